What follows belongs to an exercise in optimizing a design on an open flow for small area and a short achievable clock period; a production flow would make more cautious choices. At most, simulation tests tie the RTL to the original design; equivalence was not proved. Order is by start time. A run may have started before the one above it ended, and the first run may already hold edits. The series may have gaps, and a smaller design here may also do less where the tests do not look. The RTL of runs 3 to 5, 8, 12, 13, 18 and 19 was laid out without a check of its function. Power is estimated from default activity; no workload was simulated.

==> design/flow/design.v <==
module Correlation(
    First_Num,
    Second_Num,
    Target_Num,
    Clock,
    Reset,
	 Correct_guess,
	 Out_1,
	 Out_2
	);
	parameter N=32;
	input [N-1:0] First_Num; 
	input [N-1:0] Second_Num; 
	input [N-1:0] Target_Num; 
	input Clock,Reset;
	output [1:0] Correct_guess;
	output reg [N+2:0] Out_1;
	output reg [N+2:0] Out_2;
	assign Correct_guess = Reset? 2'b00 : {Second_Num==Target_Num,First_Num==Target_Num};
	function [N+2:0] Correlation_Func;
		input [N-1:0] Num;		
		input [N-1:0] Target;
		reg [N+2:0] total;
		integer i;
		begin
			total=0;
			for (i=0;i<N;i=i+1)
				total=total+(Num[i]==Target[i]);
			Correlation_Func=total;
		end
	endfunction
	always @(posedge Clock or posedge Reset) begin
		if(Reset) begin
			Out_1<=0;
			Out_2<=0;
		end
		else begin
			Out_1<=Out_1+Correlation_Func(First_Num,Target_Num);
			Out_2<=Out_2+Correlation_Func(Second_Num,Target_Num);
		end
	end
endmodule 
module  Winner(
	 Out_1,
	 Out_2,
	 Out_wr
	);
	parameter N=32;
	input [N+2:0] Out_1;
	input [N+2:0] Out_2;
	output [1:0] Out_wr;
	assign Out_wr = {Out_2>=Out_1,Out_1>=Out_2};
endmodule 
module Decision(
	Clock,
	Reset,
	Correct_guess,
	Out_wr,
	Result
	);
	input Clock,Reset;
	input [1:0] Correct_guess;
	input [1:0] Out_wr;
	output reg [1:0] Result;
	reg [3:0]counter;
	always @(posedge Clock or posedge Reset) begin
		if(Reset) begin
			Result<=0;
			counter<=0;
		end
		else begin
			if(Result==2'b00) begin
				if(Correct_guess!=2'b00) begin
					Result<=Correct_guess;
				end
				else begin
					counter<=counter+1;
					if(counter==9) begin
						Result<=Out_wr;
					end
				end
			end
		end
	end
endmodule
module Top_module(
    First_Num,
    Second_Num,
    Target_Num,
    Clock,
    Reset,
    Result
    );
	parameter N=32;
	input [N-1:0] First_Num; 
	input [N-1:0] Second_Num; 
	input [N-1:0] Target_Num; 
	input Clock,Reset;
	output [1:0] Result;
	wire [1:0] Correct_guess;
	wire [N+2:0] Out_1;
	wire [N+2:0] Out_2;
	wire [1:0] Out_wr;
	Correlation #(N) correlation(First_Num,Second_Num,Target_Num,Clock,Reset,Correct_guess,Out_1,Out_2);
	Winner #(N) winner(Out_1,Out_2,Out_wr);
	Decision decision(Clock,Reset,Correct_guess,Out_wr,Result);
endmodule
==> design/flow/run.sh <==
#!/bin/bash
# synth_recipe.tcl (not shown) runs the flow's synth.tcl, then flattens the netlist and writes it again
# the make line also repeats each setting of config.mk as NAME=value (left out here)
make -C /OpenROAD-flow-scripts/flow DESIGN_CONFIG=/design/flow/config.mk WORK_HOME=/design/flow/orfs CLKGATE_MAP_FILE= SYNTH_SCRIPT=/design/flow/synth_recipe.tcl finish
==> design/flow/config.mk <==
export PLATFORM = sky130hd
export DESIGN_NAME = Top_module
export DESIGN_NICKNAME = Top_module
export VERILOG_FILES = /design/flow/design.v
export SDC_FILE = /design/flow/constraint.sdc
export NUM_CORES = 4
export LEC_CHECK = 0
export CAP_MARGIN = 20
export CORE_MARGIN = 2
export CORE_UTILIZATION = 40
export SLEW_MARGIN = 20
==> design/flow/constraint.sdc <==
create_clock -name core_clock -period 10.0 [get_ports {Clock}]
set_input_delay 2.0000 -clock core_clock [delete_from_list [all_inputs] [get_ports {Clock}]]
set_output_delay 2.0000 -clock core_clock [all_outputs]
set_load 0.01 [all_outputs]
==> results of run 1 <==
==> state kept, by name (all words and copies together) (netlist names) <==
register / count
correlation.Out_2: 35
correlation.Out_1: 35
decision.counter: 4
decision.Result: 2
==> final timing paths <==
path / startpoint / slack, ns / end
min in group asynchronous: Reset / 2.22 / correlation.Out_1[0]
min: decision.counter[3] / 0.47 / decision.counter[3]
min reg2reg: decision.counter[3] / 0.47 / decision.counter[3]
max in group asynchronous: Reset / 7.29 / decision.counter[1]
max reg2reg: correlation.Out_1[1] / 4.55 / correlation.Out_1[26]
max: Target_Num[26] / 1.93 / correlation.Out_1[26]
==> critical path: stages <==
cell,delay (ns)
clkdlybuf4s50_1,0.51
xor2_1,0.19
inv_1,0.09
fa_1,0.56
inv_1,0.07
fa_1,0.47
fa_1,0.52
fa_1,0.51
fa_1,0.52
fa_1,0.54
inv_1,0.04
ha_1,0.21
fa_1,0.40
a21o_1,0.17
a21oi_1,0.26
o21ai_0,0.15
a31oi_1,0.71
nor3_1,0.18
xnor2_1,0.18
==> layer usage <==
layer  track usage [%]  wire [um]  up-vias  part of all wire (%)
li1                  -          -     2527                     -
met1              25.0       7400     2566                    45
met2              31.7       8080       89                    49
met3              3.17        673       19                   4.1
met4              5.15        246        0                   1.5
met5                 0          0        -                     0
==> kinds of logic (layout without fill, tap and decap cells) <==
family                     count (synthesis)  after routing  synth area share, %
adders and majority gates                137            137                 29.9
AOI/OAI and AO/OA                         67             67                 6.52
and+or+nand+nor                          162            162                 13.4
muxes                                      1              1                0.143
DFF                                       76             76                 27.2
buffers and inverters                    115            226                 6.22
xor gates and xnor gates                 132            132                 16.6
==> final cells by class <==
class,count,area [um2]
clock inverters,4,72.6
flip-flops and latches,76,1900
fillers,1600,8600
multi-input cells,499,4640
repair buffers,100,1000
inverters,111,417
well taps,225,282
clock buffers,11,253
==> cells in the final DEF (no fill, tap or decap), types with 3 or more instances in the layout <==
cell type,n
o21ai_0,11
nand3b_1,3
nand3_1,39
and2_1,4
and4_1,3
a211oi_1,3
clkbuf_16,9
xnor2_1,84
a21oi_1,18
nand4_1,20
nor2_1,22
nor4_1,7
or4_1,4
xor2_1,48
a21o_1,6
nor3_1,12
and3_1,9
nand2_1,20
clkdlybuf4s50_1,99
or4_4,3
fa_1,50
a21boi_0,3
ha_1,87
dfrtp_1,76
inv_1,110
==> stage by stage <==
step / worst slack [ns] / std cells / util (%) / area, um2
finish: 1.93 / 1026 / 49.9 / 8570
global route: 1.66 / 1026 / 49.9 / 8570
CTS: 1.97 / 1026 / 49.9 / 8570
detailed placement: 1.62 / 1011 / 48.0 / 8240
global placement: 1.66 / 1011 / 48.0 / 8240
floorplan: 2.67 / 690 / - / 6980
==> results.txt, run 1 <==
Slew headroom=39.8%; Setup crit end kind=flip-flop; DR vias=5,201; cell type with the largest total area after synthesis=dfrtp_1; Top FF cell, synth=dfrtp_1; Hold WS=0.475 ns; Die Area=18,500 um2; synth top area cells=dfrtp_1 27%, ha_1 16%, fa_1 14%; Slew Viols, Final=0; Seq/Total Area, Yosys=27.2%; fmax=0.124 GHz; synthesized area=6980 um2; Gates resized, CTS repair=0; Die H=136 um; hpwl dp=14,000 um; net count reported at finish=1,032; Area Overhead vs Synth=22.8%; Max-cap violations=0; postcts setup bufs=0; clk sink count=76; vias in the first global route=5,420; Avg Inst Size Synth=10.1 um2; drt total wl=16,400 um; min cycle time layout=8.07 ns; Synth Instances=690; drt wl/cell=16.0 um; top-count cell post-synth=inv_1; Critical Path AT=8.29 ns; root buffer cell=clkbuf_16; worst hold stages=1; Final setup viols=0; Synth cell types=58; layout cells sized above 1=4.37%; initial antenna violation count=0; CP Launch Type=primary input; row cnt=48; clk latency of the worst-skew pair=0.34 ns; Initial Util=40.6%; CORE AREA=17,200 um2; vias per inst=5.07; RSZ-0062 raised after global routing=false; worst path required time=10.22 ns; period utilization=80.7%; Routability Congestion=0.960; Initial DRC Count=231; reg2reg path depth=15; Max Fanout on Critical Path=7; total grt overflow=0; Worst Path Class, Setup=primary input to flip-flop; DR pass1 iterations=4; EDFF count, synth=0; Die X=136 um; Mapped Nets=925; Yosys warning total=2; pin count of the biggest net entering global routing=78; top post-synthesis cells by count=111 x inv_1, 87 x ha_1, 84 x xnor2_1, 76 x dfrtp_1, 50 x fa_1; CTS tree=yes; TritonCTS Buffers=9; Remaining DRCs=0; Post-DRT Antenna Nets=0; top cell type's share of synthesized area=27.2%; setup TNS=0 ns; total I/O pin count=100; Async SR Flop Fraction=100%; Yosys reg bits=76; Longest Clk Path Bufs=2; diodes inserted=0; Worst-Margin Slew=0.895 ns; Setup Skew=0.00583 ns; clock-pin slew of the registers on the worst-case setup and hold paths=0.06 ns; Hold WC Path Type=flip-flop to flip-flop; global-route usage over all layers=18.8%; status=timing/DRC/antenna clean; first-pass GRT wire length=26,900 um; # port buffers=99; hold_buf cts=0; final-report hold violation count=0; # H-tree levels=3
Power of run 1 is not shown: the default activity estimate is doubtful for this run.
==> run 2, diff against run 1 <==
==> design/flow/design.v (replaced) <==
module Top_module(
    First_Num,
    Second_Num,
    Target_Num,
    Clock,
    Reset,
    Result
    );
	input [31:0] First_Num;
	input [31:0] Second_Num;
	input [31:0] Target_Num;
	input Clock, Reset;
	output reg [1:0] Result;
	wire [31:0] m1 = ~(First_Num ^ Target_Num);  
	wire [31:0] x2 = Second_Num ^ Target_Num;     
	wire hit1 = &m1;
	wire hit2 = ~|x2;
	reg st_0_0;
	reg st_0_1;
	reg st_1_0;
	reg st_1_1;
	reg st_2_0;
	reg st_2_1;
	reg st_3_0;
	reg st_3_1;
	reg st_4_0;
	reg st_4_1;
	reg st_5_0;
	reg st_5_1;
	reg st_6_0;
	reg st_6_1;
	reg st_7_0;
	reg st_7_1;
	reg st_8_0;
	reg st_8_1;
	reg st_9_0;
	reg st_9_1;
	wire n1, n2;
	csa_fa u_n1 (.a(st_0_0), .b(st_0_1), .c(m1[0]), .s(n1), .co(n2));
	wire n3, n4;
	csa_fa u_n3 (.a(m1[10]), .b(m1[11]), .c(m1[12]), .s(n3), .co(n4));
	wire n5, n6;
	csa_fa u_n5 (.a(m1[13]), .b(m1[14]), .c(m1[15]), .s(n5), .co(n6));
	wire n7, n8;
	csa_fa u_n7 (.a(m1[16]), .b(m1[17]), .c(m1[18]), .s(n7), .co(n8));
	wire n9, n10;
	csa_fa u_n9 (.a(m1[19]), .b(m1[1]), .c(m1[20]), .s(n9), .co(n10));
	wire n11, n12;
	csa_fa u_n11 (.a(m1[21]), .b(m1[22]), .c(m1[23]), .s(n11), .co(n12));
	wire n13, n14;
	csa_fa u_n13 (.a(m1[24]), .b(m1[25]), .c(m1[26]), .s(n13), .co(n14));
	wire n15, n16;
	csa_fa u_n15 (.a(m1[27]), .b(m1[28]), .c(m1[29]), .s(n15), .co(n16));
	wire n17, n18;
	csa_fa u_n17 (.a(m1[2]), .b(m1[30]), .c(m1[31]), .s(n17), .co(n18));
	wire n19, n20;
	csa_fa u_n19 (.a(m1[3]), .b(m1[4]), .c(m1[5]), .s(n19), .co(n20));
	wire n21, n22;
	csa_fa u_n21 (.a(m1[6]), .b(m1[7]), .c(m1[8]), .s(n21), .co(n22));
	wire n23, n24;
	csa_fa u_n23 (.a(m1[9]), .b(x2[0]), .c(x2[10]), .s(n23), .co(n24));
	wire n25, n26;
	csa_fa u_n25 (.a(x2[11]), .b(x2[12]), .c(x2[13]), .s(n25), .co(n26));
	wire n27, n28;
	csa_fa u_n27 (.a(x2[14]), .b(x2[15]), .c(x2[16]), .s(n27), .co(n28));
	wire n29, n30;
	csa_fa u_n29 (.a(x2[17]), .b(x2[18]), .c(x2[19]), .s(n29), .co(n30));
	wire n31, n32;
	csa_fa u_n31 (.a(x2[1]), .b(x2[20]), .c(x2[21]), .s(n31), .co(n32));
	wire n33, n34;
	csa_fa u_n33 (.a(x2[22]), .b(x2[23]), .c(x2[24]), .s(n33), .co(n34));
	wire n35, n36;
	csa_fa u_n35 (.a(x2[25]), .b(x2[26]), .c(x2[27]), .s(n35), .co(n36));
	wire n37, n38;
	csa_fa u_n37 (.a(x2[28]), .b(x2[29]), .c(x2[2]), .s(n37), .co(n38));
	wire n39, n40;
	csa_fa u_n39 (.a(x2[30]), .b(x2[31]), .c(x2[3]), .s(n39), .co(n40));
	wire n41, n42;
	csa_fa u_n41 (.a(x2[4]), .b(x2[5]), .c(x2[6]), .s(n41), .co(n42));
	wire n43, n44;
	csa_fa u_n43 (.a(x2[7]), .b(x2[8]), .c(x2[9]), .s(n43), .co(n44));
	wire n45, n46;
	csa_fa u_n45 (.a(n1), .b(n11), .c(n13), .s(n45), .co(n46));
	wire n47, n48;
	csa_fa u_n47 (.a(n15), .b(n17), .c(n19), .s(n47), .co(n48));
	wire n49, n50;
	csa_fa u_n49 (.a(n21), .b(n23), .c(n25), .s(n49), .co(n50));
	wire n51, n52;
	csa_fa u_n51 (.a(n27), .b(n29), .c(n3), .s(n51), .co(n52));
	wire n53, n54;
	csa_fa u_n53 (.a(n31), .b(n33), .c(n35), .s(n53), .co(n54));
	wire n55, n56;
	csa_fa u_n55 (.a(n37), .b(n39), .c(n41), .s(n55), .co(n56));
	wire n57, n58;
	csa_fa u_n57 (.a(n43), .b(n5), .c(n7), .s(n57), .co(n58));
	wire n59, n60;
	csa_fa u_n59 (.a(n9), .b(n45), .c(n47), .s(n59), .co(n60));
	wire n61, n62;
	csa_fa u_n61 (.a(n49), .b(n51), .c(n53), .s(n61), .co(n62));
	wire n63, n64;
	csa_fa u_n63 (.a(n55), .b(n57), .c(n59), .s(n63), .co(n64));
	wire n65, n66;
	csa_fa u_n65 (.a(st_1_0), .b(st_1_1), .c(n10), .s(n65), .co(n66));
	wire n67, n68;
	csa_fa u_n67 (.a(n12), .b(n14), .c(n16), .s(n67), .co(n68));
	wire n69, n70;
	csa_fa u_n69 (.a(n18), .b(n2), .c(n20), .s(n69), .co(n70));
	wire n71, n72;
	csa_fa u_n71 (.a(n22), .b(n24), .c(n26), .s(n71), .co(n72));
	wire n73, n74;
	csa_fa u_n73 (.a(n28), .b(n30), .c(n32), .s(n73), .co(n74));
	wire n75, n76;
	csa_fa u_n75 (.a(n34), .b(n36), .c(n38), .s(n75), .co(n76));
	wire n77, n78;
	csa_fa u_n77 (.a(n4), .b(n40), .c(n42), .s(n77), .co(n78));
	wire n79, n80;
	csa_fa u_n79 (.a(n44), .b(n6), .c(n8), .s(n79), .co(n80));
	wire n81, n82;
	csa_fa u_n81 (.a(n46), .b(n48), .c(n50), .s(n81), .co(n82));
	wire n83, n84;
	csa_fa u_n83 (.a(n52), .b(n54), .c(n56), .s(n83), .co(n84));
	wire n85, n86;
	csa_fa u_n85 (.a(n58), .b(n65), .c(n67), .s(n85), .co(n86));
	wire n87, n88;
	csa_fa u_n87 (.a(n69), .b(n71), .c(n73), .s(n87), .co(n88));
	wire n89, n90;
	csa_fa u_n89 (.a(n75), .b(n77), .c(n79), .s(n89), .co(n90));
	wire n91, n92;
	csa_fa u_n91 (.a(n60), .b(n62), .c(n81), .s(n91), .co(n92));
	wire n93, n94;
	csa_fa u_n93 (.a(n83), .b(n85), .c(n87), .s(n93), .co(n94));
	wire n95, n96;
	csa_fa u_n95 (.a(n89), .b(n64), .c(n91), .s(n95), .co(n96));
	wire n97, n98;
	csa_fa u_n97 (.a(st_2_0), .b(st_2_1), .c(n66), .s(n97), .co(n98));
	wire n99, n100;
	csa_fa u_n99 (.a(n68), .b(n70), .c(n72), .s(n99), .co(n100));
	wire n101, n102;
	csa_fa u_n101 (.a(n74), .b(n76), .c(n78), .s(n101), .co(n102));
	wire n103, n104;
	csa_fa u_n103 (.a(n80), .b(n101), .c(n82), .s(n103), .co(n104));
	wire n105, n106;
	csa_fa u_n105 (.a(n84), .b(n86), .c(n88), .s(n105), .co(n106));
	wire n107, n108;
	csa_fa u_n107 (.a(n90), .b(n97), .c(n99), .s(n107), .co(n108));
	wire n109, n110;
	csa_fa u_n109 (.a(n103), .b(n105), .c(n107), .s(n109), .co(n110));
	wire n111, n112;
	csa_fa u_n111 (.a(n92), .b(n94), .c(n109), .s(n111), .co(n112));
	wire n113, n114;
	csa_fa u_n113 (.a(st_3_0), .b(st_3_1), .c(n100), .s(n113), .co(n114));
	wire n115, n116;
	csa_fa u_n115 (.a(n102), .b(n98), .c(n104), .s(n115), .co(n116));
	wire n117, n118;
	csa_fa u_n117 (.a(n106), .b(n108), .c(n113), .s(n117), .co(n118));
	wire n119, n120;
	csa_fa u_n119 (.a(n110), .b(n115), .c(n117), .s(n119), .co(n120));
	wire n121, n122;
	csa_fa u_n121 (.a(st_4_0), .b(st_4_1), .c(n114), .s(n121), .co(n122));
	wire n123, n124;
	csa_fa u_n123 (.a(n116), .b(n118), .c(n121), .s(n123), .co(n124));
	wire n125, n126;
	csa_fa u_n125 (.a(st_5_0), .b(st_5_1), .c(n122), .s(n125), .co(n126));
	wire n127 = st_6_0 ^ st_6_1;
	wire n128 = st_6_0 & st_6_1;
	wire n129 = st_7_0 ^ st_7_1;
	wire n130 = st_7_0 & st_7_1;
	wire n131 = st_8_0 ^ st_8_1;
	wire n132 = st_8_0 & st_8_1;
	wire n133 = st_9_0 ^ st_9_1;
	wire [9:0] tot = {st_9_0, st_8_0, st_7_0, st_6_0, st_5_0, st_4_0, st_3_0, st_2_0, st_1_0, st_0_0} + {st_9_1, st_8_1, st_7_1, st_6_1, st_5_1, st_4_1, st_3_1, st_2_1, st_1_1, st_0_1};
	wire d_neg  = tot[9];
	wire d_zero = ~|tot;
	reg [3:0] cnt;
	always @(posedge Clock or posedge Reset) begin
		if (Reset) begin
			st_0_0 <= 1'b0;
			st_0_1 <= 1'b0;
			st_1_0 <= 1'b0;
			st_1_1 <= 1'b0;
			st_2_0 <= 1'b0;
			st_2_1 <= 1'b0;
			st_3_0 <= 1'b0;
			st_3_1 <= 1'b0;
			st_4_0 <= 1'b0;
			st_4_1 <= 1'b0;
			st_5_0 <= 1'b1;
			st_5_1 <= 1'b0;
			st_6_0 <= 1'b1;
			st_6_1 <= 1'b0;
			st_7_0 <= 1'b1;
			st_7_1 <= 1'b0;
			st_8_0 <= 1'b0;
			st_8_1 <= 1'b0;
			st_9_0 <= 1'b1;
			st_9_1 <= 1'b0;
		end else begin
			st_0_0 <= n61;
			st_0_1 <= n63;
			st_1_0 <= n93;
			st_1_1 <= n95;
			st_2_0 <= n111;
			st_2_1 <= n96;
			st_3_0 <= n112;
			st_3_1 <= n119;
			st_4_0 <= n120;
			st_4_1 <= n123;
			st_5_0 <= n124;
			st_5_1 <= n125;
			st_6_0 <= n126;
			st_6_1 <= n127;
			st_7_0 <= n128;
			st_7_1 <= n129;
			st_8_0 <= n130;
			st_8_1 <= n131;
			st_9_0 <= n132;
			st_9_1 <= n133;
		end
	end
	always @(posedge Clock or posedge Reset) begin
		if (Reset) begin
			Result <= 2'b00;
			cnt <= 4'd0;
		end else begin
			cnt <= cnt + 4'd1;
			if (Result == 2'b00) begin
				if (hit1 | hit2)
					Result <= {hit2, hit1};
				else if (cnt[3] & cnt[0])  
					Result <= {d_neg | d_zero, ~d_neg};
			end
		end
	end
endmodule
module csa_fa(a, b, c, s, co);
	input a, b, c;
	output s, co;
	assign s = a ^ b ^ c;
	assign co = (a & b) | (a & c) | (b & c);
endmodule
==> design/flow/flow/run.sh (new file) <==
#!/bin/bash
# Standard ORFS layout (standard.sh), except that the port buffers
# are the platform's smallest plain buffer instead of the delay buffer
# buffer_ports picks by default. Every port still gets its own buffer.
set -euo pipefail
bash standard.sh "BUFFER_PORTS_ARGS=-buffer_cell sky130_fd_sc_hd__buf_1" finish > standard_make.log 2>&1
==> design/flow/standard.sh (new file) <==
#!/bin/bash
# synth_recipe.tcl (not shown) runs the flow's synth.tcl, then flattens the netlist and writes it again
# the make line also repeats each setting of config.mk as NAME=value (left out here)
make -C /OpenROAD-flow-scripts/flow DESIGN_CONFIG=/design/flow/config.mk WORK_HOME=/design/flow/orfs CLKGATE_MAP_FILE= SYNTH_SCRIPT=/design/flow/synth_recipe.tcl "${@:-finish}"
--- a/design/flow/config.mk
+++ b/design/flow/config.mk
@@ -10,2 +10,3 @@
 export CORE_UTILIZATION = 40
 export SLEW_MARGIN = 20
+export SYNTH_HIERARCHICAL = 1
removed: design/flow/run.sh
==> run 2 against run 1 <==
Net effect:
- still clean on timing, DRC and antenna
- first-iteration DRC count is 77% lower
- flip-flop and latch count is 50 lower
- worst hold slack worse by 0.0043 ns
- core utilization is 1.9 points lower
- global-route usage decreased by 2.1 points
- sequential share of layout area fell by 4.3 points
- critical path type unchanged
- critical endpoint is now st_3_1
==> results.txt, run 2 <==
Critical Path AT=5.35 ns; layout cells sized above 1=2.88%; hpwl dp=6360 um; Yosys warning total=7; Routability Congestion=0.917; leakage=1.39 nW; Hold WS=0.470 ns; Peak VDD IR=0.178 mV; cell type with the largest total area after synthesis=fa_1; setup TNS=0 ns; period utilization=52.1%; postcts setup bufs=0; row cnt=32; Initial DRC Count=53; GRT met2 Usage=26.6%; Max-cap violations=0; clk latency of the worst-skew pair=0.27 ns; Buf/Inv on CP=1; hold_buf cts=0; initial antenna violation count=0; largest family of logic cells by synthesized area=adder cells; Reg with most FFs=cnt; Most common cell on crit path=fa_1; Worst Min Path Start=cnt[3]; Post-DRT Antenna Nets=0; Synth Instances=244; Longest Clk Path Bufs=2; Largest register FFs=4; clock-pin slew of the registers on the worst-case setup and hold paths=0.09 ns; total I/O pin count=100; root buffer cell=clkbuf_8; DR pass1 iterations=4; Synth cell types=30; total grt overflow=0; Multi-input gate area=2430 um2; XOR/XNOR share of the synthesized area=19.7%; top-count cell post-synth=fa_1; most frequent cells in the layout=99 x buf_1, 64 x fa_1, 35 x xor2_1, 35 x xnor2_1, 22 x dfrtp_1; Remaining DRCs=0; synthesized area=3120 um2; commonest non-fill, non-tap cell in the layout=buf_1; first-pass GRT wire length=11,000 um; CP Launch Type=primary input; drt total wl=6770 um; vias per inst=4.84; min cycle time layout=5.21 ns; CTS tree=yes; largest registers=cnt x4, Result x2; Die Area=8520 um2; Slew Viols, Final=0; vias in the first global route=2,328; # H-tree levels=1; Async SR Flop Fraction=100%; final-report hold violation count=0; met3 Use GR=2.93%; synth top area cells=fa_1 41%, dfrtp_1 18%, xnor2_1 9.8%; Largest stage delay, worst path=0.57 ns; hold path endpoint=cnt[3]; Die X=92.3 um; Reg-to-Reg Start=st_0_0; Area Overhead vs Synth=17.8%; # port buffers=99; status=timing/DRC/antenna clean; r2r setup slk=6.59 ns; EDFF count, synth=0; Mapped Nets=416; Critical-path top delay cell=fa_1; pin count of the biggest net entering global routing=27; Seq/Total Area, Yosys=21.0%; global-route usage over all layers=16.7%; diodes inserted=0; Most Crowded Layer GR=met2; Simple-Gate Fraction of Synth Area=7.98%; Worst-Margin Slew=0.482 ns; Final setup viols=0; worst hold stages=1; Synth Area in Compound Gates=5.17%; Post-Synth Adder-Cell Area=45.1%; Worst Path Class, Setup=primary input to flip-flop; Hold WC Path Type=flip-flop to flip-flop; met1 usage=24.2%; RSZ-0062 raised after global routing=false; drt wl/cell=15.1 um; clk sink count=26; top cell type's share of synthesized area=41.1%; Slew headroom=67.9%; mux share of post-synthesis cell area=0%; Filler cells=727; Setup Skew=0.00509 ns; Die H=92.3 um; TritonCTS Buffers=3; Setup crit end kind=flip-flop; Initial Util=40.8%; Top FF cell, synth=dfrtp_1; top post-synthesis cells by count=64 x fa_1, 35 x xnor2_1, 35 x xor2_1, 22 x dfrtp_1, 12 x nand4_1; fmax=0.192 GHz; Yosys reg bits=26; Max Fanout on Critical Path=2; register area=656 um2; DR vias=2,171; net count reported at finish=521; worst path required time=10.14 ns; reg2reg path depth=6; pwr/cell area=319 nW/um2; CORE AREA=7650 um2; Avg Inst Size Synth=12.8 um2; Reg-to-Reg End=st_3_1; CP top delay family=adder cells; Gates resized, CTS repair=0; cells along the critical path=buf_1, xor2_1, fa_1, fa_1, fa_1, fa_1, fa_1, fa_1
-- run 2: modules after synthesis (local to each module, per instance) --
module / flops+latches / cells
Top_module: 26 / 181
csa_fa: 0 / 1
-- run 2: metrics by stage --
step / worst slack [ns] / total power, mW / util (%) / instances / area (um2)
floorplan: 4.84 / 0.901 / - / 244 / 3120
global placement: 4.52 / 1.10 / 47.3 / 445 / 3620
detailed placement: 4.48 / 1.15 / 47.3 / 445 / 3620
CTS: 4.76 / 1.21 / 47.9 / 448 / 3660
global route: 4.61 / 1.33 / 48.1 / 449 / 3670
finish: 4.79 / 1.17 / 48.1 / 449 / 3670
-- run 2: layer usage --
layer  part of all wire [%]  vias to the layer above
li1                       -                     1040
met1                     45                     1059
met2                     49                       66
met3                    5.0                        6
met4                    1.2                        0
met5                      0                        -
-- run 2: where the power goes --
part / total (mW) / switching, mW / internal [mW]
clock: 0.0580 / 0.0310 / 0.0270
sequential: 0.210 / 0.0281 / 0.182
combinational: 0.904 / 0.473 / 0.431
-- run 2: cell families after synthesis --
group           count (synthesis)
fa+ha+maj                      74
compound gates                 24
simple gates                   41
xor+xnor                       70
buf+inv                         9
flops                          26
-- run 2: area by class of cell --
| type | instances | area share (%) |
|---|---|---|
| multi-input combinational | 209 | 66.1 |
| sequential | 26 | 17.8 |
| timing repair buffer | 100 | 10.5 |
| tap | 102 | 3.47 |
| clock buffer | 3 | 1.12 |
| inverter | 9 | 0.919 |
-- run 2: worst max-delay path by stage --
stage,from,to,slack (ns),depth (start not counted)
finish,Target_Num[17],st_3_1,4.79,8
global route,Target_Num[17],st_3_1,4.61,8
CTS,Target_Num[17],st_3_1,4.76,8
detailed placement,Target_Num[17],st_3_1,4.48,8
global placement,Target_Num[17],st_2_0,4.52,8
floorplan,Target_Num[14],st_2_0,4.84,7
==> run 3, diff against run 2 <==
--- a/design/flow/design.v
+++ b/design/flow/design.v
@@ -31,9 +31,6 @@
 	reg st_6_1;
 	reg st_7_0;
-	reg st_7_1;
 	reg st_8_0;
-	reg st_8_1;
 	reg st_9_0;
-	reg st_9_1;
 	wire n1, n2;
 	csa_fa u_n1 (.a(st_0_0), .b(st_0_1), .c(m1[0]), .s(n1), .co(n2));
@@ -164,10 +161,10 @@
 	wire n127 = st_6_0 ^ st_6_1;
 	wire n128 = st_6_0 & st_6_1;
-	wire n129 = st_7_0 ^ st_7_1;
-	wire n130 = st_7_0 & st_7_1;
-	wire n131 = st_8_0 ^ st_8_1;
-	wire n132 = st_8_0 & st_8_1;
-	wire n133 = st_9_0 ^ st_9_1;
-	wire [9:0] tot = {st_9_0, st_8_0, st_7_0, st_6_0, st_5_0, st_4_0, st_3_0, st_2_0, st_1_0, st_0_0} + {st_9_1, st_8_1, st_7_1, st_6_1, st_5_1, st_4_1, st_3_1, st_2_1, st_1_1, st_0_1};
+	wire n129 = st_7_0 ^ n128;
+	wire n130 = st_7_0 & n128;
+	wire n131 = st_8_0 ^ n130;
+	wire n132 = st_8_0 & n130;
+	wire n133 = st_9_0 ^ n132;
+	wire [9:0] tot = {st_9_0, st_8_0, st_7_0, st_6_0, st_5_0, st_4_0, st_3_0, st_2_0, st_1_0, st_0_0} + {1'b0, 1'b0, 1'b0, st_6_1, st_5_1, st_4_1, st_3_1, st_2_1, st_1_1, st_0_1};
 	wire d_neg  = tot[9];
 	wire d_zero = ~|tot;
@@ -190,9 +187,6 @@
 			st_6_1 <= 1'b0;
 			st_7_0 <= 1'b1;
-			st_7_1 <= 1'b0;
 			st_8_0 <= 1'b0;
-			st_8_1 <= 1'b0;
 			st_9_0 <= 1'b1;
-			st_9_1 <= 1'b0;
 		end else begin
 			st_0_0 <= n61;
@@ -210,10 +204,7 @@
 			st_6_0 <= n126;
 			st_6_1 <= n127;
-			st_7_0 <= n128;
-			st_7_1 <= n129;
-			st_8_0 <= n130;
-			st_8_1 <= n131;
-			st_9_0 <= n132;
-			st_9_1 <= n133;
+			st_7_0 <= n129;
+			st_8_0 <= n131;
+			st_9_0 <= n133;
 		end
 	end
==> run 3 against run 2 <==
Net effect:
- non-clock buffer count fell by 1
- die area is 2.5% lower
- via count shrank 1.5%
- clock power shrank 3%
- register-to-register slack about the same
- flip-flop and latch count is 3 lower
- maximum frequency grew 0.52%
- worst hold slack better by 0.0019 ns
==> results.txt, run 3 <==
Max-cap violations=0; Die Area=8310 um2; initial antenna violation count=0; layout cells sized above 1=4.09%; Initial DRC Count=69; clk latency of the worst-skew pair=0.26 ns; Synth cell types=30; diodes inserted=0; net count reported at finish=515; CORE AREA=7290 um2; top-count cell post-synth=fa_1; hpwl dp=6270 um; Peak VDD IR=0.197 mV; DR vias=2,139; Yosys reg bits=23; largest registers=cnt x4, Result x2; CTS tree=yes; Die X=91.2 um; Reg-to-Reg Start=st_0_0; total grt overflow=0; first-pass GRT wire length=12,000 um; Synth Instances=239; Setup Skew=0.00182 ns; most frequent cells in the layout=99 x buf_1, 64 x fa_1, 37 x xor2_1; Largest register FFs=4; total I/O pin count=100; r2r setup slk=6.58 ns; RSZ-0062 raised after global routing=false; Seq/Total Area, Yosys=19.1%; Hold WC Path Type=flip-flop to flip-flop; synthesized area=3040 um2; Setup crit end kind=flip-flop; Critical Path AT=5.33 ns; Remaining DRCs=0; cell type with the largest total area after synthesis=fa_1; top post-synthesis cells by count=64 x fa_1, 37 x xor2_1, 36 x xnor2_1, 19 x dfrtp_1, 12 x nor2_1; final instance count without filler cells=441; end point of the critical path=st_2_0; Top FF cell, synth=dfrtp_1; Mapped Nets=411; global-route usage over all layers=18.4%; postcts setup bufs=0; min cycle time layout=5.19 ns; Final setup viols=0; pin count of the biggest net entering global routing=24; Reg-to-Reg End=st_2_0; hold_buf cts=0; Longest Clk Path Bufs=2; Post-DRT Antenna Nets=0; top cell type's share of synthesized area=42.2%; DR pass1 iterations=4; final-report hold violation count=0; Worst-Margin Slew=0.833 ns; Slew headroom=44.4%; Initial Util=41.7%; fmax=0.193 GHz; CP Launch Point=Target_Num[16]; synth top area cells=fa_1 42%, dfrtp_1 16%, xor2_1 11%; root buffer cell=clkbuf_8; Gates resized, CTS repair=0; Reg with most FFs=cnt; commonest non-fill, non-tap cell in the layout=buf_1; drt total wl=6830 um; status=timing/DRC/antenna clean; placed insts=437; Avg Inst Size Synth=12.7 um2; CP Launch Type=primary input; Filler cells=688; Design Area, Final=3580 um2; drt wl/cell=15.5 um; pwr/cell area=326 nW/um2; Area Overhead vs Synth=17.8%; vias in the first global route=2,524; clock-pin slew of the registers on the worst-case setup and hold paths=0.08 ns; Die H=91.2 um; Power, Total=1.17 mW; Async SR Flop Fraction=100%; row cnt=31; reg2reg path depth=6; Yosys warning total=7; Slew Viols, Final=0; setup TNS=0 ns; leakage=1.33 nW; vias per inst=4.85; TritonCTS Buffers=3; Worst Path Class, Setup=primary input to flip-flop; # port buffers=99; clk sink count=23; Routability Congestion=0.812; Max Fanout on Critical Path=2; period utilization=51.9%; EDFF count, synth=0; # H-tree levels=1; Placed Area=3530 um2; worst path required time=10.14 ns
## run 3: changes by cell type in the layout (fill, tap and decap cells not counted), moves of 2 or more
| cell | delta |
|---|---|
| nand3b_1 | -2 |
| nand3_1 | +2 |
| nor2_1 | +9 |
| o2111ai_1 | -2 |
| or3_1 | -2 |
| a21oi_1 | -5 |
| xor2_1 | +2 |
| dfrtp_1 | -3 |
| nand2b_1 | +2 |
| o21ai_0 | -4 |
| inv_1 | -3 |
| nor4_1 | -2 |
## run 3: through the flow
stage	hold slack, ns	setup WS [ns]	util (%)
after floorplan	0.439	4.84	-
after global placement	0.458	4.55	48.5
after detailed placement	0.463	4.51	48.5
after CTS	0.474	4.80	49.1
after global routing	0.496	4.67	49.1
final	0.472	4.81	49.1
## run 3: how the worst min path moves through the flow
stage,end,start,cells past startpoint
after floorplan,cnt[2],cnt[2],1
after global placement,cnt[2],cnt[2],1
after detailed placement,cnt[2],cnt[2],1
after CTS,cnt[2],cnt[2],1
after global routing,cnt[2],cnt[2],1
final,cnt[2],cnt[2],1
## run 3: routing by layer
| metal | routed length, um | track usage, % | vias to the layer above |
|---|---|---|---|
| met5 | 0 | 0 | - |
| met4 | 59 | 2.40 | 0 |
| met3 | 428 | 3.49 | 6 |
| met2 | 3460 | 32.5 | 65 |
| met1 | 2890 | 24.4 | 1068 |
| li1 | - | - | 1000 |
## run 3: worst max-delay path: stages
cell and delay (ns):
buf_1 0.13, xor2_1 0.27, fa_1 0.50, fa_1 0.47
fa_1 0.49, fa_1 0.52, fa_1 0.54, fa_1 0.41
## run 3: cell type report
type	count	area, um2	share of cell area (%)
clock buffers	3	41.3	1.15
clock inverters	1	5.00	0.140
inverters	6	22.5	0.629
multi-input cells	210	2430	68.0
flip-flops and latches	23	581	16.2
well taps	99	124	3.46
repair buffers	99	372	10.4
## run 3: power by group
group / internal [mW] / total [mW] / switching, mW
Combinational: 0.444 / 0.913 / 0.469
Sequential: 0.166 / 0.197 / 0.0310
Clock: 0.0278 / 0.0562 / 0.0284
Total: 0.638 / 1.17 / 0.528
## run 3: cells by family (layout without fill, tap and decap cells)
group                      count (synthesis)  after routing  synth area share [%]
adders and majority gates                 74             74                  46.3
DFF                                       23             23                  19.1
and+or+nand+nor                           49             49                  8.94
buffers and inverters                      6            109                 0.741
muxes                                      2              2                  1.11
xor gates and xnor gates                  73             73                  21.0
AOI/OAI and AO/OA                         12             12                  2.76
## run 3: Yosys stat by module, one instance, submodules excluded
| module | cells | cell area [um2] |
|---|---|---|
| Top_module | 176 | 1780 |
| csa_fa | 1 | 20.0 |
==> run 4, diff against run 3 <==
--- a/design/flow/design.v
+++ b/design/flow/design.v
@@ -20,14 +20,21 @@
 	reg st_1_0;
 	reg st_1_1;
+	reg st_1_2;
+	reg st_1_3;
 	reg st_2_0;
 	reg st_2_1;
+	reg st_2_2;
+	reg st_2_3;
+	reg st_2_4;
 	reg st_3_0;
 	reg st_3_1;
+	reg st_3_2;
+	reg st_3_3;
+	reg st_3_4;
 	reg st_4_0;
 	reg st_4_1;
+	reg st_4_2;
 	reg st_5_0;
-	reg st_5_1;
 	reg st_6_0;
-	reg st_6_1;
 	reg st_7_0;
 	reg st_8_0;
@@ -98,67 +105,67 @@
 	csa_fa u_n63 (.a(n55), .b(n57), .c(n59), .s(n63), .co(n64));
 	wire n65, n66;
-	csa_fa u_n65 (.a(st_1_0), .b(st_1_1), .c(n10), .s(n65), .co(n66));
+	csa_fa u_n65 (.a(st_1_0), .b(st_1_1), .c(st_1_2), .s(n65), .co(n66));
 	wire n67, n68;
-	csa_fa u_n67 (.a(n12), .b(n14), .c(n16), .s(n67), .co(n68));
+	csa_fa u_n67 (.a(st_1_3), .b(n65), .c(n10), .s(n67), .co(n68));
 	wire n69, n70;
-	csa_fa u_n69 (.a(n18), .b(n2), .c(n20), .s(n69), .co(n70));
+	csa_fa u_n69 (.a(n12), .b(n14), .c(n16), .s(n69), .co(n70));
 	wire n71, n72;
-	csa_fa u_n71 (.a(n22), .b(n24), .c(n26), .s(n71), .co(n72));
+	csa_fa u_n71 (.a(n18), .b(n2), .c(n20), .s(n71), .co(n72));
 	wire n73, n74;
-	csa_fa u_n73 (.a(n28), .b(n30), .c(n32), .s(n73), .co(n74));
+	csa_fa u_n73 (.a(n22), .b(n24), .c(n26), .s(n73), .co(n74));
 	wire n75, n76;
-	csa_fa u_n75 (.a(n34), .b(n36), .c(n38), .s(n75), .co(n76));
+	csa_fa u_n75 (.a(n28), .b(n30), .c(n32), .s(n75), .co(n76));
 	wire n77, n78;
-	csa_fa u_n77 (.a(n4), .b(n40), .c(n42), .s(n77), .co(n78));
+	csa_fa u_n77 (.a(n34), .b(n36), .c(n38), .s(n77), .co(n78));
 	wire n79, n80;
-	csa_fa u_n79 (.a(n44), .b(n6), .c(n8), .s(n79), .co(n80));
+	csa_fa u_n79 (.a(n4), .b(n40), .c(n42), .s(n79), .co(n80));
 	wire n81, n82;
-	csa_fa u_n81 (.a(n46), .b(n48), .c(n50), .s(n81), .co(n82));
+	csa_fa u_n81 (.a(n44), .b(n6), .c(n8), .s(n81), .co(n82));
 	wire n83, n84;
-	csa_fa u_n83 (.a(n52), .b(n54), .c(n56), .s(n83), .co(n84));
+	csa_fa u_n83 (.a(n46), .b(n48), .c(n50), .s(n83), .co(n84));
 	wire n85, n86;
-	csa_fa u_n85 (.a(n58), .b(n65), .c(n67), .s(n85), .co(n86));
+	csa_fa u_n85 (.a(n52), .b(n54), .c(n56), .s(n85), .co(n86));
 	wire n87, n88;
-	csa_fa u_n87 (.a(n69), .b(n71), .c(n73), .s(n87), .co(n88));
+	csa_fa u_n87 (.a(n58), .b(n67), .c(n69), .s(n87), .co(n88));
 	wire n89, n90;
-	csa_fa u_n89 (.a(n75), .b(n77), .c(n79), .s(n89), .co(n90));
+	csa_fa u_n89 (.a(n71), .b(n73), .c(n75), .s(n89), .co(n90));
 	wire n91, n92;
-	csa_fa u_n91 (.a(n60), .b(n62), .c(n81), .s(n91), .co(n92));
+	csa_fa u_n91 (.a(n77), .b(n79), .c(n81), .s(n91), .co(n92));
 	wire n93, n94;
-	csa_fa u_n93 (.a(n83), .b(n85), .c(n87), .s(n93), .co(n94));
+	csa_fa u_n93 (.a(n60), .b(n62), .c(n83), .s(n93), .co(n94));
 	wire n95, n96;
-	csa_fa u_n95 (.a(n89), .b(n64), .c(n91), .s(n95), .co(n96));
+	csa_fa u_n95 (.a(n85), .b(n87), .c(n89), .s(n95), .co(n96));
 	wire n97, n98;
-	csa_fa u_n97 (.a(st_2_0), .b(st_2_1), .c(n66), .s(n97), .co(n98));
+	csa_fa u_n97 (.a(st_2_0), .b(st_2_1), .c(st_2_2), .s(n97), .co(n98));
 	wire n99, n100;
-	csa_fa u_n99 (.a(n68), .b(n70), .c(n72), .s(n99), .co(n100));
+	csa_fa u_n99 (.a(st_2_3), .b(st_2_4), .c(n66), .s(n99), .co(n100));
 	wire n101, n102;
-	csa_fa u_n101 (.a(n74), .b(n76), .c(n78), .s(n101), .co(n102));
+	csa_fa u_n101 (.a(n97), .b(n99), .c(n68), .s(n101), .co(n102));
 	wire n103, n104;
-	csa_fa u_n103 (.a(n80), .b(n101), .c(n82), .s(n103), .co(n104));
+	csa_fa u_n103 (.a(n70), .b(n72), .c(n74), .s(n103), .co(n104));
 	wire n105, n106;
-	csa_fa u_n105 (.a(n84), .b(n86), .c(n88), .s(n105), .co(n106));
+	csa_fa u_n105 (.a(n76), .b(n78), .c(n80), .s(n105), .co(n106));
 	wire n107, n108;
-	csa_fa u_n107 (.a(n90), .b(n97), .c(n99), .s(n107), .co(n108));
+	csa_fa u_n107 (.a(n82), .b(n101), .c(n103), .s(n107), .co(n108));
 	wire n109, n110;
-	csa_fa u_n109 (.a(n103), .b(n105), .c(n107), .s(n109), .co(n110));
+	csa_fa u_n109 (.a(n105), .b(n84), .c(n86), .s(n109), .co(n110));
 	wire n111, n112;
-	csa_fa u_n111 (.a(n92), .b(n94), .c(n109), .s(n111), .co(n112));
+	csa_fa u_n111 (.a(n88), .b(n90), .c(n92), .s(n111), .co(n112));
 	wire n113, n114;
-	csa_fa u_n113 (.a(st_3_0), .b(st_3_1), .c(n100), .s(n113), .co(n114));
+	csa_fa u_n113 (.a(st_3_0), .b(st_3_1), .c(st_3_2), .s(n113), .co(n114));
 	wire n115, n116;
-	csa_fa u_n115 (.a(n102), .b(n98), .c(n104), .s(n115), .co(n116));
+	csa_fa u_n115 (.a(st_3_3), .b(st_3_4), .c(n98), .s(n115), .co(n116));
 	wire n117, n118;
-	csa_fa u_n117 (.a(n106), .b(n108), .c(n113), .s(n117), .co(n118));
+	csa_fa u_n117 (.a(n113), .b(n100), .c(n115), .s(n117), .co(n118));
 	wire n119, n120;
-	csa_fa u_n119 (.a(n110), .b(n115), .c(n117), .s(n119), .co(n120));
+	csa_fa u_n119 (.a(n117), .b(n102), .c(n104), .s(n119), .co(n120));
 	wire n121, n122;
-	csa_fa u_n121 (.a(st_4_0), .b(st_4_1), .c(n114), .s(n121), .co(n122));
+	csa_fa u_n121 (.a(st_4_0), .b(st_4_1), .c(st_4_2), .s(n121), .co(n122));
 	wire n123, n124;
-	csa_fa u_n123 (.a(n116), .b(n118), .c(n121), .s(n123), .co(n124));
+	csa_fa u_n123 (.a(n114), .b(n121), .c(n116), .s(n123), .co(n124));
 	wire n125, n126;
-	csa_fa u_n125 (.a(st_5_0), .b(st_5_1), .c(n122), .s(n125), .co(n126));
-	wire n127 = st_6_0 ^ st_6_1;
-	wire n128 = st_6_0 & st_6_1;
+	csa_fa u_n125 (.a(st_5_0), .b(n122), .c(n124), .s(n125), .co(n126));
+	wire n127 = st_6_0 ^ n126;
+	wire n128 = st_6_0 & n126;
 	wire n129 = st_7_0 ^ n128;
 	wire n130 = st_7_0 & n128;
@@ -166,5 +173,23 @@
 	wire n132 = st_8_0 & n130;
 	wire n133 = st_9_0 ^ n132;
-	wire [9:0] tot = {st_9_0, st_8_0, st_7_0, st_6_0, st_5_0, st_4_0, st_3_0, st_2_0, st_1_0, st_0_0} + {1'b0, 1'b0, 1'b0, st_6_1, st_5_1, st_4_1, st_3_1, st_2_1, st_1_1, st_0_1};
+	wire q1, q1c;
+	csa_fa u_q1 (.a(st_1_0), .b(st_1_1), .c(st_1_2), .s(q1), .co(q1c));
+	wire q2, q2c;
+	csa_fa u_q2 (.a(st_2_0), .b(st_2_1), .c(st_2_2), .s(q2), .co(q2c));
+	wire q3, q3c;
+	csa_fa u_q3 (.a(st_2_3), .b(st_2_4), .c(q1c), .s(q3), .co(q3c));
+	wire q4, q4c;
+	csa_fa u_q4 (.a(st_3_0), .b(st_3_1), .c(st_3_2), .s(q4), .co(q4c));
+	wire q5, q5c;
+	csa_fa u_q5 (.a(st_3_3), .b(st_3_4), .c(q2c), .s(q5), .co(q5c));
+	wire q6, q6c;
+	csa_fa u_q6 (.a(q4), .b(q3c), .c(q5), .s(q6), .co(q6c));
+	wire q7, q7c;
+	csa_fa u_q7 (.a(st_4_0), .b(st_4_1), .c(st_4_2), .s(q7), .co(q7c));
+	wire q8, q8c;
+	csa_fa u_q8 (.a(q4c), .b(q7), .c(q5c), .s(q8), .co(q8c));
+	wire q9, q9c;
+	csa_fa u_q9 (.a(st_5_0), .b(q7c), .c(q8c), .s(q9), .co(q9c));
+	wire [9:0] tot = {st_9_0, st_8_0, st_7_0, st_6_0, q9, q6c, q6, q2, st_1_3, st_0_0} + {1'b0, 1'b0, 1'b0, q9c, 1'b0, q8, 1'b0, q3, q1, st_0_1};
 	wire d_neg  = tot[9];
 	wire d_zero = ~|tot;
@@ -176,14 +201,21 @@
 			st_1_0 <= 1'b0;
 			st_1_1 <= 1'b0;
+			st_1_2 <= 1'b0;
+			st_1_3 <= 1'b0;
 			st_2_0 <= 1'b0;
 			st_2_1 <= 1'b0;
+			st_2_2 <= 1'b0;
+			st_2_3 <= 1'b0;
+			st_2_4 <= 1'b0;
 			st_3_0 <= 1'b0;
 			st_3_1 <= 1'b0;
+			st_3_2 <= 1'b0;
+			st_3_3 <= 1'b0;
+			st_3_4 <= 1'b0;
 			st_4_0 <= 1'b0;
 			st_4_1 <= 1'b0;
+			st_4_2 <= 1'b0;
 			st_5_0 <= 1'b1;
-			st_5_1 <= 1'b0;
 			st_6_0 <= 1'b1;
-			st_6_1 <= 1'b0;
 			st_7_0 <= 1'b1;
 			st_8_0 <= 1'b0;
@@ -192,16 +224,23 @@
 			st_0_0 <= n61;
 			st_0_1 <= n63;
-			st_1_0 <= n93;
-			st_1_1 <= n95;
-			st_2_0 <= n111;
-			st_2_1 <= n96;
-			st_3_0 <= n112;
-			st_3_1 <= n119;
-			st_4_0 <= n120;
-			st_4_1 <= n123;
-			st_5_0 <= n124;
-			st_5_1 <= n125;
-			st_6_0 <= n126;
-			st_6_1 <= n127;
+			st_1_0 <= n64;
+			st_1_1 <= n91;
+			st_1_2 <= n93;
+			st_1_3 <= n95;
+			st_2_0 <= n107;
+			st_2_1 <= n109;
+			st_2_2 <= n111;
+			st_2_3 <= n94;
+			st_2_4 <= n96;
+			st_3_0 <= n106;
+			st_3_1 <= n108;
+			st_3_2 <= n110;
+			st_3_3 <= n112;
+			st_3_4 <= n119;
+			st_4_0 <= n118;
+			st_4_1 <= n120;
+			st_4_2 <= n123;
+			st_5_0 <= n125;
+			st_6_0 <= n127;
 			st_7_0 <= n129;
 			st_8_0 <= n131;
==> run 4 against run 3 <==
Net effect:
- sequential share of layout area grew 2.6 points
- first-iteration DRC count grew 8.7%
- global-route usage shrank 0.67 points
- maximum frequency grew 19%
- design area grew 12%
- core utilization shrank 0.12 points
- flip-flop and latch count grew 7
- clock-buffer cell count grew 4
- synthesized area grew 11%
==> results.txt, run 4 <==
status=timing/DRC/antenna clean; setup TNS=0 ns; CTS tree=yes; Avg Inst Size Synth=13.2 um2; clk sink count=30; Synth cell types=35; Slew headroom=59.2%; period utilization=43.5%; pin count of the biggest net entering global routing=18; DR pass1 iterations=4; Final setup viols=0; top cell type's share of synthesized area=43.3%; RSZ-0062 raised after global routing=false; Initial Util=41.1%; Reg with most FFs=cnt; fmax=0.230 GHz; Top FF cell, synth=dfrtp_1; global-route usage over all layers=17.8%; final setup margin=5.65 ns; Max-cap violations=0; Longest Clk Path Bufs=2; Simple-Gate Fraction of Synth Area=7.37%; min cycle time layout=4.35 ns; drt total wl=7610 um; postcts setup bufs=0; Seq/Total Area, Yosys=22.4%; Largest register FFs=4; Placed Area=3910 um2; largest family of logic cells by synthesized area=adder cells; Synth Instances=255; EDFF count, synth=0; Post-Synth Adder-Cell Area=46.6%; vias in the first global route=2,466; clock-pin slew of the registers on the worst-case setup and hold paths=0.06 ns; r2r setup slk=6.26 ns; CP Launch Type=primary input; Mapped Nets=435; Area Overhead vs Synth=19.2%; row cnt=33; # port buffers=99; Design Area, Final=4020 um2; mux share of post-synthesis cell area=0%; Async SR Flop Fraction=100%; worst path required time=10.15 ns; XOR/XNOR share of the synthesized area=17.6%; hpwl dp=7030 um; diodes inserted=0; cell type with the largest total area after synthesis=fa_1; Die H=95.9 um; total grt overflow=0; CORE AREA=8220 um2; drt wl/cell=16.3 um; largest registers=cnt x4, Result x2; synthesized area=3380 um2; Yosys reg bits=30; Worst-Margin Slew=0.612 ns; Critical Path AT=4.50 ns; vias per inst=5.01; Die Area=9190 um2; final-report hold violation count=0; Setup Skew=0.00534 ns; Gates resized, CTS repair=0; synth top area cells=fa_1 43%, dfrtp_1 19%, xnor2_1 8.8%; # H-tree levels=2; Remaining DRCs=0; clk latency of the worst-skew pair=0.28 ns; Synth Area in Compound Gates=5.00%; top post-synthesis cells by count=73 x fa_1, 34 x xnor2_1, 34 x xor2_1, 26 x dfrtp_1, 11 x nand4_1; commonest non-fill, non-tap cell in the layout=buf_1; Yosys warning total=7; Max Fanout on Critical Path=2; root buffer cell=clkbuf_8; pre-CTS WS=5.35 ns; hold_buf cts=0; total I/O pin count=100; Filler cells=734; most frequent cells in the layout=99 x buf_1, 73 x fa_1, 34 x xnor2_1, 34 x xor2_1, 26 x dfrtp_1; Die X=95.9 um; DR vias=2,346; top-count cell post-synth=fa_1; Routability Congestion=0.829; first-pass GRT wire length=12,200 um; Initial DRC Count=75; initial antenna violation count=0; Post-DRT Antenna Nets=0; net count reported at finish=542; Worst Path Class, Setup=primary input to flip-flop; Slew Viols, Final=0; Setup crit end kind=flip-flop; TritonCTS Buffers=5; Hold WC Path Type=flip-flop to flip-flop; layout cells sized above 1=4.13%
## run 4: changes by cell type after synthesis, moves of 3 or more
| cell | change |
|---|---|
| fa_1 | +9 |
| nor2_1 | -8 |
| dfrtp_1 | +7 |
| nand2_1 | +4 |
| nand3_1 | -4 |
| inv_1 | +3 |
| nand2b_1 | -3 |
| nor2b_1 | +3 |
| xor2_1 | -3 |
## run 4: final timing paths
kind                                   to  cells past startpoint           start
worst max-delay path               st_1_3                      6  Target_Num[17]
worst min-delay path               cnt[3]                      1          cnt[3]
worst max register to register  Result[1]                     10          st_2_0
worst min register to register     cnt[3]                      1          cnt[3]
max in group asynchronous          st_5_0                      3           Reset
min in group asynchronous          st_8_0                      2           Reset
## run 4: final cells by class
class / instances / area, um2 / area share, %
Multi-Input combinational cell: 216 / 2590 / 64.3
Sequential cell: 30 / 756 / 18.8
Timing Repair Buffer: 100 / 399 / 9.92
Tap cell: 105 / 131 / 3.26
Clock buffer: 7 / 86.3 / 2.15
Inverter: 9 / 33.8 / 0.840
Clock inverter: 1 / 30.0 / 0.746
## run 4: Yosys stat by module, one instance, submodules excluded
| module | cells | times used |
|---|---|---|
| Top_module | 183 | 1 |
| csa_fa | 1 | 72 |
## run 4: per-layer routing
metal / global-route usage [%] / vias up / wire length [um]
li1: - / 1079 / -
met1: 25.7 / 1197 / 3360
met2: 29.9 / 65 / 3950
met3: 1.25 / 5 / 254
met4: 3.57 / 0 / 48
met5: 0 / - / 0
## run 4: worst max-delay path: stages
cell	delay (ns)
buf_1	0.12
xor2_1	0.42
fa_1	0.51
fa_1	0.43
fa_1	0.53
fa_1	0.48
## run 4: metrics by stage
| stage | utilization [%] | instances | hold slack, ns |
|---|---|---|---|
| detailed placement | 47.6 | 460 | 0.463 |
| global route | 49.0 | 468 | 0.487 |
| global placement | 47.2 | 459 | 0.460 |
| floorplan | - | 255 | 0.442 |
| CTS | 49.0 | 468 | 0.476 |
| finish | 49.0 | 468 | 0.473 |
## run 4: kinds of logic after synthesis
group	Yosys count
AOI/OAI and AO/OA	23
xor gates and xnor gates	68
and+or+nand+nor	43
DFF	30
adders and majority gates	82
buffers and inverters	9
Power of run 4 is not shown: the default activity estimate is doubtful for this run.
==> run 5, diff against run 4 <==
==> design/flow/design.v (replaced) <==
module Top_module(
    First_Num,
    Second_Num,
    Target_Num,
    Clock,
    Reset,
    Result
    );
	input [31:0] First_Num;
	input [31:0] Second_Num;
	input [31:0] Target_Num;
	input Clock, Reset;
	output reg [1:0] Result;
	wire [31:0] m1 = ~(First_Num ^ Target_Num);  
	wire [31:0] x2 = Second_Num ^ Target_Num;     
	wire hit1 = &m1;
	wire hit2 = ~|x2;
	reg st_0_0;
	reg st_1_0;
	reg st_1_1;
	reg st_1_2;
	reg st_1_3;
	reg st_2_0;
	reg st_2_1;
	reg st_3_0;
	reg st_3_1;
	reg st_3_2;
	reg st_3_3;
	reg st_4_0;
	reg st_4_1;
	reg st_5_0;
	reg st_5_1;
	reg st_6_0;
	reg st_7_0;
	reg st_8_0;
	reg st_9_0;
	wire n1, n2;
	csa_fa u_n1 (.a(st_0_0), .b(m1[0]), .c(m1[10]), .s(n1), .co(n2));
	wire n3, n4;
	csa_fa u_n3 (.a(m1[11]), .b(m1[12]), .c(m1[13]), .s(n3), .co(n4));
	wire n5, n6;
	csa_fa u_n5 (.a(m1[14]), .b(m1[15]), .c(m1[16]), .s(n5), .co(n6));
	wire n7, n8;
	csa_fa u_n7 (.a(m1[17]), .b(m1[18]), .c(m1[19]), .s(n7), .co(n8));
	wire n9, n10;
	csa_fa u_n9 (.a(m1[1]), .b(m1[20]), .c(m1[21]), .s(n9), .co(n10));
	wire n11, n12;
	csa_fa u_n11 (.a(m1[22]), .b(m1[23]), .c(m1[24]), .s(n11), .co(n12));
	wire n13, n14;
	csa_fa u_n13 (.a(m1[25]), .b(m1[26]), .c(m1[27]), .s(n13), .co(n14));
	wire n15, n16;
	csa_fa u_n15 (.a(m1[28]), .b(m1[29]), .c(m1[2]), .s(n15), .co(n16));
	wire n17, n18;
	csa_fa u_n17 (.a(m1[30]), .b(m1[31]), .c(m1[3]), .s(n17), .co(n18));
	wire n19, n20;
	csa_fa u_n19 (.a(m1[4]), .b(m1[5]), .c(m1[6]), .s(n19), .co(n20));
	wire n21, n22;
	csa_fa u_n21 (.a(m1[7]), .b(m1[8]), .c(m1[9]), .s(n21), .co(n22));
	wire n23, n24;
	csa_fa u_n23 (.a(x2[0]), .b(x2[10]), .c(x2[11]), .s(n23), .co(n24));
	wire n25, n26;
	csa_fa u_n25 (.a(x2[12]), .b(x2[13]), .c(x2[14]), .s(n25), .co(n26));
	wire n27, n28;
	csa_fa u_n27 (.a(x2[15]), .b(x2[16]), .c(x2[17]), .s(n27), .co(n28));
	wire n29, n30;
	csa_fa u_n29 (.a(x2[18]), .b(x2[19]), .c(x2[1]), .s(n29), .co(n30));
	wire n31, n32;
	csa_fa u_n31 (.a(x2[20]), .b(x2[21]), .c(x2[22]), .s(n31), .co(n32));
	wire n33, n34;
	csa_fa u_n33 (.a(x2[23]), .b(x2[24]), .c(x2[25]), .s(n33), .co(n34));
	wire n35, n36;
	csa_fa u_n35 (.a(x2[26]), .b(x2[27]), .c(x2[28]), .s(n35), .co(n36));
	wire n37, n38;
	csa_fa u_n37 (.a(x2[29]), .b(x2[2]), .c(x2[30]), .s(n37), .co(n38));
	wire n39, n40;
	csa_fa u_n39 (.a(x2[31]), .b(x2[3]), .c(x2[4]), .s(n39), .co(n40));
	wire n41, n42;
	csa_fa u_n41 (.a(x2[5]), .b(x2[6]), .c(x2[7]), .s(n41), .co(n42));
	wire n43, n44;
	csa_fa u_n43 (.a(x2[8]), .b(x2[9]), .c(n1), .s(n43), .co(n44));
	wire n45, n46;
	csa_fa u_n45 (.a(n11), .b(n13), .c(n15), .s(n45), .co(n46));
	wire n47, n48;
	csa_fa u_n47 (.a(n17), .b(n19), .c(n21), .s(n47), .co(n48));
	wire n49, n50;
	csa_fa u_n49 (.a(n23), .b(n25), .c(n27), .s(n49), .co(n50));
	wire n51, n52;
	csa_fa u_n51 (.a(n29), .b(n3), .c(n31), .s(n51), .co(n52));
	wire n53, n54;
	csa_fa u_n53 (.a(n33), .b(n35), .c(n37), .s(n53), .co(n54));
	wire n55, n56;
	csa_fa u_n55 (.a(n39), .b(n41), .c(n5), .s(n55), .co(n56));
	wire n57, n58;
	csa_fa u_n57 (.a(n7), .b(n9), .c(n43), .s(n57), .co(n58));
	wire n59, n60;
	csa_fa u_n59 (.a(n45), .b(n47), .c(n49), .s(n59), .co(n60));
	wire n61, n62;
	csa_fa u_n61 (.a(n51), .b(n53), .c(n55), .s(n61), .co(n62));
	wire n63, n64;
	csa_fa u_n63 (.a(n57), .b(n59), .c(n61), .s(n63), .co(n64));
	wire n65, n66;
	csa_fa u_n65 (.a(st_1_0), .b(st_1_1), .c(st_1_2), .s(n65), .co(n66));
	wire n67, n68;
	csa_fa u_n67 (.a(st_1_3), .b(n65), .c(n10), .s(n67), .co(n68));
	wire n69, n70;
	csa_fa u_n69 (.a(n12), .b(n14), .c(n16), .s(n69), .co(n70));
	wire n71, n72;
	csa_fa u_n71 (.a(n18), .b(n2), .c(n20), .s(n71), .co(n72));
	wire n73, n74;
	csa_fa u_n73 (.a(n22), .b(n24), .c(n26), .s(n73), .co(n74));
	wire n75, n76;
	csa_fa u_n75 (.a(n28), .b(n30), .c(n32), .s(n75), .co(n76));
	wire n77, n78;
	csa_fa u_n77 (.a(n34), .b(n36), .c(n38), .s(n77), .co(n78));
	wire n79, n80;
	csa_fa u_n79 (.a(n4), .b(n40), .c(n42), .s(n79), .co(n80));
	wire n81, n82;
	csa_fa u_n81 (.a(n6), .b(n8), .c(n44), .s(n81), .co(n82));
	wire n83, n84;
	csa_fa u_n83 (.a(n46), .b(n48), .c(n50), .s(n83), .co(n84));
	wire n85, n86;
	csa_fa u_n85 (.a(n52), .b(n54), .c(n56), .s(n85), .co(n86));
	wire n87, n88;
	csa_fa u_n87 (.a(n67), .b(n69), .c(n71), .s(n87), .co(n88));
	wire n89, n90;
	csa_fa u_n89 (.a(n73), .b(n75), .c(n77), .s(n89), .co(n90));
	wire n91, n92;
	csa_fa u_n91 (.a(n79), .b(n58), .c(n60), .s(n91), .co(n92));
	wire n93, n94;
	csa_fa u_n93 (.a(n62), .b(n81), .c(n83), .s(n93), .co(n94));
	wire n95, n96;
	csa_fa u_n95 (.a(n85), .b(n87), .c(n89), .s(n95), .co(n96));
	wire n97, n98;
	csa_fa u_n97 (.a(st_2_0), .b(st_2_1), .c(n66), .s(n97), .co(n98));
	wire n99, n100;
	csa_fa u_n99 (.a(n97), .b(n68), .c(n70), .s(n99), .co(n100));
	wire n101, n102;
	csa_fa u_n101 (.a(n72), .b(n74), .c(n76), .s(n101), .co(n102));
	wire n103, n104;
	csa_fa u_n103 (.a(n78), .b(n80), .c(n101), .s(n103), .co(n104));
	wire n105, n106;
	csa_fa u_n105 (.a(n82), .b(n84), .c(n86), .s(n105), .co(n106));
	wire n107, n108;
	csa_fa u_n107 (.a(n88), .b(n90), .c(n99), .s(n107), .co(n108));
	wire n109, n110;
	csa_fa u_n109 (.a(n103), .b(n105), .c(n107), .s(n109), .co(n110));
	wire n111, n112;
	csa_fa u_n111 (.a(n92), .b(n94), .c(n96), .s(n111), .co(n112));
	wire n113, n114;
	csa_fa u_n113 (.a(st_3_0), .b(st_3_1), .c(st_3_2), .s(n113), .co(n114));
	wire n115, n116;
	csa_fa u_n115 (.a(st_3_3), .b(n113), .c(n98), .s(n115), .co(n116));
	wire n117, n118;
	csa_fa u_n117 (.a(n115), .b(n100), .c(n102), .s(n117), .co(n118));
	wire n119, n120;
	csa_fa u_n119 (.a(n104), .b(n106), .c(n108), .s(n119), .co(n120));
	wire n121, n122;
	csa_fa u_n121 (.a(st_4_0), .b(st_4_1), .c(n114), .s(n121), .co(n122));
	wire n123, n124;
	csa_fa u_n123 (.a(n121), .b(n116), .c(n118), .s(n123), .co(n124));
	wire n125, n126;
	csa_fa u_n125 (.a(st_5_0), .b(st_5_1), .c(n122), .s(n125), .co(n126));
	wire n127 = st_6_0 ^ n126;
	wire n128 = st_6_0 & n126;
	wire n129 = st_7_0 ^ n128;
	wire n130 = st_7_0 & n128;
	wire n131 = st_8_0 ^ n130;
	wire n132 = st_8_0 & n130;
	wire n133 = st_9_0 ^ n132;
	wire q1, q1c;
	csa_fa u_q1 (.a(st_1_0), .b(st_1_1), .c(st_1_2), .s(q1), .co(q1c));
	wire q2, q2c;
	csa_fa u_q2 (.a(st_2_0), .b(st_2_1), .c(q1c), .s(q2), .co(q2c));
	wire q3, q3c;
	csa_fa u_q3 (.a(st_3_0), .b(st_3_1), .c(st_3_2), .s(q3), .co(q3c));
	wire q4, q4c;
	csa_fa u_q4 (.a(st_3_3), .b(q3), .c(q2c), .s(q4), .co(q4c));
	wire q5, q5c;
	csa_fa u_q5 (.a(st_4_0), .b(st_4_1), .c(q3c), .s(q5), .co(q5c));
	wire q6, q6c;
	csa_fa u_q6 (.a(st_5_0), .b(st_5_1), .c(q5c), .s(q6), .co(q6c));
	wire [9:0] tot = {st_9_0, st_8_0, st_7_0, st_6_0, q6, q4c, q4, q2, st_1_3, st_0_0} + {1'b0, 1'b0, 1'b0, q6c, 1'b0, q5, 1'b0, 1'b0, q1, 1'b0};
	wire d_neg  = tot[9];
	wire d_zero = ~|tot;
	reg [3:0] cnt;
	always @(posedge Clock or posedge Reset) begin
		if (Reset) begin
			st_0_0 <= 1'b0;
			st_1_0 <= 1'b0;
			st_1_1 <= 1'b0;
			st_1_2 <= 1'b0;
			st_1_3 <= 1'b0;
			st_2_0 <= 1'b0;
			st_2_1 <= 1'b0;
			st_3_0 <= 1'b0;
			st_3_1 <= 1'b0;
			st_3_2 <= 1'b0;
			st_3_3 <= 1'b0;
			st_4_0 <= 1'b0;
			st_4_1 <= 1'b0;
			st_5_0 <= 1'b1;
			st_5_1 <= 1'b0;
			st_6_0 <= 1'b1;
			st_7_0 <= 1'b1;
			st_8_0 <= 1'b0;
			st_9_0 <= 1'b1;
		end else begin
			st_0_0 <= n63;
			st_1_0 <= n64;
			st_1_1 <= n91;
			st_1_2 <= n93;
			st_1_3 <= n95;
			st_2_0 <= n109;
			st_2_1 <= n111;
			st_3_0 <= n110;
			st_3_1 <= n112;
			st_3_2 <= n117;
			st_3_3 <= n119;
			st_4_0 <= n120;
			st_4_1 <= n123;
			st_5_0 <= n124;
			st_5_1 <= n125;
			st_6_0 <= n127;
			st_7_0 <= n129;
			st_8_0 <= n131;
			st_9_0 <= n133;
		end
	end
	always @(posedge Clock or posedge Reset) begin
		if (Reset) begin
			Result <= 2'b00;
			cnt <= 4'd0;
		end else begin
			cnt <= cnt + 4'd1;
			if (Result == 2'b00) begin
				if (hit1 | hit2)
					Result <= {hit2, hit1};
				else if (cnt[3] & cnt[0])  
					Result <= {d_neg | d_zero, ~d_neg};
			end
		end
	end
endmodule
module csa_fa(a, b, c, s, co);
	input a, b, c;
	output s, co;
	assign s = a ^ b ^ c;
	assign co = (a & b) | (a & c) | (b & c);
endmodule
==> design/flow/flow/run.sh (replaced) <==
#!/bin/bash
# Standard ORFS layout (standard.sh), except that:
# - the port buffers are the platform's smallest plain buffer instead of the
#   delay buffer buffer_ports picks by default (every port still gets one);
# - clock tree synthesis uses small clock buffers and adds no dummy loads.
set -euo pipefail
bash standard.sh \
  "BUFFER_PORTS_ARGS=-buffer_cell sky130_fd_sc_hd__buf_1" \
  "CTS_ARGS=-sink_clustering_enable -repair_clock_nets -dont_use_dummy_load -buf_list {sky130_fd_sc_hd__clkbuf_4 sky130_fd_sc_hd__clkbuf_8}" \
  finish > standard_make.log 2>&1
==> run 5 against run 4 <==
Net effect:
- largest cell class unchanged
- still clean on timing, DRC and antenna
- core utilization down 0.14 points
- critical path depth up 1
- flip-flop and latch count down 5
- critical endpoint is now st_2_1
- worst hold slack worse by 0.0083 ns
==> results.txt, run 5 <==
status=timing/DRC/antenna clean; total I/O pin count=100; EDFF count, synth=0; drt total wl=6500 um; cells along the critical path=buf_1, xor2_1, fa_1, fa_1, fa_1, fa_1, fa_1; synth top area cells=fa_1 46%, dfrtp_1 17%, xor2_1 10%; cell type with the largest total area after synthesis=fa_1; top cell type's share of synthesized area=45.7%; Largest stage delay, worst path=0.51 ns; Critical-path top delay cell=fa_1; CTS tree=yes; CORE AREA=7290 um2; global-route usage over all layers=16.3%; RSZ-0062 raised after global routing=false; Final setup viols=0; Post-DRT Antenna Nets=0; DR pass1 iterations=4; total grt overflow=0; row cnt=31; net count reported at finish=498; largest registers=cnt x4, Result x2; Max Fanout on Critical Path=2; final setup margin=5.32 ns; final-report hold violation count=0; first-pass GRT wire length=10,700 um; Routability Congestion=0.917; min cycle time layout=4.68 ns; CP top delay family=adder cells; # port buffers=99; Mapped Nets=394; Hold WC Path Type=flip-flop to flip-flop; Die H=91.0 um; leakage=1.30 nW; Area Overhead vs Synth=17.7%; Remaining DRCs=0; Setup crit end kind=flip-flop; Most common cell on crit path=fa_1; clk sink count=25; top-count cell post-synth=fa_1; Longest Clk Path Bufs=2; top post-synthesis cells by count=69 x fa_1, 35 x xor2_1, 33 x xnor2_1, 21 x dfrtp_1; Peak VDD IR=0.122 mV; Async SR Flop Fraction=100%; synthesized area=3020 um2; clock-pin slew of the registers on the worst-case setup and hold paths=0.08 ns; Yosys warning total=7; Slew Viols, Final=0; commonest non-fill, non-tap cell in the layout=buf_1; Critical Path AT=4.82 ns; Largest register FFs=4; Die Area=8270 um2; postcts setup bufs=0; hpwl dp=6260 um; clk latency of the worst-skew pair=0.26 ns; Buf/Inv on CP=1; diodes inserted=0; period utilization=46.8%; Avg Inst Size Synth=13.8 um2; pwr/cell area=319 nW/um2; pin count of the biggest net entering global routing=26; fmax=0.214 GHz; Yosys reg bits=25; initial antenna violation count=0; Max-cap violations=0; Synth cell types=30; Slew headroom=39.2%; register area=631 um2; Die X=91.0 um; Synth Instances=219; worst path required time=10.14 ns; Worst Path Class, Setup=primary input to flip-flop; most frequent cells in the layout=99 x buf_1, 69 x fa_1, 35 x xor2_1; drt wl/cell=15.5 um; Reg with most FFs=cnt; CP Launch Type=primary input; vias per inst=4.87; Filler cells=707; Seq/Total Area, Yosys=20.9%; Gates resized, CTS repair=0; Initial Util=41.5%; Worst-Margin Slew=0.910 ns; root buffer cell=clkbuf_8; layout cells sized above 1=3.74%; # H-tree levels=1; Multi-input gate area=2380 um2; setup TNS=0 ns; Core Util, Final=48.8%; TritonCTS Buffers=3; Setup Skew=0.00568 ns; hold_buf cts=0; DR vias=2,046; vias in the first global route=2,324; r2r setup slk=6.90 ns; Top FF cell, synth=dfrtp_1; Initial DRC Count=41; pre-CTS WS=5.03 ns
## run 5: area by class of cell
cell class	instances	area share, %
multi-input combinational	191	66.9
tap	99	3.48
inverter	3	0.316
clock buffer	3	1.16
timing repair buffer	99	10.4
sequential	25	17.7
## run 5: worst reg2reg max path: cells and delay by family, from the launching register on
kind                     cells  cell delay, ns
flip-flops                   1            0.43
AND/OR/NAND/NOR              1            0.08
adder cells (fa/ha/maj)      4            1.58
XOR/XNOR                     1            0.26
AO/OA/AOI/OAI                3            0.65
## run 5: metrics by stage
stage               hold WS, ns  total power, mW  area, um2  instances
finish                    0.465             1.14       3560        420
global route              0.484             1.32       3560        420
CTS                       0.475             1.17       3560        420
detailed placement        0.461             1.11       3520        417
global placement          0.456             1.07       3520        417
floorplan                 0.439            0.872       3020        219
## run 5: modules after synthesis, one instance, submodules excluded
module,flip-flops and latches,cell area (um2),cells,copies in the design
Top_module,25,1640,150,1
csa_fa,0,20.0,1,69
## run 5: final timing paths
check / from / endpoint / cells after the start
max: Target_Num[1] / st_2_1 / 7
min: cnt[2] / cnt[2] / 1
max reg2reg: st_3_0 / Result[0] / 9
min reg2reg: cnt[2] / cnt[2] / 1
max in group asynchronous: Reset / st_1_1 / 2
min in group asynchronous: Reset / st_4_1 / 2
## run 5: where the power goes
| group | internal, mW | switching (mW) |
|---|---|---|
| sequential | 0.177 | 0.0440 |
| combinational | 0.415 | 0.445 |
| clock | 0.0269 | 0.0287 |
## run 5: kinds of logic after synthesis
family	count (synthesis)	share of synthesized area, %
buffers and inverters	3	0.372
and+or+nand+nor	33	6.62
AOI/OAI and AO/OA	13	3.48
xor gates and xnor gates	68	19.7
adders and majority gates	77	49.0
DFF	25	20.9
## run 5: per-layer routing
metal / track usage (%) / vias to the layer above / part of all wire (%)
li1: - / 944 / -
met1: 22.3 / 1022 / 42
met2: 27.6 / 74 / 52
met3: 2.16 / 6 / 5.3
met4: 4.04 / 0 / 0.92
met5: 0 / - / 0
==> run 6, diff against run 5 <==
==> design/flow/design.v (replaced) <==
module Top_module(
    First_Num,
    Second_Num,
    Target_Num,
    Clock,
    Reset,
    Result
    );
	input [31:0] First_Num;
	input [31:0] Second_Num;
	input [31:0] Target_Num;
	input Clock, Reset;
	output reg [1:0] Result;
	wire [31:0] m1 = ~(First_Num ^ Target_Num);  
	wire [31:0] x2 = Second_Num ^ Target_Num;     
	wire hit1 = &m1;
	wire hit2 = ~|x2;
	reg st_0_0;
	reg st_0_1;
	reg st_1_0;
	reg st_1_1;
	reg st_1_2;
	reg st_1_3;
	reg st_2_0;
	reg st_2_1;
	reg st_2_2;
	reg st_2_3;
	reg st_2_4;
	reg st_3_0;
	reg st_3_1;
	reg st_3_2;
	reg st_3_3;
	reg st_3_4;
	reg st_4_0;
	reg st_4_1;
	reg st_5_0;
	reg st_6_0;
	reg st_7_0;
	reg st_8_0;
	reg st_9_0;
	wire n1, n2;
	csa_fa u_n1 (.a(st_0_0), .b(st_0_1), .c(m1[0]), .s(n1), .co(n2));
	wire n3, n4;
	csa_fa u_n3 (.a(m1[10]), .b(m1[11]), .c(m1[12]), .s(n3), .co(n4));
	wire n5, n6;
	csa_fa u_n5 (.a(m1[13]), .b(m1[14]), .c(m1[15]), .s(n5), .co(n6));
	wire n7, n8;
	csa_fa u_n7 (.a(m1[16]), .b(m1[17]), .c(m1[18]), .s(n7), .co(n8));
	wire n9, n10;
	csa_fa u_n9 (.a(m1[19]), .b(m1[1]), .c(m1[20]), .s(n9), .co(n10));
	wire n11, n12;
	csa_fa u_n11 (.a(m1[21]), .b(m1[22]), .c(m1[23]), .s(n11), .co(n12));
	wire n13, n14;
	csa_fa u_n13 (.a(m1[24]), .b(m1[25]), .c(m1[26]), .s(n13), .co(n14));
	wire n15, n16;
	csa_fa u_n15 (.a(m1[27]), .b(m1[28]), .c(m1[29]), .s(n15), .co(n16));
	wire n17, n18;
	csa_fa u_n17 (.a(m1[2]), .b(m1[30]), .c(m1[31]), .s(n17), .co(n18));
	wire n19, n20;
	csa_fa u_n19 (.a(m1[3]), .b(m1[4]), .c(m1[5]), .s(n19), .co(n20));
	wire n21, n22;
	csa_fa u_n21 (.a(m1[6]), .b(m1[7]), .c(m1[8]), .s(n21), .co(n22));
	wire n23, n24;
	csa_fa u_n23 (.a(m1[9]), .b(x2[0]), .c(x2[10]), .s(n23), .co(n24));
	wire n25, n26;
	csa_fa u_n25 (.a(x2[11]), .b(x2[12]), .c(x2[13]), .s(n25), .co(n26));
	wire n27, n28;
	csa_fa u_n27 (.a(x2[14]), .b(x2[15]), .c(x2[16]), .s(n27), .co(n28));
	wire n29, n30;
	csa_fa u_n29 (.a(x2[17]), .b(x2[18]), .c(x2[19]), .s(n29), .co(n30));
	wire n31, n32;
	csa_fa u_n31 (.a(x2[1]), .b(x2[20]), .c(x2[21]), .s(n31), .co(n32));
	wire n33, n34;
	csa_fa u_n33 (.a(x2[22]), .b(x2[23]), .c(x2[24]), .s(n33), .co(n34));
	wire n35, n36;
	csa_fa u_n35 (.a(x2[25]), .b(x2[26]), .c(x2[27]), .s(n35), .co(n36));
	wire n37, n38;
	csa_fa u_n37 (.a(x2[28]), .b(x2[29]), .c(x2[2]), .s(n37), .co(n38));
	wire n39, n40;
	csa_fa u_n39 (.a(x2[30]), .b(x2[31]), .c(x2[3]), .s(n39), .co(n40));
	wire n41, n42;
	csa_fa u_n41 (.a(x2[4]), .b(x2[5]), .c(x2[6]), .s(n41), .co(n42));
	wire n43, n44;
	csa_fa u_n43 (.a(x2[7]), .b(x2[8]), .c(x2[9]), .s(n43), .co(n44));
	wire n45, n46;
	csa_fa u_n45 (.a(n1), .b(n11), .c(n13), .s(n45), .co(n46));
	wire n47, n48;
	csa_fa u_n47 (.a(n15), .b(n17), .c(n19), .s(n47), .co(n48));
	wire n49, n50;
	csa_fa u_n49 (.a(n21), .b(n23), .c(n25), .s(n49), .co(n50));
	wire n51, n52;
	csa_fa u_n51 (.a(n27), .b(n29), .c(n3), .s(n51), .co(n52));
	wire n53, n54;
	csa_fa u_n53 (.a(n31), .b(n33), .c(n35), .s(n53), .co(n54));
	wire n55, n56;
	csa_fa u_n55 (.a(n37), .b(n39), .c(n41), .s(n55), .co(n56));
	wire n57, n58;
	csa_fa u_n57 (.a(n43), .b(n5), .c(n7), .s(n57), .co(n58));
	wire n59, n60;
	csa_fa u_n59 (.a(n9), .b(n45), .c(n47), .s(n59), .co(n60));
	wire n61, n62;
	csa_fa u_n61 (.a(n49), .b(n51), .c(n53), .s(n61), .co(n62));
	wire n63, n64;
	csa_fa u_n63 (.a(n55), .b(n57), .c(n59), .s(n63), .co(n64));
	wire n65, n66;
	csa_fa u_n65 (.a(st_1_0), .b(st_1_1), .c(st_1_2), .s(n65), .co(n66));
	wire n67, n68;
	csa_fa u_n67 (.a(st_1_3), .b(n65), .c(n10), .s(n67), .co(n68));
	wire n69, n70;
	csa_fa u_n69 (.a(n12), .b(n14), .c(n16), .s(n69), .co(n70));
	wire n71, n72;
	csa_fa u_n71 (.a(n18), .b(n2), .c(n20), .s(n71), .co(n72));
	wire n73, n74;
	csa_fa u_n73 (.a(n22), .b(n24), .c(n26), .s(n73), .co(n74));
	wire n75, n76;
	csa_fa u_n75 (.a(n28), .b(n30), .c(n32), .s(n75), .co(n76));
	wire n77, n78;
	csa_fa u_n77 (.a(n34), .b(n36), .c(n38), .s(n77), .co(n78));
	wire n79, n80;
	csa_fa u_n79 (.a(n4), .b(n40), .c(n42), .s(n79), .co(n80));
	wire n81, n82;
	csa_fa u_n81 (.a(n44), .b(n6), .c(n8), .s(n81), .co(n82));
	wire n83, n84;
	csa_fa u_n83 (.a(n46), .b(n48), .c(n50), .s(n83), .co(n84));
	wire n85, n86;
	csa_fa u_n85 (.a(n52), .b(n54), .c(n56), .s(n85), .co(n86));
	wire n87, n88;
	csa_fa u_n87 (.a(n58), .b(n67), .c(n69), .s(n87), .co(n88));
	wire n89, n90;
	csa_fa u_n89 (.a(n71), .b(n73), .c(n75), .s(n89), .co(n90));
	wire n91, n92;
	csa_fa u_n91 (.a(n77), .b(n79), .c(n81), .s(n91), .co(n92));
	wire n93, n94;
	csa_fa u_n93 (.a(n60), .b(n62), .c(n83), .s(n93), .co(n94));
	wire n95, n96;
	csa_fa u_n95 (.a(n85), .b(n87), .c(n89), .s(n95), .co(n96));
	wire n97, n98;
	csa_fa u_n97 (.a(st_2_0), .b(st_2_1), .c(st_2_2), .s(n97), .co(n98));
	wire n99, n100;
	csa_fa u_n99 (.a(st_2_3), .b(st_2_4), .c(n66), .s(n99), .co(n100));
	wire n101, n102;
	csa_fa u_n101 (.a(n97), .b(n99), .c(n68), .s(n101), .co(n102));
	wire n103, n104;
	csa_fa u_n103 (.a(n70), .b(n72), .c(n74), .s(n103), .co(n104));
	wire n105, n106;
	csa_fa u_n105 (.a(n76), .b(n78), .c(n80), .s(n105), .co(n106));
	wire n107, n108;
	csa_fa u_n107 (.a(n82), .b(n101), .c(n103), .s(n107), .co(n108));
	wire n109, n110;
	csa_fa u_n109 (.a(n105), .b(n84), .c(n86), .s(n109), .co(n110));
	wire n111, n112;
	csa_fa u_n111 (.a(n88), .b(n90), .c(n92), .s(n111), .co(n112));
	wire n113, n114;
	csa_fa u_n113 (.a(st_3_0), .b(st_3_1), .c(st_3_2), .s(n113), .co(n114));
	wire n115, n116;
	csa_fa u_n115 (.a(st_3_3), .b(st_3_4), .c(n98), .s(n115), .co(n116));
	wire n117, n118;
	csa_fa u_n117 (.a(n113), .b(n100), .c(n115), .s(n117), .co(n118));
	wire n119, n120;
	csa_fa u_n119 (.a(n117), .b(n102), .c(n104), .s(n119), .co(n120));
	wire n121, n122;
	csa_fa u_n121 (.a(st_4_0), .b(st_4_1), .c(n114), .s(n121), .co(n122));
	wire n123, n124;
	csa_fa u_n123 (.a(n116), .b(n121), .c(n118), .s(n123), .co(n124));
	wire n125, n126;
	csa_fa u_n125 (.a(st_5_0), .b(n122), .c(n124), .s(n125), .co(n126));
	wire n127 = st_6_0 ^ n126;
	wire n128 = st_6_0 & n126;
	wire n129 = st_7_0 ^ n128;
	wire n130 = st_7_0 & n128;
	wire n131 = st_8_0 ^ n130;
	wire n132 = st_8_0 & n130;
	wire n133 = st_9_0 ^ n132;
	wire q1, q1c;
	csa_fa u_q1 (.a(st_1_0), .b(st_1_1), .c(st_1_2), .s(q1), .co(q1c));
	wire q2, q2c;
	csa_fa u_q2 (.a(st_2_0), .b(st_2_1), .c(st_2_2), .s(q2), .co(q2c));
	wire q3, q3c;
	csa_fa u_q3 (.a(st_2_3), .b(st_2_4), .c(q1c), .s(q3), .co(q3c));
	wire q4, q4c;
	csa_fa u_q4 (.a(st_3_0), .b(st_3_1), .c(st_3_2), .s(q4), .co(q4c));
	wire q5, q5c;
	csa_fa u_q5 (.a(st_3_3), .b(st_3_4), .c(q2c), .s(q5), .co(q5c));
	wire q6, q6c;
	csa_fa u_q6 (.a(q4), .b(q3c), .c(q5), .s(q6), .co(q6c));
	wire q7, q7c;
	csa_fa u_q7 (.a(st_4_0), .b(st_4_1), .c(q4c), .s(q7), .co(q7c));
	wire q8, q8c;
	csa_fa u_q8 (.a(q5c), .b(q7), .c(q6c), .s(q8), .co(q8c));
	wire q9, q9c;
	csa_fa u_q9 (.a(st_5_0), .b(q7c), .c(q8c), .s(q9), .co(q9c));
	wire [9:0] tot = {st_9_0, st_8_0, st_7_0, st_6_0, q9, q8, q6, q2, st_1_3, st_0_0} + {1'b0, 1'b0, 1'b0, q9c, 1'b0, 1'b0, 1'b0, q3, q1, st_0_1};
	wire d_neg  = tot[9];
	wire d_zero = ~|tot;
	reg [3:0] cnt;
	always @(posedge Clock or posedge Reset) begin
		if (Reset) begin
			st_0_0 <= 1'b0;
			st_0_1 <= 1'b0;
			st_1_0 <= 1'b0;
			st_1_1 <= 1'b0;
			st_1_2 <= 1'b0;
			st_1_3 <= 1'b0;
			st_2_0 <= 1'b0;
			st_2_1 <= 1'b0;
			st_2_2 <= 1'b0;
			st_2_3 <= 1'b0;
			st_2_4 <= 1'b0;
			st_3_0 <= 1'b0;
			st_3_1 <= 1'b0;
			st_3_2 <= 1'b0;
			st_3_3 <= 1'b0;
			st_3_4 <= 1'b0;
			st_4_0 <= 1'b0;
			st_4_1 <= 1'b0;
			st_5_0 <= 1'b1;
			st_6_0 <= 1'b1;
			st_7_0 <= 1'b1;
			st_8_0 <= 1'b0;
			st_9_0 <= 1'b1;
		end else begin
			st_0_0 <= n61;
			st_0_1 <= n63;
			st_1_0 <= n64;
			st_1_1 <= n91;
			st_1_2 <= n93;
			st_1_3 <= n95;
			st_2_0 <= n107;
			st_2_1 <= n109;
			st_2_2 <= n111;
			st_2_3 <= n94;
			st_2_4 <= n96;
			st_3_0 <= n106;
			st_3_1 <= n108;
			st_3_2 <= n110;
			st_3_3 <= n112;
			st_3_4 <= n119;
			st_4_0 <= n120;
			st_4_1 <= n123;
			st_5_0 <= n125;
			st_6_0 <= n127;
			st_7_0 <= n129;
			st_8_0 <= n131;
			st_9_0 <= n133;
		end
	end
	always @(posedge Clock or posedge Reset) begin
		if (Reset) begin
			Result <= 2'b00;
			cnt <= 4'd0;
		end else begin
			cnt <= cnt + 4'd1;
			if (Result == 2'b00) begin
				if (hit1 | hit2)
					Result <= {hit2, hit1};
				else if (cnt[3] & cnt[0])  
					Result <= {d_neg | d_zero, ~d_neg};
			end
		end
	end
endmodule
module csa_fa(a, b, c, s, co);
	input a, b, c;
	output s, co;
	assign s = a ^ b ^ c;
	assign co = (a & b) | (a & c) | (b & c);
endmodule
==> run 6 against run 5 <==
Net effect:
- sequential share of layout area grew 1.3 points
- critical path depth shrank 1
- combinational power grew 16%
- worst hold slack gained 0.0072 ns
- global-route usage grew 0.53 points
- clock power grew 47%
- synthesized area grew 7.9%
==> results.txt, run 6 <==
Pint=728 uW; final-report hold violation count=0; initial antenna violation count=0; pin count of the biggest net entering global routing=30; Reg power frac=19.0%; clock-pin slew of the registers on the worst-case setup and hold paths=0.05 ns; CTS tree=yes; DR pass1 iterations=4; Seq/Total Area, Yosys=22.4%; RSZ-0062 raised after global routing=false; largest registers=cnt x4, Result x2; top-count cell post-synth=fa_1; Die H=94.3 um; sw power=605 uW; drt wl/cell=15.5 um; Setup crit end kind=flip-flop; Top FF cell, synth=dfrtp_1; worst path required time=10.20 ns; # port buffers=99; Hold WC Path Type=flip-flop to flip-flop; r2r setup slk=5.83 ns; Critical Path AT=4.46 ns; Filler cells=725; net count reported at finish=520; Max Fanout on Critical Path=2; combinational power share=74.9%; commonest non-fill, non-tap cell in the layout=buf_1; pwr/cell area=347 nW/um2; top post-synthesis cells by count=73 x fa_1, 35 x xor2_1, 34 x xnor2_1, 25 x dfrtp_1, 9 x nand4_1; CORE AREA=7810 um2; Largest register FFs=4; Initial Util=41.8%; diodes inserted=0; status=timing/DRC/antenna clean; global-route usage over all layers=16.8%; Max-cap violations=0; worst hold stages=1; Avg Inst Size Synth=13.9 um2; layout cells sized above 1=4.42%; reg2reg path depth=11; DR vias=2,159; # H-tree levels=2; synth top area cells=fa_1 45%, dfrtp_1 19%, xor2_1 9.4%; vias per inst=4.90; total grt overflow=0; vias in the first global route=2,355; Core Util, Final=49.2%; Reg-to-Reg End=Result[1]; root buffer cell=clkbuf_8; clk sink count=29; leakage=1.41 nW; Final setup viols=0; hold path endpoint=cnt[2]; Clock Power Share=6.1%; Slew headroom=67.2%; Peak VDD IR=0.147 mV; Multi-input gate area=2510 um2; Reg-to-Reg Start=st_2_0; hold_buf cts=0; Reg with most FFs=cnt; Worst-Margin Slew=0.489 ns; final instance count without filler cells=441; drt total wl=6850 um; Die Area=8890 um2; Synth cell types=33; fmax=0.235 GHz; Worst Min Path Start=cnt[2]; Setup Skew=0.0186 ns; Die X=94.3 um; min cycle time layout=4.26 ns; TritonCTS Buffers=5; row cnt=32; first-pass GRT wire length=11,200 um; Yosys reg bits=29; hpwl dp=6510 um; most frequent cells in the layout=99 x buf_1, 73 x fa_1, 35 x xor2_1; Mapped Nets=413; placed insts=436; pre-CTS WS=5.43 ns; synthesized area=3260 um2; postcts setup bufs=0; EDFF count, synth=0; cell type with the largest total area after synthesis=fa_1; Async SR Flop Fraction=100%; register area=731 um2; Yosys warning total=7; top cell type's share of synthesized area=44.8%; CP Launch Type=primary input; period utilization=42.6%; switching fraction of total power=45.4%; final setup margin=5.74 ns; Synth Instances=234; Routability Congestion=0.871; setup TNS=0 ns; Area Overhead vs Synth=17.6%; Longest Clk Path Bufs=2; Post-DRT Antenna Nets=0; Slew Viols, Final=0; clk latency of the worst-skew pair=0.28 ns; total I/O pin count=100; Worst Path Class, Setup=primary input to flip-flop; Remaining DRCs=0; Initial DRC Count=61; Gates resized, CTS repair=0
==> run 6: cell type report <==
type / count / share of cell area [%]
multi-input cells: 199 / 65.4
repair buffers: 100 / 9.88
well taps: 102 / 3.33
flip-flops and latches: 29 / 19.0
clock buffers: 5 / 1.79
inverters: 6 / 0.587
==> run 6: through the flow <==
step / total power [mW] / instance area, um2 / hold slack (ns)
3_5_place_dp: 1.29 / 3770 / 0.464
3_3_place_gp: 1.25 / 3770 / 0.456
2_1_floorplan: 1.02 / 3260 / 0.439
5_1_grt: 1.54 / 3840 / 0.496
6_report: 1.33 / 3840 / 0.472
4_1_cts: 1.37 / 3840 / 0.477
==> run 6: metal layers <==
metal	vias to the layer above	global-route usage, %	share of wire [%]
met5	-	0	0
met4	0	5.31	1.5
met3	8	2.81	4.7
met2	73	27.4	51
met1	1081	23.2	43
li1	997	-	-
==> run 6: power groups by stage <==
stage	logic, mW	registers (mW)	clock network (mW)
CTS	1.03	0.256	0.0863
global placement	0.990	0.256	0
floorplan	0.771	0.245	0
finish	0.998	0.254	0.0815
detailed placement	1.03	0.257	0
global route	1.18	0.265	0.0942
==> run 6: cell families (layout without fill, tap and decap cells) <==
logic type | Yosys count | in the layout | share of synthesized area [%]
adders and majority gates | 81 | 81 | 47.9
xor gates and xnor gates | 69 | 69 | 18.5
and+or+nand+nor | 38 | 38 | 7.36
DFF | 29 | 29 | 22.4
AOI/OAI and AO/OA | 10 | 10 | 2.84
buffers and inverters | 6 | 111 | 0.690
muxes | 1 | 1 | 0.307
==> run 6: Yosys stat by module (local to each module, per instance) <==
| module | flops+latches | area, um2 | copies in the design | cells inside |
|---|---|---|---|---|
| Top_module | 29 | 1820 | 1 | 162 |
| csa_fa | 0 | 20.0 | 72 | 1 |
==> run 6: worst max-delay path: stages <==
cell	delay [ns]
buf_1	0.12
xor2_1	0.29
fa_1	0.52
fa_1	0.47
fa_1	0.51
fa_1	0.54
==> run 6: worst max-delay path by stage <==
stage	depth (start not counted)	slack [ns]	to	startpoint
finish	6	5.74	st_1_3	Target_Num[15]
global route	6	5.62	st_1_3	Target_Num[15]
CTS	6	5.72	st_1_3	Target_Num[15]
detailed placement	6	5.43	st_1_3	Target_Num[15]
global placement	6	5.44	st_1_2	Target_Num[0]
floorplan	5	5.75	st_1_3	Target_Num[15]
==> run 7, diff against run 6 <==
--- a/design/flow/config.mk
+++ b/design/flow/config.mk
@@ -8,5 +8,6 @@
 export CAP_MARGIN = 20
 export CORE_MARGIN = 2
-export CORE_UTILIZATION = 40
+export CORE_UTILIZATION = 70
+export PLACE_DENSITY = 0.8
 export SLEW_MARGIN = 20
 export SYNTH_HIERARCHICAL = 1
==> run 7 against run 6 <==
Net effect:
- sequential share of layout area is 0.35 points higher
- first-iteration DRC count increased by 44%
- non-clock buffer count is 1 lower
- flip-flop and latch count did not move
- maximum frequency fell by 0.40%
- register-to-register slack gained 0.06 ns
- clock-buffer cell count unchanged
- global-route usage rose by 15 points
- sequential power about the same
- synthesized area unchanged
- via count is 4.4% higher
- total power increased by 5.2%
==> results.txt, run 7 <==
total grt overflow=0; CP Launch Type=primary input; end point of the critical path=st_1_2; TritonCTS Buffers=5; Die Area=5220 um2; Synth Instances=234; CTS tree=yes; Design Area, Final=3770 um2; clk latency of the worst-skew pair=0.28 ns; commonest non-fill, non-tap cell in the layout=buf_1; Reg with most FFs=cnt; Yosys reg bits=29; vias per inst=5.78; Die H=72.3 um; worst hold stages=1; Remaining DRCs=0; final instance count without filler cells=390; Final setup viols=0; largest registers=cnt x4, Result x2; Placed Area=3700 um2; DR pass1 iterations=4; worst path required time=10.14 ns; period utilization=42.8%; Peak VDD IR=0.465 mV; initial antenna violation count=0; synth top area cells=fa_1 45%, dfrtp_1 19%, xor2_1 9.4%; min cycle time layout=4.28 ns; Critical Path AT=4.42 ns; first-pass GRT wire length=11,900 um; RSZ-0062 raised after global routing=false; Initial Util=73.9%; hpwl dp=6670 um; clk sink count=29; global-route usage over all layers=31.5%; # port buffers=99; r2r setup slk=5.89 ns; net count reported at finish=519; Max-cap violations=0; reg2reg path depth=11; pin count of the biggest net entering global routing=30; Power, Total=1.40 mW; GRT met2 Usage=51.3%; # H-tree levels=2; drt wl/cell=18.9 um; total I/O pin count=100; Initial DRC Count=88; postcts setup bufs=0; top-count cell post-synth=fa_1; Hold WC Path Type=flip-flop to flip-flop; most frequent cells in the layout=99 x buf_1, 73 x fa_1, 35 x xor2_1; Post-DRT Antenna Nets=0; Setup Skew=0.0148 ns; clock-pin slew of the registers on the worst-case setup and hold paths=0.06 ns; diodes inserted=0; root buffer cell=clkbuf_8; Mapped Nets=413; Most Crowded Layer GR=met2; Reg-to-Reg Start=st_2_0; EDFF count, synth=0; final-report hold violation count=0; met3 Use GR=8.75%; Synth cell types=33; Worst-Margin Slew=0.600 ns; fmax=0.234 GHz; vias in the first global route=2,501; CP Launch Point=Target_Num[10]; cell type with the largest total area after synthesis=fa_1; DR vias=2,255; met1 usage=41.8%; setup TNS=0 ns; Area Overhead vs Synth=15.5%; Filler cells=227; layout cells sized above 1=4.44%; Largest register FFs=4; Seq/Total Area, Yosys=22.4%; Avg Inst Size Synth=13.9 um2; top cell type's share of synthesized area=44.8%; hold_buf cts=0; Setup crit end kind=flip-flop; Max Fanout on Critical Path=2; Gates resized, CTS repair=0; Top FF cell, synth=dfrtp_1; row cnt=24; placed insts=385; CORE AREA=4410 um2; leakage=1.41 nW; Slew headroom=59.9%; Reg-to-Reg End=Result[1]; top post-synthesis cells by count=73 x fa_1, 35 x xor2_1, 34 x xnor2_1, 25 x dfrtp_1, 9 x nand4_1; Longest Clk Path Bufs=2; Die X=72.3 um; Worst Path Class, Setup=primary input to flip-flop; Routability Congestion=0.896; drt total wl=7360 um; Slew Viols, Final=0; Async SR Flop Fraction=100%; Yosys warning total=7; pwr/cell area=372 nW/um2; synthesized area=3260 um2; status=timing/DRC/antenna clean
==> run 7: worst min-delay path by stage <==
stage,from,end,slack (ns)
6_report,cnt[0],cnt[0],0.48
5_1_grt,cnt[2],cnt[2],0.49
4_1_cts,cnt[0],cnt[0],0.48
3_5_place_dp,cnt[2],cnt[2],0.47
3_3_place_gp,cnt[2],cnt[2],0.45
2_1_floorplan,cnt[2],cnt[2],0.44
==> run 7: per-module statistics from Yosys (local to each module, per instance) <==
module,copies in the design,area [um2],flops+latches,cells inside
csa_fa,72,20.0,0,1
Top_module,1,1820,29,162
==> run 7: layout make-up <==
type,instances,area [um2],area share [%]
Sequential cell,29,731,19.4
Inverter,6,22.5,0.598
Tap cell,52,65.1,1.73
Timing Repair Buffer,99,372,9.86
Clock buffer,5,68.8,1.83
Multi-Input combinational cell,199,2510,66.6
==> run 7: kinds of logic (layout without fill, tap and decap cells) <==
group | Yosys count | after routing | share of synthesized area [%]
compound gates | 10 | 10 | 2.84
mux | 1 | 1 | 0.307
flops | 29 | 29 | 22.4
simple gates | 38 | 38 | 7.36
fa+ha+maj | 81 | 81 | 47.9
buf+inv | 6 | 110 | 0.690
xor+xnor | 69 | 69 | 18.5
==> run 7: metal layers <==
layer / vias up / share of wire, %
li1: 996 / -
met2: 118 / 51
met3: 23 / 9.0
met5: - / 0
met1: 1118 / 37
met4: 0 / 2.2
==> run 7: worst max-delay path, stage by stage <==
cell,delay (ns)
buf_1,0.14
xor2_1,0.32
fa_1,0.50
fa_1,0.51
fa_1,0.47
fa_1,0.47
==> run 7: through the flow <==
| stage | util (%) | setup WS (ns) | hold WS [ns] |
|---|---|---|---|
| 2_1_floorplan | - | 5.75 | 0.439 |
| 3_3_place_gp | 83.8 | 5.46 | 0.455 |
| 3_5_place_dp | 83.8 | 5.44 | 0.468 |
| 4_1_cts | 85.3 | 5.72 | 0.478 |
| 5_1_grt | 85.3 | 5.60 | 0.488 |
| 6_report | 85.3 | 5.72 | 0.479 |
==> run 7: report_power, final <==
| part | switching [mW] | internal [mW] |
|---|---|---|
| clock network | 0.0383 | 0.0444 |
| logic | 0.554 | 0.509 |
| registers | 0.0569 | 0.200 |
==> run 8, diff against run 7 <==
==> design/flow/design.v (replaced) <==
module Top_module(
    First_Num,
    Second_Num,
    Target_Num,
    Clock,
    Reset,
    Result
    );
	input [31:0] First_Num;
	input [31:0] Second_Num;
	input [31:0] Target_Num;
	input Clock, Reset;
	output reg [1:0] Result;
	wire [31:0] m1 = ~(First_Num ^ Target_Num);  
	wire [31:0] x2 = Second_Num ^ Target_Num;     
	wire hit1 = &m1;
	wire hit2 = ~|x2;
	reg st_0_0;
	reg st_0_1;
	reg st_0_2;
	reg st_0_3;
	reg st_1_0;
	reg st_1_1;
	reg st_1_2;
	reg st_2_0;
	reg st_2_1;
	reg st_2_2;
	reg st_2_3;
	reg st_2_4;
	reg st_3_0;
	reg st_3_1;
	reg st_3_2;
	reg st_3_3;
	reg st_3_4;
	reg st_3_5;
	reg st_4_0;
	reg st_4_1;
	reg st_5_0;
	reg st_6_0;
	reg st_7_0;
	reg st_8_0;
	reg st_9_0;
	wire q1, q2;
	csa_fa u_q1 (.a(st_0_0), .b(st_0_1), .c(st_0_2), .s(q1), .co(q2));
	wire q3, q4;
	csa_fa u_q3 (.a(st_1_0), .b(st_1_1), .c(st_1_2), .s(q3), .co(q4));
	wire q5, q6;
	csa_fa u_q5 (.a(st_2_0), .b(st_2_1), .c(st_2_2), .s(q5), .co(q6));
	wire q7, q8;
	csa_fa u_q7 (.a(st_2_3), .b(st_2_4), .c(q4), .s(q7), .co(q8));
	wire q9, q10;
	csa_fa u_q9 (.a(st_3_0), .b(st_3_1), .c(st_3_2), .s(q9), .co(q10));
	wire q11, q12;
	csa_fa u_q11 (.a(st_3_3), .b(st_3_4), .c(st_3_5), .s(q11), .co(q12));
	wire q13, q14;
	csa_fa u_q13 (.a(q6), .b(q11), .c(q9), .s(q13), .co(q14));
	wire q15, q16;
	csa_fa u_q15 (.a(st_4_0), .b(st_4_1), .c(q10), .s(q15), .co(q16));
	wire q17 = q12 ^ q14;
	wire q18 = q12 & q14;
	wire q19 = st_5_0 ^ q16;
	wire q20 = st_5_0 & q16;
	wire n1, n2;
	csa_fa u_n1 (.a(st_0_3), .b(q1), .c(m1[0]), .s(n1), .co(n2));
	wire n3, n4;
	csa_fa u_n3 (.a(m1[10]), .b(m1[11]), .c(m1[12]), .s(n3), .co(n4));
	wire n5, n6;
	csa_fa u_n5 (.a(m1[13]), .b(m1[14]), .c(m1[15]), .s(n5), .co(n6));
	wire n7, n8;
	csa_fa u_n7 (.a(m1[16]), .b(m1[17]), .c(m1[18]), .s(n7), .co(n8));
	wire n9, n10;
	csa_fa u_n9 (.a(m1[19]), .b(m1[1]), .c(m1[20]), .s(n9), .co(n10));
	wire n11, n12;
	csa_fa u_n11 (.a(m1[21]), .b(m1[22]), .c(m1[23]), .s(n11), .co(n12));
	wire n13, n14;
	csa_fa u_n13 (.a(m1[24]), .b(m1[25]), .c(m1[26]), .s(n13), .co(n14));
	wire n15, n16;
	csa_fa u_n15 (.a(m1[27]), .b(m1[28]), .c(m1[29]), .s(n15), .co(n16));
	wire n17, n18;
	csa_fa u_n17 (.a(m1[2]), .b(m1[30]), .c(m1[31]), .s(n17), .co(n18));
	wire n19, n20;
	csa_fa u_n19 (.a(m1[3]), .b(m1[4]), .c(m1[5]), .s(n19), .co(n20));
	wire n21, n22;
	csa_fa u_n21 (.a(m1[6]), .b(m1[7]), .c(m1[8]), .s(n21), .co(n22));
	wire n23, n24;
	csa_fa u_n23 (.a(m1[9]), .b(x2[0]), .c(x2[10]), .s(n23), .co(n24));
	wire n25, n26;
	csa_fa u_n25 (.a(x2[11]), .b(x2[12]), .c(x2[13]), .s(n25), .co(n26));
	wire n27, n28;
	csa_fa u_n27 (.a(x2[14]), .b(x2[15]), .c(x2[16]), .s(n27), .co(n28));
	wire n29, n30;
	csa_fa u_n29 (.a(x2[17]), .b(x2[18]), .c(x2[19]), .s(n29), .co(n30));
	wire n31, n32;
	csa_fa u_n31 (.a(x2[1]), .b(x2[20]), .c(x2[21]), .s(n31), .co(n32));
	wire n33, n34;
	csa_fa u_n33 (.a(x2[22]), .b(x2[23]), .c(x2[24]), .s(n33), .co(n34));
	wire n35, n36;
	csa_fa u_n35 (.a(x2[25]), .b(x2[26]), .c(x2[27]), .s(n35), .co(n36));
	wire n37, n38;
	csa_fa u_n37 (.a(x2[28]), .b(x2[29]), .c(x2[2]), .s(n37), .co(n38));
	wire n39, n40;
	csa_fa u_n39 (.a(x2[30]), .b(x2[31]), .c(x2[3]), .s(n39), .co(n40));
	wire n41, n42;
	csa_fa u_n41 (.a(x2[4]), .b(x2[5]), .c(x2[6]), .s(n41), .co(n42));
	wire n43, n44;
	csa_fa u_n43 (.a(x2[7]), .b(x2[8]), .c(x2[9]), .s(n43), .co(n44));
	wire n45, n46;
	csa_fa u_n45 (.a(n1), .b(n11), .c(n13), .s(n45), .co(n46));
	wire n47, n48;
	csa_fa u_n47 (.a(n15), .b(n17), .c(n19), .s(n47), .co(n48));
	wire n49, n50;
	csa_fa u_n49 (.a(n21), .b(n23), .c(n25), .s(n49), .co(n50));
	wire n51, n52;
	csa_fa u_n51 (.a(n27), .b(n29), .c(n3), .s(n51), .co(n52));
	wire n53, n54;
	csa_fa u_n53 (.a(n31), .b(n33), .c(n35), .s(n53), .co(n54));
	wire n55, n56;
	csa_fa u_n55 (.a(n37), .b(n39), .c(n41), .s(n55), .co(n56));
	wire n57, n58;
	csa_fa u_n57 (.a(n43), .b(n5), .c(n7), .s(n57), .co(n58));
	wire n59, n60;
	csa_fa u_n59 (.a(n9), .b(n45), .c(n47), .s(n59), .co(n60));
	wire n61, n62;
	csa_fa u_n61 (.a(n49), .b(n51), .c(n53), .s(n61), .co(n62));
	wire n63, n64;
	csa_fa u_n63 (.a(q2), .b(q3), .c(n10), .s(n63), .co(n64));
	wire n65, n66;
	csa_fa u_n65 (.a(n12), .b(n14), .c(n16), .s(n65), .co(n66));
	wire n67, n68;
	csa_fa u_n67 (.a(n18), .b(n2), .c(n20), .s(n67), .co(n68));
	wire n69, n70;
	csa_fa u_n69 (.a(n22), .b(n24), .c(n26), .s(n69), .co(n70));
	wire n71, n72;
	csa_fa u_n71 (.a(n28), .b(n30), .c(n32), .s(n71), .co(n72));
	wire n73, n74;
	csa_fa u_n73 (.a(n34), .b(n36), .c(n38), .s(n73), .co(n74));
	wire n75, n76;
	csa_fa u_n75 (.a(n4), .b(n40), .c(n42), .s(n75), .co(n76));
	wire n77, n78;
	csa_fa u_n77 (.a(n44), .b(n6), .c(n8), .s(n77), .co(n78));
	wire n79, n80;
	csa_fa u_n79 (.a(n46), .b(n48), .c(n50), .s(n79), .co(n80));
	wire n81, n82;
	csa_fa u_n81 (.a(n52), .b(n54), .c(n56), .s(n81), .co(n82));
	wire n83, n84;
	csa_fa u_n83 (.a(n58), .b(n63), .c(n65), .s(n83), .co(n84));
	wire n85, n86;
	csa_fa u_n85 (.a(n67), .b(n69), .c(n71), .s(n85), .co(n86));
	wire n87, n88;
	csa_fa u_n87 (.a(n73), .b(n75), .c(n77), .s(n87), .co(n88));
	wire n89, n90;
	csa_fa u_n89 (.a(n60), .b(n62), .c(n79), .s(n89), .co(n90));
	wire n91, n92;
	csa_fa u_n91 (.a(n81), .b(n83), .c(n85), .s(n91), .co(n92));
	wire n93, n94;
	csa_fa u_n93 (.a(q5), .b(q7), .c(n64), .s(n93), .co(n94));
	wire n95, n96;
	csa_fa u_n95 (.a(n66), .b(n68), .c(n70), .s(n95), .co(n96));
	wire n97, n98;
	csa_fa u_n97 (.a(n72), .b(n74), .c(n76), .s(n97), .co(n98));
	wire n99, n100;
	csa_fa u_n99 (.a(n78), .b(n80), .c(n82), .s(n99), .co(n100));
	wire n101, n102;
	csa_fa u_n101 (.a(n84), .b(n86), .c(n88), .s(n101), .co(n102));
	wire n103, n104;
	csa_fa u_n103 (.a(n93), .b(n95), .c(n97), .s(n103), .co(n104));
	wire n105, n106;
	csa_fa u_n105 (.a(q8), .b(q13), .c(n94), .s(n105), .co(n106));
	wire n107 = q15 ^ q17;
	wire n108 = q15 & q17;
	wire n109, n110;
	csa_fa u_n109 (.a(q18), .b(q19), .c(n108), .s(n109), .co(n110));
	wire n111, n112;
	csa_fa u_n111 (.a(st_6_0), .b(q20), .c(n110), .s(n111), .co(n112));
	wire n113 = st_7_0 ^ n112;
	wire n114 = st_7_0 & n112;
	wire n115 = st_8_0 ^ n114;
	wire n116 = st_8_0 & n114;
	wire n117 = st_9_0 ^ n116;
	wire [9:0] tot = {st_9_0, st_8_0, st_7_0, st_6_0, q18, q15, q8, q5, q2, st_0_3} + {1'b0, 1'b0, 1'b0, q20, q19, q17, q13, q7, q3, q1};
	wire d_neg  = tot[9];
	wire d_zero = ~|tot;
	reg [3:0] cnt;
	always @(posedge Clock or posedge Reset) begin
		if (Reset) begin
			st_0_0 <= 1'b0;
			st_0_1 <= 1'b0;
			st_0_2 <= 1'b0;
			st_0_3 <= 1'b0;
			st_1_0 <= 1'b0;
			st_1_1 <= 1'b0;
			st_1_2 <= 1'b0;
			st_2_0 <= 1'b0;
			st_2_1 <= 1'b0;
			st_2_2 <= 1'b0;
			st_2_3 <= 1'b0;
			st_2_4 <= 1'b0;
			st_3_0 <= 1'b0;
			st_3_1 <= 1'b0;
			st_3_2 <= 1'b0;
			st_3_3 <= 1'b0;
			st_3_4 <= 1'b0;
			st_3_5 <= 1'b0;
			st_4_0 <= 1'b0;
			st_4_1 <= 1'b0;
			st_5_0 <= 1'b1;
			st_6_0 <= 1'b1;
			st_7_0 <= 1'b1;
			st_8_0 <= 1'b0;
			st_9_0 <= 1'b1;
		end else begin
			st_0_0 <= n55;
			st_0_1 <= n57;
			st_0_2 <= n59;
			st_0_3 <= n61;
			st_1_0 <= n87;
			st_1_1 <= n89;
			st_1_2 <= n91;
			st_2_0 <= n101;
			st_2_1 <= n103;
			st_2_2 <= n90;
			st_2_3 <= n92;
			st_2_4 <= n99;
			st_3_0 <= n100;
			st_3_1 <= n102;
			st_3_2 <= n104;
			st_3_3 <= n105;
			st_3_4 <= n96;
			st_3_5 <= n98;
			st_4_0 <= n106;
			st_4_1 <= n107;
			st_5_0 <= n109;
			st_6_0 <= n111;
			st_7_0 <= n113;
			st_8_0 <= n115;
			st_9_0 <= n117;
		end
	end
	always @(posedge Clock or posedge Reset) begin
		if (Reset) begin
			Result <= 2'b00;
			cnt <= 4'd0;
		end else begin
			cnt <= cnt + 4'd1;
			if (Result == 2'b00) begin
				if (hit1 | hit2)
					Result <= {hit2, hit1};
				else if (cnt[3] & cnt[0])  
					Result <= {d_neg | d_zero, ~d_neg};
			end
		end
	end
endmodule
module csa_fa(a, b, c, s, co);
	input a, b, c;
	output s, co;
	assign s = a ^ b ^ c;
	assign co = (a & b) | (a & c) | (b & c);
endmodule
--- a/design/flow/config.mk
+++ b/design/flow/config.mk
@@ -8,6 +8,5 @@
 export CAP_MARGIN = 20
 export CORE_MARGIN = 2
-export CORE_UTILIZATION = 70
-export PLACE_DENSITY = 0.8
+export CORE_UTILIZATION = 40
 export SLEW_MARGIN = 20
 export SYNTH_HIERARCHICAL = 1
==> run 8 against run 7 <==
Net effect:
- global-route usage down 14 points
- highest routed layer unchanged
- cell count grew 20%
- die area up 75%
- worst hold slack got worse by 0.012 ns
- critical path depth stayed put
- synthesized cell count increased by 11%
- synthesized area rose by 2.6%
- clock-buffer cell count is the same
- critical path type unchanged
- clock skew grew 0.014 ns
- critical endpoint unchanged
- flip-flop and latch count is 2 higher
- setup slack got worse by 0.013 ns
==> results.txt, run 8 <==
status=timing/DRC/antenna clean; total I/O pin count=100; Longest Clk Path Bufs=2; RSZ-0062 raised after global routing=false; Final setup viols=0; drt total wl=7310 um; fmax=0.233 GHz; Yosys warning total=7; final-report hold violation count=0; final instance count without filler cells=469; synthesized area=3350 um2; hold_buf cts=0; Hold WS=0.467 ns; top cell type's share of synthesized area=38.3%; Initial DRC Count=97; GRT met2 Usage=28.7%; worst path required time=10.14 ns; Avg Inst Size Synth=12.9 um2; hold path endpoint=cnt[2]; Most Crowded Layer GR=met2; Mapped Nets=434; Max-cap violations=0; total grt overflow=0; vias per inst=4.99; Worst Min Path Start=cnt[2]; Filler cells=775; Reg-to-Reg End=Result[1]; postcts setup bufs=0; initial antenna violation count=0; Slew headroom=64.1%; met1 usage=23.6%; # H-tree levels=2; setup TNS=0 ns; most frequent cells in the layout=99 x buf_1, 64 x fa_1, 34 x xnor2_1, 34 x xor2_1, 27 x dfrtp_1; # port buffers=99; CP Launch Type=primary input; period utilization=42.9%; net count reported at finish=540; vias in the first global route=2,488; pin count of the biggest net entering global routing=32; Largest register FFs=4; Initial Util=40.9%; Async SR Flop Fraction=100%; synth top area cells=fa_1 38%, dfrtp_1 20%, xnor2_1 8.9%; Setup Skew=0.0292 ns; reg2reg path depth=11; Die H=95.5 um; Synth cell types=38; min cycle time layout=4.29 ns; global-route usage over all layers=17.2%; clk latency of the worst-skew pair=0.29 ns; CTS tree=yes; Reg with most FFs=cnt; Synth Instances=260; root buffer cell=clkbuf_8; worst hold stages=1; Worst-Margin Slew=0.532 ns; Post-DRT Antenna Nets=0; Remaining DRCs=0; cell type with the largest total area after synthesis=fa_1; Most common cell on crit path=fa_1; Die Area=9120 um2; Critical-path top delay cell=fa_1; Top FF cell, synth=dfrtp_1; CP top delay family=adder cells; Largest stage delay, worst path=0.51 ns; r2r setup slk=6.51 ns; Reg-to-Reg Start=st_3_3; drt wl/cell=15.6 um; Hold WC Path Type=flip-flop to flip-flop; Slew Viols, Final=0; Critical Path AT=4.43 ns; met3 Use GR=2.21%; TritonCTS Buffers=5; Routability Congestion=0.917; row cnt=33; diodes inserted=0; clk sink count=31; Die X=95.5 um; CORE AREA=8180 um2; DR pass1 iterations=4; largest registers=cnt x4, Result x2; commonest non-fill, non-tap cell in the layout=buf_1; clock-pin slew of the registers on the worst-case setup and hold paths=0.05 ns; Area Overhead vs Synth=16.7%; DR vias=2,339; Setup crit end kind=flip-flop; top-count cell post-synth=fa_1; cells along the critical path=buf_1, xor2_1, fa_1, fa_1, fa_1, fa_1; Gates resized, CTS repair=0; Seq/Total Area, Yosys=23.3%; hpwl dp=6730 um; EDFF count, synth=0; top post-synthesis cells by count=64 x fa_1, 34 x xnor2_1, 34 x xor2_1, 27 x dfrtp_1, 13 x nand4_1; Max Fanout on Critical Path=2; first-pass GRT wire length=11,800 um; Buf/Inv on CP=1; Worst Path Class, Setup=primary input to flip-flop; layout cells sized above 1=4.12%; placed insts=464; Yosys reg bits=31
[run 8: cell count changes after synthesis, moves of 3 or more]
cell,delta
fa_1,-9
nand4_1,+4
ha_1,+4
nand3_1,+3
nor2_1,+7
nor4_1,+3
nand2b_1,+3
o21ai_0,+3
[run 8: worst max-delay path by stage]
stage	cells after the start	from	end	slack (ns)
final	6	Target_Num[1]	st_1_2	5.71
after global routing	6	Target_Num[0]	st_1_1	5.64
after CTS	6	Target_Num[1]	st_1_2	5.72
after detailed placement	6	Target_Num[1]	st_1_2	5.43
after global placement	6	Target_Num[0]	st_1_1	5.46
after floorplan	5	Target_Num[15]	st_1_2	5.75
[run 8: cell families (layout without fill, tap and decap cells)]
family	Yosys count	count (layout)	share of synthesized area [%]
buffers and inverters	8	112	1.38
AND/OR/NAND/NOR	54	54	9.27
flip-flops	31	31	23.3
AO/OA/AOI/OAI	23	23	5.46
XOR/XNOR	68	68	17.8
adder cells (fa/ha/maj)	76	76	42.8
[run 8: layout make-up]
cell class | instances | area (um2) | area share (%)
Timing Repair Buffer | 100 | 379 | 9.71
Tap cell | 105 | 131 | 3.36
Multi-Input combinational cell | 221 | 2520 | 64.5
Clock buffer | 5 | 68.8 | 1.76
Sequential cell | 31 | 781 | 20.0
Inverter | 7 | 26.3 | 0.673
[run 8: Yosys stat by module, one instance, submodules excluded]
module | times used | flip-flops and latches | cells inside
Top_module | 1 | 31 | 197
csa_fa | 63 | 0 | 1
[run 8: metal layers]
metal,up-vias,share of wire [%]
li1,1104,-
met1,1144,43
met2,78,51
met3,13,4.7
met4,0,1.6
met5,-,0
[run 8: worst reg2reg max path, stage by stage (launching register included)]
cell and delay [ns]:
dfrtp_1 0.40, fa_1 0.50, fa_1 0.41, ha_1 0.29, ha_1 0.37, nand2b_1 0.17, or4_1 0.39, a21oi_1 0.16
a211oi_1 0.07, a2111oi_2 0.36, a31oi_1 0.14, o21ai_1 0.13
[run 8: metrics by stage]
stage / util, % / worst slack (ns) / area [um2]
floorplan: - / 5.75 / 3350
global placement: 46.9 / 5.46 / 3840
detailed placement: 46.9 / 5.43 / 3840
CTS: 47.8 / 5.72 / 3910
global route: 47.8 / 5.64 / 3910
finish: 47.8 / 5.71 / 3910
Power of run 8 is not shown: the default activity estimate is doubtful for this run.
==> run 9, diff against run 8 <==
--- a/design/flow/design.v
+++ b/design/flow/design.v
@@ -23,4 +23,8 @@
 	reg st_1_1;
 	reg st_1_2;
+	reg st_1_3;
+	reg st_1_4;
+	reg st_1_5;
+	reg st_1_6;
 	reg st_2_0;
 	reg st_2_1;
@@ -28,13 +32,15 @@
 	reg st_2_3;
 	reg st_2_4;
+	reg st_2_5;
+	reg st_2_6;
+	reg st_2_7;
+	reg st_2_8;
 	reg st_3_0;
 	reg st_3_1;
 	reg st_3_2;
 	reg st_3_3;
-	reg st_3_4;
-	reg st_3_5;
 	reg st_4_0;
-	reg st_4_1;
 	reg st_5_0;
+	reg st_5_1;
 	reg st_6_0;
 	reg st_7_0;
@@ -46,19 +52,31 @@
 	csa_fa u_q3 (.a(st_1_0), .b(st_1_1), .c(st_1_2), .s(q3), .co(q4));
 	wire q5, q6;
-	csa_fa u_q5 (.a(st_2_0), .b(st_2_1), .c(st_2_2), .s(q5), .co(q6));
+	csa_fa u_q5 (.a(st_1_3), .b(st_1_4), .c(st_1_5), .s(q5), .co(q6));
 	wire q7, q8;
-	csa_fa u_q7 (.a(st_2_3), .b(st_2_4), .c(q4), .s(q7), .co(q8));
+	csa_fa u_q7 (.a(st_1_6), .b(q2), .c(q3), .s(q7), .co(q8));
 	wire q9, q10;
-	csa_fa u_q9 (.a(st_3_0), .b(st_3_1), .c(st_3_2), .s(q9), .co(q10));
+	csa_fa u_q9 (.a(st_2_0), .b(st_2_1), .c(st_2_2), .s(q9), .co(q10));
 	wire q11, q12;
-	csa_fa u_q11 (.a(st_3_3), .b(st_3_4), .c(st_3_5), .s(q11), .co(q12));
+	csa_fa u_q11 (.a(st_2_3), .b(st_2_4), .c(st_2_5), .s(q11), .co(q12));
 	wire q13, q14;
-	csa_fa u_q13 (.a(q6), .b(q11), .c(q9), .s(q13), .co(q14));
+	csa_fa u_q13 (.a(st_2_6), .b(st_2_7), .c(st_2_8), .s(q13), .co(q14));
 	wire q15, q16;
-	csa_fa u_q15 (.a(st_4_0), .b(st_4_1), .c(q10), .s(q15), .co(q16));
-	wire q17 = q12 ^ q14;
-	wire q18 = q12 & q14;
-	wire q19 = st_5_0 ^ q16;
-	wire q20 = st_5_0 & q16;
+	csa_fa u_q15 (.a(q4), .b(q6), .c(q11), .s(q15), .co(q16));
+	wire q17, q18;
+	csa_fa u_q17 (.a(q13), .b(q9), .c(q8), .s(q17), .co(q18));
+	wire q19, q20;
+	csa_fa u_q19 (.a(st_3_0), .b(st_3_1), .c(st_3_2), .s(q19), .co(q20));
+	wire q21, q22;
+	csa_fa u_q21 (.a(st_3_3), .b(q10), .c(q12), .s(q21), .co(q22));
+	wire q23, q24;
+	csa_fa u_q23 (.a(q14), .b(q19), .c(q16), .s(q23), .co(q24));
+	wire q25 = q21 ^ q18;
+	wire q26 = q21 & q18;
+	wire q27, q28;
+	csa_fa u_q27 (.a(st_4_0), .b(q20), .c(q22), .s(q27), .co(q28));
+	wire q29 = q24 ^ q27;
+	wire q30 = q24 & q27;
+	wire q31, q32;
+	csa_fa u_q31 (.a(st_5_0), .b(st_5_1), .c(q28), .s(q31), .co(q32));
 	wire n1, n2;
 	csa_fa u_n1 (.a(st_0_3), .b(q1), .c(m1[0]), .s(n1), .co(n2));
@@ -124,5 +142,5 @@
 	csa_fa u_n61 (.a(n49), .b(n51), .c(n53), .s(n61), .co(n62));
 	wire n63, n64;
-	csa_fa u_n63 (.a(q2), .b(q3), .c(n10), .s(n63), .co(n64));
+	csa_fa u_n63 (.a(q5), .b(q7), .c(n10), .s(n63), .co(n64));
 	wire n65, n66;
 	csa_fa u_n65 (.a(n12), .b(n14), .c(n16), .s(n65), .co(n66));
@@ -150,33 +168,23 @@
 	csa_fa u_n87 (.a(n73), .b(n75), .c(n77), .s(n87), .co(n88));
 	wire n89, n90;
-	csa_fa u_n89 (.a(n60), .b(n62), .c(n79), .s(n89), .co(n90));
+	csa_fa u_n89 (.a(q15), .b(q17), .c(n64), .s(n89), .co(n90));
 	wire n91, n92;
-	csa_fa u_n91 (.a(n81), .b(n83), .c(n85), .s(n91), .co(n92));
+	csa_fa u_n91 (.a(n66), .b(n68), .c(n70), .s(n91), .co(n92));
 	wire n93, n94;
-	csa_fa u_n93 (.a(q5), .b(q7), .c(n64), .s(n93), .co(n94));
-	wire n95, n96;
-	csa_fa u_n95 (.a(n66), .b(n68), .c(n70), .s(n95), .co(n96));
+	csa_fa u_n93 (.a(n72), .b(n74), .c(n76), .s(n93), .co(n94));
+	wire n95 = q23 ^ q25;
+	wire n96 = q23 & q25;
 	wire n97, n98;
-	csa_fa u_n97 (.a(n72), .b(n74), .c(n76), .s(n97), .co(n98));
-	wire n99, n100;
-	csa_fa u_n99 (.a(n78), .b(n80), .c(n82), .s(n99), .co(n100));
+	csa_fa u_n97 (.a(q26), .b(q29), .c(n96), .s(n97), .co(n98));
+	wire n99 = q30 ^ q31;
+	wire n100 = q30 & q31;
 	wire n101, n102;
-	csa_fa u_n101 (.a(n84), .b(n86), .c(n88), .s(n101), .co(n102));
-	wire n103, n104;
-	csa_fa u_n103 (.a(n93), .b(n95), .c(n97), .s(n103), .co(n104));
-	wire n105, n106;
-	csa_fa u_n105 (.a(q8), .b(q13), .c(n94), .s(n105), .co(n106));
-	wire n107 = q15 ^ q17;
-	wire n108 = q15 & q17;
-	wire n109, n110;
-	csa_fa u_n109 (.a(q18), .b(q19), .c(n108), .s(n109), .co(n110));
-	wire n111, n112;
-	csa_fa u_n111 (.a(st_6_0), .b(q20), .c(n110), .s(n111), .co(n112));
-	wire n113 = st_7_0 ^ n112;
-	wire n114 = st_7_0 & n112;
-	wire n115 = st_8_0 ^ n114;
-	wire n116 = st_8_0 & n114;
-	wire n117 = st_9_0 ^ n116;
-	wire [9:0] tot = {st_9_0, st_8_0, st_7_0, st_6_0, q18, q15, q8, q5, q2, st_0_3} + {1'b0, 1'b0, 1'b0, q20, q19, q17, q13, q7, q3, q1};
+	csa_fa u_n101 (.a(st_6_0), .b(q32), .c(n100), .s(n101), .co(n102));
+	wire n103 = st_7_0 ^ n102;
+	wire n104 = st_7_0 & n102;
+	wire n105 = st_8_0 ^ n104;
+	wire n106 = st_8_0 & n104;
+	wire n107 = st_9_0 ^ n106;
+	wire [9:0] tot = {st_9_0, st_8_0, st_7_0, st_6_0, q30, q26, q23, q15, q5, st_0_3} + {1'b0, 1'b0, 1'b0, q32, q31, q29, q25, q17, q7, q1};
 	wire d_neg  = tot[9];
 	wire d_zero = ~|tot;
@@ -191,4 +199,8 @@
 			st_1_1 <= 1'b0;
 			st_1_2 <= 1'b0;
+			st_1_3 <= 1'b0;
+			st_1_4 <= 1'b0;
+			st_1_5 <= 1'b0;
+			st_1_6 <= 1'b0;
 			st_2_0 <= 1'b0;
 			st_2_1 <= 1'b0;
@@ -196,13 +208,15 @@
 			st_2_3 <= 1'b0;
 			st_2_4 <= 1'b0;
+			st_2_5 <= 1'b0;
+			st_2_6 <= 1'b0;
+			st_2_7 <= 1'b0;
+			st_2_8 <= 1'b0;
 			st_3_0 <= 1'b0;
 			st_3_1 <= 1'b0;
 			st_3_2 <= 1'b0;
 			st_3_3 <= 1'b0;
-			st_3_4 <= 1'b0;
-			st_3_5 <= 1'b0;
 			st_4_0 <= 1'b0;
-			st_4_1 <= 1'b0;
 			st_5_0 <= 1'b1;
+			st_5_1 <= 1'b0;
 			st_6_0 <= 1'b1;
 			st_7_0 <= 1'b1;
@@ -214,25 +228,31 @@
 			st_0_2 <= n59;
 			st_0_3 <= n61;
-			st_1_0 <= n87;
-			st_1_1 <= n89;
-			st_1_2 <= n91;
-			st_2_0 <= n101;
-			st_2_1 <= n103;
-			st_2_2 <= n90;
-			st_2_3 <= n92;
-			st_2_4 <= n99;
-			st_3_0 <= n100;
-			st_3_1 <= n102;
-			st_3_2 <= n104;
-			st_3_3 <= n105;
-			st_3_4 <= n96;
-			st_3_5 <= n98;
-			st_4_0 <= n106;
-			st_4_1 <= n107;
-			st_5_0 <= n109;
-			st_6_0 <= n111;
-			st_7_0 <= n113;
-			st_8_0 <= n115;
-			st_9_0 <= n117;
+			st_1_0 <= n60;
+			st_1_1 <= n62;
+			st_1_2 <= n79;
+			st_1_3 <= n81;
+			st_1_4 <= n83;
+			st_1_5 <= n85;
+			st_1_6 <= n87;
+			st_2_0 <= n78;
+			st_2_1 <= n80;
+			st_2_2 <= n82;
+			st_2_3 <= n84;
+			st_2_4 <= n86;
+			st_2_5 <= n88;
+			st_2_6 <= n89;
+			st_2_7 <= n91;
+			st_2_8 <= n93;
+			st_3_0 <= n90;
+			st_3_1 <= n92;
+			st_3_2 <= n94;
+			st_3_3 <= n95;
+			st_4_0 <= n97;
+			st_5_0 <= n98;
+			st_5_1 <= n99;
+			st_6_0 <= n101;
+			st_7_0 <= n103;
+			st_8_0 <= n105;
+			st_9_0 <= n107;
 		end
 	end
--- a/design/flow/flow/run.sh
+++ b/design/flow/flow/run.sh
@@ -7,4 +7,4 @@
 bash standard.sh \
   "BUFFER_PORTS_ARGS=-buffer_cell sky130_fd_sc_hd__buf_1" \
-  "CTS_ARGS=-sink_clustering_enable -repair_clock_nets -dont_use_dummy_load -buf_list {sky130_fd_sc_hd__clkbuf_4 sky130_fd_sc_hd__clkbuf_8}" \
+  "CTS_ARGS=-sink_clustering_enable -repair_clock_nets -dont_use_dummy_load -sink_clustering_size 30 -sink_clustering_max_diameter 200 -buf_list {sky130_fd_sc_hd__clkbuf_8}" \
   finish > standard_make.log 2>&1
==> run 9 against run 8 <==
Net effect:
- via count is 3.7% lower
- synthesized area is 1.9% higher
- core utilization is 0.52 points higher
- critical path depth is 5 higher
- routed wire length is 1.3% higher
- worst hold slack hardly changed
- critical endpoint is now Result[1]
- highest routed layer unchanged
- maximum frequency is 10% higher
==> results.txt, run 9 <==
Initial DRC Count=48; Largest stage delay, worst path=0.51 ns; Async SR Flop Fraction=100%; Buf/Inv on CP=0; largest registers=cnt x4, Result x2; cell type with the largest total area after synthesis=fa_1; EDFF count, synth=0; period utilization=39.0%; synthesized area=3410 um2; clock-pin slew of the registers on the worst-case setup and hold paths=0.07 ns; Worst Path Class, Setup=flip-flop to flip-flop; Yosys reg bits=37; Largest register FFs=4; clk sink count=37; Yosys warning total=7; Setup Skew=0.0108 ns; worst path required time=10.19 ns; Post-DRT Antenna Nets=0; Most common cell on crit path=fa_1; CTS tree=yes; top cell type's share of synthesized area=37.6%; final-report hold violation count=0; clk latency of the worst-skew pair=0.28 ns; diodes inserted=0; Max Fanout on Critical Path=6; DR pass1 iterations=4; Final setup viols=0; Seq/Total Area, Yosys=27.3%; # port buffers=99; CP top delay family=adder cells; Worst-Margin Slew=0.461 ns; layout cells sized above 1=4.23%; top post-synthesis cells by count=64 x fa_1, 35 x xnor2_1, 34 x xor2_1, 33 x dfrtp_1, 12 x ha_1; Critical-path top delay cell=fa_1; Reg with most FFs=cnt; row cnt=33; Area Overhead vs Synth=17.0%; Mapped Nets=424; Die H=96.3 um; Longest Clk Path Bufs=2; min cycle time layout=3.90 ns; Critical Path AT=4.09 ns; fmax=0.257 GHz; most frequent cells in the layout=99 x buf_1, 64 x fa_1, 35 x xnor2_1; TritonCTS Buffers=5; top-count cell post-synth=fa_1; Setup crit end kind=flip-flop; hpwl dp=6810 um; DR vias=2,253; vias per inst=4.90; Design Area, Final=3990 um2; Synth Instances=250; Remaining DRCs=0; vias in the first global route=2,370; Slew headroom=69.3%; Avg Inst Size Synth=13.6 um2; total grt overflow=0; drt wl/cell=16.1 um; synth top area cells=fa_1 38%, dfrtp_1 24%, xnor2_1 9.0%; Hold WC Path Type=flip-flop to flip-flop; Initial Util=41.3%; net count reported at finish=531; postcts setup bufs=0; first-pass GRT wire length=11,300 um; Die Area=9280 um2; Slew Viols, Final=0; CORE AREA=8260 um2; status=timing/DRC/antenna clean; total I/O pin count=100; drt total wl=7410 um; Gates resized, CTS repair=0; RSZ-0062 raised after global routing=false; Routability Congestion=0.890; Top FF cell, synth=dfrtp_1; hold_buf cts=0; initial antenna violation count=0; cells along the critical path=fa_1, fa_1, fa_1, ha_1, ha_1, and3_2, a22oi_1, or4b_1, o2111ai_1, nand4_1, a311oi_1; # H-tree levels=2; CP Launch Type=flip-flop; pin count of the biggest net entering global routing=38; global-route usage over all layers=16.7%; Die X=96.3 um; commonest non-fill, non-tap cell in the layout=buf_1; Placed Area=3920 um2; setup TNS=0 ns; Max-cap violations=0; root buffer cell=clkbuf_8; Synth cell types=38
run 9: per-stage QoR:
step                      cells  utilization [%]  hold WS [ns]  setup slack [ns]
after floorplan             250                -         0.442              6.19
after global placement      455             47.5         0.460              5.91
after detailed placement    455             47.5         0.457              5.88
after CTS                   460             48.3         0.472              6.08
after global routing        460             48.3         0.502              5.87
final                       460             48.3         0.467              6.10
run 9: layer usage:
layer	part of all wire [%]	wire length, um	GRT usage, %	vias to the layer above
met4	0.96	71	4.34	0
met1	45	3330	24.4	1117
met2	49	3610	24.8	57
met3	5.4	399	4.54	6
met5	0	0	0	-
li1	-	-	-	1073
run 9: path summary, 6_finish.rpt:
path	startpoint	to	slack (ns)	cells after the start
setup / recovery	st_2_3	Result[1]	6.10	11
hold / removal	cnt[2]	cnt[2]	0.47	1
setup reg to reg	st_2_3	Result[1]	6.10	11
hold reg to reg	cnt[2]	cnt[2]	0.47	1
max in group asynchronous	Reset	st_6_0	7.87	3
min in group asynchronous	Reset	cnt[3]	1.78	3
run 9: logic make-up after synthesis:
kind of cell             count (synthesis)  share of synthesized area, %
buffers and inverters                    7                         0.771
AO/OA/AOI/OAI                           23                          5.21
adder cells (fa/ha/maj)                 76                          42.0
AND/OR/NAND/NOR                         38                          7.01
XOR/XNOR                                69                          17.7
flip-flops                              37                          27.3
run 9: area by class of cell:
cell class	count	area, um2
clock buffer	5	68.8
fill	765	4270
inverter	7	26.3
multi-input combinational	206	2450
sequential	37	931
tap	105	131
timing repair buffer	100	379
run 9: per-module statistics from Yosys, one instance, submodules excluded:
module / times used / cells / flip-flops and latches / area (um2)
Top_module: 1 / 187 / 37 / 2150
csa_fa: 63 / 1 / 0 / 20.0
Power of run 9 is not shown: the default activity estimate is doubtful for this run.
==> run 10, diff against run 9 <==
--- a/design/flow/flow/run.sh
+++ b/design/flow/flow/run.sh
@@ -7,4 +7,4 @@
 bash standard.sh \
   "BUFFER_PORTS_ARGS=-buffer_cell sky130_fd_sc_hd__buf_1" \
-  "CTS_ARGS=-sink_clustering_enable -repair_clock_nets -dont_use_dummy_load -sink_clustering_size 30 -sink_clustering_max_diameter 200 -buf_list {sky130_fd_sc_hd__clkbuf_8}" \
+  "CTS_ARGS=-sink_clustering_enable -repair_clock_nets -dont_use_dummy_load -buf_list {sky130_fd_sc_hd__clkbuf_4 sky130_fd_sc_hd__clkbuf_8}" \
   finish > standard_make.log 2>&1
--- a/design/flow/config.mk
+++ b/design/flow/config.mk
@@ -6,4 +6,5 @@
 export NUM_CORES = 4
 export LEC_CHECK = 0
+export ABC_CLOCK_PERIOD_IN_PS = 2000
 export CAP_MARGIN = 20
 export CORE_MARGIN = 2
==> run 10 against run 9 <==
Net effect:
- synthesized cell count unchanged
- setup slack unchanged
- global-route usage unchanged
- non-clock buffer count unchanged
- maximum frequency unchanged
- flip-flop and latch count unchanged
- first-iteration DRC count unchanged
- largest cell class unchanged
==> results.txt, run 10 <==
end point of the critical path=Result[1]; synth top area cells=fa_1 38%, dfrtp_1 24%, xnor2_1 9.0%; setup TNS=0 ns; postcts setup bufs=0; Reg-to-Reg Start=st_2_3; Max-cap violations=0; Seq/Total Area, Yosys=27.3%; top post-synthesis cells by count=64 x fa_1, 35 x xnor2_1, 34 x xor2_1, 33 x dfrtp_1, 12 x ha_1; Setup crit end kind=flip-flop; commonest non-fill, non-tap cell in the layout=buf_1; Post-DRT Antenna Nets=0; Critical Path AT=4.09 ns; Worst-Margin Slew=0.461 ns; Die X=96.3 um; cell type with the largest total area after synthesis=fa_1; period utilization=39.0%; r2r setup slk=6.10 ns; Area Overhead vs Synth=17.0%; top-count cell post-synth=fa_1; met3 Use GR=4.54%; status=timing/DRC/antenna clean; pin count of the biggest net entering global routing=38; CORE AREA=8260 um2; drt wl/cell=16.1 um; top cell type's share of synthesized area=37.6%; clk sink count=37; total I/O pin count=100; hpwl dp=6810 um; # H-tree levels=2; CP Launch Type=flip-flop; Max Fanout on Critical Path=6; clk latency of the worst-skew pair=0.28 ns; worst path required time=10.19 ns; global-route usage over all layers=16.7%; CP Launch Point=st_2_3; net count reported at finish=531; EDFF count, synth=0; Yosys reg bits=37; most frequent cells in the layout=99 x buf_1, 64 x fa_1, 35 x xnor2_1; total grt overflow=0; row cnt=33; min cycle time layout=3.90 ns; reg2reg path depth=11; synthesized area=3410 um2; clock-pin slew of the registers on the worst-case setup and hold paths=0.07 ns; met1 usage=24.4%; vias in the first global route=2,370; drt total wl=7410 um; Reg-to-Reg End=Result[1]; Reg with most FFs=cnt; diodes inserted=0; Longest Clk Path Bufs=2; Die Area=9280 um2; vias per inst=4.90; initial antenna violation count=0; GRT met2 Usage=24.8%; Slew headroom=69.3%; Initial DRC Count=48; Filler cells=765; root buffer cell=clkbuf_8; Remaining DRCs=0; Avg Inst Size Synth=13.6 um2; Synth Instances=250; Mapped Nets=424; Yosys warning total=7; Setup Skew=0.0108 ns; Hold WC Path Type=flip-flop to flip-flop; fmax=0.257 GHz; Largest register FFs=4; Final setup viols=0; largest registers=cnt x4, Result x2; layout cells sized above 1=4.23%; DR pass1 iterations=4; CTS tree=yes; Die H=96.3 um; Most Crowded Layer GR=met2; TritonCTS Buffers=5; Worst Path Class, Setup=flip-flop to flip-flop; Slew Viols, Final=0; final-report hold violation count=0; Synth cell types=38; Routability Congestion=0.890; Gates resized, CTS repair=0; # port buffers=99; RSZ-0062 raised after global routing=false; first-pass GRT wire length=11,300 um; Async SR Flop Fraction=100%; hold_buf cts=0; DR vias=2,253; Top FF cell, synth=dfrtp_1; Initial Util=41.3%
-- run 10: worst max-delay path: stages (launching register included) --
cell       delay [ns]
dfrtp_1          0.40
fa_1             0.51
fa_1             0.40
fa_1             0.38
ha_1             0.34
ha_1             0.39
and3_2           0.21
a22oi_1          0.14
or4b_1           0.49
o2111ai_1        0.12
nand4_1          0.15
a311oi_1         0.28
-- run 10: routing by layer --
metal	vias to the layer above	routed length (um)
met1	1117	3330
met2	57	3610
li1	1073	-
met4	0	71
met5	-	0
met3	6	399
-- run 10: cell type report --
class	instances	area, um2	area share (%)
multi-input cells	206	2450	61.5
well taps	105	131	3.29
inverters	7	26.3	0.659
clock buffers	5	68.8	1.73
flip-flops and latches	37	931	23.3
repair buffers	100	379	9.50
-- run 10: modules after synthesis, one instance, submodules excluded --
module	times used	cell area, um2	flops+latches
csa_fa	63	20.0	0
Top_module	1	2150	37
-- run 10: cells by family after synthesis --
logic type | Yosys count | synth area share, %
adders and majority gates | 76 | 42.0
xor gates and xnor gates | 69 | 17.7
and+or+nand+nor | 38 | 7.01
DFF | 37 | 27.3
AOI/OAI and AO/OA | 23 | 5.21
buffers and inverters | 7 | 0.771
-- run 10: worst min path at each step --
stage             end  cells after the start  startpoint  slack [ns]
2_1_floorplan  cnt[2]                      1      cnt[2]        0.44
3_3_place_gp   cnt[2]                      1      cnt[2]        0.46
5_1_grt        cnt[2]                      1      cnt[2]        0.50
3_5_place_dp   cnt[2]                      1      cnt[2]        0.46
6_report       cnt[2]                      1      cnt[2]        0.47
4_1_cts        cnt[2]                      1      cnt[2]        0.47
-- run 10: through the flow --
stage	util [%]	hold WS (ns)	setup slack (ns)	cell area, um2	std cells
finish	48.3	0.467	6.10	3990	460
global route	48.3	0.502	5.87	3990	460
CTS	48.3	0.472	6.08	3990	460
detailed placement	47.5	0.457	5.88	3920	455
global placement	47.5	0.460	5.91	3920	455
floorplan	-	0.442	6.19	3410	250
Power of run 10 is not shown: the default activity estimate is doubtful for this run.
==> run 11, diff against run 10 <==
--- a/design/flow/config.mk
+++ b/design/flow/config.mk
@@ -6,5 +6,4 @@
 export NUM_CORES = 4
 export LEC_CHECK = 0
-export ABC_CLOCK_PERIOD_IN_PS = 2000
 export CAP_MARGIN = 20
 export CORE_MARGIN = 2
==> run 11 against run 10 <==
Net effect:
- still clean on timing, DRC and antenna
- flip-flop and latch count stayed put
- clock-buffer cell count stayed put
- worst hold slack stayed put
- design area stayed put
- global-route usage stayed put
- clock skew stayed put
- setup slack stayed put
- core utilization stayed put
- largest cell class unchanged
- highest routed layer unchanged
==> results.txt, run 11 <==
total grt overflow=0; Die Area=9280 um2; Post-Synth Adder-Cell Area=42.0%; Initial DRC Count=48; Avg Inst Size Synth=13.6 um2; mux share of post-synthesis cell area=0%; Hold WS=0.467 ns; min cycle time layout=3.90 ns; reg2reg path depth=11; CP Launch Type=flip-flop; # port buffers=99; clk sink count=37; Max-cap violations=0; Routability Congestion=0.890; most frequent cells in the layout=99 x buf_1, 64 x fa_1, 35 x xnor2_1; Synth Area in Compound Gates=5.21%; # H-tree levels=2; Final setup viols=0; diodes inserted=0; setup TNS=0 ns; final-report hold violation count=0; hpwl dp=6810 um; Filler cells=765; initial antenna violation count=0; Worst Path Class, Setup=flip-flop to flip-flop; Area Overhead vs Synth=17.0%; Post-DRT Antenna Nets=0; first-pass GRT wire length=11,300 um; Synth Instances=250; Slew headroom=69.3%; period utilization=39.0%; Yosys warning total=7; DR vias=2,253; synth top area cells=fa_1 38%, dfrtp_1 24%, xnor2_1 9.0%; CORE AREA=8260 um2; Placed Area=3920 um2; largest registers=cnt x4, Result x2; Top FF cell, synth=dfrtp_1; Reg with most FFs=cnt; Hold WC Path Type=flip-flop to flip-flop; pre-CTS WS=5.88 ns; TritonCTS Buffers=5; Async SR Flop Fraction=100%; drt total wl=7410 um; commonest non-fill, non-tap cell in the layout=buf_1; Gates resized, CTS repair=0; synthesized area=3410 um2; Die H=96.3 um; total I/O pin count=100; XOR/XNOR share of the synthesized area=17.7%; Seq/Total Area, Yosys=27.3%; fmax=0.257 GHz; RSZ-0062 raised after global routing=false; Die X=96.3 um; worst hold stages=1; DR pass1 iterations=4; hold_buf cts=0; vias in the first global route=2,370; top-count cell post-synth=fa_1; Setup crit end kind=flip-flop; net count reported at finish=531; pin count of the biggest net entering global routing=38; Critical Path AT=4.09 ns; postcts setup bufs=0; Slew Viols, Final=0; row cnt=33; worst path required time=10.19 ns; EDFF count, synth=0; global-route usage over all layers=16.7%; Initial Util=41.3%; layout cells sized above 1=4.23%; root buffer cell=clkbuf_8; status=timing/DRC/antenna clean; Mapped Nets=424; CTS tree=yes; top post-synthesis cells by count=64 x fa_1, 35 x xnor2_1, 34 x xor2_1, 33 x dfrtp_1, 12 x ha_1; Remaining DRCs=0; largest family of logic cells by synthesized area=adder cells; drt wl/cell=16.1 um; final setup margin=6.10 ns; Longest Clk Path Bufs=2; Setup Skew=0.0108 ns; Yosys reg bits=37; Max Fanout on Critical Path=6; Synth cell types=38; Largest register FFs=4; Simple-Gate Fraction of Synth Area=7.01%; cell type with the largest total area after synthesis=fa_1; Worst-Margin Slew=0.461 ns; top cell type's share of synthesized area=37.6%; clk latency of the worst-skew pair=0.28 ns; vias per inst=4.90; clock-pin slew of the registers on the worst-case setup and hold paths=0.07 ns; Design Area, Final=3990 um2
## run 11: modules after synthesis, one instance, submodules excluded
module,cell area (um2),flip-flops and latches,cells,times used
csa_fa,20.0,0,1,63
Top_module,2150,37,187,1
## run 11: cells by family (layout without fill, tap and decap cells)
group	after synthesis	count (layout)
simple gates	38	38
compound gates	23	23
buf+inv	7	112
flops	37	37
xor+xnor	69	69
fa+ha+maj	76	76
## run 11: final cells by class
type / count / area [um2] / area share (%)
Multi-Input combinational cell: 206 / 2450 / 61.5
Clock buffer: 5 / 68.8 / 1.73
Timing Repair Buffer: 100 / 379 / 9.50
Inverter: 7 / 26.3 / 0.659
Sequential cell: 37 / 931 / 23.3
Tap cell: 105 / 131 / 3.29
## run 11: layer usage
layer	up-vias	routed length (um)	global-route usage (%)
li1	1073	-	-
met1	1117	3330	24.4
met2	57	3610	24.8
met3	6	399	4.54
met4	0	71	4.34
met5	-	0	0
## run 11: path summary, 6_finish.rpt
check                      slack, ns   start        end
max                             6.10  st_2_3  Result[1]
min                             0.47  cnt[2]     cnt[2]
max reg2reg                     6.10  st_2_3  Result[1]
min reg2reg                     0.47  cnt[2]     cnt[2]
max in group asynchronous       7.87   Reset     st_6_0
min in group asynchronous       1.78   Reset     cnt[3]
## run 11: through the flow
| step | cells | utilization (%) |
|---|---|---|
| finish | 460 | 48.3 |
| global route | 460 | 48.3 |
| CTS | 460 | 48.3 |
| detailed placement | 455 | 47.5 |
| global placement | 455 | 47.5 |
| floorplan | 250 | - |
## run 11: worst max-delay path: stages, from the launching register on
cell       delay [ns]
dfrtp_1          0.40
fa_1             0.51
fa_1             0.40
fa_1             0.38
ha_1             0.34
ha_1             0.39
and3_2           0.21
a22oi_1          0.14
or4b_1           0.49
o2111ai_1        0.12
nand4_1          0.15
a311oi_1         0.28
Power of run 11 is not shown: the default activity estimate is doubtful for this run.
==> run 12, diff against run 11 <==
--- a/design/flow/design.v
+++ b/design/flow/design.v
@@ -42,7 +42,7 @@
 	reg st_4_0;
 	reg st_5_0;
-	reg st_5_1;
 	reg st_6_0;
 	reg st_7_0;
+	reg st_7_1;
 	reg st_8_0;
 	reg st_9_0;
@@ -77,6 +77,6 @@
 	wire q29 = q24 ^ q27;
 	wire q30 = q24 & q27;
-	wire q31, q32;
-	csa_fa u_q31 (.a(st_5_0), .b(st_5_1), .c(q28), .s(q31), .co(q32));
+	wire q31 = st_5_0 ^ q28;
+	wire q32 = st_5_0 & q28;
 	wire n1, n2;
 	csa_fa u_n1 (.a(st_0_3), .b(q1), .c(m1[0]), .s(n1), .co(n2));
@@ -177,14 +177,14 @@
 	wire n97, n98;
 	csa_fa u_n97 (.a(q26), .b(q29), .c(n96), .s(n97), .co(n98));
-	wire n99 = q30 ^ q31;
-	wire n100 = q30 & q31;
+	wire n99, n100;
+	csa_fa u_n99 (.a(q30), .b(q31), .c(n98), .s(n99), .co(n100));
 	wire n101, n102;
 	csa_fa u_n101 (.a(st_6_0), .b(q32), .c(n100), .s(n101), .co(n102));
-	wire n103 = st_7_0 ^ n102;
-	wire n104 = st_7_0 & n102;
+	wire n103 = st_7_0 ^ st_7_1;
+	wire n104 = st_7_0 & st_7_1;
 	wire n105 = st_8_0 ^ n104;
 	wire n106 = st_8_0 & n104;
 	wire n107 = st_9_0 ^ n106;
-	wire [9:0] tot = {st_9_0, st_8_0, st_7_0, st_6_0, q30, q26, q23, q15, q5, st_0_3} + {1'b0, 1'b0, 1'b0, q32, q31, q29, q25, q17, q7, q1};
+	wire [9:0] tot = {st_9_0, st_8_0, st_7_0, st_6_0, q30, q26, q23, q15, q5, st_0_3} + {1'b0, 1'b0, st_7_1, q32, q31, q29, q25, q17, q7, q1};
 	wire d_neg  = tot[9];
 	wire d_zero = ~|tot;
@@ -218,7 +218,7 @@
 			st_4_0 <= 1'b0;
 			st_5_0 <= 1'b1;
-			st_5_1 <= 1'b0;
 			st_6_0 <= 1'b1;
 			st_7_0 <= 1'b1;
+			st_7_1 <= 1'b0;
 			st_8_0 <= 1'b0;
 			st_9_0 <= 1'b1;
@@ -249,8 +249,8 @@
 			st_3_3 <= n95;
 			st_4_0 <= n97;
-			st_5_0 <= n98;
-			st_5_1 <= n99;
+			st_5_0 <= n99;
 			st_6_0 <= n101;
-			st_7_0 <= n103;
+			st_7_0 <= n102;
+			st_7_1 <= n103;
 			st_8_0 <= n105;
 			st_9_0 <= n107;
==> run 12 against run 11 <==
Net effect:
- synthesized cell count grew 5.6%
- via count grew 5.7%
- maximum frequency grew 1.2%
- first-iteration DRC count grew 19%
- flip-flop and latch count is the same
- design area grew 2.7%
- cell count grew 3.7%
- critical path depth shrank 6
==> results.txt, run 12 <==
EDFF count, synth=0; Final setup viols=0; total grt overflow=0; cell type with the largest total area after synthesis=fa_1; Setup Skew=0.00639 ns; # H-tree levels=2; Max Fanout on Critical Path=2; Yosys reg bits=37; CP top delay family=adder cells; Slew Viols, Final=0; drt wl/cell=16.3 um; layout cells sized above 1=4.61%; final-report hold violation count=0; Die X=97.7 um; Multi-input gate area=2560 um2; hold_buf cts=0; global-route usage over all layers=17.7%; clock-pin slew of the registers on the worst-case setup and hold paths=0.07 ns; Worst Path Class, Setup=primary input to flip-flop; final instance count without filler cells=477; Post-DRT Antenna Nets=0; Critical-path top delay cell=fa_1; Avg Inst Size Synth=13.3 um2; diodes inserted=0; Die H=97.7 um; clk sink count=37; top cell type's share of synthesized area=36.5%; final setup margin=6.15 ns; DR vias=2,382; Top FF cell, synth=dfrtp_1; worst path required time=10.15 ns; Critical Path AT=4.01 ns; Mapped Nets=439; Gates resized, CTS repair=0; Async SR Flop Fraction=100%; Routability Congestion=0.863; CP Launch Type=primary input; Seq/Total Area, Yosys=26.5%; postcts setup bufs=0; Longest Clk Path Bufs=2; Buf/Inv on CP=1; hpwl dp=7170 um; Largest register FFs=4; Hold WS=0.475 ns; status=timing/DRC/antenna clean; top-count cell post-synth=fa_1; fmax=0.260 GHz; RSZ-0062 raised after global routing=false; DR pass1 iterations=4; synthesized area=3510 um2; clk latency of the worst-skew pair=0.28 ns; min cycle time layout=3.85 ns; Hold WC Path Type=flip-flop to flip-flop; Reg with most FFs=cnt; Area Overhead vs Synth=16.6%; Worst-Margin Slew=0.553 ns; largest registers=cnt x4, Result x2; Most common cell on crit path=fa_1; cells along the critical path=buf_1, xor2_1, fa_1, fa_1, fa_1; Yosys warning total=7; Synth cell types=37; Initial DRC Count=57; Max-cap violations=0; setup TNS=0 ns; root buffer cell=clkbuf_8; vias in the first global route=2,660; net count reported at finish=546; pin count of the biggest net entering global routing=38; placed insts=472; Filler cells=814; Die Area=9550 um2; CTS tree=yes; Synth Instances=264; Slew headroom=62.8%; top post-synthesis cells by count=64 x fa_1, 36 x xnor2_1, 36 x xor2_1, 33 x dfrtp_1, 13 x ha_1; first-pass GRT wire length=13,000 um; Remaining DRCs=0; period utilization=38.5%; Initial Util=40.7%; CORE AREA=8640 um2; Setup crit end kind=flip-flop; most frequent cells in the layout=99 x buf_1, 64 x fa_1, 36 x xnor2_1, 36 x xor2_1, 33 x dfrtp_1; vias per inst=4.99; # port buffers=99; register area=931 um2; Largest stage delay, worst path=0.54 ns; row cnt=34; total I/O pin count=100; synth top area cells=fa_1 36%, dfrtp_1 24%, xnor2_1 9.0%; TritonCTS Buffers=5; pre-CTS WS=5.83 ns; initial antenna violation count=0; commonest non-fill, non-tap cell in the layout=buf_1; drt total wl=7780 um
run 12: logic make-up after synthesis:
kind of cell               share of synthesized area, %
muxes                                             0.285
DFF                                                26.5
adders and majority gates                          41.1
and+or+nand+nor                                    7.87
AOI/OAI and AO/OA                                  5.56
buffers and inverters                             0.748
xor gates and xnor gates                           17.9
run 12: stage by stage:
step                utilization, %  area [um2]
finish                        47.4        4100
global route                  47.4        4100
CTS                           47.4        4100
detailed placement            46.6        4030
global placement              46.6        4030
floorplan                        -        3510
run 12: area by class of cell:
cell class | count | area share (%)
multi-input combinational | 220 | 62.4
sequential | 37 | 22.7
timing repair buffer | 100 | 9.25
tap | 108 | 3.30
clock buffer | 5 | 1.68
inverter | 7 | 0.641
run 12: worst paths after layout:
| check | startpoint | slack, ns | depth (start not counted) | to |
|---|---|---|---|---|
| worst max register to register | st_2_0 | 6.28 | 11 | Result[1] |
| worst max-delay path | Target_Num[17] | 6.15 | 5 | st_0_3 |
| max in group asynchronous | Reset | 7.85 | 3 | st_5_0 |
| min in group asynchronous | Reset | 1.80 | 3 | st_8_0 |
| worst min-delay path | cnt[3] | 0.47 | 1 | cnt[3] |
| worst min register to register | cnt[3] | 0.47 | 1 | cnt[3] |
run 12: per-module statistics from Yosys (local to each module, per instance):
module	cell area, um2	times used
Top_module	2250	1
csa_fa	20.0	63
run 12: routing by layer:
layer,wire length (um),global-route usage (%)
met1,3210,23.1
met3,491,4.17
met4,270,7.16
met5,0,0
met2,3810,28.7
Power of run 12 is left out: the tool's default activity adds up to more than one toggle a clock period on the data nets, which glitch-free logic cannot reach.
==> run 13, diff against run 12 <==
==> design/flow/design.v (replaced) <==
module Top_module(
    First_Num,
    Second_Num,
    Target_Num,
    Clock,
    Reset,
    Result
    );
	input [31:0] First_Num;
	input [31:0] Second_Num;
	input [31:0] Target_Num;
	input Clock, Reset;
	output reg [1:0] Result;
	wire [31:0] m1 = ~(First_Num ^ Target_Num);  
	wire [31:0] x2 = Second_Num ^ Target_Num;     
	wire hit1 = &m1;
	wire hit2 = ~|x2;
	reg st_0_0;
	reg st_0_1;
	reg st_0_2;
	reg st_0_3;
	reg st_0_4;
	reg st_0_5;
	reg st_0_6;
	reg st_0_7;
	reg st_1_0;
	reg st_1_1;
	reg st_1_2;
	reg st_1_3;
	reg st_1_4;
	reg st_2_0;
	reg st_2_1;
	reg st_2_2;
	reg st_2_3;
	reg st_2_4;
	reg st_2_5;
	reg st_2_6;
	reg st_2_7;
	reg st_2_8;
	reg st_3_0;
	reg st_3_1;
	reg st_3_2;
	reg st_3_3;
	reg st_3_4;
	reg st_4_0;
	reg st_4_1;
	reg st_5_0;
	reg st_6_0;
	reg st_7_0;
	reg st_8_0;
	reg st_9_0;
	wire q1, q2;
	csa_fa u_q1 (.a(st_0_0), .b(st_0_1), .c(st_0_2), .s(q1), .co(q2));
	wire q3, q4;
	csa_fa u_q3 (.a(st_0_3), .b(st_0_4), .c(st_0_5), .s(q3), .co(q4));
	wire q5, q6;
	csa_fa u_q5 (.a(st_0_6), .b(st_0_7), .c(q1), .s(q5), .co(q6));
	wire q7, q8;
	csa_fa u_q7 (.a(st_1_0), .b(st_1_1), .c(st_1_2), .s(q7), .co(q8));
	wire q9, q10;
	csa_fa u_q9 (.a(st_1_3), .b(st_1_4), .c(q2), .s(q9), .co(q10));
	wire q11, q12;
	csa_fa u_q11 (.a(q4), .b(q7), .c(q6), .s(q11), .co(q12));
	wire q13, q14;
	csa_fa u_q13 (.a(st_2_0), .b(st_2_1), .c(st_2_2), .s(q13), .co(q14));
	wire q15, q16;
	csa_fa u_q15 (.a(st_2_3), .b(st_2_4), .c(st_2_5), .s(q15), .co(q16));
	wire q17, q18;
	csa_fa u_q17 (.a(st_2_6), .b(st_2_7), .c(st_2_8), .s(q17), .co(q18));
	wire q19, q20;
	csa_fa u_q19 (.a(q8), .b(q13), .c(q15), .s(q19), .co(q20));
	wire q21, q22;
	csa_fa u_q21 (.a(q17), .b(q10), .c(q19), .s(q21), .co(q22));
	wire q23, q24;
	csa_fa u_q23 (.a(st_3_0), .b(st_3_1), .c(st_3_2), .s(q23), .co(q24));
	wire q25, q26;
	csa_fa u_q25 (.a(st_3_3), .b(st_3_4), .c(q14), .s(q25), .co(q26));
	wire q27, q28;
	csa_fa u_q27 (.a(q16), .b(q18), .c(q23), .s(q27), .co(q28));
	wire q29, q30;
	csa_fa u_q29 (.a(q20), .b(q25), .c(q27), .s(q29), .co(q30));
	wire q31, q32;
	csa_fa u_q31 (.a(st_4_0), .b(st_4_1), .c(q24), .s(q31), .co(q32));
	wire q33, q34;
	csa_fa u_q33 (.a(q26), .b(q28), .c(q31), .s(q33), .co(q34));
	wire q35 = st_5_0 ^ q32;
	wire q36 = st_5_0 & q32;
	wire n1, n2;
	csa_fa u_n1 (.a(q3), .b(q5), .c(m1[0]), .s(n1), .co(n2));
	wire n3, n4;
	csa_fa u_n3 (.a(m1[10]), .b(m1[11]), .c(m1[12]), .s(n3), .co(n4));
	wire n5, n6;
	csa_fa u_n5 (.a(m1[13]), .b(m1[14]), .c(m1[15]), .s(n5), .co(n6));
	wire n7, n8;
	csa_fa u_n7 (.a(m1[16]), .b(m1[17]), .c(m1[18]), .s(n7), .co(n8));
	wire n9, n10;
	csa_fa u_n9 (.a(m1[19]), .b(m1[1]), .c(m1[20]), .s(n9), .co(n10));
	wire n11, n12;
	csa_fa u_n11 (.a(m1[21]), .b(m1[22]), .c(m1[23]), .s(n11), .co(n12));
	wire n13, n14;
	csa_fa u_n13 (.a(m1[24]), .b(m1[25]), .c(m1[26]), .s(n13), .co(n14));
	wire n15, n16;
	csa_fa u_n15 (.a(m1[27]), .b(m1[28]), .c(m1[29]), .s(n15), .co(n16));
	wire n17, n18;
	csa_fa u_n17 (.a(m1[2]), .b(m1[30]), .c(m1[31]), .s(n17), .co(n18));
	wire n19, n20;
	csa_fa u_n19 (.a(m1[3]), .b(m1[4]), .c(m1[5]), .s(n19), .co(n20));
	wire n21, n22;
	csa_fa u_n21 (.a(m1[6]), .b(m1[7]), .c(m1[8]), .s(n21), .co(n22));
	wire n23, n24;
	csa_fa u_n23 (.a(m1[9]), .b(x2[0]), .c(x2[10]), .s(n23), .co(n24));
	wire n25, n26;
	csa_fa u_n25 (.a(x2[11]), .b(x2[12]), .c(x2[13]), .s(n25), .co(n26));
	wire n27, n28;
	csa_fa u_n27 (.a(x2[14]), .b(x2[15]), .c(x2[16]), .s(n27), .co(n28));
	wire n29, n30;
	csa_fa u_n29 (.a(x2[17]), .b(x2[18]), .c(x2[19]), .s(n29), .co(n30));
	wire n31, n32;
	csa_fa u_n31 (.a(x2[1]), .b(x2[20]), .c(x2[21]), .s(n31), .co(n32));
	wire n33, n34;
	csa_fa u_n33 (.a(x2[22]), .b(x2[23]), .c(x2[24]), .s(n33), .co(n34));
	wire n35, n36;
	csa_fa u_n35 (.a(x2[25]), .b(x2[26]), .c(x2[27]), .s(n35), .co(n36));
	wire n37, n38;
	csa_fa u_n37 (.a(x2[28]), .b(x2[29]), .c(x2[2]), .s(n37), .co(n38));
	wire n39, n40;
	csa_fa u_n39 (.a(x2[30]), .b(x2[31]), .c(x2[3]), .s(n39), .co(n40));
	wire n41, n42;
	csa_fa u_n41 (.a(x2[4]), .b(x2[5]), .c(x2[6]), .s(n41), .co(n42));
	wire n43, n44;
	csa_fa u_n43 (.a(x2[7]), .b(x2[8]), .c(x2[9]), .s(n43), .co(n44));
	wire n45, n46;
	csa_fa u_n45 (.a(n1), .b(n11), .c(n13), .s(n45), .co(n46));
	wire n47, n48;
	csa_fa u_n47 (.a(n15), .b(n17), .c(n19), .s(n47), .co(n48));
	wire n49, n50;
	csa_fa u_n49 (.a(n21), .b(n23), .c(n25), .s(n49), .co(n50));
	wire n51, n52;
	csa_fa u_n51 (.a(n27), .b(n29), .c(n3), .s(n51), .co(n52));
	wire n53, n54;
	csa_fa u_n53 (.a(n31), .b(n33), .c(n35), .s(n53), .co(n54));
	wire n55, n56;
	csa_fa u_n55 (.a(n37), .b(n39), .c(n41), .s(n55), .co(n56));
	wire n57, n58;
	csa_fa u_n57 (.a(n43), .b(n5), .c(n7), .s(n57), .co(n58));
	wire n59, n60;
	csa_fa u_n59 (.a(q9), .b(q11), .c(n10), .s(n59), .co(n60));
	wire n61, n62;
	csa_fa u_n61 (.a(n12), .b(n14), .c(n16), .s(n61), .co(n62));
	wire n63, n64;
	csa_fa u_n63 (.a(n18), .b(n2), .c(n20), .s(n63), .co(n64));
	wire n65, n66;
	csa_fa u_n65 (.a(n22), .b(n24), .c(n26), .s(n65), .co(n66));
	wire n67, n68;
	csa_fa u_n67 (.a(n28), .b(n30), .c(n32), .s(n67), .co(n68));
	wire n69, n70;
	csa_fa u_n69 (.a(n34), .b(n36), .c(n38), .s(n69), .co(n70));
	wire n71, n72;
	csa_fa u_n71 (.a(n4), .b(n40), .c(n42), .s(n71), .co(n72));
	wire n73, n74;
	csa_fa u_n73 (.a(n44), .b(n6), .c(n8), .s(n73), .co(n74));
	wire n75, n76;
	csa_fa u_n75 (.a(n46), .b(n48), .c(n50), .s(n75), .co(n76));
	wire n77, n78;
	csa_fa u_n77 (.a(n52), .b(n54), .c(n56), .s(n77), .co(n78));
	wire n79, n80;
	csa_fa u_n79 (.a(n58), .b(n59), .c(n61), .s(n79), .co(n80));
	wire n81, n82;
	csa_fa u_n81 (.a(n63), .b(n65), .c(n67), .s(n81), .co(n82));
	wire n83, n84;
	csa_fa u_n83 (.a(n69), .b(n71), .c(n73), .s(n83), .co(n84));
	wire n85, n86;
	csa_fa u_n85 (.a(q12), .b(q21), .c(n60), .s(n85), .co(n86));
	wire n87, n88;
	csa_fa u_n87 (.a(n62), .b(n64), .c(n66), .s(n87), .co(n88));
	wire n89, n90;
	csa_fa u_n89 (.a(n68), .b(n70), .c(n72), .s(n89), .co(n90));
	wire n91 = q35 ^ q34;
	wire n92 = q35 & q34;
	wire n93, n94;
	csa_fa u_n93 (.a(st_6_0), .b(q36), .c(n92), .s(n93), .co(n94));
	wire n95 = st_7_0 ^ n94;
	wire n96 = st_7_0 & n94;
	wire n97 = st_8_0 ^ n96;
	wire n98 = st_8_0 & n96;
	wire n99 = st_9_0 ^ n98;
	wire [9:0] ra = {st_9_0, st_8_0, st_7_0, st_6_0, q34, q30, q22, q12, q9, q3};
	wire [9:0] rb = {1'b0, 1'b0, 1'b0, q36, q35, q33, q29, q21, q11, q5};
	wire [9:0] tot = ra + rb;
	wire d_neg  = tot[9];
	wire d_zero = &(~((ra ^ rb) ^ {ra[8:0] | rb[8:0], 1'b0}));
	reg [3:0] cnt;
	always @(posedge Clock or posedge Reset) begin
		if (Reset) begin
			st_0_0 <= 1'b0;
			st_0_1 <= 1'b0;
			st_0_2 <= 1'b0;
			st_0_3 <= 1'b0;
			st_0_4 <= 1'b0;
			st_0_5 <= 1'b0;
			st_0_6 <= 1'b0;
			st_0_7 <= 1'b0;
			st_1_0 <= 1'b0;
			st_1_1 <= 1'b0;
			st_1_2 <= 1'b0;
			st_1_3 <= 1'b0;
			st_1_4 <= 1'b0;
			st_2_0 <= 1'b0;
			st_2_1 <= 1'b0;
			st_2_2 <= 1'b0;
			st_2_3 <= 1'b0;
			st_2_4 <= 1'b0;
			st_2_5 <= 1'b0;
			st_2_6 <= 1'b0;
			st_2_7 <= 1'b0;
			st_2_8 <= 1'b0;
			st_3_0 <= 1'b0;
			st_3_1 <= 1'b0;
			st_3_2 <= 1'b0;
			st_3_3 <= 1'b0;
			st_3_4 <= 1'b0;
			st_4_0 <= 1'b0;
			st_4_1 <= 1'b0;
			st_5_0 <= 1'b1;
			st_6_0 <= 1'b1;
			st_7_0 <= 1'b1;
			st_8_0 <= 1'b0;
			st_9_0 <= 1'b1;
		end else begin
			st_0_0 <= n45;
			st_0_1 <= n47;
			st_0_2 <= n49;
			st_0_3 <= n51;
			st_0_4 <= n53;
			st_0_5 <= n55;
			st_0_6 <= n57;
			st_0_7 <= n9;
			st_1_0 <= n75;
			st_1_1 <= n77;
			st_1_2 <= n79;
			st_1_3 <= n81;
			st_1_4 <= n83;
			st_2_0 <= n74;
			st_2_1 <= n76;
			st_2_2 <= n78;
			st_2_3 <= n80;
			st_2_4 <= n82;
			st_2_5 <= n84;
			st_2_6 <= n85;
			st_2_7 <= n87;
			st_2_8 <= n89;
			st_3_0 <= n86;
			st_3_1 <= n88;
			st_3_2 <= n90;
			st_3_3 <= q22;
			st_3_4 <= q29;
			st_4_0 <= q30;
			st_4_1 <= q33;
			st_5_0 <= n91;
			st_6_0 <= n93;
			st_7_0 <= n95;
			st_8_0 <= n97;
			st_9_0 <= n99;
		end
	end
	always @(posedge Clock or posedge Reset) begin
		if (Reset) begin
			Result <= 2'b00;
			cnt <= 4'd0;
		end else begin
			cnt <= cnt + 4'd1;
			if (Result == 2'b00) begin
				if (hit1 | hit2)
					Result <= {hit2, hit1};
				else if (cnt[3] & cnt[0])  
					Result <= {d_neg | d_zero, ~d_neg};
			end
		end
	end
endmodule
module csa_fa(a, b, c, s, co);
	input a, b, c;
	output s, co;
	assign s = a ^ b ^ c;
	assign co = (a & b) | (a & c) | (b & c);
endmodule
==> run 13 against run 12 <==
Net effect:
- still clean on timing, DRC and antenna
- first-iteration DRC count increased by 49%
- sequential share of layout area increased by 1.7 points
- die area is 0.61% higher
- non-clock buffer count did not move
- clock-buffer cell count unchanged
- routed wire length shrank 4.9%
- critical path type unchanged
==> results.txt, run 13 <==
worst path required time=10.17 ns; top post-synthesis cells by count=63 x fa_1, 40 x xor2_1, 36 x dfrtp_1, 35 x xnor2_1, 19 x ha_1; setup TNS=0 ns; Setup Skew=0.0146 ns; Async SR Flop Fraction=100%; Routability Congestion=0.938; layout cells sized above 1=3.56%; Reg-to-Reg Start=st_2_0; most frequent cells in the layout=99 x buf_1, 63 x fa_1, 40 x xor2_1; DR pass1 iterations=4; hpwl dp=6810 um; commonest non-fill, non-tap cell in the layout=buf_1; Area Overhead vs Synth=16.5%; placed insts=468; Reg with most FFs=cnt; synth top area cells=fa_1 36%, dfrtp_1 25%, xor2_1 9.9%; period utilization=37.7%; Worst Min Path Start=cnt[2]; Setup crit end kind=flip-flop; hold path endpoint=cnt[2]; largest registers=cnt x4, Result x2; Worst Path Class, Setup=primary input to flip-flop; root buffer cell=clkbuf_8; met3 routed WL=355 um; Seq/Total Area, Yosys=28.5%; Critical Path AT=3.94 ns; Avg Inst Size Synth=13.6 um2; top-count cell post-synth=fa_1; Synth cell types=25; hold_buf cts=0; total I/O pin count=100; CTS tree=yes; Gates resized, CTS repair=0; row cnt=34; Final setup viols=0; clk latency of the worst-skew pair=0.29 ns; drt total wl=7400 um; fmax=0.265 GHz; global-route usage over all layers=16.7%; Top FF cell, synth=dfrtp_1; r2r setup slk=6.35 ns; clock-pin slew of the registers on the worst-case setup and hold paths=0.08 ns; pre-CTS WS=5.91 ns; RSZ-0062 raised after global routing=false; final-report hold violation count=0; net count reported at finish=547; Die X=98.0 um; Remaining DRCs=0; top cell type's share of synthesized area=35.7%; EDFF count, synth=0; uppermost layer routed=met4; Worst-Margin Slew=0.688 ns; Slew Viols, Final=0; first-pass GRT wire length=12,400 um; vias in the first global route=2,533; Yosys reg bits=40; total grt overflow=0; initial antenna violation count=0; diodes inserted=0; Die H=98.0 um; CP Launch Type=primary input; vias per inst=4.86; Mapped Nets=440; Filler cells=822; Max-cap violations=0; M1 WL=3240 um; worst hold stages=1; Hold WC Path Type=flip-flop to flip-flop; Slew headroom=54.1%; TritonCTS Buffers=5; Die Area=9610 um2; cell type with the largest total area after synthesis=fa_1; final setup margin=6.23 ns; status=timing/DRC/antenna clean; postcts setup bufs=0; Synth Instances=260; DR vias=2,297; Yosys warning total=7; # H-tree levels=2; Initial DRC Count=85; Max Fanout on Critical Path=2; drt wl/cell=15.6 um; met2 WL=3640 um; Largest register FFs=4; pin count of the biggest net entering global routing=24; clk sink count=40; final instance count without filler cells=473; CORE AREA=8640 um2; min cycle time layout=3.77 ns; Longest Clk Path Bufs=2; Initial Util=40.9%; # port buffers=99; Post-DRT Antenna Nets=0; synthesized area=3540 um2; Reg-to-Reg End=Result[1]; reg2reg path depth=11
==> run 13: cell types whose count changed in the layout (fill, tap and decap cells not counted), moves of 3 or more <==
cell / delta
inv_1: +9
ha_1: +6
xor2_1: +4
dfrtp_1: +3
nand2b_1: -3
nor2_1: -3
==> run 13: kinds of logic after synthesis <==
group,synth area share [%]
AOI/OAI and AO/OA,2.34
xor gates and xnor gates,18.6
adders and majority gates,42.4
buffers and inverters,1.70
DFF,28.4
and+or+nand+nor,6.55
==> run 13: layout make-up <==
class / count / area (um2) / share of cell area [%]
Clock buffer: 5 / 68.8 / 1.67
Inverter: 16 / 60.1 / 1.46
Multi-Input combinational cell: 204 / 2470 / 60.0
Sequential cell: 40 / 1010 / 24.4
Tap cell: 108 / 135 / 3.28
Timing Repair Buffer: 100 / 379 / 9.20
==> run 13: worst max-delay path by stage <==
stage / startpoint / end / slack, ns / cells past startpoint
after floorplan: Target_Num[15] / st_1_1 / 6.26 / 4
after global placement: Target_Num[17] / st_1_1 / 5.93 / 5
after detailed placement: Target_Num[1] / st_1_1 / 5.91 / 5
after CTS: Target_Num[1] / st_1_1 / 6.23 / 5
after global routing: st_2_0 / Result[1] / 6.13 / 11
final: Target_Num[1] / st_1_1 / 6.23 / 5
==> run 13: worst max-delay path: stages <==
cell    delay, ns
buf_1        0.13
xor2_1       0.37
fa_1         0.49
fa_1         0.48
fa_1         0.46
==> run 13: modules after synthesis (local to each module, per instance) <==
module / area [um2] / times used
Top_module: 2270 / 1
csa_fa: 20.0 / 63
==> run 13: per-stage QoR <==
stage,hold WS [ns],util [%],instance area (um2)
floorplan,0.438,-,3540
finish,0.469,47.7,4120
global route,0.486,47.7,4120
detailed placement,0.463,46.9,4050
global placement,0.454,46.9,4050
CTS,0.475,47.7,4120
==> run 13: per-layer routing <==
layer,vias up,track usage [%]
met2,86,26.9
li1,1061,-
met5,-,0
met3,12,2.72
met1,1138,23.5
met4,0,4.91
Power of run 13 is not shown: the default activity estimate is doubtful for this run.
==> run 14, diff against run 13 <==
==> design/flow/design.v (replaced) <==
module Top_module(
    First_Num,
    Second_Num,
    Target_Num,
    Clock,
    Reset,
    Result
    );
	input [31:0] First_Num;
	input [31:0] Second_Num;
	input [31:0] Target_Num;
	input Clock, Reset;
	output reg [1:0] Result;
	wire [31:0] m1 = ~(First_Num ^ Target_Num);  
	wire [31:0] x2 = Second_Num ^ Target_Num;     
	wire hit1 = &m1;
	wire hit2 = ~|x2;
	reg st_0_0;
	reg st_0_1;
	reg st_0_2;
	reg st_0_3;
	reg st_1_0;
	reg st_1_1;
	reg st_1_2;
	reg st_1_3;
	reg st_1_4;
	reg st_1_5;
	reg st_1_6;
	reg st_2_0;
	reg st_2_1;
	reg st_2_2;
	reg st_2_3;
	reg st_2_4;
	reg st_2_5;
	reg st_2_6;
	reg st_2_7;
	reg st_2_8;
	reg st_3_0;
	reg st_3_1;
	reg st_3_2;
	reg st_3_3;
	reg st_4_0;
	reg st_5_0;
	reg st_6_0;
	reg st_7_0;
	reg st_7_1;
	reg st_8_0;
	reg st_9_0;
	wire q1, q2;
	csa_fa u_q1 (.a(st_0_0), .b(st_0_1), .c(st_0_2), .s(q1), .co(q2));
	wire q3, q4;
	csa_fa u_q3 (.a(st_1_0), .b(st_1_1), .c(st_1_2), .s(q3), .co(q4));
	wire q5, q6;
	csa_fa u_q5 (.a(st_1_3), .b(st_1_4), .c(st_1_5), .s(q5), .co(q6));
	wire q7, q8;
	csa_fa u_q7 (.a(st_1_6), .b(q2), .c(q3), .s(q7), .co(q8));
	wire q9, q10;
	csa_fa u_q9 (.a(st_2_0), .b(st_2_1), .c(st_2_2), .s(q9), .co(q10));
	wire q11, q12;
	csa_fa u_q11 (.a(st_2_3), .b(st_2_4), .c(st_2_5), .s(q11), .co(q12));
	wire q13, q14;
	csa_fa u_q13 (.a(st_2_6), .b(st_2_7), .c(st_2_8), .s(q13), .co(q14));
	wire q15, q16;
	csa_fa u_q15 (.a(q4), .b(q6), .c(q11), .s(q15), .co(q16));
	wire q17, q18;
	csa_fa u_q17 (.a(q13), .b(q9), .c(q8), .s(q17), .co(q18));
	wire q19, q20;
	csa_fa u_q19 (.a(st_3_0), .b(st_3_1), .c(st_3_2), .s(q19), .co(q20));
	wire q21, q22;
	csa_fa u_q21 (.a(st_3_3), .b(q10), .c(q12), .s(q21), .co(q22));
	wire q23, q24;
	csa_fa u_q23 (.a(q14), .b(q19), .c(q16), .s(q23), .co(q24));
	wire q25 = q21 ^ q18;
	wire q26 = q21 & q18;
	wire q27, q28;
	csa_fa u_q27 (.a(st_4_0), .b(q20), .c(q22), .s(q27), .co(q28));
	wire q29 = q24 ^ q27;
	wire q30 = q24 & q27;
	wire q31 = st_5_0 ^ q28;
	wire q32 = st_5_0 & q28;
	wire n1, n2;
	csa_fa u_n1 (.a(st_0_3), .b(q1), .c(m1[0]), .s(n1), .co(n2));
	wire n3, n4;
	csa_fa u_n3 (.a(m1[10]), .b(m1[11]), .c(m1[12]), .s(n3), .co(n4));
	wire n5, n6;
	csa_fa u_n5 (.a(m1[13]), .b(m1[14]), .c(m1[15]), .s(n5), .co(n6));
	wire n7, n8;
	csa_fa u_n7 (.a(m1[16]), .b(m1[17]), .c(m1[18]), .s(n7), .co(n8));
	wire n9, n10;
	csa_fa u_n9 (.a(m1[19]), .b(m1[1]), .c(m1[20]), .s(n9), .co(n10));
	wire n11, n12;
	csa_fa u_n11 (.a(m1[21]), .b(m1[22]), .c(m1[23]), .s(n11), .co(n12));
	wire n13, n14;
	csa_fa u_n13 (.a(m1[24]), .b(m1[25]), .c(m1[26]), .s(n13), .co(n14));
	wire n15, n16;
	csa_fa u_n15 (.a(m1[27]), .b(m1[28]), .c(m1[29]), .s(n15), .co(n16));
	wire n17, n18;
	csa_fa u_n17 (.a(m1[2]), .b(m1[30]), .c(m1[31]), .s(n17), .co(n18));
	wire n19, n20;
	csa_fa u_n19 (.a(m1[3]), .b(m1[4]), .c(m1[5]), .s(n19), .co(n20));
	wire n21, n22;
	csa_fa u_n21 (.a(m1[6]), .b(m1[7]), .c(m1[8]), .s(n21), .co(n22));
	wire n23, n24;
	csa_fa u_n23 (.a(m1[9]), .b(x2[0]), .c(x2[10]), .s(n23), .co(n24));
	wire n25, n26;
	csa_fa u_n25 (.a(x2[11]), .b(x2[12]), .c(x2[13]), .s(n25), .co(n26));
	wire n27, n28;
	csa_fa u_n27 (.a(x2[14]), .b(x2[15]), .c(x2[16]), .s(n27), .co(n28));
	wire n29, n30;
	csa_fa u_n29 (.a(x2[17]), .b(x2[18]), .c(x2[19]), .s(n29), .co(n30));
	wire n31, n32;
	csa_fa u_n31 (.a(x2[1]), .b(x2[20]), .c(x2[21]), .s(n31), .co(n32));
	wire n33, n34;
	csa_fa u_n33 (.a(x2[22]), .b(x2[23]), .c(x2[24]), .s(n33), .co(n34));
	wire n35, n36;
	csa_fa u_n35 (.a(x2[25]), .b(x2[26]), .c(x2[27]), .s(n35), .co(n36));
	wire n37, n38;
	csa_fa u_n37 (.a(x2[28]), .b(x2[29]), .c(x2[2]), .s(n37), .co(n38));
	wire n39, n40;
	csa_fa u_n39 (.a(x2[30]), .b(x2[31]), .c(x2[3]), .s(n39), .co(n40));
	wire n41, n42;
	csa_fa u_n41 (.a(x2[4]), .b(x2[5]), .c(x2[6]), .s(n41), .co(n42));
	wire n43, n44;
	csa_fa u_n43 (.a(x2[7]), .b(x2[8]), .c(x2[9]), .s(n43), .co(n44));
	wire n45, n46;
	csa_fa u_n45 (.a(n1), .b(n11), .c(n13), .s(n45), .co(n46));
	wire n47, n48;
	csa_fa u_n47 (.a(n15), .b(n17), .c(n19), .s(n47), .co(n48));
	wire n49, n50;
	csa_fa u_n49 (.a(n21), .b(n23), .c(n25), .s(n49), .co(n50));
	wire n51, n52;
	csa_fa u_n51 (.a(n27), .b(n29), .c(n3), .s(n51), .co(n52));
	wire n53, n54;
	csa_fa u_n53 (.a(n31), .b(n33), .c(n35), .s(n53), .co(n54));
	wire n55, n56;
	csa_fa u_n55 (.a(n37), .b(n39), .c(n41), .s(n55), .co(n56));
	wire n57, n58;
	csa_fa u_n57 (.a(n43), .b(n5), .c(n7), .s(n57), .co(n58));
	wire n59, n60;
	csa_fa u_n59 (.a(n9), .b(n45), .c(n47), .s(n59), .co(n60));
	wire n61, n62;
	csa_fa u_n61 (.a(n49), .b(n51), .c(n53), .s(n61), .co(n62));
	wire n63, n64;
	csa_fa u_n63 (.a(q5), .b(q7), .c(n10), .s(n63), .co(n64));
	wire n65, n66;
	csa_fa u_n65 (.a(n12), .b(n14), .c(n16), .s(n65), .co(n66));
	wire n67, n68;
	csa_fa u_n67 (.a(n18), .b(n2), .c(n20), .s(n67), .co(n68));
	wire n69, n70;
	csa_fa u_n69 (.a(n22), .b(n24), .c(n26), .s(n69), .co(n70));
	wire n71, n72;
	csa_fa u_n71 (.a(n28), .b(n30), .c(n32), .s(n71), .co(n72));
	wire n73, n74;
	csa_fa u_n73 (.a(n34), .b(n36), .c(n38), .s(n73), .co(n74));
	wire n75, n76;
	csa_fa u_n75 (.a(n4), .b(n40), .c(n42), .s(n75), .co(n76));
	wire n77, n78;
	csa_fa u_n77 (.a(n44), .b(n6), .c(n8), .s(n77), .co(n78));
	wire n79, n80;
	csa_fa u_n79 (.a(n46), .b(n48), .c(n50), .s(n79), .co(n80));
	wire n81, n82;
	csa_fa u_n81 (.a(n52), .b(n54), .c(n56), .s(n81), .co(n82));
	wire n83, n84;
	csa_fa u_n83 (.a(n58), .b(n63), .c(n65), .s(n83), .co(n84));
	wire n85, n86;
	csa_fa u_n85 (.a(n67), .b(n69), .c(n71), .s(n85), .co(n86));
	wire n87, n88;
	csa_fa u_n87 (.a(n73), .b(n75), .c(n77), .s(n87), .co(n88));
	wire n89, n90;
	csa_fa u_n89 (.a(q15), .b(q17), .c(n64), .s(n89), .co(n90));
	wire n91, n92;
	csa_fa u_n91 (.a(n66), .b(n68), .c(n70), .s(n91), .co(n92));
	wire n93, n94;
	csa_fa u_n93 (.a(n72), .b(n74), .c(n76), .s(n93), .co(n94));
	wire n95 = q23 ^ q25;
	wire n96 = q23 & q25;
	wire n97, n98;
	csa_fa u_n97 (.a(q26), .b(q29), .c(n96), .s(n97), .co(n98));
	wire n99, n100;
	csa_fa u_n99 (.a(q30), .b(q31), .c(n98), .s(n99), .co(n100));
	wire n101, n102;
	csa_fa u_n101 (.a(st_6_0), .b(q32), .c(n100), .s(n101), .co(n102));
	wire n103 = st_7_0 ^ st_7_1;
	wire n104 = st_7_0 & st_7_1;
	wire n105 = st_8_0 ^ n104;
	wire n106 = st_8_0 & n104;
	wire n107 = st_9_0 ^ n106;
	wire [9:0] ra = {st_9_0, st_8_0, st_7_0, st_6_0, q30, q26, q23, q15, q5, st_0_3};
	wire [9:0] rb = {1'b0, 1'b0, st_7_1, q32, q31, q29, q25, q17, q7, q1};
	wire [9:0] tot = ra + rb;
	wire d_neg  = tot[9];
	wire d_zero = &(~((ra ^ rb) ^ {ra[8:0] | rb[8:0], 1'b0}));
	reg [3:0] cnt;
	always @(posedge Clock or posedge Reset) begin
		if (Reset) begin
			st_0_0 <= 1'b0;
			st_0_1 <= 1'b0;
			st_0_2 <= 1'b0;
			st_0_3 <= 1'b0;
			st_1_0 <= 1'b0;
			st_1_1 <= 1'b0;
			st_1_2 <= 1'b0;
			st_1_3 <= 1'b0;
			st_1_4 <= 1'b0;
			st_1_5 <= 1'b0;
			st_1_6 <= 1'b0;
			st_2_0 <= 1'b0;
			st_2_1 <= 1'b0;
			st_2_2 <= 1'b0;
			st_2_3 <= 1'b0;
			st_2_4 <= 1'b0;
			st_2_5 <= 1'b0;
			st_2_6 <= 1'b0;
			st_2_7 <= 1'b0;
			st_2_8 <= 1'b0;
			st_3_0 <= 1'b0;
			st_3_1 <= 1'b0;
			st_3_2 <= 1'b0;
			st_3_3 <= 1'b0;
			st_4_0 <= 1'b0;
			st_5_0 <= 1'b1;
			st_6_0 <= 1'b1;
			st_7_0 <= 1'b1;
			st_7_1 <= 1'b0;
			st_8_0 <= 1'b0;
			st_9_0 <= 1'b1;
		end else begin
			st_0_0 <= n55;
			st_0_1 <= n57;
			st_0_2 <= n59;
			st_0_3 <= n61;
			st_1_0 <= n60;
			st_1_1 <= n62;
			st_1_2 <= n79;
			st_1_3 <= n81;
			st_1_4 <= n83;
			st_1_5 <= n85;
			st_1_6 <= n87;
			st_2_0 <= n78;
			st_2_1 <= n80;
			st_2_2 <= n82;
			st_2_3 <= n84;
			st_2_4 <= n86;
			st_2_5 <= n88;
			st_2_6 <= n89;
			st_2_7 <= n91;
			st_2_8 <= n93;
			st_3_0 <= n90;
			st_3_1 <= n92;
			st_3_2 <= n94;
			st_3_3 <= n95;
			st_4_0 <= n97;
			st_5_0 <= n99;
			st_6_0 <= n101;
			st_7_0 <= n102;
			st_7_1 <= n103;
			st_8_0 <= n105;
			st_9_0 <= n107;
		end
	end
	always @(posedge Clock or posedge Reset) begin
		if (Reset) begin
			Result <= 2'b00;
			cnt <= 4'd0;
		end else begin
			cnt <= cnt + 4'd1;
			if (Result == 2'b00) begin
				if (hit1 | hit2)
					Result <= {hit2, hit1};
				else if (cnt[3] & cnt[0])  
					Result <= {d_neg | d_zero, ~d_neg};
			end
		end
	end
endmodule
module csa_fa(a, b, c, s, co);
	input a, b, c;
	output s, co;
	assign s = a ^ b ^ c;
	assign co = (a & b) | (a & c) | (b & c);
endmodule
==> run 14 against run 13 <==
Net effect:
- still clean on timing, DRC and antenna
- design area shrank 2.1%
- clock-buffer cell count is the same
- synthesized cell count grew 0.38%
- critical path type unchanged
- synthesized area shrank 2.3%
- die area shrank 2.2%
==> results.txt, run 14 <==
uppermost layer routed=met4; diodes inserted=0; cell type with the largest total area after synthesis=fa_1; layout cells sized above 1=2.73%; pin count of the biggest net entering global routing=38; CORE AREA=8300 um2; top cell type's share of synthesized area=36.5%; Die H=96.9 um; Longest Clk Path Bufs=2; Worst Path Class, Setup=primary input to flip-flop; period utilization=38.0%; Placed Area=3960 um2; Setup Skew=0.0196 ns; RSZ-0062 raised after global routing=false; met2 WL=3740 um; Max Fanout on Critical Path=2; min cycle time layout=3.80 ns; Avg Inst Size Synth=13.2 um2; largest registers=cnt x4, Result x2; root buffer cell=clkbuf_8; Filler cells=763; Synth cell types=22; Multi-input gate area=2450 um2; fmax=0.263 GHz; Synth Instances=261; top post-synthesis cells by count=63 x fa_1, 40 x xnor2_1, 34 x xor2_1, 33 x dfrtp_1, 21 x ha_1; total grt overflow=0; Setup crit end kind=flip-flop; worst path required time=10.16 ns; most frequent cells in the layout=99 x buf_1, 63 x fa_1, 40 x xnor2_1; Max-cap violations=0; top-count cell post-synth=fa_1; Initial Util=41.6%; first-pass GRT wire length=12,300 um; # port buffers=99; DR vias=2,270; TritonCTS Buffers=5; Seq/Total Area, Yosys=27.0%; met3 routed WL=320 um; Remaining DRCs=0; commonest non-fill, non-tap cell in the layout=buf_1; Mapped Nets=443; setup TNS=0 ns; drt total wl=7380 um; DR pass1 iterations=4; clk sink count=37; Die X=96.9 um; M1 WL=3210 um; Die Area=9390 um2; Yosys warning total=7; Design Area, Final=4030 um2; Final setup viols=0; register area=931 um2; final-report hold violation count=0; Slew Viols, Final=0; CP Launch Type=primary input; global-route usage over all layers=16.7%; clock-pin slew of the registers on the worst-case setup and hold paths=0.08 ns; net count reported at finish=550; row cnt=33; Post-DRT Antenna Nets=0; vias in the first global route=2,543; Critical Path AT=3.96 ns; Hold WC Path Type=flip-flop to flip-flop; drt wl/cell=15.7 um; # H-tree levels=2; EDFF count, synth=0; CTS tree=yes; Area Overhead vs Synth=16.8%; Largest register FFs=4; synthesized area=3450 um2; Top FF cell, synth=dfrtp_1; synth top area cells=fa_1 37%, dfrtp_1 24%, xnor2_1 10%; hpwl dp=6830 um; initial antenna violation count=0; status=timing/DRC/antenna clean; Worst-Margin Slew=0.466 ns; Initial DRC Count=67; postcts setup bufs=0; Yosys reg bits=37; Routability Congestion=0.901; Gates resized, CTS repair=0; clk latency of the worst-skew pair=0.29 ns; Reg with most FFs=cnt; Async SR Flop Fraction=100%; total I/O pin count=100; Slew headroom=69.0%; hold_buf cts=0; vias per inst=4.82
run 14: Yosys stat by module, one instance, submodules excluded:
module	cells	copies in the design	cell area, um2
Top_module	198	1	2190
csa_fa	1	63	20.0
run 14: critical path: stages:
cell and delay [ns]:
buf_1 0.13, xor2_1 0.30, fa_1 0.53, fa_1 0.58
fa_1 0.41
run 14: metrics by stage:
| stage | instances | utilization, % | setup WS (ns) | hold slack, ns |
|---|---|---|---|---|
| floorplan | 261 | - | 6.19 | 0.439 |
| global placement | 466 | 47.8 | 5.92 | 0.459 |
| detailed placement | 466 | 47.8 | 5.88 | 0.466 |
| CTS | 471 | 48.6 | 6.19 | 0.483 |
| global route | 471 | 48.6 | 6.11 | 0.505 |
| finish | 471 | 48.6 | 6.20 | 0.481 |
run 14: kinds of logic (layout without fill, tap and decap cells):
group           after synthesis  after routing  share of synthesized area, %
simple gates                 35             35                          5.72
compound gates               12             12                          2.35
fa+ha+maj                    84             84                          44.1
flops                        37             37                          27.0
xor+xnor                     74             74                          18.8
buf+inv                      19            124                          2.07
run 14: metal layers:
layer / global-route usage (%) / vias to the layer above
li1: - / 1073
met1: 22.5 / 1115
met2: 27.9 / 72
met3: 2.96 / 10
met4: 4.44 / 0
met5: 0 / -
run 14: area by class of cell:
| cell class | instances | share of cell area [%] |
|---|---|---|
| multi-input combinational | 205 | 60.8 |
| sequential | 37 | 23.1 |
| timing repair buffer | 100 | 9.40 |
| tap | 105 | 3.26 |
| inverter | 19 | 1.77 |
| clock buffer | 5 | 1.71 |
run 14: final timing paths:
| check | end | slack (ns) | start | cells past startpoint |
|---|---|---|---|---|
| worst min register to register | cnt[3] | 0.48 | cnt[3] | 1 |
| worst max register to register | Result[1] | 6.39 | st_1_0 | 11 |
| min in group asynchronous | cnt[2] | 1.77 | Reset | 3 |
| max in group asynchronous | st_7_0 | 7.87 | Reset | 3 |
| worst max-delay path | st_0_3 | 6.20 | Target_Num[15] | 5 |
| worst min-delay path | cnt[3] | 0.48 | cnt[3] | 1 |
Power of run 14 is not shown: the default activity estimate is doubtful for this run.
==> run 15, diff against run 14 <==
--- a/design/flow/design.v
+++ b/design/flow/design.v
@@ -42,7 +42,7 @@
 	reg st_4_0;
 	reg st_5_0;
+	reg st_5_1;
 	reg st_6_0;
 	reg st_7_0;
-	reg st_7_1;
 	reg st_8_0;
 	reg st_9_0;
@@ -77,6 +77,6 @@
 	wire q29 = q24 ^ q27;
 	wire q30 = q24 & q27;
-	wire q31 = st_5_0 ^ q28;
-	wire q32 = st_5_0 & q28;
+	wire q31, q32;
+	csa_fa u_q31 (.a(st_5_0), .b(st_5_1), .c(q28), .s(q31), .co(q32));
 	wire n1, n2;
 	csa_fa u_n1 (.a(st_0_3), .b(q1), .c(m1[0]), .s(n1), .co(n2));
@@ -177,18 +177,16 @@
 	wire n97, n98;
 	csa_fa u_n97 (.a(q26), .b(q29), .c(n96), .s(n97), .co(n98));
-	wire n99, n100;
-	csa_fa u_n99 (.a(q30), .b(q31), .c(n98), .s(n99), .co(n100));
+	wire n99 = q30 ^ q31;
+	wire n100 = q30 & q31;
 	wire n101, n102;
 	csa_fa u_n101 (.a(st_6_0), .b(q32), .c(n100), .s(n101), .co(n102));
-	wire n103 = st_7_0 ^ st_7_1;
-	wire n104 = st_7_0 & st_7_1;
+	wire n103 = st_7_0 ^ n102;
+	wire n104 = st_7_0 & n102;
 	wire n105 = st_8_0 ^ n104;
 	wire n106 = st_8_0 & n104;
 	wire n107 = st_9_0 ^ n106;
-	wire [9:0] ra = {st_9_0, st_8_0, st_7_0, st_6_0, q30, q26, q23, q15, q5, st_0_3};
-	wire [9:0] rb = {1'b0, 1'b0, st_7_1, q32, q31, q29, q25, q17, q7, q1};
-	wire [9:0] tot = ra + rb;
+	wire [9:0] tot = {st_9_0, st_8_0, st_7_0, st_6_0, q30, q26, q23, q15, q5, st_0_3} + {1'b0, 1'b0, 1'b0, q32, q31, q29, q25, q17, q7, q1};
 	wire d_neg  = tot[9];
-	wire d_zero = &(~((ra ^ rb) ^ {ra[8:0] | rb[8:0], 1'b0}));
+	wire d_zero = ~|tot;
 	reg [3:0] cnt;
 	always @(posedge Clock or posedge Reset) begin
@@ -220,7 +218,7 @@
 			st_4_0 <= 1'b0;
 			st_5_0 <= 1'b1;
+			st_5_1 <= 1'b0;
 			st_6_0 <= 1'b1;
 			st_7_0 <= 1'b1;
-			st_7_1 <= 1'b0;
 			st_8_0 <= 1'b0;
 			st_9_0 <= 1'b1;
@@ -251,8 +249,8 @@
 			st_3_3 <= n95;
 			st_4_0 <= n97;
-			st_5_0 <= n99;
+			st_5_0 <= n98;
+			st_5_1 <= n99;
 			st_6_0 <= n101;
-			st_7_0 <= n102;
-			st_7_1 <= n103;
+			st_7_0 <= n103;
 			st_8_0 <= n105;
 			st_9_0 <= n107;
--- a/design/flow/flow/run.sh
+++ b/design/flow/flow/run.sh
@@ -7,4 +7,4 @@
 bash standard.sh \
   "BUFFER_PORTS_ARGS=-buffer_cell sky130_fd_sc_hd__buf_1" \
-  "CTS_ARGS=-sink_clustering_enable -repair_clock_nets -dont_use_dummy_load -buf_list {sky130_fd_sc_hd__clkbuf_4 sky130_fd_sc_hd__clkbuf_8}" \
+  "CTS_ARGS=-sink_clustering_enable -repair_clock_nets -dont_use_dummy_load -root_buf sky130_fd_sc_hd__clkbuf_4 -buf_list {sky130_fd_sc_hd__clkbuf_2 sky130_fd_sc_hd__clkbuf_4}" \
   finish > standard_make.log 2>&1
==> run 15 against run 14 <==
Net effect:
- via count is 1.2% lower
- worst hold slack worse by 0.0080 ns
- routed wire length decreased by 0.20%
- critical path depth up 6
- critical endpoint is now Result[1]
- die area fell by 1.2%
- synthesized area fell by 1.3%
==> results.txt, run 15 <==
status=timing/DRC/antenna clean; Worst-Margin Slew=0.457 ns; top post-synthesis cells by count=64 x fa_1, 35 x xnor2_1, 34 x xor2_1, 33 x dfrtp_1, 12 x ha_1; Die Area=9280 um2; Hold WC Path Type=flip-flop to flip-flop; vias in the first global route=2,367; Routability Congestion=0.890; min cycle time layout=3.90 ns; synth top area cells=fa_1 38%, dfrtp_1 24%, xnor2_1 9.0%; final-report hold violation count=0; Async SR Flop Fraction=100%; Post-DRT Antenna Nets=0; clk latency of the worst-skew pair=0.33 ns; Area Overhead vs Synth=16.1%; Avg Inst Size Synth=13.6 um2; worst path required time=10.25 ns; clock-pin slew of the registers on the worst-case setup and hold paths=0.11 ns; Seq/Total Area, Yosys=27.3%; Remaining DRCs=0; fmax=0.257 GHz; hold_buf cts=0; cell type with the largest total area after synthesis=fa_1; Yosys reg bits=37; Synth cell types=38; hpwl dp=6810 um; period utilization=39.0%; Worst Path Class, Setup=flip-flop to flip-flop; Max Fanout on Critical Path=6; DR vias=2,242; layout cells sized above 1=4.23%; RSZ-0062 raised after global routing=false; pin count of the biggest net entering global routing=38; top cell type's share of synthesized area=37.6%; hold path endpoint=cnt[2]; EDFF count, synth=0; global-route usage over all layers=16.8%; commonest non-fill, non-tap cell in the layout=buf_1; Die H=96.3 um; Reg-to-Reg End=Result[1]; Slew Viols, Final=0; Reg-to-Reg Start=st_2_3; largest registers=cnt x4, Result x2; CTS tree=yes; Setup Skew=0.0152 ns; clk sink count=37; Reg with most FFs=cnt; Core Util, Final=47.9%; Largest register FFs=4; Initial DRC Count=52; Slew headroom=69.5%; first-pass GRT wire length=11,300 um; reg2reg path depth=11; Yosys warning total=7; placed insts=455; Final setup viols=0; Max-cap violations=0; diodes inserted=0; initial antenna violation count=0; # port buffers=99; total I/O pin count=100; postcts setup bufs=0; synthesized area=3410 um2; top-count cell post-synth=fa_1; Gates resized, CTS repair=0; CP Launch Type=flip-flop; CORE AREA=8260 um2; row cnt=33; DR pass1 iterations=4; Mapped Nets=424; drt total wl=7370 um; # H-tree levels=2; Placed Area=3920 um2; r2r setup slk=6.10 ns; Longest Clk Path Bufs=2; worst hold stages=1; vias per inst=4.87; Worst Min Path Start=cnt[2]; Synth Instances=250; Initial Util=41.3%; Setup crit end kind=flip-flop; TritonCTS Buffers=5; drt wl/cell=16.0 um; Die X=96.3 um; most frequent cells in the layout=99 x buf_1, 64 x fa_1, 35 x xnor2_1; root buffer cell=clkbuf_4; net count reported at finish=531; Critical Path AT=4.14 ns; setup TNS=0 ns; Design Area, Final=3960 um2; final instance count without filler cells=460; total grt overflow=0; Top FF cell, synth=dfrtp_1
run 15: cell count changes in the layout (fill, tap and decap cells not counted), moves of 5 or more:
cell      previous run  this run
clkbuf_8             5         0
inv_1               19         7
clkbuf_4             0         5
ha_1                21        12
xnor2_1             40        35
run 15: layer usage:
metal / vias up / GRT usage [%] / routed length, um
li1: 1077 / - / -
met1: 1104 / 24.4 / 3320
met2: 57 / 24.8 / 3600
met3: 4 / 4.54 / 390
met4: 0 / 4.69 / 56
met5: - / 0 / 0
run 15: worst max-delay path by stage:
stage | startpoint | end | cells after the start
final | st_2_3 | Result[1] | 11
after floorplan | First_Num[7] | st_0_3 | 4
after detailed placement | Target_Num[0] | st_0_3 | 5
after global routing | st_2_0 | Result[1] | 11
after global placement | Target_Num[20] | st_0_3 | 5
after CTS | st_2_3 | Result[1] | 11
run 15: Yosys stat by module, one instance, submodules excluded:
module / cells / times used / flops+latches
Top_module: 187 / 1 / 37
csa_fa: 1 / 63 / 0
run 15: layout make-up:
cell class,count,area [um2]
clock buffers,5,37.5
fillers,773,4300
repair buffers,100,379
flip-flops and latches,37,931
well taps,105,131
inverters,7,26.3
multi-input cells,206,2450
run 15: worst max-delay path, stage by stage (launching register included):
cell       delay, ns
dfrtp_1         0.41
fa_1            0.51
fa_1            0.40
fa_1            0.38
ha_1            0.34
ha_1            0.39
and3_2          0.21
a22oi_1         0.14
or4b_1          0.49
o2111ai_1       0.12
nand4_1         0.15
a311oi_1        0.28
run 15: logic make-up (layout without fill, tap and decap cells):
family / count (synthesis) / count (layout) / share of synthesized area (%)
compound gates: 23 / 23 / 5.21
xor+xnor: 69 / 69 / 17.7
fa+ha+maj: 76 / 76 / 42.0
buf+inv: 7 / 112 / 0.771
flops: 37 / 37 / 27.3
simple gates: 38 / 38 / 7.01
run 15: metrics by stage:
step           hold WS, ns  setup WS, ns
2_1_floorplan        0.442          6.19
3_3_place_gp         0.460          5.91
3_5_place_dp         0.457          5.88
4_1_cts              0.478          6.08
5_1_grt              0.508          5.87
6_report             0.473          6.10
Power of run 15 is not shown: the default activity estimate is doubtful for this run.
==> run 16, diff against run 15 <==
--- a/design/flow/design.v
+++ b/design/flow/design.v
@@ -42,7 +42,7 @@
 	reg st_4_0;
 	reg st_5_0;
-	reg st_5_1;
 	reg st_6_0;
 	reg st_7_0;
+	reg st_7_1;
 	reg st_8_0;
 	reg st_9_0;
@@ -77,6 +77,6 @@
 	wire q29 = q24 ^ q27;
 	wire q30 = q24 & q27;
-	wire q31, q32;
-	csa_fa u_q31 (.a(st_5_0), .b(st_5_1), .c(q28), .s(q31), .co(q32));
+	wire q31 = st_5_0 ^ q28;
+	wire q32 = st_5_0 & q28;
 	wire n1, n2;
 	csa_fa u_n1 (.a(st_0_3), .b(q1), .c(m1[0]), .s(n1), .co(n2));
@@ -177,16 +177,18 @@
 	wire n97, n98;
 	csa_fa u_n97 (.a(q26), .b(q29), .c(n96), .s(n97), .co(n98));
-	wire n99 = q30 ^ q31;
-	wire n100 = q30 & q31;
+	wire n99, n100;
+	csa_fa u_n99 (.a(q30), .b(q31), .c(n98), .s(n99), .co(n100));
 	wire n101, n102;
 	csa_fa u_n101 (.a(st_6_0), .b(q32), .c(n100), .s(n101), .co(n102));
-	wire n103 = st_7_0 ^ n102;
-	wire n104 = st_7_0 & n102;
+	wire n103 = st_7_0 ^ st_7_1;
+	wire n104 = st_7_0 & st_7_1;
 	wire n105 = st_8_0 ^ n104;
 	wire n106 = st_8_0 & n104;
 	wire n107 = st_9_0 ^ n106;
-	wire [9:0] tot = {st_9_0, st_8_0, st_7_0, st_6_0, q30, q26, q23, q15, q5, st_0_3} + {1'b0, 1'b0, 1'b0, q32, q31, q29, q25, q17, q7, q1};
+	wire [9:0] ra = {st_9_0, st_8_0, st_7_0, st_6_0, q30, q26, q23, q15, q5, st_0_3};
+	wire [9:0] rb = {1'b0, 1'b0, st_7_1, q32, q31, q29, q25, q17, q7, q1};
+	wire [9:0] tot = ra + rb;
 	wire d_neg  = tot[9];
-	wire d_zero = ~|tot;
+	wire d_zero = &(~((ra ^ rb) ^ {ra[8:0] | rb[8:0], 1'b0}));
 	reg [3:0] cnt;
 	always @(posedge Clock or posedge Reset) begin
@@ -218,7 +220,7 @@
 			st_4_0 <= 1'b0;
 			st_5_0 <= 1'b1;
-			st_5_1 <= 1'b0;
 			st_6_0 <= 1'b1;
 			st_7_0 <= 1'b1;
+			st_7_1 <= 1'b0;
 			st_8_0 <= 1'b0;
 			st_9_0 <= 1'b1;
@@ -249,8 +251,8 @@
 			st_3_3 <= n95;
 			st_4_0 <= n97;
-			st_5_0 <= n98;
-			st_5_1 <= n99;
+			st_5_0 <= n99;
 			st_6_0 <= n101;
-			st_7_0 <= n103;
+			st_7_0 <= n102;
+			st_7_1 <= n103;
 			st_8_0 <= n105;
 			st_9_0 <= n107;
==> design/flow/flow/run.sh (replaced) <==
#!/bin/bash
# Standard ORFS layout (standard.sh), except that:
# - the port buffers are the platform's smallest plain buffer instead of the
#   delay buffer buffer_ports picks by default (every port still gets one);
# - clock tree synthesis uses small clock buffers and adds no dummy loads;
# - timing repair aims for 6.35 ns of setup slack (a 3.65 ns critical path).
set -euo pipefail
bash standard.sh \
  "BUFFER_PORTS_ARGS=-buffer_cell sky130_fd_sc_hd__buf_1" \
  "CTS_ARGS=-sink_clustering_enable -repair_clock_nets -dont_use_dummy_load -root_buf sky130_fd_sc_hd__clkbuf_4 -buf_list {sky130_fd_sc_hd__clkbuf_2 sky130_fd_sc_hd__clkbuf_4}" \
  SETUP_SLACK_MARGIN=6.35 \
  finish > standard_make.log 2>&1
==> run 16 against run 15 <==
Net effect:
- still clean on timing, DRC and antenna
- via count grew 0.58%
- die area rose by 1.2%
- sequential share of layout area fell by 3.8 points
- critical path type is now primary input to flip-flop
==> results.txt, run 16 <==
status=timing/DRC/antenna clean; Die H=96.9 um; Yosys warning total=7; clock-pin slew of the registers on the worst-case setup and hold paths=0.11 ns; Die Area=9390 um2; # H-tree levels=2; Reg-to-Reg Start=st_1_0; most frequent cells in the layout=60 x buf_1, 54 x fa_1, 33 x dfrtp_1; Critical Path AT=3.89 ns; top-count cell post-synth=fa_1; Reg with most FFs=cnt; # port buffers=99; r2r setup slk=6.49 ns; vias in the first global route=2,570; Filler cells=695; DR vias=2,255; cells along the critical path=clkbuf_2, xor2_4, fa_2, fa_1, fa_1; Core Util, Final=56.8%; clk latency of the worst-skew pair=0.34 ns; Max-cap violations=0; pin count of the biggest net entering global routing=38; Routability Congestion=0.845; Worst Min Path Start=cnt[3]; min cycle time layout=3.64 ns; Hold WC Path Type=flip-flop to flip-flop; Worst-Margin Slew=0.467 ns; hold_buf cts=0; Top FF cell, synth=dfrtp_1; cell type with the largest total area after synthesis=fa_1; initial antenna violation count=0; layout cells sized above 1=32.3%; root buffer cell=clkbuf_4; EDFF count, synth=0; Avg Inst Size Synth=13.2 um2; setup TNS=0 ns; Most common cell on crit path=fa_1; Slew Viols, Final=0; Longest Clk Path Bufs=2; row cnt=33; Slew headroom=68.9%; Initial Util=41.6%; top cell type's share of synthesized area=36.5%; period utilization=36.4%; total grt overflow=0; drt total wl=7520 um; hpwl dp=6780 um; CP top delay family=adder cells; Reg-to-Reg End=st_6_0; synth top area cells=fa_1 37%, dfrtp_1 24%, xnor2_1 10%; global-route usage over all layers=17.1%; Seq/Total Area, Yosys=27.0%; Area Overhead vs Synth=36.4%; Setup Skew=0.0307 ns; net count reported at finish=555; pre-CTS WS=5.89 ns; Yosys reg bits=37; RSZ-0062 raised after global routing=true; drt wl/cell=15.8 um; TritonCTS Buffers=5; synthesized area=3450 um2; Synth cell types=22; Final setup viols=0; first-pass GRT wire length=12,600 um; Max Fanout on Critical Path=2; final setup margin=6.36 ns; fmax=0.275 GHz; Post-DRT Antenna Nets=0; Largest register FFs=4; final-report hold violation count=0; Synth Instances=261; Worst Path Class, Setup=primary input to flip-flop; reg2reg path depth=8; vias per inst=4.74; CORE AREA=8300 um2; clk sink count=37; Async SR Flop Fraction=100%; hold path endpoint=cnt[3]; commonest non-fill, non-tap cell in the layout=buf_1; Setup crit end kind=flip-flop; worst hold stages=1; DR pass1 iterations=4; diodes inserted=0; Critical-path top delay cell=fa_1; Design Area, Final=4710 um2; Mapped Nets=443; Placed Area=4260 um2; total I/O pin count=100; Largest stage delay, worst path=0.54 ns; Remaining DRCs=0; CP Launch Type=primary input; CTS tree=yes; worst path required time=10.25 ns; Die X=96.9 um; top post-synthesis cells by count=63 x fa_1, 40 x xnor2_1, 34 x xor2_1, 33 x dfrtp_1, 21 x ha_1; largest registers=cnt x4, Result x2; Initial DRC Count=41; Buf/Inv on CP=1
run 16: per-layer routing:
layer / track usage (%) / vias to the layer above / wire [um]
met5: 0 / - / 0
met1: 23.3 / 1123 / 3160
met4: 2.60 / 0 / 20
li1: - / 1054 / -
met3: 3.61 / 5 / 333
met2: 29.2 / 73 / 4010
run 16: through the flow:
stage / instances / hold slack [ns]
floorplan: 261 / 0.439
global placement: 466 / 0.455
detailed placement: 466 / 0.464
CTS: 473 / 0.485
global route: 476 / 0.528
finish: 476 / 0.477
run 16: worst max-delay path by stage:
| stage | start | to | cells past startpoint |
|---|---|---|---|
| after global routing | Second_Num[26] | st_0_3 | 5 |
| after detailed placement | Target_Num[25] | st_0_3 | 5 |
| after CTS | Target_Num[27] | st_0_3 | 5 |
| final | Second_Num[25] | st_0_3 | 5 |
| after floorplan | Target_Num[20] | st_0_3 | 4 |
| after global placement | Target_Num[25] | st_0_3 | 5 |
run 16: logic make-up after synthesis:
family | after synthesis | share of synthesized area [%]
AOI/OAI and AO/OA | 12 | 2.35
buffers and inverters | 19 | 2.07
and+or+nand+nor | 35 | 5.72
xor gates and xnor gates | 74 | 18.8
DFF | 37 | 27.0
adders and majority gates | 84 | 44.1
run 16: repair_timing:
action,CTS,global route
setup endpoints to repair,5,9
pin swaps,12,28
endpoints found under the hold margin,0,0
buffers inserted,2,3
resized for setup,23,73
run 16: modules after synthesis, one instance, submodules excluded:
module      cells  copies in the design  cell area [um2]  flip-flops and latches
Top_module    198                     1             2190                      37
csa_fa          1                    63             20.0                       0
run 16: final cells by class:
| class | instances | area, um2 | share of cell area, % |
|---|---|---|---|
| Inverter | 19 | 71.3 | 1.51 |
| Sequential cell | 37 | 931 | 19.8 |
| Tap cell | 105 | 131 | 2.79 |
| Clock buffer | 5 | 37.5 | 0.797 |
| Timing Repair Buffer | 105 | 503 | 10.7 |
| Multi-Input combinational cell | 205 | 3040 | 64.5 |
Power of run 16 is not shown: the default activity estimate is doubtful for this run.
==> run 17, diff against run 16 <==
==> design/flow/flow/run.sh (replaced) <==
#!/bin/bash
# Standard ORFS layout (standard.sh), except that:
# - the port buffers are the platform's smallest plain buffer instead of the
#   delay buffer buffer_ports picks by default (every port still gets one);
# - clock tree synthesis uses small clock buffers and adds no dummy loads.
set -euo pipefail
bash standard.sh \
  "BUFFER_PORTS_ARGS=-buffer_cell sky130_fd_sc_hd__buf_1" \
  "CTS_ARGS=-sink_clustering_enable -repair_clock_nets -dont_use_dummy_load -root_buf sky130_fd_sc_hd__clkbuf_4 -buf_list {sky130_fd_sc_hd__clkbuf_2 sky130_fd_sc_hd__clkbuf_4}" \
  finish > standard_make.log 2>&1
==> run 17 against run 16 <==
Net effect:
- core utilization down 8.5 points
- critical path depth stayed put
- synthesized cell count is the same
- register-to-register slack got worse by 0.10 ns
- critical endpoint unchanged
- critical path type unchanged
==> results.txt, run 17 <==
status=timing/DRC/antenna clean; Worst Path Class, Setup=primary input to flip-flop; DR pass1 iterations=4; Hold WC Path Type=flip-flop to flip-flop; EDFF count, synth=0; Post-DRT Antenna Nets=0; period utilization=37.3%; first-pass GRT wire length=12,300 um; # H-tree levels=2; Top FF cell, synth=dfrtp_1; Critical-path top delay cell=fa_1; vias in the first global route=2,547; diodes inserted=0; total I/O pin count=100; top cell type's share of synthesized area=36.5%; net count reported at finish=550; Yosys warning total=7; Core Util, Final=48.2%; top post-synthesis cells by count=63 x fa_1, 40 x xnor2_1, 34 x xor2_1, 33 x dfrtp_1, 21 x ha_1; cells along the critical path=buf_1, xor2_1, fa_1, fa_1, fa_1; r2r setup slk=6.39 ns; initial antenna violation count=0; TritonCTS Buffers=5; Seq/Total Area, Yosys=27.0%; CTS tree=yes; Max Fanout on Critical Path=2; Gates resized, CTS repair=0; largest registers=cnt x4, Result x2; Largest stage delay, worst path=0.58 ns; CP Launch Type=primary input; pin count of the biggest net entering global routing=38; Slew Viols, Final=0; final-report hold violation count=0; Buf/Inv on CP=1; fmax=0.268 GHz; drt wl/cell=15.6 um; clock-pin slew of the registers on the worst-case setup and hold paths=0.12 ns; Worst-Margin Slew=0.466 ns; Die Area=9390 um2; CP top delay family=adder cells; Final setup viols=0; postcts setup bufs=0; Remaining DRCs=0; hpwl dp=6830 um; Most common cell on crit path=fa_1; Setup crit end kind=flip-flop; DR vias=2,274; min cycle time layout=3.73 ns; synthesized area=3450 um2; Initial DRC Count=59; cell type with the largest total area after synthesis=fa_1; hold_buf cts=0; layout cells sized above 1=2.73%; RSZ-0062 raised after global routing=false; setup TNS=0 ns; Async SR Flop Fraction=100%; Avg Inst Size Synth=13.2 um2; most frequent cells in the layout=99 x buf_1, 63 x fa_1, 40 x xnor2_1; Slew headroom=69.0%; CORE AREA=8300 um2; Yosys reg bits=37; Longest Clk Path Bufs=2; clk latency of the worst-skew pair=0.34 ns; Synth Instances=261; root buffer cell=clkbuf_4; row cnt=33; Reg with most FFs=cnt; clk sink count=37; synth top area cells=fa_1 37%, dfrtp_1 24%, xnor2_1 10%; Critical Path AT=3.95 ns; Die X=96.9 um; global-route usage over all layers=16.5%; Die H=96.9 um; Routability Congestion=0.901; top-count cell post-synth=fa_1; drt total wl=7350 um; Initial Util=41.6%; worst path required time=10.22 ns; Setup Skew=0.0386 ns; Synth cell types=22; # port buffers=99; vias per inst=4.83; Mapped Nets=443; Largest register FFs=4; Area Overhead vs Synth=15.9%; Max-cap violations=0; commonest non-fill, non-tap cell in the layout=buf_1; total grt overflow=0
==> run 17: cell counts after synthesis <==
Identical to the previous run, type by type.
==> run 17: path summary, 6_finish.rpt <==
check,startpoint,to,cells past startpoint
setup / recovery,Target_Num[15],st_0_3,5
hold / removal,cnt[3],cnt[3],1
setup reg to reg,st_2_0,Result[1],11
hold reg to reg,cnt[3],cnt[3],1
max in group asynchronous,Reset,st_1_5,3
min in group asynchronous,Reset,cnt[2],3
==> run 17: metal layers <==
layer | up-vias | wire length, um | track usage (%)
met5 | - | 0 | 0
met4 | 0 | 95 | 3.79
met3 | 9 | 346 | 2.96
met2 | 75 | 3730 | 27.8
met1 | 1116 | 3180 | 22.5
li1 | 1074 | - | -
==> run 17: layout make-up <==
| class | count | area (um2) |
|---|---|---|
| clock buffers | 5 | 37.5 |
| inverters | 19 | 71.3 |
| repair buffers | 100 | 379 |
| fillers | 769 | 4300 |
| flip-flops and latches | 37 | 931 |
| well taps | 105 | 131 |
| multi-input cells | 205 | 2450 |
==> run 17: cells by family after synthesis <==
family | Yosys count | synth area share [%]
AO/OA/AOI/OAI | 12 | 2.35
XOR/XNOR | 74 | 18.8
adder cells (fa/ha/maj) | 84 | 44.1
buffers and inverters | 19 | 2.07
flip-flops | 37 | 27.0
AND/OR/NAND/NOR | 35 | 5.72
==> run 17: worst reg2reg max path, delay by kind of cell (launching register included) <==
family / cells / cell delay (ns)
compound gates: 4 / 0.74
fa+ha+maj: 5 / 1.96
flops: 1 / 0.42
simple gates: 1 / 0.35
buf+inv: 1 / 0.06
==> run 17: modules after synthesis (local to each module, per instance) <==
module      times used  flops+latches  cells inside
Top_module           1             37           198
csa_fa              63              0             1
==> run 17: per-stage QoR <==
step / hold WS (ns) / worst slack [ns] / cells / instance area (um2)
floorplan: 0.439 / 6.19 / 261 / 3450
global placement: 0.459 / 5.92 / 466 / 3960
detailed placement: 0.466 / 5.88 / 466 / 3960
CTS: 0.489 / 6.25 / 471 / 4000
global route: 0.511 / 6.18 / 471 / 4000
finish: 0.487 / 6.27 / 471 / 4000
Power of run 17 is not shown: the default activity estimate is doubtful for this run.
==> run 18, diff against run 17 <==
--- a/design/flow/design.v
+++ b/design/flow/design.v
@@ -20,4 +20,6 @@
 	reg st_0_2;
 	reg st_0_3;
+	reg st_0_4;
+	reg st_0_5;
 	reg st_1_0;
 	reg st_1_1;
@@ -26,5 +28,4 @@
 	reg st_1_4;
 	reg st_1_5;
-	reg st_1_6;
 	reg st_2_0;
 	reg st_2_1;
@@ -40,9 +41,10 @@
 	reg st_3_2;
 	reg st_3_3;
+	reg st_3_4;
 	reg st_4_0;
+	reg st_4_1;
 	reg st_5_0;
 	reg st_6_0;
 	reg st_7_0;
-	reg st_7_1;
 	reg st_8_0;
 	reg st_9_0;
@@ -50,35 +52,37 @@
 	csa_fa u_q1 (.a(st_0_0), .b(st_0_1), .c(st_0_2), .s(q1), .co(q2));
 	wire q3, q4;
-	csa_fa u_q3 (.a(st_1_0), .b(st_1_1), .c(st_1_2), .s(q3), .co(q4));
+	csa_fa u_q3 (.a(st_0_3), .b(st_0_4), .c(st_0_5), .s(q3), .co(q4));
 	wire q5, q6;
-	csa_fa u_q5 (.a(st_1_3), .b(st_1_4), .c(st_1_5), .s(q5), .co(q6));
+	csa_fa u_q5 (.a(st_1_0), .b(st_1_1), .c(st_1_2), .s(q5), .co(q6));
 	wire q7, q8;
-	csa_fa u_q7 (.a(st_1_6), .b(q2), .c(q3), .s(q7), .co(q8));
+	csa_fa u_q7 (.a(st_1_3), .b(st_1_4), .c(st_1_5), .s(q7), .co(q8));
 	wire q9, q10;
-	csa_fa u_q9 (.a(st_2_0), .b(st_2_1), .c(st_2_2), .s(q9), .co(q10));
+	csa_fa u_q9 (.a(q2), .b(q4), .c(q5), .s(q9), .co(q10));
 	wire q11, q12;
-	csa_fa u_q11 (.a(st_2_3), .b(st_2_4), .c(st_2_5), .s(q11), .co(q12));
+	csa_fa u_q11 (.a(st_2_0), .b(st_2_1), .c(st_2_2), .s(q11), .co(q12));
 	wire q13, q14;
-	csa_fa u_q13 (.a(st_2_6), .b(st_2_7), .c(st_2_8), .s(q13), .co(q14));
+	csa_fa u_q13 (.a(st_2_3), .b(st_2_4), .c(st_2_5), .s(q13), .co(q14));
 	wire q15, q16;
-	csa_fa u_q15 (.a(q4), .b(q6), .c(q11), .s(q15), .co(q16));
+	csa_fa u_q15 (.a(st_2_6), .b(st_2_7), .c(st_2_8), .s(q15), .co(q16));
 	wire q17, q18;
-	csa_fa u_q17 (.a(q13), .b(q9), .c(q8), .s(q17), .co(q18));
+	csa_fa u_q17 (.a(q6), .b(q8), .c(q11), .s(q17), .co(q18));
 	wire q19, q20;
-	csa_fa u_q19 (.a(st_3_0), .b(st_3_1), .c(st_3_2), .s(q19), .co(q20));
+	csa_fa u_q19 (.a(q13), .b(q15), .c(q10), .s(q19), .co(q20));
 	wire q21, q22;
-	csa_fa u_q21 (.a(st_3_3), .b(q10), .c(q12), .s(q21), .co(q22));
+	csa_fa u_q21 (.a(st_3_0), .b(st_3_1), .c(st_3_2), .s(q21), .co(q22));
 	wire q23, q24;
-	csa_fa u_q23 (.a(q14), .b(q19), .c(q16), .s(q23), .co(q24));
-	wire q25 = q21 ^ q18;
-	wire q26 = q21 & q18;
+	csa_fa u_q23 (.a(st_3_3), .b(st_3_4), .c(q12), .s(q23), .co(q24));
+	wire q25, q26;
+	csa_fa u_q25 (.a(q14), .b(q16), .c(q21), .s(q25), .co(q26));
 	wire q27, q28;
-	csa_fa u_q27 (.a(st_4_0), .b(q20), .c(q22), .s(q27), .co(q28));
-	wire q29 = q24 ^ q27;
-	wire q30 = q24 & q27;
-	wire q31 = st_5_0 ^ q28;
-	wire q32 = st_5_0 & q28;
+	csa_fa u_q27 (.a(q18), .b(q23), .c(q25), .s(q27), .co(q28));
+	wire q29, q30;
+	csa_fa u_q29 (.a(st_4_0), .b(st_4_1), .c(q22), .s(q29), .co(q30));
+	wire q31, q32;
+	csa_fa u_q31 (.a(q24), .b(q26), .c(q29), .s(q31), .co(q32));
+	wire q33 = st_5_0 ^ q30;
+	wire q34 = st_5_0 & q30;
 	wire n1, n2;
-	csa_fa u_n1 (.a(st_0_3), .b(q1), .c(m1[0]), .s(n1), .co(n2));
+	csa_fa u_n1 (.a(q1), .b(q3), .c(m1[0]), .s(n1), .co(n2));
 	wire n3, n4;
 	csa_fa u_n3 (.a(m1[10]), .b(m1[11]), .c(m1[12]), .s(n3), .co(n4));
@@ -140,52 +144,46 @@
 	csa_fa u_n59 (.a(n9), .b(n45), .c(n47), .s(n59), .co(n60));
 	wire n61, n62;
-	csa_fa u_n61 (.a(n49), .b(n51), .c(n53), .s(n61), .co(n62));
+	csa_fa u_n61 (.a(q7), .b(q9), .c(n10), .s(n61), .co(n62));
 	wire n63, n64;
-	csa_fa u_n63 (.a(q5), .b(q7), .c(n10), .s(n63), .co(n64));
+	csa_fa u_n63 (.a(n12), .b(n14), .c(n16), .s(n63), .co(n64));
 	wire n65, n66;
-	csa_fa u_n65 (.a(n12), .b(n14), .c(n16), .s(n65), .co(n66));
+	csa_fa u_n65 (.a(n18), .b(n2), .c(n20), .s(n65), .co(n66));
 	wire n67, n68;
-	csa_fa u_n67 (.a(n18), .b(n2), .c(n20), .s(n67), .co(n68));
+	csa_fa u_n67 (.a(n22), .b(n24), .c(n26), .s(n67), .co(n68));
 	wire n69, n70;
-	csa_fa u_n69 (.a(n22), .b(n24), .c(n26), .s(n69), .co(n70));
+	csa_fa u_n69 (.a(n28), .b(n30), .c(n32), .s(n69), .co(n70));
 	wire n71, n72;
-	csa_fa u_n71 (.a(n28), .b(n30), .c(n32), .s(n71), .co(n72));
+	csa_fa u_n71 (.a(n34), .b(n36), .c(n38), .s(n71), .co(n72));
 	wire n73, n74;
-	csa_fa u_n73 (.a(n34), .b(n36), .c(n38), .s(n73), .co(n74));
+	csa_fa u_n73 (.a(n4), .b(n40), .c(n42), .s(n73), .co(n74));
 	wire n75, n76;
-	csa_fa u_n75 (.a(n4), .b(n40), .c(n42), .s(n75), .co(n76));
+	csa_fa u_n75 (.a(n44), .b(n6), .c(n8), .s(n75), .co(n76));
 	wire n77, n78;
-	csa_fa u_n77 (.a(n44), .b(n6), .c(n8), .s(n77), .co(n78));
+	csa_fa u_n77 (.a(n46), .b(n48), .c(n50), .s(n77), .co(n78));
 	wire n79, n80;
-	csa_fa u_n79 (.a(n46), .b(n48), .c(n50), .s(n79), .co(n80));
+	csa_fa u_n79 (.a(n52), .b(n54), .c(n56), .s(n79), .co(n80));
 	wire n81, n82;
-	csa_fa u_n81 (.a(n52), .b(n54), .c(n56), .s(n81), .co(n82));
+	csa_fa u_n81 (.a(n58), .b(n61), .c(n63), .s(n81), .co(n82));
 	wire n83, n84;
-	csa_fa u_n83 (.a(n58), .b(n63), .c(n65), .s(n83), .co(n84));
+	csa_fa u_n83 (.a(n65), .b(n67), .c(n69), .s(n83), .co(n84));
 	wire n85, n86;
-	csa_fa u_n85 (.a(n67), .b(n69), .c(n71), .s(n85), .co(n86));
+	csa_fa u_n85 (.a(n71), .b(n73), .c(n75), .s(n85), .co(n86));
 	wire n87, n88;
-	csa_fa u_n87 (.a(n73), .b(n75), .c(n77), .s(n87), .co(n88));
+	csa_fa u_n87 (.a(q17), .b(q19), .c(n62), .s(n87), .co(n88));
 	wire n89, n90;
-	csa_fa u_n89 (.a(q15), .b(q17), .c(n64), .s(n89), .co(n90));
+	csa_fa u_n89 (.a(n64), .b(n66), .c(n68), .s(n89), .co(n90));
 	wire n91, n92;
-	csa_fa u_n91 (.a(n66), .b(n68), .c(n70), .s(n91), .co(n92));
-	wire n93, n94;
-	csa_fa u_n93 (.a(n72), .b(n74), .c(n76), .s(n93), .co(n94));
-	wire n95 = q23 ^ q25;
-	wire n96 = q23 & q25;
-	wire n97, n98;
-	csa_fa u_n97 (.a(q26), .b(q29), .c(n96), .s(n97), .co(n98));
-	wire n99, n100;
-	csa_fa u_n99 (.a(q30), .b(q31), .c(n98), .s(n99), .co(n100));
-	wire n101, n102;
-	csa_fa u_n101 (.a(st_6_0), .b(q32), .c(n100), .s(n101), .co(n102));
-	wire n103 = st_7_0 ^ st_7_1;
-	wire n104 = st_7_0 & st_7_1;
-	wire n105 = st_8_0 ^ n104;
-	wire n106 = st_8_0 & n104;
-	wire n107 = st_9_0 ^ n106;
-	wire [9:0] ra = {st_9_0, st_8_0, st_7_0, st_6_0, q30, q26, q23, q15, q5, st_0_3};
-	wire [9:0] rb = {1'b0, 1'b0, st_7_1, q32, q31, q29, q25, q17, q7, q1};
+	csa_fa u_n91 (.a(n70), .b(n72), .c(n74), .s(n91), .co(n92));
+	wire n93 = q33 ^ q32;
+	wire n94 = q33 & q32;
+	wire n95, n96;
+	csa_fa u_n95 (.a(st_6_0), .b(q34), .c(n94), .s(n95), .co(n96));
+	wire n97 = st_7_0 ^ n96;
+	wire n98 = st_7_0 & n96;
+	wire n99 = st_8_0 ^ n98;
+	wire n100 = st_8_0 & n98;
+	wire n101 = st_9_0 ^ n100;
+	wire [9:0] ra = {st_9_0, st_8_0, st_7_0, st_6_0, q32, q28, q20, q17, q7, q1};
+	wire [9:0] rb = {1'b0, 1'b0, 1'b0, q34, q33, q31, q27, q19, q9, q3};
 	wire [9:0] tot = ra + rb;
 	wire d_neg  = tot[9];
@@ -198,4 +196,6 @@
 			st_0_2 <= 1'b0;
 			st_0_3 <= 1'b0;
+			st_0_4 <= 1'b0;
+			st_0_5 <= 1'b0;
 			st_1_0 <= 1'b0;
 			st_1_1 <= 1'b0;
@@ -204,5 +204,4 @@
 			st_1_4 <= 1'b0;
 			st_1_5 <= 1'b0;
-			st_1_6 <= 1'b0;
 			st_2_0 <= 1'b0;
 			st_2_1 <= 1'b0;
@@ -218,43 +217,46 @@
 			st_3_2 <= 1'b0;
 			st_3_3 <= 1'b0;
+			st_3_4 <= 1'b0;
 			st_4_0 <= 1'b0;
+			st_4_1 <= 1'b0;
 			st_5_0 <= 1'b1;
 			st_6_0 <= 1'b1;
 			st_7_0 <= 1'b1;
-			st_7_1 <= 1'b0;
 			st_8_0 <= 1'b0;
 			st_9_0 <= 1'b1;
 		end else begin
-			st_0_0 <= n55;
-			st_0_1 <= n57;
-			st_0_2 <= n59;
-			st_0_3 <= n61;
+			st_0_0 <= n49;
+			st_0_1 <= n51;
+			st_0_2 <= n53;
+			st_0_3 <= n55;
+			st_0_4 <= n57;
+			st_0_5 <= n59;
 			st_1_0 <= n60;
-			st_1_1 <= n62;
+			st_1_1 <= n77;
 			st_1_2 <= n79;
 			st_1_3 <= n81;
 			st_1_4 <= n83;
 			st_1_5 <= n85;
-			st_1_6 <= n87;
-			st_2_0 <= n78;
-			st_2_1 <= n80;
-			st_2_2 <= n82;
-			st_2_3 <= n84;
-			st_2_4 <= n86;
-			st_2_5 <= n88;
-			st_2_6 <= n89;
-			st_2_7 <= n91;
-			st_2_8 <= n93;
-			st_3_0 <= n90;
-			st_3_1 <= n92;
-			st_3_2 <= n94;
-			st_3_3 <= n95;
-			st_4_0 <= n97;
-			st_5_0 <= n99;
-			st_6_0 <= n101;
-			st_7_0 <= n102;
-			st_7_1 <= n103;
-			st_8_0 <= n105;
-			st_9_0 <= n107;
+			st_2_0 <= n76;
+			st_2_1 <= n78;
+			st_2_2 <= n80;
+			st_2_3 <= n82;
+			st_2_4 <= n84;
+			st_2_5 <= n86;
+			st_2_6 <= n87;
+			st_2_7 <= n89;
+			st_2_8 <= n91;
+			st_3_0 <= n88;
+			st_3_1 <= n90;
+			st_3_2 <= n92;
+			st_3_3 <= q20;
+			st_3_4 <= q27;
+			st_4_0 <= q28;
+			st_4_1 <= q31;
+			st_5_0 <= n93;
+			st_6_0 <= n95;
+			st_7_0 <= n97;
+			st_8_0 <= n99;
+			st_9_0 <= n101;
 		end
 	end
--- a/design/flow/flow/run.sh
+++ b/design/flow/flow/run.sh
@@ -7,4 +7,4 @@
 bash standard.sh \
   "BUFFER_PORTS_ARGS=-buffer_cell sky130_fd_sc_hd__buf_1" \
-  "CTS_ARGS=-sink_clustering_enable -repair_clock_nets -dont_use_dummy_load -root_buf sky130_fd_sc_hd__clkbuf_4 -buf_list {sky130_fd_sc_hd__clkbuf_2 sky130_fd_sc_hd__clkbuf_4}" \
+  "CTS_ARGS=-sink_clustering_enable -repair_clock_nets -dont_use_dummy_load -buf_list {sky130_fd_sc_hd__clkbuf_4 sky130_fd_sc_hd__clkbuf_8}" \
   finish > standard_make.log 2>&1
==> run 18 against run 17 <==
Net effect:
- still clean
- synthesized area increased by 1.7%
- flip-flop and latch count grew 2
- via count is 0.66% lower
- critical endpoint is now st_1_2
- global-route usage rose by 0.55 points
- cell count increased by 0.21%
- largest cell class unchanged
- first-iteration DRC count up 24%
==> results.txt, run 18 <==
Worst-Margin Slew=0.672 ns; # port buffers=99; synth top area cells=fa_1 36%, dfrtp_1 25%, xor2_1 10%; Largest register FFs=4; period utilization=38.1%; final instance count without filler cells=472; Core Util, Final=47.4%; root buffer cell=clkbuf_8; layout cells sized above 1=3.57%; Post-DRT Antenna Nets=0; Longest Clk Path Bufs=2; initial antenna violation count=0; row cnt=34; diodes inserted=0; Worst Path Class, Setup=primary input to flip-flop; clk sink count=39; Mapped Nets=439; Die Area=9540 um2; Routability Congestion=0.930; Slew headroom=55.2%; cell type with the largest total area after synthesis=fa_1; Initial Util=40.7%; EDFF count, synth=0; Design Area, Final=4090 um2; status=timing/DRC/antenna clean; Seq/Total Area, Yosys=27.9%; hpwl dp=6920 um; total grt overflow=0; Avg Inst Size Synth=13.6 um2; Area Overhead vs Synth=16.6%; Setup crit end kind=flip-flop; # H-tree levels=2; clk latency of the worst-skew pair=0.28 ns; commonest non-fill, non-tap cell in the layout=buf_1; hold_buf cts=0; DR pass1 iterations=4; clock-pin slew of the registers on the worst-case setup and hold paths=0.07 ns; CP Launch Type=primary input; Hold WC Path Type=flip-flop to flip-flop; min cycle time layout=3.81 ns; top cell type's share of synthesized area=35.9%; total I/O pin count=100; Yosys reg bits=39; global-route usage over all layers=17.1%; Max-cap violations=0; Synth Instances=259; drt wl/cell=15.7 um; Top FF cell, synth=dfrtp_1; setup TNS=0 ns; Yosys warning total=7; Remaining DRCs=0; pin count of the biggest net entering global routing=22; Critical Path AT=3.96 ns; worst path required time=10.16 ns; Async SR Flop Fraction=100%; Setup Skew=0.0203 ns; top post-synthesis cells by count=63 x fa_1, 40 x xor2_1, 35 x dfrtp_1, 35 x xnor2_1, 19 x ha_1; vias per inst=4.79; first-pass GRT wire length=12,600 um; CTS tree=yes; Max Fanout on Critical Path=2; vias in the first global route=2,567; placed insts=467; TritonCTS Buffers=5; CORE AREA=8640 um2; Final setup viols=0; DR vias=2,259; final-report hold violation count=0; RSZ-0062 raised after global routing=false; fmax=0.263 GHz; Initial DRC Count=73; drt total wl=7420 um; postcts setup bufs=0; Placed Area=4030 um2; Slew Viols, Final=0; net count reported at finish=546; synthesized area=3510 um2; Die X=97.7 um; Gates resized, CTS repair=0; largest registers=cnt x4, Result x2; most frequent cells in the layout=99 x buf_1, 63 x fa_1, 40 x xor2_1; Synth cell types=25; top-count cell post-synth=fa_1; Die H=97.7 um; Reg with most FFs=cnt
==> run 18: changes by cell type after synthesis, moves of 2 or more <==
cell	delta
dfrtp_1	+2
inv_1	-3
ha_1	-2
nor4_1	-4
o22ai_1	-2
nor2_1	+4
nand2_1	-2
xor2_1	+6
xnor2_1	-5
or4_1	+2
a211oi_1	-2
==> run 18: final cells by class <==
class                      instances  area [um2]
fill                             777        4540
sequential                        39         981
inverter                          16        60.1
tap                              108         135
clock buffer                       5        68.8
timing repair buffer             100         379
multi-input combinational        204        2470
==> run 18: per-module statistics from Yosys (local to each module, per instance) <==
module | copies in the design | flops+latches
csa_fa | 63 | 0
Top_module | 1 | 39
==> run 18: cell families (layout without fill, tap and decap cells) <==
family | Yosys count | count (layout) | synth area share [%]
adders and majority gates | 82 | 82 | 42.7
xor gates and xnor gates | 75 | 75 | 18.7
DFF | 39 | 39 | 27.9
and+or+nand+nor | 38 | 38 | 6.59
buffers and inverters | 16 | 121 | 1.71
AOI/OAI and AO/OA | 9 | 9 | 2.35
==> run 18: final timing paths <==
check	startpoint	to	slack, ns	depth (start not counted)
hold reg to reg	cnt[2]	cnt[2]	0.47	1
setup / recovery	Target_Num[17]	st_1_2	6.19	5
setup reg to reg	st_3_0	Result[1]	6.32	11
min in group asynchronous	Reset	st_1_2	1.78	2
max in group asynchronous	Reset	st_5_0	7.42	3
hold / removal	cnt[2]	cnt[2]	0.47	1
==> run 18: critical path, cell delays in order <==
cell and delay (ns):
buf_1 0.12, xor2_1 0.43, fa_1 0.50, fa_1 0.43, fa_1 0.48
==> run 18: per-stage QoR <==
stage	setup slack, ns	hold WS, ns
finish	6.19	0.471
global route	6.09	0.505
CTS	6.21	0.466
detailed placement	5.90	0.456
global placement	5.90	0.463
floorplan	6.22	0.438
==> run 18: routing by layer <==
metal  vias up  share of wire, %  wire length [um]  GRT usage [%]
met5         -                 0                 0              0
met4         0               1.6               120           4.81
met3        11               5.2               386           2.66
met2        80                51              3800           29.1
met1      1109                42              3110           22.8
li1       1059                 -                 -              -
Power of run 18 is not shown: the default activity estimate is doubtful for this run.
==> run 19, diff against run 18 <==
--- a/design/flow/design.v
+++ b/design/flow/design.v
@@ -20,6 +20,4 @@
 	reg st_0_2;
 	reg st_0_3;
-	reg st_0_4;
-	reg st_0_5;
 	reg st_1_0;
 	reg st_1_1;
@@ -28,4 +26,5 @@
 	reg st_1_4;
 	reg st_1_5;
+	reg st_1_6;
 	reg st_2_0;
 	reg st_2_1;
@@ -43,8 +42,8 @@
 	reg st_3_4;
 	reg st_4_0;
-	reg st_4_1;
 	reg st_5_0;
 	reg st_6_0;
 	reg st_7_0;
+	reg st_7_1;
 	reg st_8_0;
 	reg st_9_0;
@@ -52,37 +51,35 @@
 	csa_fa u_q1 (.a(st_0_0), .b(st_0_1), .c(st_0_2), .s(q1), .co(q2));
 	wire q3, q4;
-	csa_fa u_q3 (.a(st_0_3), .b(st_0_4), .c(st_0_5), .s(q3), .co(q4));
+	csa_fa u_q3 (.a(st_1_0), .b(st_1_1), .c(st_1_2), .s(q3), .co(q4));
 	wire q5, q6;
-	csa_fa u_q5 (.a(st_1_0), .b(st_1_1), .c(st_1_2), .s(q5), .co(q6));
+	csa_fa u_q5 (.a(st_1_3), .b(st_1_4), .c(st_1_5), .s(q5), .co(q6));
 	wire q7, q8;
-	csa_fa u_q7 (.a(st_1_3), .b(st_1_4), .c(st_1_5), .s(q7), .co(q8));
+	csa_fa u_q7 (.a(st_1_6), .b(q2), .c(q3), .s(q7), .co(q8));
 	wire q9, q10;
-	csa_fa u_q9 (.a(q2), .b(q4), .c(q5), .s(q9), .co(q10));
+	csa_fa u_q9 (.a(st_2_0), .b(st_2_1), .c(st_2_2), .s(q9), .co(q10));
 	wire q11, q12;
-	csa_fa u_q11 (.a(st_2_0), .b(st_2_1), .c(st_2_2), .s(q11), .co(q12));
+	csa_fa u_q11 (.a(st_2_3), .b(st_2_4), .c(st_2_5), .s(q11), .co(q12));
 	wire q13, q14;
-	csa_fa u_q13 (.a(st_2_3), .b(st_2_4), .c(st_2_5), .s(q13), .co(q14));
+	csa_fa u_q13 (.a(st_2_6), .b(st_2_7), .c(st_2_8), .s(q13), .co(q14));
 	wire q15, q16;
-	csa_fa u_q15 (.a(st_2_6), .b(st_2_7), .c(st_2_8), .s(q15), .co(q16));
+	csa_fa u_q15 (.a(q4), .b(q6), .c(q11), .s(q15), .co(q16));
 	wire q17, q18;
-	csa_fa u_q17 (.a(q6), .b(q8), .c(q11), .s(q17), .co(q18));
+	csa_fa u_q17 (.a(q13), .b(q9), .c(q8), .s(q17), .co(q18));
 	wire q19, q20;
-	csa_fa u_q19 (.a(q13), .b(q15), .c(q10), .s(q19), .co(q20));
+	csa_fa u_q19 (.a(st_3_0), .b(st_3_1), .c(st_3_2), .s(q19), .co(q20));
 	wire q21, q22;
-	csa_fa u_q21 (.a(st_3_0), .b(st_3_1), .c(st_3_2), .s(q21), .co(q22));
+	csa_fa u_q21 (.a(st_3_3), .b(st_3_4), .c(q10), .s(q21), .co(q22));
 	wire q23, q24;
-	csa_fa u_q23 (.a(st_3_3), .b(st_3_4), .c(q12), .s(q23), .co(q24));
+	csa_fa u_q23 (.a(q12), .b(q14), .c(q19), .s(q23), .co(q24));
 	wire q25, q26;
-	csa_fa u_q25 (.a(q14), .b(q16), .c(q21), .s(q25), .co(q26));
+	csa_fa u_q25 (.a(q16), .b(q21), .c(q23), .s(q25), .co(q26));
 	wire q27, q28;
-	csa_fa u_q27 (.a(q18), .b(q23), .c(q25), .s(q27), .co(q28));
-	wire q29, q30;
-	csa_fa u_q29 (.a(st_4_0), .b(st_4_1), .c(q22), .s(q29), .co(q30));
-	wire q31, q32;
-	csa_fa u_q31 (.a(q24), .b(q26), .c(q29), .s(q31), .co(q32));
-	wire q33 = st_5_0 ^ q30;
-	wire q34 = st_5_0 & q30;
+	csa_fa u_q27 (.a(st_4_0), .b(q20), .c(q22), .s(q27), .co(q28));
+	wire q29 = q24 ^ q27;
+	wire q30 = q24 & q27;
+	wire q31 = st_5_0 ^ q28;
+	wire q32 = st_5_0 & q28;
 	wire n1, n2;
-	csa_fa u_n1 (.a(q1), .b(q3), .c(m1[0]), .s(n1), .co(n2));
+	csa_fa u_n1 (.a(st_0_3), .b(q1), .c(m1[0]), .s(n1), .co(n2));
 	wire n3, n4;
 	csa_fa u_n3 (.a(m1[10]), .b(m1[11]), .c(m1[12]), .s(n3), .co(n4));
@@ -144,46 +141,50 @@
 	csa_fa u_n59 (.a(n9), .b(n45), .c(n47), .s(n59), .co(n60));
 	wire n61, n62;
-	csa_fa u_n61 (.a(q7), .b(q9), .c(n10), .s(n61), .co(n62));
+	csa_fa u_n61 (.a(n49), .b(n51), .c(n53), .s(n61), .co(n62));
 	wire n63, n64;
-	csa_fa u_n63 (.a(n12), .b(n14), .c(n16), .s(n63), .co(n64));
+	csa_fa u_n63 (.a(q5), .b(q7), .c(n10), .s(n63), .co(n64));
 	wire n65, n66;
-	csa_fa u_n65 (.a(n18), .b(n2), .c(n20), .s(n65), .co(n66));
+	csa_fa u_n65 (.a(n12), .b(n14), .c(n16), .s(n65), .co(n66));
 	wire n67, n68;
-	csa_fa u_n67 (.a(n22), .b(n24), .c(n26), .s(n67), .co(n68));
+	csa_fa u_n67 (.a(n18), .b(n2), .c(n20), .s(n67), .co(n68));
 	wire n69, n70;
-	csa_fa u_n69 (.a(n28), .b(n30), .c(n32), .s(n69), .co(n70));
+	csa_fa u_n69 (.a(n22), .b(n24), .c(n26), .s(n69), .co(n70));
 	wire n71, n72;
-	csa_fa u_n71 (.a(n34), .b(n36), .c(n38), .s(n71), .co(n72));
+	csa_fa u_n71 (.a(n28), .b(n30), .c(n32), .s(n71), .co(n72));
 	wire n73, n74;
-	csa_fa u_n73 (.a(n4), .b(n40), .c(n42), .s(n73), .co(n74));
+	csa_fa u_n73 (.a(n34), .b(n36), .c(n38), .s(n73), .co(n74));
 	wire n75, n76;
-	csa_fa u_n75 (.a(n44), .b(n6), .c(n8), .s(n75), .co(n76));
+	csa_fa u_n75 (.a(n4), .b(n40), .c(n42), .s(n75), .co(n76));
 	wire n77, n78;
-	csa_fa u_n77 (.a(n46), .b(n48), .c(n50), .s(n77), .co(n78));
+	csa_fa u_n77 (.a(n44), .b(n6), .c(n8), .s(n77), .co(n78));
 	wire n79, n80;
-	csa_fa u_n79 (.a(n52), .b(n54), .c(n56), .s(n79), .co(n80));
+	csa_fa u_n79 (.a(n46), .b(n48), .c(n50), .s(n79), .co(n80));
 	wire n81, n82;
-	csa_fa u_n81 (.a(n58), .b(n61), .c(n63), .s(n81), .co(n82));
+	csa_fa u_n81 (.a(n52), .b(n54), .c(n56), .s(n81), .co(n82));
 	wire n83, n84;
-	csa_fa u_n83 (.a(n65), .b(n67), .c(n69), .s(n83), .co(n84));
+	csa_fa u_n83 (.a(n58), .b(n63), .c(n65), .s(n83), .co(n84));
 	wire n85, n86;
-	csa_fa u_n85 (.a(n71), .b(n73), .c(n75), .s(n85), .co(n86));
+	csa_fa u_n85 (.a(n67), .b(n69), .c(n71), .s(n85), .co(n86));
 	wire n87, n88;
-	csa_fa u_n87 (.a(q17), .b(q19), .c(n62), .s(n87), .co(n88));
+	csa_fa u_n87 (.a(n73), .b(n75), .c(n77), .s(n87), .co(n88));
 	wire n89, n90;
-	csa_fa u_n89 (.a(n64), .b(n66), .c(n68), .s(n89), .co(n90));
+	csa_fa u_n89 (.a(q15), .b(q17), .c(n64), .s(n89), .co(n90));
 	wire n91, n92;
-	csa_fa u_n91 (.a(n70), .b(n72), .c(n74), .s(n91), .co(n92));
-	wire n93 = q33 ^ q32;
-	wire n94 = q33 & q32;
-	wire n95, n96;
-	csa_fa u_n95 (.a(st_6_0), .b(q34), .c(n94), .s(n95), .co(n96));
-	wire n97 = st_7_0 ^ n96;
-	wire n98 = st_7_0 & n96;
-	wire n99 = st_8_0 ^ n98;
-	wire n100 = st_8_0 & n98;
-	wire n101 = st_9_0 ^ n100;
-	wire [9:0] ra = {st_9_0, st_8_0, st_7_0, st_6_0, q32, q28, q20, q17, q7, q1};
-	wire [9:0] rb = {1'b0, 1'b0, 1'b0, q34, q33, q31, q27, q19, q9, q3};
+	csa_fa u_n91 (.a(n66), .b(n68), .c(n70), .s(n91), .co(n92));
+	wire n93, n94;
+	csa_fa u_n93 (.a(n72), .b(n74), .c(n76), .s(n93), .co(n94));
+	wire n95 = q26 ^ q29;
+	wire n96 = q26 & q29;
+	wire n97, n98;
+	csa_fa u_n97 (.a(q30), .b(q31), .c(n96), .s(n97), .co(n98));
+	wire n99, n100;
+	csa_fa u_n99 (.a(st_6_0), .b(q32), .c(n98), .s(n99), .co(n100));
+	wire n101 = st_7_0 ^ st_7_1;
+	wire n102 = st_7_0 & st_7_1;
+	wire n103 = st_8_0 ^ n102;
+	wire n104 = st_8_0 & n102;
+	wire n105 = st_9_0 ^ n104;
+	wire [9:0] ra = {st_9_0, st_8_0, st_7_0, st_6_0, q30, q26, q18, q15, q5, st_0_3};
+	wire [9:0] rb = {1'b0, 1'b0, st_7_1, q32, q31, q29, q25, q17, q7, q1};
 	wire [9:0] tot = ra + rb;
 	wire d_neg  = tot[9];
@@ -196,6 +197,4 @@
 			st_0_2 <= 1'b0;
 			st_0_3 <= 1'b0;
-			st_0_4 <= 1'b0;
-			st_0_5 <= 1'b0;
 			st_1_0 <= 1'b0;
 			st_1_1 <= 1'b0;
@@ -204,4 +203,5 @@
 			st_1_4 <= 1'b0;
 			st_1_5 <= 1'b0;
+			st_1_6 <= 1'b0;
 			st_2_0 <= 1'b0;
 			st_2_1 <= 1'b0;
@@ -219,44 +219,43 @@
 			st_3_4 <= 1'b0;
 			st_4_0 <= 1'b0;
-			st_4_1 <= 1'b0;
 			st_5_0 <= 1'b1;
 			st_6_0 <= 1'b1;
 			st_7_0 <= 1'b1;
+			st_7_1 <= 1'b0;
 			st_8_0 <= 1'b0;
 			st_9_0 <= 1'b1;
 		end else begin
-			st_0_0 <= n49;
-			st_0_1 <= n51;
-			st_0_2 <= n53;
-			st_0_3 <= n55;
-			st_0_4 <= n57;
-			st_0_5 <= n59;
+			st_0_0 <= n55;
+			st_0_1 <= n57;
+			st_0_2 <= n59;
+			st_0_3 <= n61;
 			st_1_0 <= n60;
-			st_1_1 <= n77;
+			st_1_1 <= n62;
 			st_1_2 <= n79;
 			st_1_3 <= n81;
 			st_1_4 <= n83;
 			st_1_5 <= n85;
-			st_2_0 <= n76;
-			st_2_1 <= n78;
-			st_2_2 <= n80;
-			st_2_3 <= n82;
-			st_2_4 <= n84;
-			st_2_5 <= n86;
-			st_2_6 <= n87;
-			st_2_7 <= n89;
-			st_2_8 <= n91;
-			st_3_0 <= n88;
-			st_3_1 <= n90;
-			st_3_2 <= n92;
-			st_3_3 <= q20;
-			st_3_4 <= q27;
-			st_4_0 <= q28;
-			st_4_1 <= q31;
-			st_5_0 <= n93;
-			st_6_0 <= n95;
-			st_7_0 <= n97;
-			st_8_0 <= n99;
-			st_9_0 <= n101;
+			st_1_6 <= n87;
+			st_2_0 <= n78;
+			st_2_1 <= n80;
+			st_2_2 <= n82;
+			st_2_3 <= n84;
+			st_2_4 <= n86;
+			st_2_5 <= n88;
+			st_2_6 <= n89;
+			st_2_7 <= n91;
+			st_2_8 <= n93;
+			st_3_0 <= n90;
+			st_3_1 <= n92;
+			st_3_2 <= n94;
+			st_3_3 <= q18;
+			st_3_4 <= q25;
+			st_4_0 <= n95;
+			st_5_0 <= n97;
+			st_6_0 <= n99;
+			st_7_0 <= n100;
+			st_7_1 <= n101;
+			st_8_0 <= n103;
+			st_9_0 <= n105;
 		end
 	end
==> run 19 against run 18 <==
Net effect:
- routed wire length rose by 0.55%
- flip-flop and latch count fell by 1
- die area fell by 1.2%
- via count rose by 1.9%
- still clean
- highest routed layer unchanged
- critical endpoint is now st_0_3
- core utilization rose by 1.3 points
- non-clock buffer count did not move
- worst hold slack got worse by 0.0016 ns
- clock-buffer cell count did not move
- synthesized cell count rose by 0.77%
==> results.txt, run 19 <==
Hold WC Path Type=flip-flop to flip-flop; CORE AREA=8300 um2; status=timing/DRC/antenna clean; total I/O pin count=100; setup TNS=0 ns; most frequent cells in the layout=99 x buf_1, 63 x fa_1, 40 x xnor2_1; Gates resized, CTS repair=0; Max Fanout on Critical Path=2; root buffer cell=clkbuf_8; critical path depth=5; DR pass1 iterations=4; drt total wl=7460 um; cells along the critical path=buf_1, xor2_1, fa_1, fa_1, fa_1; fmax=0.261 GHz; Synth Instances=261; hpwl dp=6910 um; hold_buf cts=0; worst path required time=10.15 ns; synthesized area=3470 um2; Area Overhead vs Synth=16.7%; Worst Path Class, Setup=primary input to flip-flop; EDFF count, synth=0; Reg-to-Reg Start=st_2_0; drt wl/cell=15.8 um; cell type with the largest total area after synthesis=fa_1; Critical Path AT=3.99 ns; Setup Skew=0.0242 ns; Avg Inst Size Synth=13.3 um2; Max-cap violations=0; Most common cell on crit path=fa_1; Initial DRC Count=97; net count reported at finish=549; Reg with most FFs=cnt; top post-synthesis cells by count=63 x fa_1, 40 x xnor2_1, 34 x dfrtp_1, 34 x xor2_1, 20 x ha_1; CTS tree=yes; postcts setup bufs=0; first-pass GRT wire length=12,400 um; Slew headroom=68.6%; # port buffers=99; Yosys warning total=7; min cycle time layout=3.84 ns; largest registers=cnt x4, Result x2; Final setup viols=0; Remaining DRCs=0; clock-pin slew of the registers on the worst-case setup and hold paths=0.08 ns; diodes inserted=0; final-report hold violation count=0; RSZ-0062 raised after global routing=false; layout cells sized above 1=2.73%; Worst-Margin Slew=0.471 ns; Reg-to-Reg End=Result[1]; Hold WS=0.469 ns; Post-DRT Antenna Nets=0; commonest non-fill, non-tap cell in the layout=buf_1; Setup crit end kind=flip-flop; vias per inst=4.89; Die Area=9430 um2; total grt overflow=0; DR vias=2,302; Die X=97.1 um; Synth cell types=22; Largest stage delay, worst path=0.58 ns; pin count of the biggest net entering global routing=39; # H-tree levels=2; vias in the first global route=2,677; clk latency of the worst-skew pair=0.29 ns; synth top area cells=fa_1 36%, dfrtp_1 25%, xnor2_1 10%; top-count cell post-synth=fa_1; period utilization=38.4%; Critical-path top delay cell=fa_1; Yosys reg bits=38; Seq/Total Area, Yosys=27.6%; Filler cells=745; Slew Viols, Final=0; reg2reg path depth=11; clk sink count=38; row cnt=33; Top FF cell, synth=dfrtp_1; end point of the critical path=st_0_3; global-route usage over all layers=16.8%; Initial Util=41.8%; Routability Congestion=0.893; TritonCTS Buffers=5; initial antenna violation count=0; CP Launch Point=Target_Num[15]; CP Launch Type=primary input; Async SR Flop Fraction=100%; top cell type's share of synthesized area=36.4%; CP top delay family=adder cells; Longest Clk Path Bufs=2; r2r setup slk=6.56 ns; Mapped Nets=442; Largest register FFs=4; Buf/Inv on CP=1; Die H=97.1 um
-- run 19: layout make-up --
type / instances / area (um2) / area share (%)
timing repair buffer: 100 / 379 / 9.37
multi-input combinational: 204 / 2440 / 60.3
tap: 105 / 131 / 3.25
clock buffer: 5 / 68.8 / 1.70
inverter: 19 / 71.3 / 1.76
sequential: 38 / 956 / 23.6
-- run 19: per-module statistics from Yosys, one instance, submodules excluded --
| module | cells | area (um2) | flip-flops and latches | copies in the design |
|---|---|---|---|---|
| Top_module | 198 | 2200 | 38 | 1 |
| csa_fa | 1 | 20.0 | 0 | 63 |
-- run 19: worst min path at each step --
stage	startpoint	to	slack (ns)	depth (start not counted)
after floorplan	cnt[2]	cnt[2]	0.44	1
after global placement	cnt[2]	cnt[2]	0.46	1
after detailed placement	cnt[2]	cnt[2]	0.46	1
after CTS	cnt[2]	cnt[2]	0.48	1
after global routing	cnt[3]	cnt[3]	0.49	1
final	cnt[2]	cnt[2]	0.47	1
-- run 19: cells by family (layout without fill, tap and decap cells) --
group / count (synthesis) / after routing / share of synthesized area (%)
AND/OR/NAND/NOR: 35 / 35 / 5.70
XOR/XNOR: 74 / 74 / 18.7
AO/OA/AOI/OAI: 12 / 12 / 2.35
adder cells (fa/ha/maj): 83 / 83 / 43.6
flip-flops: 38 / 38 / 27.6
buffers and inverters: 19 / 124 / 2.06
-- run 19: metal layers --
| metal | part of all wire, % | GRT usage, % |
|---|---|---|
| met5 | 0 | 0 |
| met4 | 2.1 | 4.88 |
| met3 | 5.1 | 2.09 |
| met2 | 51 | 28.3 |
| met1 | 42 | 23.0 |
-- run 19: per-stage QoR --
step / cell area (um2) / utilization [%] / setup slack [ns] / cells
4_1_cts: 4050 / 48.7 / 6.17 / 471
5_1_grt: 4050 / 48.7 / 6.13 / 471
3_5_place_dp: 3980 / 47.9 / 5.86 / 466
2_1_floorplan: 3470 / - / 6.19 / 261
3_3_place_gp: 3980 / 47.9 / 5.90 / 466
6_report: 4050 / 48.7 / 6.16 / 471
Power of run 19 is not shown: the default activity estimate is doubtful for this run.

[separate check: timing with driven ports]
In the flow no input, the clock included, has a driving cell. The finished layouts below were timed again as built, in two steps. Step 1, drivers: a clkbuf_16 drives Clock and a buf_2 each remaining input, both assumed. Step 2 adds t to the input delays and takes it off the output delays; t is the mean of the earliest and latest rising clock arrival at the registers after step 1. Input paths then give back, and output paths get back, about the clock's delay inside the block. Slacks: no drivers / after step 1 / after step 2; pairs: no drivers / after step 1.
run | shift t [ns] | setup slack, ns | worst setup path after step 2 | slew at the worst register clock pin (ns) | worst slew at a driven data input, ns
run 1 | 0.374 | 1.928 / 1.932 / 1.557 | input to register | 0.06 / 0.06 | 0.06
run 2 | 0.290 | 4.787 / 4.787 / 4.497 | input to register | 0.09 / 0.09 | 0.04
run 3 | 0.285 | 4.814 / 4.807 / 4.522 | input to register | 0.08 / 0.08 | 0.04
run 4 | 0.298 | 5.646 / 5.646 / 5.348 | input to register | 0.06 / 0.06 | 0.04
run 5 | 0.280 | 5.321 / 5.320 / 5.040 | input to register | 0.08 / 0.08 | 0.04
run 6 | 0.297 | 5.737 / 5.745 / 5.448 | input to register | 0.07 / 0.07 | 0.03
run 7 | 0.296 | 5.720 / 5.717 / 5.421 | input to register | 0.06 / 0.06 | 0.05
run 8 | 0.299 | 5.707 / 5.713 / 5.413 | input to register | 0.08 / 0.08 | 0.04
run 9 | 0.306 | 6.103 / 6.103 / 5.845 | input to register | 0.07 / 0.07 | 0.04
run 10 | 0.306 | 6.103 / 6.103 / 5.845 | input to register | 0.07 / 0.07 | 0.04
run 11 | 0.306 | 6.103 / 6.103 / 5.845 | input to register | 0.07 / 0.07 | 0.04
run 12 | 0.302 | 6.148 / 6.154 / 5.852 | input to register | 0.07 / 0.07 | 0.03
run 13 | 0.311 | 6.232 / 6.238 / 5.927 | input to register | 0.08 / 0.08 | 0.04
run 14 | 0.307 | 6.203 / 6.208 / 5.900 | input to register | 0.08 / 0.08 | 0.04
run 15 | 0.348 | 6.105 / 6.105 / 5.885 | input to register | 0.11 / 0.11 | 0.04
run 16 | 0.343 | 6.359 / 6.351 / 6.008 | input to register | 0.11 / 0.11 | 0.06
run 17 | 0.347 | 6.267 / 6.270 / 5.923 | input to register | 0.12 / 0.12 | 0.04
run 18 | 0.304 | 6.195 / 6.204 / 5.900 | input to register | 0.07 / 0.07 | 0.04
run 19 | 0.304 | 6.163 / 6.166 / 5.862 | input to register | 0.08 / 0.08 | 0.03
After both steps every run listed still meets setup and hold. For run 1, which loses most, drivers alone change the setup slack by +0.004 ns; drivers and shift together by -0.371 ns.
